This design comes from an exercise in tuning for small area and a short achievable clock period on the open sky130 flow, not from production work. Where RTL was checked, it was by simulation tests only, not by an equivalence proof against the original. Order is by start time. A run may have started before the one above it ended, and the first run may already hold edits. Not every run is shown, and edits may drop behaviour that the tests do not exercise. For runs 1 and 3 to 8, only the layout was checked, not whether the RTL still works. Power is estimated from default activity; no workload was simulated.

## design/flow/design.v

```verilog
module decoder_2x4(
  input wire [1:0] in,
  output reg out0,
  output reg out1,
  output reg out2,
  output reg out3
  );
  always @(*)
  begin
    case (in)
      2'b00:
        begin
          out0 = 1'b1;
          out1 = 1'b0;
          out2 = 1'b0;
          out3 = 1'b0;
        end
      2'b01:
        begin
          out0 = 1'b0;
          out1 = 1'b1;
          out2 = 1'b0;
          out3 = 1'b0;
        end
      2'b10:
        begin
          out0 = 1'b0;
          out1 = 1'b0;
          out2 = 1'b1;
          out3 = 1'b0;
        end
      2'b11:
        begin
          out0 = 1'b0;
          out1 = 1'b0;
          out2 = 1'b0;
          out3 = 1'b1;
        end
    endcase
  end
endmodule
module ARITHMETIC_UNIT #(
  parameter DATA_WIDTH = 8
  ) (
  input wire [DATA_WIDTH - 1 : 0]        in1,
  input wire [DATA_WIDTH - 1 : 0]        in2,
  input wire                            clk,
  input wire [1:0]                      arith_fun,
  input wire                            arith_en,
  output reg [DATA_WIDTH - 1 : 0]  arith_out,
  output reg                            arith_cout,
  output reg                            arith_flag
  );
  reg [DATA_WIDTH - 1 : 0] arith_out_comb;
  reg arith_cout_comb;
  reg arith_flag_comb;
  always @(posedge clk)
  begin
    arith_out <= arith_out_comb;
    arith_cout <= arith_cout_comb;
    arith_flag <= arith_flag_comb;
  end
  always @(*)
    begin
      arith_out_comb = 'b0;
      arith_cout_comb = 1'b0;
      arith_flag_comb = 1'b0;
      if (arith_en)
        begin
          case (arith_fun)
            2'b00: 
            begin
              {arith_cout_comb, arith_out_comb} = in1 + in2;
              arith_flag_comb = 1'b1;
            end
            2'b01:
            begin
              {arith_cout_comb, arith_out_comb} = in1 - in2;
              arith_flag_comb = 1'b1;
            end
            2'b10:
            begin
              {arith_cout_comb, arith_out_comb} = in1 * in2;
              arith_flag_comb = 1'b1;
            end
            2'b11:
            begin
              if (in2 == 0)
                {arith_cout_comb, arith_out_comb} = {1'b0, {DATA_WIDTH{1'b1}}};
              else
                {arith_cout_comb, arith_out_comb} = in1 / in2;
              arith_flag_comb = 1'b1;
            end
            default:
            begin
              arith_out_comb = 'b0;
              arith_cout_comb = 1'b0;
              arith_flag_comb = 1'b0;
            end
          endcase
        end
      else
        begin
          arith_out_comb = 'b0;
          arith_cout_comb = 1'b0;
          arith_flag_comb = 1'b0;
        end  
    end
endmodule
module LOGIC_UNIT #(
  parameter DATA_WIDTH = 8
  ) (
  input wire [DATA_WIDTH - 1 : 0]        in1,
  input wire [DATA_WIDTH - 1 : 0]        in2,
  input wire                            clk,
  input wire [1:0]                      logic_fun,
  input wire                            logic_en,
  output reg [DATA_WIDTH - 1 : 0]  logic_out,
  output reg                            logic_flag
  );
  reg [DATA_WIDTH - 1 : 0] logic_out_comb;
  reg logic_flag_comb;
  always @(posedge clk)
    begin
      logic_out <= logic_out_comb;
      logic_flag <= logic_flag_comb;      
    end
  always @(*)
    begin
      logic_out_comb = 'b0;
      logic_flag_comb = 1'b0;
      if (logic_en)
        begin
          case (logic_fun)
            2'b00: 
            begin
              logic_out_comb = in1 & in2;
              logic_flag_comb = 1'b1;
            end
            2'b01:
            begin
              logic_out_comb = in1 | in2;
              logic_flag_comb = 1'b1;
            end
            2'b10:
            begin
              logic_out_comb = ~(in1 & in2);
              logic_flag_comb = 1'b1;
            end
            2'b11:
            begin
              logic_out_comb = ~(in1 | in2);
              logic_flag_comb = 1'b1;
            end
            default:
            begin
              logic_out_comb = 'b0;
              logic_flag_comb = 1'b0;
            end
          endcase
        end
      else
        begin
          logic_out_comb = 'b0;
          logic_flag_comb = 1'b0;
        end  
    end
endmodule
module SHIFT_UNIT #(
  parameter DATA_WIDTH = 8
  ) (
  input wire [DATA_WIDTH - 1 : 0]        in1,
  input wire [DATA_WIDTH - 1 : 0]        in2,
  input wire                            clk,
  input wire [1:0]                      shift_fun,
  input wire                            shift_en,
  output reg [DATA_WIDTH - 1 : 0]  shift_out,
  output reg                            shift_flag
  );
  reg [DATA_WIDTH - 1 : 0] shift_out_comb;
  reg shift_flag_comb;
  always @(posedge clk)
    begin
      shift_out <= shift_out_comb;
      shift_flag <= shift_flag_comb;      
    end
  always @(*)
    begin
      shift_out_comb = 'b0;
      shift_flag_comb = 1'b0;
      if (shift_en)
        begin
          case (shift_fun)
            2'b00: 
            begin
              shift_out_comb = in1 >> 1'b1;
              shift_flag_comb = 1'b1;
            end
            2'b01:
            begin
              shift_out_comb = in1 << 1'b1;
              shift_flag_comb = 1'b1;
            end
            2'b10:
            begin
              shift_out_comb = in2 >> 1'b1;
              shift_flag_comb = 1'b1;
            end
            2'b11:
            begin
              shift_out_comb = in2 << 1'b1;
              shift_flag_comb = 1'b1;
            end
            default:
            begin
              shift_out_comb = 'b0;
              shift_flag_comb = 1'b0;
            end
          endcase
        end
      else
        begin
          shift_out_comb = 'b0;
          shift_flag_comb = 1'b0;
        end  
    end
endmodule
module CMP_UNIT #(
  parameter DATA_WIDTH = 8
  ) (
  input wire [DATA_WIDTH - 1 : 0]        in1,
  input wire [DATA_WIDTH - 1 : 0]        in2,
  input wire                            clk,
  input wire [1:0]                      cmp_fun,
  input wire                            cmp_en,
  output reg [DATA_WIDTH - 1 : 0]    cmp_out,
  output reg                            cmp_flag
  );
  reg [DATA_WIDTH - 1 : 0] cmp_out_comb;
  reg cmp_flag_comb;
  always @(posedge clk)
    begin
      cmp_out <= cmp_out_comb;
      cmp_flag <= cmp_flag_comb;      
    end
  always @(*)
    begin
      cmp_out_comb = 'b0;
      cmp_flag_comb = 1'b0;
      if (cmp_en)
        begin
          case (cmp_fun)
            2'b00: 
            begin
              cmp_out_comb = 'b0;
              cmp_flag_comb = 1'b1;
            end
            2'b01:
            begin
              if(in1 == in2)
                begin
                  cmp_out_comb = 'b1;
                end
              else
                begin
                  cmp_out_comb = 'b0;
                end
              cmp_flag_comb = 1'b1;
            end
            2'b10:
            begin
              if(in1 > in2)
                begin
                  cmp_out_comb = 'b10;
                end
              else
                begin
                  cmp_out_comb = 'b0;
                end
              cmp_flag_comb = 1'b1;
            end
            2'b11:
            begin
              if(in1 < in2)
                begin
                  cmp_out_comb = 'b11;
                end
              else
                begin
                  cmp_out_comb = 'b0;
                end
              cmp_flag_comb = 1'b1;
            end
            default:
            begin
              cmp_out_comb = 'b0;
              cmp_flag_comb = 1'b0;
            end
          endcase
        end
      else
        begin
          cmp_out_comb = 'b0;
          cmp_flag_comb = 1'b0;
        end  
    end
endmodule
module ALU_TOP #(
  parameter DATA_WIDTH = 16
  ) (
  input wire [DATA_WIDTH - 1 : 0] A,
  input wire [DATA_WIDTH - 1 : 0] B,
  input wire [3:0] ALU_FUN,
  input wire CLK,
  output wire [DATA_WIDTH - 1 : 0] Arith_OUT,
  output wire Carry_OUT,
  output wire Arith_Flag,  
  output wire [DATA_WIDTH - 1 : 0] Logic_OUT,
  output wire Logic_Flag,
  output wire [DATA_WIDTH - 1 : 0] Shift_OUT,
  output wire Shift_Flag,
  output wire [DATA_WIDTH - 1 : 0] CMP_OUT,
  output wire CMP_Flag
  );
  wire Arith_Enable, Logic_Enable, Shift_Enable, CMP_Enable;
  ARITHMETIC_UNIT # (
  .DATA_WIDTH(DATA_WIDTH)
  ) U_arith(
  .in1(A),
  .in2(B),
  .clk(CLK),
  .arith_fun( ALU_FUN[1:0] ),
  .arith_en(Arith_Enable),
  .arith_out(Arith_OUT),
  .arith_cout(Carry_OUT),
  .arith_flag(Arith_Flag)
  );
  LOGIC_UNIT # (
  .DATA_WIDTH(DATA_WIDTH)
  ) U_logic(
  .in1(A),
  .in2(B),
  .clk(CLK),
  .logic_fun( ALU_FUN[1:0] ),
  .logic_en(Logic_Enable),
  .logic_out(Logic_OUT),
  .logic_flag(Logic_Flag)
  );
  SHIFT_UNIT # (
  .DATA_WIDTH(DATA_WIDTH)
  ) U_shift(
  .in1(A),
  .in2(B),
  .clk(CLK),
  .shift_fun( ALU_FUN[1:0] ),
  .shift_en(Shift_Enable),
  .shift_out(Shift_OUT),
  .shift_flag(Shift_Flag)
  );
  CMP_UNIT # (
  .DATA_WIDTH(DATA_WIDTH)
  ) U_cmp(
  .in1(A),
  .in2(B),
  .clk(CLK),
  .cmp_fun( ALU_FUN[1:0] ),
  .cmp_en(CMP_Enable),
  .cmp_out(CMP_OUT),
  .cmp_flag(CMP_Flag)
  );
  decoder_2x4 U_decoder(
  .in( ALU_FUN[3:2] ),
  .out0(Arith_Enable),
  .out1(Logic_Enable),
  .out2(CMP_Enable),
  .out3(Shift_Enable)
  );
endmodule
```

## design/flow/run.sh

```bash
#!/bin/bash
# synth_recipe.tcl (not shown) runs the flow's synth.tcl, then flattens the netlist and writes it again
# the make line also repeats each setting of config.mk as NAME=value (left out here)
make -C /OpenROAD-flow-scripts/flow DESIGN_CONFIG=/design/flow/config.mk WORK_HOME=/design/flow/orfs CLKGATE_MAP_FILE= SYNTH_SCRIPT=/design/flow/synth_recipe.tcl finish
```

## design/flow/config.mk

```make
export PLATFORM = sky130hd
export DESIGN_NAME = ALU_TOP
export DESIGN_NICKNAME = ALU_TOP
export VERILOG_FILES = /design/flow/design.v
export SDC_FILE = /design/flow/constraint.sdc
export NUM_CORES = 4
export LEC_CHECK = 0
export CAP_MARGIN = 20
export CORE_MARGIN = 2
export CORE_UTILIZATION = 40
export SLEW_MARGIN = 20
```

## design/flow/constraint.sdc

```tcl
create_clock -name core_clock -period 38.0 [get_ports {CLK}]
set_input_delay 7.6000 -clock core_clock [delete_from_list [all_inputs] [get_ports {CLK}]]
set_output_delay 7.6000 -clock core_clock [all_outputs]
set_load 0.01 [all_outputs]
```

==> results.yml, run 1 <==
synthesis:
  synth_async_sr_flop_share_pct: 0
  ys_ff_latch: 55
  synth_top_cell_by_area: "ha_1"
  synth-edff-count: 0
  ys.flop_type: "dfxtp_1"
  ys_warn_count: 5
  syn_avg_cell_area_um2: 7.69
  ys_top_cells_by_area: "ha_1, fa_1, dfxtp_1"
  synth_top_area_share_pct: 19.2
  netlist_area_um2: 16400
  synthCells: 2135
  synth.distinct_cells: 96
  seq_area_frac_synth_pct: 6.70
die:
  start_util_pct: 40.4
  die_w_um: 207
  num_rows: 74
  coreArea_um2: 40600
  die_h_um: 207
  die-area_um2: 42700
  ios: 106
clock_tree:
  numCtsBuffers: 5
  clkSinkCount: 55
  clk_pin_slew_worst_paths_ns: 0.07
  cts_tree: "built"
  cts_buffer_depth: 2
  root_buffer: "clkbuf_16"
  ctsHtreeMaxLevel: 2
global_routing:
  grt_pass1_wl_um: 92300
  grt_max_degree: 76
  grt_pass1_vias: 15900
  antenna_found_initial: 2
  overflow: 0
  grtUsageTotal_pct: 28.3
placed_design:
  dpl-instance-area_um2: 17900
  place.gp.congestion: 0.985
  dp_hpwl_um: 47100
  dp.cells: 2717
  io_buffers: 91
setup_path:
  crit_path_max_incr_delay_ns: 0.55
  critical_path_arrival_ns: 36.39
  endpoint_kind: "register"
  path_class: "primary input to register"
  crit_required_ns: 38.18
  path_max_fanout: 23
  crit_path_top_delay_cell: "or4_1"
  crit_path_frequent_cell: "ha_1"
  cp-start-kind: "primary input"
status:
  status: "finished clean"
sta:
  finalCritPeriodShare_pct: 95.3
  rsz0062_at_grt: "no"
  tightest_slew_ns: 0.950
  period_minus_slack_ns: 36.22
  setup_violations: 0
  drv_slew: 0
  timing_hold_violations_final: 0
  slew_headroom_pct: 35.1
  timing.fmax_ghz: 0.0276
worst_hold_path:
  hold_start: "ALU_FUN[1]"
  hold_class: "primary input to register"
  holdPathEnd: "U_arith.arith_out[2]"
  whs_path_depth: 2
layout:
  layout-drive-gt1-share_pct: 8.22
  fillers: 4085
  fin_cells: 2734
  fin_area_um2: 18300
  n_antenna_cell: 0
  final_cell_mix: "ha_1, nor2_1, inv_1, nand2_1, a21oi_1"
  mostFrequentLayoutCell: "ha_1"
  nets: 2586
  synthToLayoutAreaGrowth_pct: 11.6
job:
  maxCapViolCount: 0
power_and_ir_drop:
  leakage_nw: 8.20
  power_density_nw_per_um2: 40.8
  ir_worst_vdd_mv: 0.0516
route:
  drt-vias-per-instance: 5.99
  ant_nets: 0
  routed_wl_um: 61100
  first_pass_iters: 6
  wl_per_cell_um: 22.4
  drc: 0
  drtIter0Drc: 1626
  num_vias: 16400
layer usage:
| metal | up-vias | wire length, um | global-route usage (%) |
|---|---|---|---|
| li1 | 7655 | - | - |
| met1 | 7809 | 26600 | 38.4 |
| met2 | 767 | 27300 | 46.3 |
| met3 | 152 | 4920 | 3.74 |
| met4 | 2 | 2330 | 9.77 |
| met5 | - | 13 | 0 |
worst max path at each step:
stage	from	endpoint	slack (ns)	cells past startpoint
floorplan	B[0]	U_arith.arith_out[0]	3.06	126
global placement	B[12]	U_arith.arith_out[0]	0.57	122
detailed placement	B[12]	U_arith.arith_out[0]	-0.01	120
CTS	B[12]	U_arith.arith_out[0]	0.20	120
global route	B[12]	U_arith.arith_out[0]	0.07	125
finish	B[0]	U_arith.arith_out[0]	1.78	125
cell families after synthesis:
kind of cell / after synthesis / synth area share, %
AOI/OAI and AO/OA: 533 / 22.1
xor gates and xnor gates: 137 / 7.30
adders and majority gates: 348 / 30.9
buffers and inverters: 300 / 7.37
DFF: 55 / 6.70
muxes: 65 / 5.26
other: 1 / 0.0228
and+or+nand+nor: 696 / 20.3
flip-flops by register name, summed over array words and instances (netlist names):
signal	count
U_cmp.cmp_out	2
U_arith.arith_cout	1
U_shift.shift_out	16
U_arith.arith_flag	1
U_logic.logic_flag	1
U_arith.arith_out	16
U_logic.logic_out	16
U_shift.shift_flag	1
U_cmp.cmp_flag	1
timing repair:
action / in CTS / in global routing
hold buffers: 0 / 0
endpoints found under the setup margin: 0 / 2
resized for setup: 0 / 36
buffers inserted: 0 / 9
report_power, final:
group	total, mW	switching (mW)	leakage [nW]	internal, mW
logic	0.634	0.369	7.68	0.265
registers	0.0642	0.00136	0.452	0.0628
clock network	0.0490	0.0239	0.0719	0.0251
total	0.747	0.394	8.20	0.353
critical path, delay by kind of cell:
kind	cells	cell delay (ns)
adders and majority gates	16	4.93
muxes	3	1.09
buffers and inverters	10	1.94
and+or+nand+nor	33	6.99
AOI/OAI and AO/OA	63	13.74
layout make-up:
class / instances / area, um2 / share of cell area (%)
repair buffers: 148 / 1340 / 7.33
inverters: 197 / 739 / 4.03
well taps: 532 / 666 / 3.63
flip-flops and latches: 55 / 1100 / 6.01
clock buffers: 5 / 125 / 0.683
clock inverters: 3 / 27.5 / 0.150
multi-input cells: 1794 / 14300 / 78.2
cells in the mapped netlist, drive strengths merged (9+ instances only):
master  number
xor2        43
o211ai      23
o21ai       76
dfxtp       55
nor2b       47
nand2      177
xnor2       94
nand2b      22
a21oi      142
a211oi      29
or3         31
o31ai       25
nand3       32
or2         15
nor3        60
a31oi       19
a21o        43
mux2i       21
a21boi      14
buf         29
o21a        40
mux2        30
clkbuf      74
ha         252
nor2       225
nor4        15
mux4        14
and2        15
o21bai      12
fa          96
and3         9
nand4       19
a41oi        9
o22ai       21
inv        194
per-stage QoR:
step / util, % / worst slack [ns] / setup TNS, ns / total power, mW / hold WS (ns)
2_1_floorplan: - / 3.06 / 0 / 0.515 / 7.69
3_3_place_gp: 44.2 / 0.568 / 0 / 0.676 / 8.00
3_5_place_dp: 44.2 / -0.0121 / -0.0121 / 0.679 / 8.00
4_1_cts: 44.5 / 0.201 / 0 / 0.733 / 7.67
5_1_grt: 45.1 / 0.0743 / 0 / 0.816 / 7.68
6_report: 45.1 / 1.78 / 0 / 0.747 / 7.68
==> run 2, diff against run 1 <==
==> design/flow/design.v (replaced) <==
module DIV_STAGES #(
  parameter FIRST = 0,
  parameter LAST = 15
  ) (
  input  wire [15:0] a,
  input  wire [15:0] b,
  input  wire [15:0] r_in,
  output wire [15:0] q,
  output wire [15:0] r_out
  );
  wire [16:0] bhi;
  assign bhi[16] = 1'b0;
  genvar w;
  generate
    for (w = 15; w >= 0; w = w - 1) begin : g_bhi
      assign bhi[w] = bhi[w + 1] | b[w];
    end
  endgenerate
  wire [15:0] r [FIRST:LAST + 1];
  assign r[FIRST] = r_in;
  genvar s;
  generate
    for (s = FIRST; s <= LAST; s = s + 1) begin : g_stage
      wire [s:0] t;
      if (s == 0) begin : g_t0
        assign t = a[15];
      end else begin : g_tn
        assign t = {r[s][s-1:0], a[15-s]};
      end
      wire [s:0] gg = ~t & b[s:0];
      wire [s:0] pp = ~t | b[s:0];
      wire [s:0] G [0:5];
      wire [s:0] P [0:5];
      assign G[0] = gg;
      assign P[0] = pp;
      genvar l, j;
      for (l = 0; l < 5; l = l + 1) begin : g_lvl
        for (j = 0; j <= s; j = j + 1) begin : g_bit
          if (j >= (1 << l)) begin : g_c
            assign G[l+1][j] = G[l][j] | (P[l][j] & G[l][j - (1 << l)]);
            assign P[l+1][j] = P[l][j] & P[l][j - (1 << l)];
          end else begin : g_p
            assign G[l+1][j] = G[l][j];
            assign P[l+1][j] = P[l][j];
          end
        end
      end
      wire [s+1:0] c = {G[5], 1'b0};
      wire ge = ~c[s+1] & ~bhi[s+1];
      wire [s:0] bc = b[s:0] ^ c[s:0];
      wire [s:0] d = t ^ bc;
      assign q[15-s] = ge;
      if (s == 15) begin : g_last
        assign r[s+1] = ge ? d : t;
      end else begin : g_mid
        assign r[s+1] = {{(15-s){1'b0}}, (ge ? d : t)};
      end
    end
  endgenerate
  assign r_out = r[LAST + 1];
  genvar u;
  generate
    for (u = 0; u < 16; u = u + 1) begin : g_q
      if (u > 15 - FIRST || u < 15 - LAST) begin : g_z
        assign q[u] = 1'b0;
      end
    end
  endgenerate
endmodule
module ALU_TOP #(
  parameter DATA_WIDTH = 16
  ) (
  input wire [DATA_WIDTH - 1 : 0] A,
  input wire [DATA_WIDTH - 1 : 0] B,
  input wire [3:0] ALU_FUN,
  input wire CLK,
  output wire [DATA_WIDTH - 1 : 0] Arith_OUT,
  output wire Carry_OUT,
  output wire Arith_Flag,
  output wire [DATA_WIDTH - 1 : 0] Logic_OUT,
  output wire Logic_Flag,
  output wire [DATA_WIDTH - 1 : 0] Shift_OUT,
  output wire Shift_Flag,
  output wire [DATA_WIDTH - 1 : 0] CMP_OUT,
  output wire CMP_Flag
  );
  localparam K = 9;    
  wire [15:0] q_pre;
  wire [15:0] r_pre;
  DIV_STAGES #(.FIRST(0), .LAST(K - 1)) U_div_pre (
    .a(A), .b(B), .r_in(16'd0), .q(q_pre), .r_out(r_pre)
  );
  reg [15:0] a_q, b_q;
  reg [3:0]  fun_q;
  reg [K-1:0] qh_q;
  reg [K-1:0] r_q;
  always @(posedge CLK) begin
    a_q   <= A;
    b_q   <= B;
    fun_q <= ALU_FUN;
    qh_q  <= q_pre[15:16-K];
    r_q   <= r_pre[K-1:0];
  end
  wire [15:0] q_post;
  wire [15:0] r_post;
  DIV_STAGES #(.FIRST(K), .LAST(15)) U_div_post (
    .a(a_q), .b(b_q), .r_in({{(16-K){1'b0}}, r_q}), .q(q_post), .r_out(r_post)
  );
  wire [15:0] quot = {qh_q, q_post[15-K:0]};
  wire [16:0] sum  = {1'b0, a_q} + {1'b0, b_q};
  wire [16:0] dif  = {1'b0, a_q} - {1'b0, b_q};
  wire [16:0] prod = a_q * b_q;
  wire sel_arith = (fun_q[3:2] == 2'b00);
  wire sel_logic = (fun_q[3:2] == 2'b01);
  wire sel_cmp   = (fun_q[3:2] == 2'b10);
  wire sel_shift = (fun_q[3:2] == 2'b11);
  reg [16:0] arith;
  always @(*) begin
    case (fun_q[1:0])
      2'b00: arith = sum;
      2'b01: arith = dif;
      2'b10: arith = prod;
      default: arith = {1'b0, quot};
    endcase
  end
  assign {Carry_OUT, Arith_OUT} = sel_arith ? arith : 17'd0;
  assign Arith_Flag = sel_arith;
  reg [15:0] logic_r;
  always @(*) begin
    case (fun_q[1:0])
      2'b00: logic_r = a_q & b_q;
      2'b01: logic_r = a_q | b_q;
      2'b10: logic_r = ~(a_q & b_q);
      default: logic_r = ~(a_q | b_q);
    endcase
  end
  assign Logic_OUT  = sel_logic ? logic_r : 16'd0;
  assign Logic_Flag = sel_logic;
  reg [1:0] cmp_r;
  always @(*) begin
    case (fun_q[1:0])
      2'b00: cmp_r = 2'd0;
      2'b01: cmp_r = (a_q == b_q) ? 2'd1 : 2'd0;
      2'b10: cmp_r = (a_q > b_q) ? 2'd2 : 2'd0;
      default: cmp_r = (a_q < b_q) ? 2'd3 : 2'd0;
    endcase
  end
  assign CMP_OUT  = sel_cmp ? {14'd0, cmp_r} : 16'd0;
  assign CMP_Flag = sel_cmp;
  reg [15:0] shift_r;
  always @(*) begin
    case (fun_q[1:0])
      2'b00: shift_r = a_q >> 1;
      2'b01: shift_r = a_q << 1;
      2'b10: shift_r = b_q >> 1;
      default: shift_r = b_q << 1;
    endcase
  end
  assign Shift_OUT  = sel_shift ? shift_r : 16'd0;
  assign Shift_Flag = sel_shift;
endmodule
==> results.yml, run 2 <==
route:
  drt-vias-per-instance: 6.02
  routed_wl_um: 64600
  drc: 0
  first_pass_iters: 5
  wl_per_cell_um: 21.6
  ant_nets: 0
  num_vias: 18000
  drtIter0Drc: 1641
setup_path:
  crit_path_max_incr_delay_ns: 0.71
  path_class: "register to output pin"
  crit_path_frequent_cell: "maj3_1"
  path_max_fanout: 22
  cpLargestDelayFamily: "compound AO/OA/AOI/OAI gates"
  endpoint_kind: "output pin"
  critical_path_arrival_ns: 16.69
  crit_path_top_delay_cell: "o21ai_2"
  crit_buf_inv: 3
  cp-start-kind: "register"
  crit_required_ns: 30.40
clock_tree:
  cts_hold_buf: 0
  ctsResizeCount: 0
  ctsHtreeMaxLevel: 2
  numCtsBuffers: 5
  clkSinkCount: 54
  clk_pin_slew_worst_paths_ns: 0.11
  cts_setup_buffers: 0
  cts_tree: "built"
  root_buffer: "clkbuf_16"
  cts_buffer_depth: 2
layout:
  final_core_utilization_pct: 43.7
  final_cell_mix: "nor2_1, inv_1, nand2_1, xnor2_1, a21oi_1"
  multi_input_area_um2: 15100
  synthToLayoutAreaGrowth_pct: 8.40
  layout-drive-gt1-share_pct: 7.54
  mostFrequentLayoutCell: "nor2_1"
  seqCellArea_um2: 1090
  reg_top3: "a_q (16), b_q (16)"
  n_antenna_cell: 0
  nets: 2662
  fin_area_um2: 19200
  fillers: 4617
  fin_cells: 2992
die:
  num_rows: 77
  die_h_um: 214
  die_w_um: 214
  ios: 106
  die-area_um2: 46000
  start_util_pct: 40.3
  coreArea_um2: 43900
sta:
  setup_tns_ns: 0
  rsz0062_at_grt: "no"
  setup_violations: 0
  finalCritPeriodShare_pct: 63.9
  timing.fmax_ghz: 0.0412
  tightest_slew_ns: 1.13
  worst_slack_ns: 13.71
  drv_slew: 0
  whs_ns: 7.69
  period_minus_slack_ns: 24.29
  slew_headroom_pct: 24.1
  timing_hold_violations_final: 0
synthesis:
  synth_top_area_share_pct: 12.0
  ys_warn_count: 3
  ys.flop_type: "dfxtp_1"
  ys_ff_latch: 54
  ys_top_cells_by_count: "nor2_1, inv_1, nand2_1"
  synth_top_cell_by_area: "fa_1"
  synth-edff-count: 0
  synthCells: 2398
  ys_top_cells_by_area: "fa_1, ha_1, xnor2_1"
  yosysMostFrequentCell: "nor2_1"
  syn_avg_cell_area_um2: 7.39
  seq_area_frac_synth_pct: 6.10
  netlist_area_um2: 17700
  synth.distinct_cells: 120
  synth_async_sr_flop_share_pct: 0
power_and_ir_drop:
  leakage_nw: 7.87
  power_density_nw_per_um2: 38.3
  power_mw: 0.735
  ir_worst_vdd_mv: 0.0400
placed_design:
  dpl-instance-area_um2: 19000
  place.gp.congestion: 0.923
  dp_hpwl_um: 48800
  post-place-ws_ns: 14.38
  dp.cells: 2984
  io_buffers: 91
global_routing:
  grt_pass1_wl_um: 101000
  antenna_found_initial: 1
  grt_pass1_vias: 17500
  grtUsageTotal_pct: 27.6
  overflow: 0
  grt_max_degree: 70
job:
  maxCapViolCount: 0
worst_hold_path:
  hold_class: "primary input to register"
status:
  status: "finished clean"
[run 2: cell count changes after synthesis, moves of 18 or more]
| cell | delta |
|---|---|
| ha_1 | -132 |
| xnor2_1 | +62 |
| nor2_1 | +40 |
| maj3_1 | +37 |
| nand2_1 | +35 |
| inv_1 | +29 |
| o21a_1 | -25 |
| and2_1 | +22 |
| o21ai_0 | +21 |
| a31oi_1 | +18 |
| nor2b_1 | -18 |
[run 2: path summary, 6_finish.rpt]
path / start / to / slack (ns) / cells after the start
max: a_q[6] / Arith_OUT[0] / 13.71 / 56
min: A[0] / a_q[0] / 7.69 / 1
[run 2: logic make-up after synthesis]
group                      Yosys count  synth area share (%)
AOI/OAI and AO/OA                  618                  25.2
buffers and inverters              378                  8.67
DFF                                 54                  6.10
adders and majority gates          271                  23.1
muxes                               55                  4.28
xor gates and xnor gates           198                  10.0
other                                1                0.0212
and+or+nand+nor                    823                  22.7
[run 2: layer usage]
layer  GRT usage [%]  vias to the layer above  part of all wire (%)
met5               0                        -                     0
met4            7.41                        0                   2.8
met3            4.26                       98                   7.9
met2            43.7                      745                    44
met1            39.0                     8737                    45
li1                -                     8426                     -
[run 2: report_power, final]
| part | internal [mW] | switching, mW | total (mW) |
|---|---|---|---|
| combinational | 0.252 | 0.354 | 0.606 |
| clock | 0.0334 | 0.0296 | 0.0630 |
| sequential | 0.0592 | 0.00675 | 0.0660 |
[run 2: area by class of cell]
type                       instances  area share, %
sequential                        54           5.66
inverter                         233           4.56
timing repair buffer             126           6.11
clock buffer                       6          0.723
tap                              592           3.86
clock inverter                     2          0.202
multi-input combinational       1979           78.9
==> run 3, diff against run 2 <==
--- a/design/flow/design.v
+++ b/design/flow/design.v
@@ -1,59 +1,85 @@
-module DIV_STAGES #(
+module SUBW #(
+  parameter W = 8
+  ) (
+  input  wire [W-1:0] x,
+  input  wire [W-1:0] y,
+  output wire [W-1:0] d,
+  output wire         bo
+  );
+  wire [W-1:0] G [0:5];
+  wire [W-1:0] P [0:5];
+  assign G[0] = ~x & y;
+  assign P[0] = ~x | y;
+  genvar l, j;
+  generate
+    for (l = 0; l < 5; l = l + 1) begin : g_lvl
+      for (j = 0; j < W; j = j + 1) begin : g_bit
+        if (j >= (1 << l)) begin : g_c
+          assign G[l+1][j] = G[l][j] | (P[l][j] & G[l][j - (1 << l)]);
+          assign P[l+1][j] = P[l][j] & P[l][j - (1 << l)];
+        end else begin : g_p
+          assign G[l+1][j] = G[l][j];
+          assign P[l+1][j] = P[l][j];
+        end
+      end
+    end
+  endgenerate
+  wire [W:0] c = {G[5], 1'b0};
+  wire [W-1:0] yc = y ^ c[W-1:0];
+  assign d  = x ^ yc;
+  assign bo = c[W];
+endmodule
+module DIV_R4 #(
   parameter FIRST = 0,
   parameter LAST = 15
   ) (
   input  wire [15:0] a,
   input  wire [15:0] b,
+  input  wire [17:0] b3,      
   input  wire [15:0] r_in,
   output wire [15:0] q,
   output wire [15:0] r_out
   );
-  wire [16:0] bhi;
-  assign bhi[16] = 1'b0;
+  wire [16:0] b2 = {b, 1'b0};
+  wire [18:0] hi1, hi2, hi3;
+  assign hi1[18] = 1'b0;
+  assign hi2[18] = 1'b0;
+  assign hi3[18] = 1'b0;
   genvar w;
   generate
-    for (w = 15; w >= 0; w = w - 1) begin : g_bhi
-      assign bhi[w] = bhi[w + 1] | b[w];
+    for (w = 17; w >= 0; w = w - 1) begin : g_hi
+      assign hi1[w] = hi1[w + 1] | ((w < 16) ? b[w < 16 ? w : 0] : 1'b0);
+      assign hi2[w] = hi2[w + 1] | ((w < 17) ? b2[w < 17 ? w : 0] : 1'b0);
+      assign hi3[w] = hi3[w + 1] | b3[w];
     end
   endgenerate
-  wire [15:0] r [FIRST:LAST + 1];
+  wire [15:0] r [FIRST:LAST + 2];
   assign r[FIRST] = r_in;
   genvar s;
   generate
-    for (s = FIRST; s <= LAST; s = s + 1) begin : g_stage
-      wire [s:0] t;
-      if (s == 0) begin : g_t0
-        assign t = a[15];
-      end else begin : g_tn
-        assign t = {r[s][s-1:0], a[15-s]};
+    for (s = FIRST; s <= LAST; s = s + 2) begin : g_step
+      localparam W = s + 2;
+      wire [W-1:0] x;
+      if (s == 0) begin : g_x0
+        assign x = a[15:14];
+      end else begin : g_xn
+        assign x = {r[s][s-1:0], a[15-s], a[14-s]};
       end
-      wire [s:0] gg = ~t & b[s:0];
-      wire [s:0] pp = ~t | b[s:0];
-      wire [s:0] G [0:5];
-      wire [s:0] P [0:5];
-      assign G[0] = gg;
-      assign P[0] = pp;
-      genvar l, j;
-      for (l = 0; l < 5; l = l + 1) begin : g_lvl
-        for (j = 0; j <= s; j = j + 1) begin : g_bit
-          if (j >= (1 << l)) begin : g_c
-            assign G[l+1][j] = G[l][j] | (P[l][j] & G[l][j - (1 << l)]);
-            assign P[l+1][j] = P[l][j] & P[l][j - (1 << l)];
-          end else begin : g_p
-            assign G[l+1][j] = G[l][j];
-            assign P[l+1][j] = P[l][j];
-          end
-        end
-      end
-      wire [s+1:0] c = {G[5], 1'b0};
-      wire ge = ~c[s+1] & ~bhi[s+1];
-      wire [s:0] bc = b[s:0] ^ c[s:0];
-      wire [s:0] d = t ^ bc;
-      assign q[15-s] = ge;
-      if (s == 15) begin : g_last
-        assign r[s+1] = ge ? d : t;
+      wire [W-1:0] d1, d2, d3;
+      wire bo1, bo2, bo3;
+      SUBW #(.W(W)) U_s1 (.x(x), .y(b [W-1:0]), .d(d1), .bo(bo1));
+      SUBW #(.W(W)) U_s2 (.x(x), .y(b2[W-1:0]), .d(d2), .bo(bo2));
+      SUBW #(.W(W)) U_s3 (.x(x), .y(b3[W-1:0]), .d(d3), .bo(bo3));
+      wire ge1 = ~bo1 & ~hi1[W];
+      wire ge2 = ~bo2 & ~hi2[W];
+      wire ge3 = ~bo3 & ~hi3[W];
+      assign q[15-s] = ge2;
+      assign q[14-s] = ge3 | (ge1 & ~ge2);
+      wire [W-1:0] rn = ge3 ? d3 : ge2 ? d2 : ge1 ? d1 : x;
+      if (W >= 16) begin : g_last
+        assign r[s+2] = rn[15:0];
       end else begin : g_mid
-        assign r[s+1] = {{(15-s){1'b0}}, (ge ? d : t)};
+        assign r[s+2] = {{(16-W){1'b0}}, rn};
       end
     end
   endgenerate
@@ -84,27 +110,30 @@
   output wire [DATA_WIDTH - 1 : 0] CMP_OUT,
   output wire CMP_Flag
   );
-  localparam K = 9;    
+  localparam K = 8;    
   wire [15:0] q_pre;
   wire [15:0] r_pre;
-  DIV_STAGES #(.FIRST(0), .LAST(K - 1)) U_div_pre (
-    .a(A), .b(B), .r_in(16'd0), .q(q_pre), .r_out(r_pre)
+  wire [17:0] b3_pre = {2'b00, B} + {1'b0, B, 1'b0};
+  DIV_R4 #(.FIRST(0), .LAST(K - 1)) U_div_pre (
+    .a(A), .b(B), .b3(b3_pre), .r_in(16'd0), .q(q_pre), .r_out(r_pre)
   );
   reg [15:0] a_q, b_q;
   reg [3:0]  fun_q;
   reg [K-1:0] qh_q;
   reg [K-1:0] r_q;
+  reg [17:0] b3_q;
   always @(posedge CLK) begin
     a_q   <= A;
     b_q   <= B;
     fun_q <= ALU_FUN;
     qh_q  <= q_pre[15:16-K];
     r_q   <= r_pre[K-1:0];
+    b3_q  <= b3_pre;
   end
   wire [15:0] q_post;
   wire [15:0] r_post;
-  DIV_STAGES #(.FIRST(K), .LAST(15)) U_div_post (
-    .a(a_q), .b(b_q), .r_in({{(16-K){1'b0}}, r_q}), .q(q_post), .r_out(r_post)
+  DIV_R4 #(.FIRST(K), .LAST(15)) U_div_post (
+    .a(a_q), .b(b_q), .b3(b3_q), .r_in({{(16-K){1'b0}}, r_q}), .q(q_post), .r_out(r_post)
   );
   wire [15:0] quot = {qh_q, q_post[15-K:0]};
   wire [16:0] sum  = {1'b0, a_q} + {1'b0, b_q};
==> design/flow/flow/run.sh (new file) <==
#!/bin/bash
# The standard layout, with the resizer's setup repair aimed well below the
# clock period (the SDC is unchanged; only how hard repair_timing works).
set -euo pipefail
MARGIN=${MARGIN:-22}
bash standard.sh SETUP_SLACK_MARGIN=$MARGIN finish > standard_make.log 2>&1
==> design/flow/standard.sh (new file) <==
#!/bin/bash
# synth_recipe.tcl (not shown) runs the flow's synth.tcl, then flattens the netlist and writes it again
# the make line also repeats each setting of config.mk as NAME=value (left out here)
make -C /OpenROAD-flow-scripts/flow DESIGN_CONFIG=/design/flow/config.mk WORK_HOME=/design/flow/orfs CLKGATE_MAP_FILE= SYNTH_SCRIPT=/design/flow/synth_recipe.tcl "${@:-finish}"
removed: design/flow/run.sh
==> results.yml, run 3 <==
power_and_ir_drop:
  power_frac_seq_pct: 10.0
  leakage_nw: 10.3
  clock_power_share_pct: 9.5
  p_switching_mw: 0.510
  internal-power_mw: 0.472
  swShare_pct: 51.9
  power_density_nw_per_um2: 39.1
  p_comb_share_pct: 80.6
  ir_worst_vdd_mv: 0.0386
layout:
  mostFrequentLayoutCell: "nor2_1"
  fin_cells: 3554
  layout-drive-gt1-share_pct: 20.8
  nets: 3176
  final_cell_mix: "nor2_1, inv_1, nand2_1, buf_4, xnor2_1"
  synthToLayoutAreaGrowth_pct: 25.5
  reg_top3: "b3_q (18), a_q (16), b_q (15)"
  n_antenna_cell: 0
  final_core_utilization_pct: 51.1
  fin_area_um2: 25100
  largest-register: "b3_q"
  fillers: 4679
  largest_reg_flops: 18
synthesis:
  netlist_area_um2: 20000
  ys_warn_count: 11
  synth-edff-count: 0
  seq_area_frac_synth_pct: 6.90
  synthCells: 2722
  synth_top_area_share_pct: 11.6
  ys_top_cells_by_count: "nor2_1, inv_1, nand2_1"
  ys.flop_type: "dfxtp_1"
  ys_ff_latch: 69
  synth.distinct_cells: 109
  syn_avg_cell_area_um2: 7.35
  synth_async_sr_flop_share_pct: 0
  ys_top_cells_by_area: "fa_1, ha_1, xnor2_1"
  synth_top_cell_by_area: "fa_1"
  yosysMostFrequentCell: "nor2_1"
sta:
  drv_slew: 0
  timing_hold_violations_final: 0
  setup_tns_ns: 0
  finalCritPeriodShare_pct: 43.3
  timing.fmax_ghz: 0.0608
  setup_violations: 0
  slew_headroom_pct: 30.5
  period_minus_slack_ns: 16.45
  rsz0062_at_grt: "yes"
  tightest_slew_ns: 1.03
die:
  num_rows: 81
  die_w_um: 228
  die_h_um: 228
  start_util_pct: 40.7
  die-area_um2: 51900
  coreArea_um2: 49200
  ios: 106
route:
  drc: 0
  drtIter0Drc: 2325
  routed_wl_um: 83700
  drt-vias-per-instance: 6.25
  wl_per_cell_um: 23.6
  ant_nets: 0
  first_pass_iters: 7
  num_vias: 22200
clock_tree:
  cts_buffer_depth: 2
  clk_pin_slew_worst_paths_ns: 0.07
  ctsHtreeMaxLevel: 3
  root_buffer: "clkbuf_16"
  clkSinkCount: 69
  cts_hold_buf: 0
  numCtsBuffers: 9
  cts_tree: "built"
worst_hold_path:
  hold_class: "primary input to register"
setup_path:
  crit_path_frequent_cell: "buf_4"
  crit_start: "b3_q[0]"
  cp-start-kind: "register"
  endpoint_kind: "output pin"
  path_class: "register to output pin"
  crit_required_ns: 30.40
  path_max_fanout: 9
  critical_path_arrival_ns: 8.85
  crit_path_end: "Arith_OUT[0]"
  crit_path_max_incr_delay_ns: 0.43
  crit_path_top_delay_cell: "a311oi_2"
global_routing:
  grt_pass1_vias: 21300
  grt_max_degree: 70
  grt_pass1_wl_um: 124000
  antenna_found_initial: 1
  overflow: 0
  grtUsageTotal_pct: 30.4
placed_design:
  dpl-instance-area_um2: 21400
  place.gp.congestion: 1.00
  dp.cells: 3359
  io_buffers: 91
  dp_hpwl_um: 59200
status:
  status: "finished clean"
job:
  maxCapViolCount: 0
[run 3: kinds of logic (layout without fill, tap and decap cells)]
kind of cell	Yosys count	in the layout	synth area share (%)
flops	69	69	6.90
simple gates	881	881	20.9
fa+ha+maj	343	343	24.8
xor+xnor	206	206	9.01
mux	55	55	3.73
compound gates	731	732	25.9
other cells	1	14	0.0187
buf+inv	436	590	8.79
[run 3: how the worst min path moves through the flow]
stage,end,start,cells after the start
6_report,b_q[10],B[10],1
5_1_grt,b_q[10],B[10],1
4_1_cts,fun_q[0],ALU_FUN[0],1
3_5_place_dp,fun_q[0],ALU_FUN[0],1
3_3_place_gp,fun_q[0],ALU_FUN[0],1
2_1_floorplan,a_q[0],A[0],0
[run 3: power groups by stage]
stage               registers [mW]  logic, mW  clock network (mW)
global route                0.0985      0.859              0.0973
floorplan                   0.0849      0.510                   0
detailed placement          0.0975      0.686                   0
finish                      0.0980      0.791              0.0930
CTS                         0.0962      0.751              0.0957
global placement            0.0972      0.673                   0
[run 3: final cells by class]
type	count	area, um2	area share (%)
Multi-Input combinational cell	2231	18600	74.1
Timing Repair Buffer	321	2970	11.8
Sequential cell	69	1410	5.63
Inverter	253	983	3.91
Tap cell	664	831	3.31
Clock buffer	11	243	0.966
Clock inverter	5	60.1	0.239
[run 3: repair_timing]
item,CTS,global route
endpoints found under the setup margin,14,11
setup buffers,110,60
resized for setup,259,157
pin swaps,93,87
gates cloned,4,5
[run 3: worst max-delay path, delay by kind of cell, from the launching register on]
kind	cells	cell delay [ns]
muxes	1	0.24
DFF	1	0.35
and+or+nand+nor	4	0.55
buffers and inverters	7	1.22
xor gates and xnor gates	1	0.24
adders and majority gates	3	0.92
AOI/OAI and AO/OA	21	4.92
[run 3: layer usage]
metal	global-route usage (%)	part of all wire [%]	vias to the layer above
li1	-	-	9953
met1	38.8	40	10700
met2	48.7	45	1245
met3	5.56	9.3	262
met4	16.1	5.5	0
met5	0	0	-
[run 3: through the flow]
stage	hold WS [ns]	setup slack, ns	total power [mW]
6_report	7.50	21.55	0.982
2_1_floorplan	7.63	22.00	0.595
3_3_place_gp	8.05	19.75	0.770
5_1_grt	7.52	21.29	1.05
3_5_place_dp	8.05	19.38	0.784
4_1_cts	7.62	21.69	0.942
==> run 4, diff against run 3 <==
==> design/flow/run.sh (new file) <==
#!/bin/bash
# synth_recipe.tcl (not shown) runs the flow's synth.tcl, then flattens the netlist and writes it again
# the make line also repeats each setting of config.mk as NAME=value (left out here)
make -C /OpenROAD-flow-scripts/flow DESIGN_CONFIG=/design/flow/config.mk WORK_HOME=/design/flow/orfs CLKGATE_MAP_FILE= SYNTH_SCRIPT=/design/flow/synth_recipe.tcl finish
removed: design/flow/flow/run.sh
removed: design/flow/standard.sh
==> results.yml, run 4 <==
route:
  ant_nets: 0
  drt-vias-per-instance: 6.19
  routed_wl_um: 77800
  drc: 0
  drtIter0Drc: 2288
  wl_per_cell_um: 23.1
  first_pass_iters: 6
  num_vias: 20900
layout:
  mostFrequentLayoutCell: "nor2_1"
  reg_top3: "b3_q (18), a_q (16), b_q (15)"
  final_cell_mix: "nor2_1, inv_1, nand2_1, xnor2_1, a21oi_1"
  layout-drive-gt1-share_pct: 6.43
  largest-register: "b3_q"
  fin_cells: 3372
  n_antenna_cell: 0
  largest_reg_flops: 18
  nets: 2994
  synthToLayoutAreaGrowth_pct: 8.24
sta:
  timing.fmax_ghz: 0.0516
  tightest_slew_ns: 1.11
  drv_slew: 0
  worst_slack_ns: 18.60
  setup_violations: 0
  finalCritPeriodShare_pct: 51.0
  slew_headroom_pct: 23.8
  timing_hold_violations_final: 0
  whs_ns: 7.65
  setup_tns_ns: 0
  rsz0062_at_grt: "no"
  period_minus_slack_ns: 19.40
global_routing:
  grt_pass1_vias: 19900
  antenna_found_initial: 0
  grt_pass1_wl_um: 118000
  grt_max_degree: 45
  grtUsageTotal_pct: 29.0
  overflow: 0
placed_design:
  place.gp.congestion: 0.997
  io_buffers: 91
  dp.cells: 3356
  post-place-ws_ns: 19.24
  dp_hpwl_um: 59300
status:
  status: "finished clean"
synthesis:
  ys_warn_count: 11
  ys_ff_latch: 69
  synth-edff-count: 0
  ys.flop_type: "dfxtp_1"
  synthCells: 2722
  synth_top_area_share_pct: 11.6
  synth.distinct_cells: 109
  yosysMostFrequentCell: "nor2_1"
  syn_avg_cell_area_um2: 7.35
  synth_top_cell_by_area: "fa_1"
  synth_async_sr_flop_share_pct: 0
  seq_area_frac_synth_pct: 6.90
  ys_top_cells_by_area: "fa_1, ha_1, xnor2_1"
  ys_top_cells_by_count: "nor2_1, inv_1, nand2_1"
  netlist_area_um2: 20000
clock_tree:
  root_buffer: "clkbuf_16"
  clkSinkCount: 69
  cts_hold_buf: 0
  cts_buffer_depth: 2
  numCtsBuffers: 9
  ctsHtreeMaxLevel: 3
  cts_tree: "built"
  cts_setup_buffers: 0
  clk_pin_slew_worst_paths_ns: 0.09
  ctsResizeCount: 0
power_and_ir_drop:
  leakage_nw: 8.88
  ir_worst_vdd_mv: 0.0434
  power_density_nw_per_um2: 39.8
  power_frac_seq_pct: 11.7
  internal-power_mw: 0.410
  clock_power_share_pct: 10.1
  p_switching_mw: 0.452
  p_comb_share_pct: 78.1
  swShare_pct: 52.4
die:
  coreArea_um2: 49200
  num_rows: 81
  die_w_um: 228
  ios: 106
  die-area_um2: 51900
  start_util_pct: 40.7
  die_h_um: 228
setup_path:
  cp-start-kind: "register"
  crit_path_max_incr_delay_ns: 0.58
  endpoint_kind: "output pin"
  path_max_fanout: 17
  crit_path_top_delay_cell: "xor2_1"
  cpLargestDelayFamily: "compound AO/OA/AOI/OAI gates"
  path_class: "register to output pin"
  critical_path_arrival_ns: 11.80
  crit_required_ns: 30.40
  crit_buf_inv: 2
job:
  maxCapViolCount: 0
worst_hold_path:
  hold_class: "primary input to register"
-- run 4: metal layers --
| layer | up-vias | routed length, um | global-route usage, % |
|---|---|---|---|
| li1 | 9573 | - | - |
| met1 | 10100 | 33100 | 38.9 |
| met2 | 1034 | 34600 | 46.5 |
| met3 | 194 | 6930 | 5.06 |
| met4 | 0 | 3170 | 10.8 |
| met5 | - | 0 | 0 |
-- run 4: area by class of cell --
type | instances | area (um2)
Fill cell | 4997 | 27500
Multi-Input combinational cell | 2230 | 16900
Sequential cell | 69 | 1390
Timing Repair Buffer | 140 | 1280
Inverter | 253 | 950
Tap cell | 664 | 831
Clock buffer | 10 | 239
Clock inverter | 6 | 43.8
-- run 4: worst paths after layout --
check                   from            to  depth (start not counted)
worst max-delay path  a_q[6]  Arith_OUT[0]                         32
worst min-delay path    A[3]        a_q[3]                          1
-- run 4: kinds of logic (layout without fill, tap and decap cells) --
family	count (synthesis)	count (layout)	synth area share (%)
other	1	14	0.0187
AO/OA/AOI/OAI	731	731	25.9
buffers and inverters	436	409	8.79
multiplexers	55	55	3.73
adder cells (fa/ha/maj)	343	343	24.8
XOR/XNOR	206	206	9.01
flip-flops	69	69	6.90
AND/OR/NAND/NOR	881	881	20.9
-- run 4: power by group through the flow --
| stage | Combinational, mW | Sequential [mW] | Clock (mW) |
|---|---|---|---|
| finish | 0.674 | 0.101 | 0.0875 |
| global route | 0.743 | 0.102 | 0.0908 |
| CTS | 0.667 | 0.0999 | 0.0885 |
| detailed placement | 0.662 | 0.102 | 0 |
| global placement | 0.655 | 0.101 | 0 |
| floorplan | 0.508 | 0.0849 | 0 |
-- run 4: through the flow --
step	total power [mW]	cell area, um2	utilization [%]
2_1_floorplan	0.593	20100	-
6_report	0.862	21700	44.1
4_1_cts	0.856	21700	44.1
5_1_grt	0.935	21700	44.1
3_5_place_dp	0.763	21400	43.5
3_3_place_gp	0.756	21400	43.5
==> run 5, diff against run 4 <==
==> design/flow/flow/run.sh (new file) <==
#!/bin/bash
# The standard layout, with the resizer's setup repair aimed well below the
# clock period (the SDC is unchanged; only how hard repair_timing works).
set -euo pipefail
bash standard.sh SETUP_SLACK_MARGIN=23 finish > standard_make.log 2>&1
==> design/flow/standard.sh (new file) <==
#!/bin/bash
# synth_recipe.tcl (not shown) runs the flow's synth.tcl, then flattens the netlist and writes it again
# the make line also repeats each setting of config.mk as NAME=value (left out here)
make -C /OpenROAD-flow-scripts/flow DESIGN_CONFIG=/design/flow/config.mk WORK_HOME=/design/flow/orfs CLKGATE_MAP_FILE= SYNTH_SCRIPT=/design/flow/synth_recipe.tcl "${@:-finish}"
--- a/design/flow/config.mk
+++ b/design/flow/config.mk
@@ -7,5 +7,5 @@
 export LEC_CHECK = 0
 export CAP_MARGIN = 20
 export CORE_MARGIN = 2
-export CORE_UTILIZATION = 40
+export CORE_UTILIZATION = 60
 export SLEW_MARGIN = 20
removed: design/flow/run.sh
==> results.yml, run 5 <==
die:
  start_util_pct: 61.2
  coreArea_um2: 32700
  die_h_um: 187
  die-area_um2: 34800
  ios: 106
  die_w_um: 187
  num_rows: 66
setup_path:
  cp-start-kind: "register"
  critical_path_arrival_ns: 8.78
  crit_required_ns: 30.40
  crit_path_top_delay_cell: "or4b_4"
  crit_path_max_incr_delay_ns: 0.61
  path_class: "register to output pin"
  path_max_fanout: 7
  endpoint_kind: "output pin"
layout:
  final_core_utilization_pct: 78.9
  final_cell_mix: "nor2_1, buf_4, inv_1, nand2_1, xnor2_1"
  mostFrequentLayoutCell: "nor2_1"
  reg_top3: "b3_q (18), a_q (16), b_q (15)"
  nets: 3231
  largest_reg_flops: 18
  largest-register: "b3_q"
  fin_cells: 3387
  n_antenna_cell: 0
  fillers: 2267
  synthToLayoutAreaGrowth_pct: 28.8
  layout-drive-gt1-share_pct: 24.5
power_and_ir_drop:
  power_density_nw_per_um2: 39.4
  clock_power_share_pct: 9.7
  swShare_pct: 51.9
  power_frac_seq_pct: 10.3
  leakage_nw: 10.7
  p_comb_share_pct: 79.9
  internal-power_mw: 0.488
  ir_worst_vdd_mv: 0.0521
  p_switching_mw: 0.527
synthesis:
  ys_warn_count: 11
  ys_top_cells_by_area: "fa_1, ha_1, xnor2_1"
  yosysMostFrequentCell: "nor2_1"
  synth_top_cell_by_area: "fa_1"
  synth-edff-count: 0
  synth_async_sr_flop_share_pct: 0
  seq_area_frac_synth_pct: 6.90
  ys_ff_latch: 69
  synth_top_area_share_pct: 11.6
  netlist_area_um2: 20000
  ys.flop_type: "dfxtp_1"
  ys_top_cells_by_count: "nor2_1, inv_1, nand2_1"
  syn_avg_cell_area_um2: 7.35
  synth.distinct_cells: 109
  synthCells: 2722
route:
  routed_wl_um: 83700
  drt-vias-per-instance: 6.94
  ant_nets: 0
  drc: 0
  first_pass_iters: 7
  num_vias: 23500
  drtIter0Drc: 3303
  wl_per_cell_um: 24.7
sta:
  setup_violations: 0
  rsz0062_at_grt: "yes"
  setup_tns_ns: 0
  slew_headroom_pct: 31.5
  tightest_slew_ns: 1.02
  timing.fmax_ghz: 0.0610
  drv_slew: 0
  period_minus_slack_ns: 16.38
  finalCritPeriodShare_pct: 43.1
  timing_hold_violations_final: 0
placed_design:
  dp_hpwl_um: 54900
  place.gp.congestion: 0.987
  dp.cells: 3129
  io_buffers: 91
global_routing:
  grt_max_degree: 51
  overflow: 0
  use_met3_pct: 8.01
  grt-busiest-layer: "met2"
  grtUsageTotal_pct: 44.6
  gr-usage-met2_pct: 70.0
  use_met1_pct: 57.6
  grt_pass1_wl_um: 123000
  grt_pass1_vias: 22000
  antenna_found_initial: 0
worst_hold_path:
  hold_class: "primary input to register"
clock_tree:
  root_buffer: "clkbuf_16"
  clkSinkCount: 69
  cts_buffer_depth: 2
  numCtsBuffers: 9
  clk_pin_slew_worst_paths_ns: 0.09
  ctsHtreeMaxLevel: 3
  cts_tree: "built"
job:
  maxCapViolCount: 0
status:
  status: "finished clean"
[run 5: cell counts after synthesis]
Identical to the previous run, type by type.
[run 5: metal layers]
layer | wire, um | up-vias
met5 | 0 | -
met4 | 6440 | 0
met3 | 10100 | 481
met2 | 36600 | 1902
met1 | 30500 | 11100
li1 | - | 10100
[run 5: worst paths after layout]
| kind | end | startpoint | cells past startpoint |
|---|---|---|---|
| setup / recovery | Arith_OUT[0] | a_q[6] | 35 |
| hold / removal | b_q[11] | B[11] | 1 |
[run 5: what timing repair did]
| action | CTS | global route |
|---|---|---|
| setup buffers | 178 | 54 |
| setup endpoints to repair | 17 | 16 |
| hold buffers | 0 | 0 |
| pin swaps | 157 | 94 |
| resized for setup | 351 | 147 |
| cloned | 8 | 2 |
[run 5: layout make-up]
type | count | area, um2 | area share [%]
clock inverter | 6 | 76.3 | 0.296
timing repair buffer | 376 | 3480 | 13.5
inverter | 253 | 1020 | 3.94
multi-input combinational | 2231 | 19000 | 73.6
sequential | 69 | 1430 | 5.56
tap | 442 | 553 | 2.14
clock buffer | 10 | 250 | 0.970
[run 5: cells by family after synthesis]
kind of cell               share of synthesized area (%)
AOI/OAI and AO/OA                                   25.9
and+or+nand+nor                                     20.9
other                                             0.0187
muxes                                               3.73
xor gates and xnor gates                            9.01
DFF                                                 6.90
buffers and inverters                               8.79
adders and majority gates                           24.8
[run 5: stage by stage]
stage / power (mW) / cell area [um2] / hold WS [ns] / setup slack, ns
2_1_floorplan: 0.602 / 20400 / 7.63 / 22.52
3_3_place_gp: 0.761 / 21400 / 8.04 / 20.27
3_5_place_dp: 0.777 / 21400 / 8.04 / 19.99
4_1_cts: 0.945 / 24700 / 7.62 / 21.88
5_1_grt: 1.08 / 25800 / 7.47 / 21.43
6_report: 1.02 / 25800 / 7.48 / 21.62
[run 5: worst max-delay path, delay by kind of cell (launching register included)]
kind | cells | cell delay, ns
simple gates | 3 | 0.86
fa+ha+maj | 5 | 1.59
mux | 1 | 0.24
xor+xnor | 1 | 0.21
flops | 1 | 0.40
buf+inv | 5 | 0.63
compound gates | 20 | 4.43
[run 5: power by group through the flow]
stage,clock [mW],combinational (mW),sequential (mW)
CTS,0.0990,0.745,0.102
global placement,0,0.659,0.103
finish,0.0990,0.812,0.105
global route,0.101,0.869,0.105
detailed placement,0,0.674,0.103
floorplan,0,0.517,0.0849
==> run 6, diff against run 5 <==
==> design/flow/flow/run.sh (replaced) <==
#!/bin/bash
# The standard layout, with the resizer's setup repair aimed well below the
# clock period (the SDC is unchanged; only how hard repair_timing works).
set -euo pipefail
bash standard.sh SETUP_SLACK_MARGIN=22 finish > standard_make.log 2>&1
--- a/design/flow/config.mk
+++ b/design/flow/config.mk
@@ -9,3 +9,4 @@
 export CORE_MARGIN = 2
 export CORE_UTILIZATION = 60
 export SLEW_MARGIN = 20
+export TNS_END_PERCENT = 0
==> results.yml, run 6 <==
synthesis:
  synthXorXnorAreaFrac_pct: 9.01
  synth_top_cell_by_area: "fa_1"
  synth.distinct_cells: 109
  synthCells: 2722
  synth_top_family_by_area: "compound AO/OA/AOI/OAI gates"
  syn_avg_cell_area_um2: 7.35
  ys.flop_type: "dfxtp_1"
  synthMuxAreaShare_pct: 3.73
  ys_top_cells_by_count: "nor2_1, inv_1, nand2_1"
  ys_warn_count: 11
  yosysMostFrequentCell: "nor2_1"
  synth_adder_area_share_pct: 24.8
  synth_compound_area_share_pct: 25.9
  synth-simple-area-share_pct: 20.9
  seq_area_frac_synth_pct: 6.90
  netlist_area_um2: 20000
  synth_async_sr_flop_share_pct: 0
  synth-edff-count: 0
  ys_top_cells_by_area: "fa_1, ha_1, xnor2_1"
  ys_ff_latch: 69
  synth_top_area_share_pct: 11.6
layout:
  reg_top3: "b3_q (18), a_q (16), b_q (15)"
  nets: 3126
  mostFrequentLayoutCell: "nor2_1"
  fin_area_um2: 23800
  synthToLayoutAreaGrowth_pct: 18.8
  largest_reg_flops: 18
  final_cell_mix: "nor2_1, inv_1, nand2_1, xnor2_1, buf_4"
  largest-register: "b3_q"
  layout-drive-gt1-share_pct: 17.2
placed_design:
  io_buffers: 91
  dp_hpwl_um: 55200
  dpl-instance-area_um2: 21100
  place.gp.congestion: 1.03
  post-place-ws_ns: 19.53
sta:
  rsz0062_at_grt: "yes"
  whs_ns: 7.67
  timing.fmax_ghz: 0.0604
  period_minus_slack_ns: 16.55
  tightest_slew_ns: 0.972
  timing_hold_violations_final: 0
  setup_tns_ns: 0
  slew_headroom_pct: 34.7
  worst_slack_ns: 21.45
  drv_slew: 0
  setup_violations: 0
  finalCritPeriodShare_pct: 43.6
route:
  routed_wl_um: 77700
  ant_nets: 0
  drt-vias-per-instance: 6.80
  maxUsedRoutingLayer: "met5"
  wirelength_met1_um: 29100
  wl_met2_um: 33700
  drc: 0
  num_vias: 22300
  drtIter0Drc: 2871
  first_pass_iters: 6
  wl_met3_um: 9430
  wl_per_cell_um: 23.7
setup_path:
  path_class: "register to output pin"
  path_max_fanout: 6
  cp-start-kind: "register"
  crit_path_top_delay_cell: "o211ai_1"
  crit_path_max_incr_delay_ns: 0.47
  critical_path_arrival_ns: 8.95
  endpoint_kind: "output pin"
  crit_required_ns: 30.40
status:
  status: "finished clean"
power_and_ir_drop:
  power_density_nw_per_um2: 40.1
  power_mw: 0.953
  ir_worst_vdd_mv: 0.0508
  leakage_nw: 9.82
clock_tree:
  root_buffer: "clkbuf_16"
  ctsHtreeMaxLevel: 3
  numCtsBuffers: 9
  clkSinkCount: 69
  clk_pin_slew_worst_paths_ns: 0.06
  cts_tree: "built"
  cts_buffer_depth: 2
die:
  num_rows: 66
  die_w_um: 187
  ios: 106
  die_h_um: 187
  start_util_pct: 61.2
  coreArea_um2: 32700
  die-area_um2: 34800
global_routing:
  grtUsageTotal_pct: 43.3
  grt_pass1_vias: 21500
  overflow: 0
  grt_pass1_wl_um: 120000
  antenna_found_initial: 3
  grt_max_degree: 70
job:
  maxCapViolCount: 0
worst_hold_path:
  hold_class: "primary input to register"
[run 6: area by class of cell]
type	count	area, um2
clock buffer	11	243
multi-input combinational	2231	18200
inverter	253	983
timing repair buffer	271	2380
fill	2651	8910
tap	442	553
sequential	69	1410
antenna	1	2.50
clock inverter	4	25.0
[run 6: cells by family (layout without fill, tap and decap cells)]
logic type	count (synthesis)	after routing
other	1	15
AOI/OAI and AO/OA	731	732
xor gates and xnor gates	206	206
muxes	55	55
adders and majority gates	343	343
DFF	69	69
buffers and inverters	436	539
and+or+nand+nor	881	881
[run 6: metrics by stage]
stage,std cells,util (%)
floorplan,2735,-
global placement,3133,64.6
detailed placement,3133,64.6
CTS,3271,71.8
global route,3281,72.7
finish,3282,72.7
[run 6: power breakdown]
group | total [mW] | internal, mW | switching [mW] | leakage [nW]
sequential | 0.0969 | 0.0788 | 0.0181 | 0.581
clock | 0.0821 | 0.0453 | 0.0367 | 0.127
combinational | 0.774 | 0.333 | 0.441 | 9.12
total | 0.953 | 0.457 | 0.496 | 9.82
[run 6: critical path, delay by kind of cell (launching register included)]
kind | cells | cell delay (ns)
compound gates | 19 | 4.54
xor+xnor | 1 | 0.24
fa+ha+maj | 4 | 1.29
buf+inv | 6 | 0.92
flops | 1 | 0.37
mux | 1 | 0.29
simple gates | 4 | 0.88
[run 6: timing repair]
item	in CTS	in global routing
gates resized for setup	249	42
setup endpoints to repair	14	13
setup buffers	121	10
hold buffers	0	0
pin swaps	100	16
cloned	2	0
[run 6: metal layers]
metal / GRT usage [%] / vias up
met1: 54.0 / 10400
met4: 26.7 / 2
met2: 67.5 / 1661
met3: 10.6 / 372
li1: - / 9842
met5: 0 / -
[run 6: final timing paths]
path,endpoint,start,slack [ns],cells after the start
worst max-delay path,Arith_OUT[0],a_q[6],21.45,35
worst min-delay path,fun_q[1],ALU_FUN[1],7.67,1
==> run 7, diff against run 6 <==
--- a/design/flow/design.v
+++ b/design/flow/design.v
@@ -1,37 +1,51 @@
 module SUBW #(
-  parameter W = 8
+  parameter W = 8,
+  parameter PREFIX = 0       
   ) (
   input  wire [W-1:0] x,
   input  wire [W-1:0] y,
   output wire [W-1:0] d,
   output wire         bo
   );
-  wire [W-1:0] G [0:5];
-  wire [W-1:0] P [0:5];
+  localparam L = (W <= 1) ? 1 : $clog2(W);
+  wire [W-1:0] G [0:2*L];
+  wire [W-1:0] P [0:2*L];
   assign G[0] = ~x & y;
   assign P[0] = ~x | y;
   genvar l, j;
   generate
-    for (l = 0; l < 5; l = l + 1) begin : g_lvl
-      for (j = 0; j < W; j = j + 1) begin : g_bit
-        if (j >= (1 << l)) begin : g_c
-          assign G[l+1][j] = G[l][j] | (P[l][j] & G[l][j - (1 << l)]);
-          assign P[l+1][j] = P[l][j] & P[l][j - (1 << l)];
-        end else begin : g_p
-          assign G[l+1][j] = G[l][j];
-          assign P[l+1][j] = P[l][j];
+    if (PREFIX == 3) begin : g_op
+      assign {bo, d} = {1'b0, x} - {1'b0, y};
+    end else begin : g_pf
+      for (l = 0; l < 2 * L; l = l + 1) begin : g_lvl
+        for (j = 0; j < W; j = j + 1) begin : g_bit
+          localparam integer K =
+            (PREFIX == 0) ? ((l < L && j >= (1 << l)) ? j - (1 << l) : -1) :
+            (PREFIX == 1) ? ((l < L && ((j >> l) & 1)) ? ((j >> l) << l) - 1 : -1) :
+            (l < L) ? (((j + 1) % (2 << l) == 0) ? j - (1 << l) : -1) :
+            (l < 2 * L - 1) ?
+              (((j + 1) % (2 << (2 * L - 2 - l)) == (1 << (2 * L - 2 - l)) &&
+                j >= (2 << (2 * L - 2 - l))) ? j - (1 << (2 * L - 2 - l)) : -1) : -1;
+          if (K >= 0) begin : g_c
+            assign G[l+1][j] = G[l][j] | (P[l][j] & G[l][K]);
+            assign P[l+1][j] = P[l][j] & P[l][K];
+          end else begin : g_p
+            assign G[l+1][j] = G[l][j];
+            assign P[l+1][j] = P[l][j];
+          end
         end
       end
-    end
-  endgenerate
-  wire [W:0] c = {G[5], 1'b0};
-  wire [W-1:0] yc = y ^ c[W-1:0];
-  assign d  = x ^ yc;
-  assign bo = c[W];
+      wire [W:0] c = {G[2*L], 1'b0};
+      wire [W-1:0] yc = y ^ c[W-1:0];
+      assign d  = x ^ yc;
+      assign bo = c[W];
+    end
+  endgenerate
 endmodule
 module DIV_R4 #(
   parameter FIRST = 0,
-  parameter LAST = 15
+  parameter LAST = 15,
+  parameter PREFIX = 2
   ) (
   input  wire [15:0] a,
   input  wire [15:0] b,
@@ -67,9 +81,9 @@
       end
       wire [W-1:0] d1, d2, d3;
       wire bo1, bo2, bo3;
-      SUBW #(.W(W)) U_s1 (.x(x), .y(b [W-1:0]), .d(d1), .bo(bo1));
-      SUBW #(.W(W)) U_s2 (.x(x), .y(b2[W-1:0]), .d(d2), .bo(bo2));
-      SUBW #(.W(W)) U_s3 (.x(x), .y(b3[W-1:0]), .d(d3), .bo(bo3));
+      SUBW #(.W(W), .PREFIX(PREFIX)) U_s1 (.x(x), .y(b [W-1:0]), .d(d1), .bo(bo1));
+      SUBW #(.W(W), .PREFIX(PREFIX)) U_s2 (.x(x), .y(b2[W-1:0]), .d(d2), .bo(bo2));
+      SUBW #(.W(W), .PREFIX(PREFIX)) U_s3 (.x(x), .y(b3[W-1:0]), .d(d3), .bo(bo3));
       wire ge1 = ~bo1 & ~hi1[W];
       wire ge2 = ~bo2 & ~hi2[W];
       wire ge3 = ~bo3 & ~hi3[W];
==> design/flow/flow/run.sh (replaced) <==
#!/bin/bash
# The standard layout with two changes to how it is made (the SDC, clock
# period and constraints are unchanged):
#  - synthesis leaves adders to ABC instead of mapping them to full/half-adder
#    cells first (ADDER_MAP_FILE empty skips extract_fa); registers are the
#    same as in the standard synthesis;
#  - the resizer's setup repair aims at a slack well above zero, so it keeps
#    sizing the critical path after the 38 ns clock is met.
set -euo pipefail
MARGIN=22
bash standard.sh ADDER_MAP_FILE= SETUP_SLACK_MARGIN=$MARGIN finish > standard_make.log 2>&1
==> results.yml, run 7 <==
status:
  status: "finished clean"
synthesis:
  ys_top_cells_by_count: "xnor2_1, nand2_1, nor2_1"
  yosysMostFrequentCell: "xnor2_1"
  ys_warn_count: 11
  synthCells: 2751
  syn_avg_cell_area_um2: 6.74
  synth_top_area_share_pct: 16.7
  synth_top_cell_by_area: "xnor2_1"
  synth_async_sr_flop_share_pct: 0
  seq_area_frac_synth_pct: 7.45
  ys_top_cells_by_area: "xnor2_1, dfxtp_1, maj3_1"
  ys_ff_latch: 69
  ys.flop_type: "dfxtp_1"
  synth-edff-count: 0
  synth.distinct_cells: 115
  netlist_area_um2: 18500
power_and_ir_drop:
  leakage_nw: 8.12
  power_frac_seq_pct: 10.5
  swShare_pct: 50.6
  ir_worst_vdd_mv: 0.0474
  power_density_nw_per_um2: 39.8
  p_switching_mw: 0.458
  power_mw: 0.904
  p_comb_share_pct: 78.6
  clock_power_share_pct: 10.9
  internal-power_mw: 0.446
setup_path:
  crit_required_ns: 30.40
  critical_path_arrival_ns: 9.25
  cp-start-kind: "register"
  path_max_fanout: 8
  crit_start: "b3_q[4]"
  crit_path_max_incr_delay_ns: 0.72
  crit_path_top_delay_cell: "dfxtp_1"
  path_class: "register to output pin"
  crit_path_frequent_cell: "buf_4"
  endpoint_kind: "output pin"
global_routing:
  grt_pass1_vias: 21400
  grtUsageTotal_pct: 44.8
  overflow: 0
  antenna_found_initial: 2
  grt_max_degree: 68
  gr-usage-met2_pct: 71.1
  grt-busiest-layer: "met2"
  use_met1_pct: 52.3
  use_met3_pct: 12.7
  grt_pass1_wl_um: 117000
route:
  routed_wl_um: 78800
  num_vias: 23100
  drtIter0Drc: 3564
  ant_nets: 0
  drc: 0
  first_pass_iters: 9
  drt-vias-per-instance: 7.10
  wl_per_cell_um: 24.2
layout:
  mostFrequentLayoutCell: "nand2_1"
  seqCellArea_um2: 1430
  multi_input_area_um2: 17100
  layout-drive-gt1-share_pct: 18.4
  fin_cells: 3252
  reg_top3: "b3_q (18), a_q (16), b_q (15)"
  fillers: 2389
  final_core_utilization_pct: 74.4
  synthToLayoutAreaGrowth_pct: 22.4
  largest-register: "b3_q"
  nets: 2885
  final_cell_mix: "nand2_1, xnor2_1, nor2_1, o21ai_0, buf_4"
  fin_area_um2: 22700
  largest_reg_flops: 18
sta:
  setup_violations: 0
  period_minus_slack_ns: 16.85
  drv_slew: 0
  rsz0062_at_grt: "yes"
  finalCritPeriodShare_pct: 44.4
  timing.fmax_ghz: 0.0593
  setup_tns_ns: 0
  timing_hold_violations_final: 0
  tightest_slew_ns: 1.00
  slew_headroom_pct: 33.3
clock_tree:
  cts_hold_buf: 0
  root_buffer: "clkbuf_16"
  cts_tree: "built"
  clk_pin_slew_worst_paths_ns: 0.07
  numCtsBuffers: 9
  cts_buffer_depth: 2
  ctsHtreeMaxLevel: 3
  clkSinkCount: 69
die:
  num_rows: 64
  start_util_pct: 60.8
  die-area_um2: 32300
  die_h_um: 180
  coreArea_um2: 30500
  die_w_um: 180
  ios: 106
worst_hold_path:
  hold_class: "primary input to register"
  whs_path_depth: 1
  hold_start: "ALU_FUN[3]"
  holdPathEnd: "fun_q[3]"
placed_design:
  dp_hpwl_um: 50600
  io_buffers: 91
  dp.cells: 3072
  place.gp.congestion: 0.997
  dpl-instance-area_um2: 19400
job:
  maxCapViolCount: 0
-- run 7: cell types whose count changed after synthesis, moves of 65 or more --
cell,delta
nand2_1,+126
inv_1,-132
ha_1,-138
fa_1,-116
xnor2_1,+181
o21ai_0,+65
-- run 7: final cells by class --
type	instances	share of cell area [%]
Timing Repair Buffer	287	12.4
Inverter	119	2.11
Sequential cell	69	6.32
Clock buffer	10	1.05
Multi-Input combinational cell	2362	75.5
Tap cell	396	2.18
Clock inverter	6	0.413
Antenna cell	3	0.0331
-- run 7: cell families (layout without fill, tap and decap cells) --
logic type | Yosys count | after routing | share of synthesized area (%)
xor gates and xnor gates | 451 | 451 | 21.6
buffers and inverters | 338 | 422 | 7.53
and+or+nand+nor | 958 | 962 | 24.0
AOI/OAI and AO/OA | 752 | 753 | 28.4
other | 1 | 17 | 0.0202
adders and majority gates | 146 | 146 | 7.95
muxes | 36 | 36 | 2.99
DFF | 69 | 69 | 7.45
-- run 7: layer usage --
metal | part of all wire, % | wire length [um] | vias to the layer above
li1 | - | - | 9974
met1 | 35 | 27500 | 10600
met2 | 43 | 34000 | 1863
met5 | 0 | 0 | -
met3 | 14 | 10700 | 623
met4 | 8.3 | 6520 | 0
-- run 7: power by group through the flow --
stage / clock, mW / combinational (mW) / sequential [mW]
after CTS: 0.0985 / 0.671 / 0.0935
after global routing: 0.101 / 0.763 / 0.0953
after global placement: 0 / 0.603 / 0.0944
final: 0.0984 / 0.711 / 0.0951
after floorplan: 0 / 0.499 / 0.0823
after detailed placement: 0 / 0.618 / 0.0945
-- run 7: how the worst max path moves through the flow --
stage / slack (ns) / cells after the start / endpoint
3_5_place_dp: 18.78 / 31 / Arith_OUT[0]
4_1_cts: 21.62 / 31 / Arith_OUT[0]
3_3_place_gp: 19.21 / 31 / Arith_OUT[0]
2_1_floorplan: 22.29 / 31 / Arith_OUT[0]
5_1_grt: 21.06 / 37 / Arith_OUT[0]
6_report: 21.15 / 35 / Arith_OUT[0]
-- run 7: per-stage QoR --
step           setup WS [ns]  hold slack [ns]
6_report               21.15             7.66
5_1_grt                21.06             7.67
4_1_cts                21.62             7.66
3_5_place_dp           18.78             8.05
3_3_place_gp           19.21             8.05
2_1_floorplan          22.29             7.63
-- run 7: timing repair --
item / 4_1_cts / 5_1_grt
gates resized for setup: 241 / 90
gates cloned: 13 / 1
buffers inserted: 103 / 44
endpoints found under the setup margin: 14 / 14
hold endpoints to repair: 0 / 0
pin swaps: 78 / 52
-- run 7: critical path: cells and delay by family, from the launching register on --
kind | cells | cell delay (ns)
AOI/OAI and AO/OA | 16 | 4.38
DFF | 1 | 0.72
buffers and inverters | 8 | 1.54
and+or+nand+nor | 10 | 1.86
adders and majority gates | 1 | 0.36
==> run 8, diff against run 7 <==
--- a/design/flow/flow/run.sh
+++ b/design/flow/flow/run.sh
@@ -7,5 +7,5 @@
 #  - the resizer's setup repair aims at a slack well above zero, so it keeps
 #    sizing the critical path after the 38 ns clock is met.
 set -euo pipefail
-MARGIN=22
+MARGIN=23.5
 bash standard.sh ADDER_MAP_FILE= SETUP_SLACK_MARGIN=$MARGIN finish > standard_make.log 2>&1
==> results.yml, run 8 <==
synthesis:
  ys_ff_latch: 69
  synth-simple-area-share_pct: 24.0
  synth_top_cell_by_area: "xnor2_1"
  synth_top_area_share_pct: 16.7
  synth_adder_area_share_pct: 7.95
  ys_warn_count: 11
  yosysMostFrequentCell: "xnor2_1"
  synthCells: 2751
  synth_compound_area_share_pct: 28.4
  seq_area_frac_synth_pct: 7.45
  synthXorXnorAreaFrac_pct: 21.6
  syn_avg_cell_area_um2: 6.74
  ys.flop_type: "dfxtp_1"
  synthMuxAreaShare_pct: 2.99
  ys_top_cells_by_area: "xnor2_1, dfxtp_1, maj3_1"
  synth_top_family_by_area: "compound AO/OA/AOI/OAI gates"
  netlist_area_um2: 18500
  synth_async_sr_flop_share_pct: 0
  synth.distinct_cells: 115
  ys_top_cells_by_count: "xnor2_1, nand2_1, nor2_1"
  synth-edff-count: 0
route:
  drt-vias-per-instance: 6.93
  routed_wl_um: 73700
  wl_per_cell_um: 23.2
  first_pass_iters: 8
  num_vias: 22100
  drtIter0Drc: 2876
  drc: 0
  ant_nets: 0
sta:
  timing.fmax_ghz: 0.0592
  drv_slew: 0
  finalCritPeriodShare_pct: 44.4
  tightest_slew_ns: 0.961
  timing_hold_violations_final: 0
  setup_violations: 0
  whs_ns: 7.66
  setup_tns_ns: 0
  slew_headroom_pct: 36.0
  rsz0062_at_grt: "yes"
  worst_slack_ns: 21.11
  period_minus_slack_ns: 16.89
placed_design:
  io_buffers: 91
  dp_hpwl_um: 51100
  place.gp.congestion: 0.985
  post-place-ws_ns: 19.04
clock_tree:
  clk_pin_slew_worst_paths_ns: 0.07
  numCtsBuffers: 9
  root_buffer: "clkbuf_16"
  cts_hold_buf: 0
  clkSinkCount: 69
  cts_tree: "built"
  cts_buffer_depth: 2
  ctsHtreeMaxLevel: 3
layout:
  reg_top3: "b3_q (18), a_q (16), b_q (15)"
  nets: 2816
  largest-register: "b3_q"
  final_cell_mix: "nand2_1, xnor2_1, nor2_1, o21ai_0, a21oi_1"
  synthToLayoutAreaGrowth_pct: 15.8
  fillers: 2644
  largest_reg_flops: 18
  layout-drive-gt1-share_pct: 14.4
  mostFrequentLayoutCell: "nand2_1"
setup_path:
  cpLargestDelayFamily: "compound AO/OA/AOI/OAI gates"
  endpoint_kind: "output pin"
  crit_path_top_delay_cell: "or4_4"
  path_max_fanout: 18
  crit_path_frequent_cell: "a2111o_1"
  crit_required_ns: 30.40
  path_class: "register to output pin"
  crit_cells: 30
  crit_path_max_incr_delay_ns: 0.59
  cp-start-kind: "register"
  critical_path_arrival_ns: 9.29
  crit_buf_inv: 2
die:
  die-area_um2: 32300
  start_util_pct: 60.8
  die_w_um: 180
  coreArea_um2: 30500
  num_rows: 64
  ios: 106
  die_h_um: 180
power_and_ir_drop:
  ir_worst_vdd_mv: 0.0514
  power_frac_seq_pct: 11.0
  p_switching_mw: 0.445
  p_comb_share_pct: 79.1
  leakage_nw: 7.55
  power_density_nw_per_um2: 40.0
  clock_power_share_pct: 9.9
  power_mw: 0.859
  swShare_pct: 51.8
  internal-power_mw: 0.414
worst_hold_path:
  hold_class: "primary input to register"
  whs_path_depth: 1
  holdPathEnd: "fun_q[0]"
  hold_start: "ALU_FUN[0]"
status:
  status: "finished clean"
global_routing:
  grt_pass1_wl_um: 113000
  grt_max_degree: 67
  overflow: 0
  grtUsageTotal_pct: 43.3
  grt_pass1_vias: 20900
  antenna_found_initial: 2
job:
  maxCapViolCount: 0
[run 8: how the worst max path moves through the flow]
stage | from | end | slack [ns]
global route | b_q[12] | Arith_OUT[0] | 20.95
detailed placement | b_q[7] | Arith_OUT[0] | 19.04
finish | b_q[12] | Arith_OUT[0] | 21.11
CTS | b_q[12] | Arith_OUT[0] | 21.49
floorplan | b_q[13] | Arith_OUT[0] | 22.56
global placement | b_q[7] | Arith_OUT[0] | 19.36
[run 8: final cells by class]
type                            instances  area [um2]  area share (%)
Antenna cell                            1        2.50          0.0117
Tap cell                              396         495            2.31
Multi-Input combinational cell       2359       16800            78.2
Inverter                              119         464            2.16
Sequential cell                        69        1410            6.55
Timing Repair Buffer                  221        2040            9.52
Clock inverter                          6        47.5           0.221
Clock buffer                            9         225            1.05
[run 8: metal layers]
metal  up-vias  part of all wire [%]  wire length (um)  track usage (%)
met2      1521                    44             32300             68.7
met3       450                    12              8780             8.95
li1       9792                     -                 -                -
met5         -                     0                 0                0
met1     10300                    37             27300             53.3
met4         0                   7.1              5240             27.4
[run 8: timing repair]
item                       4_1_cts  5_1_grt
cloned                           2        2
setup buffers                   72       11
setup endpoints to repair       22       21
resized for setup              154       33
pin swaps                       56       13
[run 8: cells by family after synthesis]
kind of cell / Yosys count
adders and majority gates: 146
DFF: 69
xor gates and xnor gates: 451
and+or+nand+nor: 958
buffers and inverters: 338
AOI/OAI and AO/OA: 752
other: 1
muxes: 36
[run 8: per-stage QoR]
step	std cells	utilization, %	area, um2
floorplan	2764	-	18900
global placement	3077	64.4	19700
detailed placement	3077	64.4	19700
CTS	3166	69.4	21200
global route	3179	70.4	21500
finish	3180	70.4	21500
[run 8: power groups by stage]
| stage | clock network [mW] | registers [mW] | logic, mW |
|---|---|---|---|
| 2_1_floorplan | 0 | 0.0823 | 0.507 |
| 5_1_grt | 0.0877 | 0.0948 | 0.733 |
| 6_report | 0.0850 | 0.0947 | 0.679 |
| 3_3_place_gp | 0 | 0.0933 | 0.614 |
| 4_1_cts | 0.0847 | 0.0923 | 0.658 |
| 3_5_place_dp | 0 | 0.0935 | 0.627 |
==> run 9, diff against run 8 <==
--- a/design/flow/design.v
+++ b/design/flow/design.v
@@ -7,7 +7,7 @@
   output wire [W-1:0] d,
   output wire         bo
   );
-  localparam L = (W <= 1) ? 1 : $clog2(W);
+  localparam L = (W <= 2) ? 1 : (W <= 4) ? 2 : (W <= 8) ? 3 : (W <= 16) ? 4 : 5;
   wire [W-1:0] G [0:2*L];
   wire [W-1:0] P [0:2*L];
   assign G[0] = ~x & y;
==> results.yml, run 9 <==
status:
  status: "finished clean"
placed_design:
  place.gp.congestion: 0.985
  dp_hpwl_um: 51100
  io_buffers: 91
  dp.cells: 3077
  dpl-instance-area_um2: 19700
  post-place-ws_ns: 19.04
sta:
  period_minus_slack_ns: 16.89
  timing.fmax_ghz: 0.0592
  drv_slew: 0
  setup_violations: 0
  rsz0062_at_grt: "yes"
  slew_headroom_pct: 36.0
  worst_slack_ns: 21.11
  finalCritPeriodShare_pct: 44.4
  tightest_slew_ns: 0.961
  setup_tns_ns: 0
  timing_hold_violations_final: 0
layout:
  final_cell_mix: "nand2_1, xnor2_1, nor2_1, o21ai_0, a21oi_1"
  fin_area_um2: 21500
  mostFrequentLayoutCell: "nand2_1"
  synthToLayoutAreaGrowth_pct: 15.8
  largest-register: "b3_q"
  nets: 2816
  seqCellArea_um2: 1410
  fillers: 2644
  reg_top3: "b3_q (18), a_q (16), b_q (15)"
  layout-drive-gt1-share_pct: 14.4
  final_core_utilization_pct: 70.4
  multi_input_area_um2: 16800
  largest_reg_flops: 18
  fin_cells: 3180
route:
  drtIter0Drc: 2876
  drc: 0
  ant_nets: 0
  num_vias: 22100
  wl_per_cell_um: 23.2
  first_pass_iters: 8
  drt-vias-per-instance: 6.93
  routed_wl_um: 73700
die:
  die_w_um: 180
  start_util_pct: 60.8
  num_rows: 64
  die_h_um: 180
  die-area_um2: 32300
  ios: 106
  coreArea_um2: 30500
synthesis:
  synthCells: 2751
  synth.distinct_cells: 115
  seq_area_frac_synth_pct: 7.45
  ys_warn_count: 11
  ys_top_cells_by_count: "xnor2_1, nand2_1, nor2_1"
  syn_avg_cell_area_um2: 6.74
  synth_top_cell_by_area: "xnor2_1"
  synth-edff-count: 0
  synth_top_area_share_pct: 16.7
  yosysMostFrequentCell: "xnor2_1"
  ys.flop_type: "dfxtp_1"
  netlist_area_um2: 18500
  ys_top_cells_by_area: "xnor2_1, dfxtp_1, maj3_1"
  ys_ff_latch: 69
  synth_async_sr_flop_share_pct: 0
power_and_ir_drop:
  leakage_nw: 7.55
  power_frac_seq_pct: 11.0
  p_comb_share_pct: 79.1
  ir_worst_vdd_mv: 0.0514
  power_density_nw_per_um2: 40.0
  internal-power_mw: 0.414
  swShare_pct: 51.8
  p_switching_mw: 0.445
  clock_power_share_pct: 9.9
setup_path:
  endpoint_kind: "output pin"
  crit_start: "b_q[12]"
  critical_path_arrival_ns: 9.29
  cp-start-kind: "register"
  path_class: "register to output pin"
  crit_path_max_incr_delay_ns: 0.59
  crit_path_frequent_cell: "a2111o_1"
  crit_required_ns: 30.40
  path_max_fanout: 18
  crit_path_top_delay_cell: "or4_4"
clock_tree:
  cts_buffer_depth: 2
  root_buffer: "clkbuf_16"
  clkSinkCount: 69
  clk_pin_slew_worst_paths_ns: 0.07
  numCtsBuffers: 9
  cts_tree: "built"
  ctsHtreeMaxLevel: 3
global_routing:
  grt_pass1_vias: 20900
  grt_max_degree: 67
  grt_pass1_wl_um: 113000
  antenna_found_initial: 2
  grtUsageTotal_pct: 43.3
  overflow: 0
worst_hold_path:
  hold_class: "primary input to register"
  hold_start: "ALU_FUN[0]"
job:
  maxCapViolCount: 0
## run 9: worst max-delay path: cells and delay by family (launching register included)
kind | cells | cell delay, ns
muxes | 2 | 0.58
DFF | 1 | 0.32
and+or+nand+nor | 9 | 3.19
xor gates and xnor gates | 2 | 0.38
adders and majority gates | 1 | 0.26
AOI/OAI and AO/OA | 14 | 3.82
buffers and inverters | 2 | 0.35
## run 9: per-stage QoR
step,hold slack [ns],power [mW]
after detailed placement,8.05,0.721
after global placement,8.05,0.707
final,7.66,0.859
after CTS,7.66,0.835
after floorplan,7.63,0.589
after global routing,7.67,0.915
## run 9: cells by family after synthesis
| family | Yosys count | share of synthesized area, % |
|---|---|---|
| adders and majority gates | 146 | 7.95 |
| and+or+nand+nor | 958 | 24.0 |
| muxes | 36 | 2.99 |
| xor gates and xnor gates | 451 | 21.6 |
| DFF | 69 | 7.45 |
| other | 1 | 0.0202 |
| AOI/OAI and AO/OA | 752 | 28.4 |
| buffers and inverters | 338 | 7.53 |
## run 9: area by class of cell
| cell class | count | share of cell area [%] |
|---|---|---|
| multi-input combinational | 2359 | 78.2 |
| timing repair buffer | 221 | 9.52 |
| sequential | 69 | 6.55 |
| tap | 396 | 2.31 |
| inverter | 119 | 2.16 |
| clock buffer | 9 | 1.05 |
| clock inverter | 6 | 0.221 |
| antenna | 1 | 0.0117 |
## run 9: timing repair
action / 4_1_cts / 5_1_grt
endpoints found under the setup margin: 22 / 21
cloned: 2 / 2
setup buffers: 72 / 11
hold buffers: 0 / 0
gates resized for setup: 154 / 33
pin swaps: 56 / 13
## run 9: worst paths after layout
check	endpoint	slack, ns	cells past startpoint
worst max-delay path	Arith_OUT[0]	21.11	30
worst min-delay path	fun_q[0]	7.66	1
## run 9: routing by layer
metal  up-vias  GRT usage, %  routed length (um)
met5         -             0                   0
met4         0          27.4                5240
met3       450          8.95                8780
met2      1521          68.7               32300
met1     10300          53.3               27300
li1       9792             -                   -
## run 9: power groups by stage
stage	registers (mW)	clock network [mW]	logic [mW]
2_1_floorplan	0.0823	0	0.507
5_1_grt	0.0948	0.0877	0.733
3_5_place_dp	0.0935	0	0.627
6_report	0.0947	0.0850	0.679
3_3_place_gp	0.0933	0	0.614
4_1_cts	0.0923	0.0847	0.658
==> run 10, diff against run 9 <==
--- a/design/flow/design.v
+++ b/design/flow/design.v
@@ -45,7 +45,8 @@
 module DIV_R4 #(
   parameter FIRST = 0,
   parameter LAST = 15,
-  parameter PREFIX = 2
+  parameter PREFIX = 2,
+  parameter HI3_FROM_B = 0    
   ) (
   input  wire [15:0] a,
   input  wire [15:0] b,
@@ -64,7 +65,11 @@
     for (w = 17; w >= 0; w = w - 1) begin : g_hi
       assign hi1[w] = hi1[w + 1] | ((w < 16) ? b[w < 16 ? w : 0] : 1'b0);
       assign hi2[w] = hi2[w + 1] | ((w < 17) ? b2[w < 17 ? w : 0] : 1'b0);
-      assign hi3[w] = hi3[w + 1] | b3[w];
+      if (HI3_FROM_B) begin : g_cmp
+        assign hi3[w] = ({16'd0, b} >= (((32'd1 << w) + 32'd2) / 32'd3));
+      end else begin : g_or
+        assign hi3[w] = hi3[w + 1] | b3[w];
+      end
     end
   endgenerate
   wire [15:0] r [FIRST:LAST + 2];
@@ -128,7 +133,7 @@
   wire [15:0] q_pre;
   wire [15:0] r_pre;
   wire [17:0] b3_pre = {2'b00, B} + {1'b0, B, 1'b0};
-  DIV_R4 #(.FIRST(0), .LAST(K - 1)) U_div_pre (
+  DIV_R4 #(.FIRST(0), .LAST(K - 1), .HI3_FROM_B(1)) U_div_pre (
     .a(A), .b(B), .b3(b3_pre), .r_in(16'd0), .q(q_pre), .r_out(r_pre)
   );
   reg [15:0] a_q, b_q;
==> results.yml, run 10 <==
status:
  status: "finished clean"
synthesis:
  netlist_area_um2: 18300
  ys_warn_count: 11
  ys_ff_latch: 69
  ys_top_cells_by_area: "xnor2_1, maj3_1, dfxtp_1"
  synth_adder_area_share_pct: 9.18
  yosysMostFrequentCell: "nand2_1"
  synth_top_area_share_pct: 15.6
  synth_top_cell_by_area: "xnor2_1"
  ys.flop_type: "dfxtp_1"
  synth-simple-area-share_pct: 22.7
  synthMuxAreaShare_pct: 3.06
  synth.distinct_cells: 132
  synthCells: 2627
  syn_avg_cell_area_um2: 6.98
  ys_top_cells_by_count: "nand2_1, xnor2_1, nor2_1"
  synth_async_sr_flop_share_pct: 0
  synth-edff-count: 0
  synth_top_family_by_area: "compound AO/OA/AOI/OAI gates"
  synthXorXnorAreaFrac_pct: 22.2
  synth_compound_area_share_pct: 27.9
  seq_area_frac_synth_pct: 7.54
layout:
  largest_reg_flops: 18
  nets: 2769
  reg_top3: "b3_q (18), a_q (16), b_q (15)"
  layout-drive-gt1-share_pct: 18.7
  fin_cells: 3127
  n_antenna_cell: 0
  fillers: 2326
  mostFrequentLayoutCell: "nand2_1"
  final_cell_mix: "nand2_1, xnor2_1, nor2_1, buf_4, maj3_1"
  fin_area_um2: 22100
  final_core_utilization_pct: 74.1
  multi_input_area_um2: 16700
  seqCellArea_um2: 1430
  synthToLayoutAreaGrowth_pct: 20.7
  largest-register: "b3_q"
sta:
  whs_ns: 7.65
  setup_tns_ns: 0
  finalCritPeriodShare_pct: 42.6
  timing.fmax_ghz: 0.0617
  timing_hold_violations_final: 0
  tightest_slew_ns: 0.970
  slew_headroom_pct: 34.9
  rsz0062_at_grt: "yes"
  setup_violations: 0
  drv_slew: 0
  worst_slack_ns: 21.80
  period_minus_slack_ns: 16.20
worst_hold_path:
  hold_class: "primary input to register"
setup_path:
  crit_path_frequent_cell: "buf_4"
  critical_path_arrival_ns: 8.60
  path_max_fanout: 12
  crit_buf_inv: 7
  cpLargestDelayFamily: "compound AO/OA/AOI/OAI gates"
  crit_path_max_incr_delay_ns: 0.51
  path_class: "register to output pin"
  cp-start-kind: "register"
  endpoint_kind: "output pin"
  crit_path_top_delay_cell: "or4bb_4"
  crit_required_ns: 30.40
route:
  drt-vias-per-instance: 6.93
  drc: 0
  routed_wl_um: 74900
  wl_per_cell_um: 24.0
  ant_nets: 0
  first_pass_iters: 8
  num_vias: 21700
  drtIter0Drc: 2761
clock_tree:
  root_buffer: "clkbuf_16"
  cts_buffer_depth: 2
  clkSinkCount: 69
  numCtsBuffers: 9
  cts_tree: "built"
  ctsHtreeMaxLevel: 3
  clk_pin_slew_worst_paths_ns: 0.08
die:
  num_rows: 63
  start_util_pct: 61.4
  coreArea_um2: 29900
  die_w_um: 179
  die-area_um2: 32000
  die_h_um: 179
  ios: 106
power_and_ir_drop:
  swShare_pct: 55.1
  p_switching_mw: 0.527
  clock_power_share_pct: 10.0
  ir_worst_vdd_mv: 0.0974
  power_frac_seq_pct: 9.6
  p_comb_share_pct: 80.4
  power_mw: 0.956
  internal-power_mw: 0.429
  leakage_nw: 7.87
  power_density_nw_per_um2: 43.2
global_routing:
  grt-busiest-layer: "met2"
  overflow: 0
  antenna_found_initial: 2
  grt_pass1_wl_um: 112000
  grt_max_degree: 71
  use_met3_pct: 14.5
  grtUsageTotal_pct: 45.2
  grt_pass1_vias: 20200
  gr-usage-met2_pct: 67.5
  use_met1_pct: 54.4
placed_design:
  dp_hpwl_um: 49200
  post-place-ws_ns: 20.42
  dpl-instance-area_um2: 19200
  place.gp.congestion: 1.02
  io_buffers: 91
  dp.cells: 2951
job:
  maxCapViolCount: 0
-- run 10: changes by cell type in the layout (fill, tap and decap cells not counted), sizes merged, moves of 12 or more --
cell	change
buf	+59
inv	-22
maj3	+21
nand3	-12
nor2	-29
nor3	-13
o21ai	-26
o31ai	-15
xnor2	-28
xor2	+37
-- run 10: path summary, 6_finish.rpt --
kind,start,end,depth (start not counted)
min,ALU_FUN[0],fun_q[0],1
max,b3_q[0],Arith_OUT[0],33
-- run 10: power by group through the flow --
stage,logic [mW],clock network [mW],registers [mW]
after floorplan,0.479,0,0.0820
final,0.768,0.0952,0.0922
after CTS,0.700,0.0945,0.0908
after detailed placement,0.643,0,0.0926
after global placement,0.634,0,0.0924
after global routing,0.813,0.0975,0.0925
-- run 10: kinds of logic (layout without fill, tap and decap cells) --
kind of cell,Yosys count,in the layout
simple gates,884,885
buf+inv,306,396
mux,38,38
fa+ha+maj,167,167
other cells,1,14
flops,69,69
compound gates,702,708
xor+xnor,460,460
-- run 10: area by class of cell --
cell class / count / share of cell area, %
clock inverter: 6 / 0.317
timing repair buffer: 286 / 12.6
multi-input combinational: 2272 / 75.6
clock buffer: 10 / 1.08
tap: 390 / 2.21
sequential: 69 / 6.46
inverter: 94 / 1.73
-- run 10: timing repair --
item	4_1_cts	5_1_grt
setup endpoints to repair	22	23
hold buffers	0	0
cloned	15	3
resized for setup	231	42
setup buffers	126	16
pin swaps	97	25
-- run 10: layer usage --
layer	wire length [um]	part of all wire, %
met1	27200	36
met2	31500	42
met3	10400	14
met4	5820	7.8
met5	28	0.037
==> run 11, diff against run 10 <==
==> design/flow/flow/run.sh (replaced) <==
#!/bin/bash
# The standard layout with three changes to how it is made (the SDC, clock
# period and constraints are unchanged):
#  - synthesis leaves adders to ABC instead of mapping them to full/half-adder
#    cells first (ADDER_MAP_FILE empty skips extract_fa); registers are the
#    same as in the standard synthesis;
#  - every input and output port still gets a buffer, but a plain buf_2
#    rather than the delay buffer buffer_ports picks by default;
#  - the resizer's setup repair aims at a slack well above zero, so it keeps
#    sizing the critical path after the 38 ns clock is met.
# standard.sh's make output goes to standard_make.log; each ORFS step writes
# its own log under orfs/logs.
set -euo pipefail
MARGIN=23.5
bash standard.sh ADDER_MAP_FILE= SETUP_SLACK_MARGIN=$MARGIN \
  "BUFFER_PORTS_ARGS=-buffer_cell sky130_fd_sc_hd__buf_2" finish > standard_make.log 2>&1
==> results.yml, run 11 <==
status:
  status: "finished clean"
sta:
  drv_slew: 0
  slew_headroom_pct: 34.9
  setup_violations: 0
  finalCritPeriodShare_pct: 42.2
  setup_tns_ns: 0
  period_minus_slack_ns: 16.04
  timing_hold_violations_final: 0
  timing.fmax_ghz: 0.0623
  rsz0062_at_grt: "yes"
  tightest_slew_ns: 0.969
synthesis:
  synth_async_sr_flop_share_pct: 0
  syn_avg_cell_area_um2: 6.98
  seq_area_frac_synth_pct: 7.54
  ys_top_cells_by_area: "xnor2_1, maj3_1, dfxtp_1"
  netlist_area_um2: 18300
  synthCells: 2627
  synth_top_cell_by_area: "xnor2_1"
  synth-edff-count: 0
  ys_ff_latch: 69
  ys_top_cells_by_count: "nand2_1, xnor2_1, nor2_1"
  ys_warn_count: 11
  ys.flop_type: "dfxtp_1"
  yosysMostFrequentCell: "nand2_1"
  synth.distinct_cells: 132
  synth_top_area_share_pct: 15.6
clock_tree:
  clk_pin_slew_worst_paths_ns: 0.09
  cts_tree: "built"
  cts_hold_buf: 0
  clkSinkCount: 69
  numCtsBuffers: 9
  cts_buffer_depth: 2
  root_buffer: "clkbuf_16"
  ctsHtreeMaxLevel: 3
worst_hold_path:
  hold_class: "primary input to register"
  hold_start: "ALU_FUN[1]"
  holdPathEnd: "fun_q[1]"
  whs_path_depth: 1
die:
  ios: 106
  num_rows: 63
  die_h_um: 179
  die_w_um: 179
  die-area_um2: 32000
  coreArea_um2: 29900
  start_util_pct: 61.4
route:
  drt-vias-per-instance: 6.86
  drc: 0
  num_vias: 21500
  routed_wl_um: 73900
  first_pass_iters: 9
  drtIter0Drc: 2786
  ant_nets: 0
  wl_per_cell_um: 23.6
layout:
  largest-register: "b3_q"
  mostFrequentLayoutCell: "nand2_1"
  largest_reg_flops: 18
  layout-drive-gt1-share_pct: 22.8
  multi_input_area_um2: 16900
  synthToLayoutAreaGrowth_pct: 20.3
  fillers: 2385
  seqCellArea_um2: 1430
  nets: 2773
  reg_top3: "b3_q (18), a_q (16), b_q (15)"
  final_cell_mix: "nand2_1, xnor2_1, nor2_1, buf_4, maj3_1"
placed_design:
  io_buffers: 91
  place.gp.congestion: 1.02
  dp_hpwl_um: 48600
global_routing:
  antenna_found_initial: 1
  grt_pass1_wl_um: 111000
  overflow: 0
  grt_max_degree: 72
  grt_pass1_vias: 19900
  grtUsageTotal_pct: 44.6
setup_path:
  path_max_fanout: 12
  cp-start-kind: "register"
  path_class: "register to output pin"
  crit_required_ns: 30.40
  endpoint_kind: "output pin"
  critical_path_arrival_ns: 8.44
  crit_path_top_delay_cell: "or4_4"
  crit_path_max_incr_delay_ns: 0.51
power_and_ir_drop:
  ir_worst_vdd_mv: 0.0676
  power_density_nw_per_um2: 42.6
  leakage_nw: 8.08
  power_mw: 0.939
job:
  maxCapViolCount: 0
==> run 11: cell counts after synthesis <==
No cell type changed its count.
==> run 11: how the worst max path moves through the flow <==
| stage | endpoint | slack [ns] | from |
|---|---|---|---|
| after floorplan | Arith_OUT[0] | 23.30 | r_q[2] |
| after global placement | Arith_OUT[1] | 20.96 | b_q[1] |
| after detailed placement | Arith_OUT[1] | 20.80 | b_q[1] |
| after CTS | Arith_OUT[0] | 22.24 | b_q[12] |
| after global routing | Arith_OUT[0] | 21.75 | b3_q[0] |
| final | Arith_OUT[0] | 21.96 | b3_q[0] |
==> run 11: metal layers <==
| layer | GRT usage [%] | vias up | share of wire (%) |
|---|---|---|---|
| met5 | 0 | - | 0 |
| met4 | 28.8 | 0 | 7.0 |
| met3 | 12.0 | 395 | 13 |
| met2 | 68.2 | 1492 | 43 |
| met1 | 55.0 | 10100 | 37 |
| li1 | - | 9512 | - |
==> run 11: area by class of cell <==
type | instances | area share [%]
Multi-Input combinational cell | 2270 | 76.8
Tap cell | 390 | 2.21
Timing Repair Buffer | 292 | 11.3
Inverter | 94 | 1.72
Clock buffer | 9 | 1.02
Antenna cell | 2 | 0.0227
Sequential cell | 69 | 6.48
Clock inverter | 7 | 0.375
==> run 11: through the flow <==
step / util (%) / std cells / area [um2] / setup WS, ns / hold WS, ns
2_1_floorplan: - / 2640 / 18500 / 23.30 / 7.63
3_3_place_gp: 62.5 / 2946 / 18700 / 20.96 / 7.70
3_5_place_dp: 62.5 / 2946 / 18700 / 20.80 / 7.70
4_1_cts: 71.6 / 3094 / 21400 / 22.24 / 7.31
5_1_grt: 73.8 / 3132 / 22000 / 21.75 / 7.32
6_report: 73.8 / 3133 / 22000 / 21.96 / 7.31
==> run 11: cell families after synthesis <==
family / count (synthesis) / synth area share, %
adder cells (fa/ha/maj): 167 / 9.18
AND/OR/NAND/NOR: 884 / 22.7
other: 1 / 0.0205
AO/OA/AOI/OAI: 702 / 27.9
buffers and inverters: 306 / 7.40
flip-flops: 69 / 7.54
multiplexers: 38 / 3.06
XOR/XNOR: 460 / 22.2
==> run 11: worst max-delay path: cells and delay by family (launching register included) <==
kind / cells / cell delay, ns
flops: 1 / 0.38
simple gates: 8 / 2.15
compound gates: 18 / 4.22
xor+xnor: 1 / 0.24
fa+ha+maj: 1 / 0.38
buf+inv: 4 / 0.68
==> run 11: timing repair <==
action                     4_1_cts  5_1_grt
cloned                          15        1
setup endpoints to repair       19       22
pin swaps                      102       64
gates resized for setup        228       81
setup buffers                  117       36
==> run 11: power by group <==
part | leakage (nW) | switching, mW | internal, mW
registers | 0.582 | 0.0150 | 0.0778
logic | 7.35 | 0.455 | 0.297
clock network | 0.145 | 0.0420 | 0.0519
==> run 12, diff against run 11 <==
--- a/design/flow/design.v
+++ b/design/flow/design.v
@@ -112,6 +112,17 @@
     end
   endgenerate
 endmodule
+module MUL_LO17 (input wire [15:0] a, input wire [15:0] b, output wire [16:0] p);
+  wire [16:0] acc [0:16];
+  assign acc[0] = 17'd0;
+  genvar i;
+  generate
+    for (i = 0; i < 16; i = i + 1) begin : g_r
+      assign acc[i+1] = acc[i] + (b[i] ? ({1'b0, a} << i) : 17'd0);
+    end
+  endgenerate
+  assign p = acc[16];
+endmodule
 module ALU_TOP #(
   parameter DATA_WIDTH = 16
   ) (
@@ -157,7 +168,8 @@
   wire [15:0] quot = {qh_q, q_post[15-K:0]};
   wire [16:0] sum  = {1'b0, a_q} + {1'b0, b_q};
   wire [16:0] dif  = {1'b0, a_q} - {1'b0, b_q};
-  wire [16:0] prod = a_q * b_q;
+  wire [16:0] prod;
+  MUL_LO17 U_mul (.a(a_q), .b(b_q), .p(prod));
   wire sel_arith = (fun_q[3:2] == 2'b00);
   wire sel_logic = (fun_q[3:2] == 2'b01);
   wire sel_cmp   = (fun_q[3:2] == 2'b10);
==> results.yml, run 12 <==
status:
  status: "finished clean"
layout:
  nets: 2621
  n_antenna_cell: 0
  fin_area_um2: 20200
  seqCellArea_um2: 1420
  synthToLayoutAreaGrowth_pct: 15.3
  largest_reg_flops: 18
  largest-register: "b3_q"
  layout-drive-gt1-share_pct: 19.2
  mostFrequentLayoutCell: "nand2_1"
  fillers: 2478
  reg_top3: "b3_q (18), a_q (16), b_q (15)"
  final_cell_mix: "nand2_1, xnor2_1, nor2_1, o21ai_0, maj3_1"
  multi_input_area_um2: 16000
global_routing:
  overflow: 0
  grt_pass1_wl_um: 99200
  use_met1_pct: 49.5
  grtUsageTotal_pct: 40.3
  grt_pass1_vias: 18500
  use_met3_pct: 7.11
  gr-usage-met2_pct: 66.8
  antenna_found_initial: 0
  grt_max_degree: 73
  grt-busiest-layer: "met2"
route:
  wl_per_cell_um: 21.9
  first_pass_iters: 8
  num_vias: 19800
  drtIter0Drc: 2117
  routed_wl_um: 65100
  drt-vias-per-instance: 6.64
  ant_nets: 0
  drc: 0
setup_path:
  critical_path_arrival_ns: 8.92
  crit_required_ns: 30.40
  path_max_fanout: 20
  crit_path_frequent_cell: "buf_4"
  crit_path_max_incr_delay_ns: 0.48
  cp-start-kind: "register"
  path_class: "register to output pin"
  crit_path_top_delay_cell: "or3_4"
  endpoint_kind: "output pin"
sta:
  setup_tns_ns: 0
  slew_headroom_pct: 37.6
  timing_hold_violations_final: 0
  finalCritPeriodShare_pct: 43.5
  rsz0062_at_grt: "yes"
  timing.fmax_ghz: 0.0605
  tightest_slew_ns: 0.936
  setup_violations: 0
  period_minus_slack_ns: 16.52
  drv_slew: 0
synthesis:
  synth_async_sr_flop_share_pct: 0
  ys.flop_type: "dfxtp_1"
  ys_ff_latch: 69
  ys_top_cells_by_area: "xnor2_1, maj3_1, dfxtp_1"
  netlist_area_um2: 17500
  synth_top_cell_by_area: "xnor2_1"
  synth-edff-count: 0
  yosysMostFrequentCell: "nand2_1"
  synthCells: 2550
  synth_top_area_share_pct: 15.6
  synth.distinct_cells: 122
  ys_top_cells_by_count: "nand2_1, xnor2_1, nor2_1"
  syn_avg_cell_area_um2: 6.86
  ys_warn_count: 12
  seq_area_frac_synth_pct: 7.90
power_and_ir_drop:
  power_density_nw_per_um2: 39.0
  p_switching_mw: 0.405
  power_frac_seq_pct: 12.0
  p_comb_share_pct: 76.7
  internal-power_mw: 0.381
  clock_power_share_pct: 11.2
  power_mw: 0.786
  leakage_nw: 7.28
  swShare_pct: 51.5
  ir_worst_vdd_mv: 0.0379
clock_tree:
  clk_pin_slew_worst_paths_ns: 0.07
  cts_tree: "built"
  numCtsBuffers: 9
  clkSinkCount: 69
  cts_hold_buf: 0
  root_buffer: "clkbuf_16"
  ctsHtreeMaxLevel: 3
  cts_buffer_depth: 2
die:
  ios: 106
  die_h_um: 175
  num_rows: 62
  die_w_um: 175
  coreArea_um2: 28700
  die-area_um2: 30500
  start_util_pct: 60.9
worst_hold_path:
  hold_class: "primary input to register"
job:
  maxCapViolCount: 0
placed_design:
  dp_hpwl_um: 44900
  dpl-instance-area_um2: 17900
  place.gp.congestion: 1.06
  io_buffers: 91
[run 12: critical path: cells and delay by family, from the launching register on]
family,cells,cell delay (ns)
fa+ha+maj,1,0.26
flops,1,0.43
compound gates,23,5.35
buf+inv,5,0.96
simple gates,6,1.55
[run 12: per-stage QoR]
step / worst slack (ns) / std cells / hold slack [ns] / utilization [%]
6_report: 21.48 / 2973 / 7.34 / 70.2
5_1_grt: 21.23 / 2973 / 7.34 / 70.2
4_1_cts: 21.68 / 2947 / 7.33 / 68.3
3_5_place_dp: 20.29 / 2861 / 7.70 / 62.4
3_3_place_gp: 20.55 / 2861 / 7.70 / 62.4
2_1_floorplan: 22.90 / 2563 / 7.63 / -
[run 12: path summary, 6_finish.rpt]
kind,start,to,slack [ns],cells past startpoint
setup / recovery,b_q[13],Arith_OUT[0],21.48,35
hold / removal,A[7],a_q[7],7.34,1
[run 12: area by class of cell]
type                            instances  share of cell area, %
Clock inverter                          7                  0.404
Clock buffer                            9                   1.12
Timing Repair Buffer                  216                   7.94
Tap cell                              384                   2.38
Multi-Input combinational cell       2191                   79.2
Inverter                               97                   1.89
Sequential cell                        69                   7.06
[run 12: cell families (layout without fill, tap and decap cells)]
logic type      Yosys count  in the layout  synth area share (%)
fa+ha+maj               173            173                  10.0
flops                    69             69                  7.90
mux                      37             37                  3.20
simple gates            845            848                  22.4
buf+inv                 309            329                  7.41
other cells               1             14                0.0215
compound gates          679            682                  27.0
xor+xnor                437            437                  22.1
[run 12: power groups by stage]
stage | Combinational (mW) | Sequential, mW | Clock (mW)
after detailed placement | 0.552 | 0.0941 | 0
after CTS | 0.580 | 0.0929 | 0.0893
final | 0.603 | 0.0945 | 0.0884
after global routing | 0.652 | 0.0951 | 0.0922
after global placement | 0.541 | 0.0940 | 0
after floorplan | 0.445 | 0.0823 | 0
[run 12: timing repair]
action	in CTS	in global routing
gates cloned	6	3
pin swaps	43	25
gates resized for setup	163	59
setup endpoints to repair	19	19
setup buffers	64	23
[run 12: per-layer routing]
layer  vias to the layer above  share of wire [%]  wire (um)
li1                       9014                  -          -
met1                      9271                 38      25100
met2                      1152                 46      29700
met3                       315                 10       6680
met4                         0                5.7       3700
met5                         -                  0          0
==> run 13, diff against run 12 <==
--- a/design/flow/design.v
+++ b/design/flow/design.v
@@ -112,17 +112,6 @@
     end
   endgenerate
 endmodule
-module MUL_LO17 (input wire [15:0] a, input wire [15:0] b, output wire [16:0] p);
-  wire [16:0] acc [0:16];
-  assign acc[0] = 17'd0;
-  genvar i;
-  generate
-    for (i = 0; i < 16; i = i + 1) begin : g_r
-      assign acc[i+1] = acc[i] + (b[i] ? ({1'b0, a} << i) : 17'd0);
-    end
-  endgenerate
-  assign p = acc[16];
-endmodule
 module ALU_TOP #(
   parameter DATA_WIDTH = 16
   ) (
@@ -168,8 +157,7 @@
   wire [15:0] quot = {qh_q, q_post[15-K:0]};
   wire [16:0] sum  = {1'b0, a_q} + {1'b0, b_q};
   wire [16:0] dif  = {1'b0, a_q} - {1'b0, b_q};
-  wire [16:0] prod;
-  MUL_LO17 U_mul (.a(a_q), .b(b_q), .p(prod));
+  wire [16:0] prod = a_q * b_q;
   wire sel_arith = (fun_q[3:2] == 2'b00);
   wire sel_logic = (fun_q[3:2] == 2'b01);
   wire sel_cmp   = (fun_q[3:2] == 2'b10);
==> design/flow/flow/run.sh (replaced) <==
#!/bin/bash
set -euo pipefail
MARGIN=23.5
bash standard.sh ADDER_MAP_FILE= SETUP_SLACK_MARGIN=$MARGIN \
  "BUFFER_PORTS_ARGS=-buffer_cell sky130_fd_sc_hd__buf_2" finish > standard_make.log 2>&1
--- a/design/flow/config.mk
+++ b/design/flow/config.mk
@@ -5,6 +5,7 @@
 export SDC_FILE = /design/flow/constraint.sdc
 export NUM_CORES = 4
 export LEC_CHECK = 0
+export ABC_AREA = 1
 export CAP_MARGIN = 20
 export CORE_MARGIN = 2
 export CORE_UTILIZATION = 60
==> results.yml, run 13 <==
power_and_ir_drop:
  ir_worst_vdd_mv: 0.0348
  p_comb_share_pct: 73.9
  leakage_nw: 10.8
  clock_power_share_pct: 12.8
  power_density_nw_per_um2: 35.3
  internal-power_mw: 0.283
  swShare_pct: 57.6
  p_switching_mw: 0.385
  power_frac_seq_pct: 13.3
setup_path:
  crit_path_top_delay_cell: "dfxtp_1"
  crit_buf_inv: 5
  crit_required_ns: 30.40
  path_class: "register to output pin"
  crit_path_frequent_cell: "nand2_1"
  cp-start-kind: "register"
  crit_path_max_incr_delay_ns: 0.46
  critical_path_arrival_ns: 6.51
  cpLargestDelayFamily: "simple AND/OR/NAND/NOR gates"
  endpoint_kind: "output pin"
  path_max_fanout: 18
worst_hold_path:
  hold_start: "ALU_FUN[3]"
  holdPathEnd: "fun_q[3]"
  whs_path_depth: 1
  hold_class: "primary input to register"
synthesis:
  synth_top_area_share_pct: 25.4
  ys_top_cells_by_count: "nand2_1, inv_1, nor2_1"
  synth_adder_area_share_pct: 0.501
  yosysMostFrequentCell: "nand2_1"
  synth.distinct_cells: 69
  synth_async_sr_flop_share_pct: 0
  synth_compound_area_share_pct: 15.9
  synthCells: 3470
  synthMuxAreaShare_pct: 0
  ys_ff_latch: 69
  ys_top_cells_by_area: "nand2_1, inv_1, nand3_1"
  syn_avg_cell_area_um2: 5.19
  synth-edff-count: 0
  ys_warn_count: 11
  synthXorXnorAreaFrac_pct: 9.83
  synth_top_cell_by_area: "nand2_1"
  synth-simple-area-share_pct: 52.8
  seq_area_frac_synth_pct: 7.68
  ys.flop_type: "dfxtp_1"
  synth_top_family_by_area: "simple AND/OR/NAND/NOR gates"
  netlist_area_um2: 18000
route:
  num_vias: 23000
  routed_wl_um: 70300
  drtIter0Drc: 3054
  ant_nets: 0
  drt-vias-per-instance: 5.90
  drc: 0
  first_pass_iters: 12
  wl_per_cell_um: 18.0
sta:
  tightest_slew_ns: 1.22
  drv_slew: 0
  setup_tns_ns: 0
  timing.fmax_ghz: 0.0709
  slew_headroom_pct: 18.5
  rsz0062_at_grt: "no"
  setup_violations: 0
  period_minus_slack_ns: 14.11
  timing_hold_violations_final: 0
  finalCritPeriodShare_pct: 37.1
job:
  maxCapViolCount: 0
die:
  die_h_um: 177
  die-area_um2: 31400
  ios: 106
  die_w_um: 177
  num_rows: 63
  coreArea_um2: 29600
  start_util_pct: 60.9
clock_tree:
  numCtsBuffers: 9
  clkSinkCount: 69
  root_buffer: "clkbuf_16"
  cts_buffer_depth: 2
  ctsHtreeMaxLevel: 3
  clk_pin_slew_worst_paths_ns: 0.08
  cts_tree: "built"
  cts_hold_buf: 0
placed_design:
  place.gp.congestion: 1.05
  dp_hpwl_um: 54400
  io_buffers: 91
layout:
  n_antenna_cell: 0
  mostFrequentLayoutCell: "nand2_1"
  layout-drive-gt1-share_pct: 11.3
  synthToLayoutAreaGrowth_pct: 5.20
  largest-register: "b3_q"
  fillers: 3007
  final_core_utilization_pct: 64.0
  reg_top3: "b3_q (18), a_q (16), b_q (15)"
  largest_reg_flops: 18
  final_cell_mix: "nand2_1, inv_1, nor2_1, nand3_1, o21ai_0"
  nets: 3548
global_routing:
  grt_pass1_vias: 20900
  overflow: 0
  grt_max_degree: 37
  grtUsageTotal_pct: 43.9
  antenna_found_initial: 0
  grt_pass1_wl_um: 108000
status:
  status: "finished clean"
run 13: cell types whose count changed after synthesis, sizes merged, moves of 31 or more:
cell and change:
xnor2 -247, maj3 -164, nand2 +984, inv +329, nand3 +278, or2 +31
nor2 +115, nand2b -34, nand4 +32, nor2b -37, clkbuf -76
run 13: cell type report:
type	count	area, um2	share of cell area [%]
timing repair buffer	137	836	4.42
inverter	427	1650	8.74
tap	390	488	2.58
clock inverter	7	57.6	0.304
sequential	69	1390	7.32
clock buffer	9	225	1.19
multi-input combinational	2867	14300	75.4
run 13: routing by layer:
| layer | routed length (um) | global-route usage [%] | share of wire (%) | vias to the layer above |
|---|---|---|---|---|
| met5 | 0 | 0 | 0 | - |
| met4 | 3930 | 22.2 | 5.6 | 0 |
| li1 | - | - | - | 11200 |
| met1 | 27600 | 55.5 | 39 | 10200 |
| met3 | 9230 | 12.7 | 13 | 293 |
| met2 | 29600 | 67.6 | 42 | 1409 |
run 13: cell families (layout without fill, tap and decap cells):
logic type,Yosys count,after routing
AOI/OAI and AO/OA,492,492
xor gates and xnor gates,202,202
adders and majority gates,9,9
buffers and inverters,547,580
DFF,69,69
other,1,14
and+or+nand+nor,2150,2150
run 13: power groups by stage:
stage	logic, mW	clock network, mW	registers [mW]
after floorplan	0.366	0	0.0831
after global placement	0.458	0	0.0892
after detailed placement	0.469	0	0.0893
after CTS	0.472	0.0851	0.0876
after global routing	0.545	0.0880	0.0891
final	0.494	0.0854	0.0890
run 13: how the worst max path moves through the flow:
stage	startpoint	cells past startpoint	slack, ns	to
3_5_place_dp	b_q[7]	47	23.89	Arith_OUT[0]
6_report	b_q[15]	44	23.89	Arith_OUT[0]
5_1_grt	b_q[1]	51	23.49	Arith_OUT[0]
2_1_floorplan	b_q[14]	48	26.07	Arith_OUT[0]
4_1_cts	b_q[8]	44	23.61	Arith_OUT[0]
3_3_place_gp	b_q[7]	46	23.99	Arith_OUT[0]
run 13: what timing repair did:
action,CTS,global route
setup buffers,1,17
resized for setup,1,23
setup endpoints to repair,1,2
run 13: through the flow:
stage          instances  hold slack, ns  total power [mW]  setup WS (ns)  cell area, um2
6_report            3906            7.31             0.669          23.89           18900
2_1_floorplan       3483            7.63             0.449          26.07           18000
3_3_place_gp        3872            7.70             0.548          23.99           18400
4_1_cts             3889            7.31             0.645          23.61           18700
3_5_place_dp        3872            7.70             0.558          23.89           18400
5_1_grt             3906            7.31             0.722          23.49           18900
==> run 14, diff against run 13 <==
--- a/design/flow/design.v
+++ b/design/flow/design.v
@@ -57,18 +57,23 @@
   );
   wire [16:0] b2 = {b, 1'b0};
   wire [18:0] hi1, hi2, hi3;
-  assign hi1[18] = 1'b0;
-  assign hi2[18] = 1'b0;
-  assign hi3[18] = 1'b0;
+  wire [17:0] b1x = {2'b00, b};
+  wire [17:0] b2x = {1'b0, b2};
   genvar w;
   generate
-    for (w = 17; w >= 0; w = w - 1) begin : g_hi
-      assign hi1[w] = hi1[w + 1] | ((w < 16) ? b[w < 16 ? w : 0] : 1'b0);
-      assign hi2[w] = hi2[w + 1] | ((w < 17) ? b2[w < 17 ? w : 0] : 1'b0);
-      if (HI3_FROM_B) begin : g_cmp
-        assign hi3[w] = ({16'd0, b} >= (((32'd1 << w) + 32'd2) / 32'd3));
+    for (w = 0; w <= 18; w = w + 1) begin : g_hi
+      if (w == 18) begin : g_top
+        assign hi1[w] = 1'b0;
+        assign hi2[w] = 1'b0;
+        assign hi3[w] = 1'b0;
       end else begin : g_or
-        assign hi3[w] = hi3[w + 1] | b3[w];
+        assign hi1[w] = |b1x[17:w];
+        assign hi2[w] = |b2x[17:w];
+        if (HI3_FROM_B) begin : g_cmp
+          assign hi3[w] = ({16'd0, b} >= (((32'd1 << w) + 32'd2) / 32'd3));
+        end else begin : g_b3
+          assign hi3[w] = |b3[17:w];
+        end
       end
     end
   endgenerate
@@ -129,7 +134,7 @@
   output wire [DATA_WIDTH - 1 : 0] CMP_OUT,
   output wire CMP_Flag
   );
-  localparam K = 8;    
+  localparam K = 10;    
   wire [15:0] q_pre;
   wire [15:0] r_pre;
   wire [17:0] b3_pre = {2'b00, B} + {1'b0, B, 1'b0};
==> design/flow/flow/run.sh (replaced) <==
#!/bin/bash
set -euo pipefail
MARGIN=24.5
bash standard.sh ADDER_MAP_FILE= SETUP_SLACK_MARGIN=$MARGIN \
  "BUFFER_PORTS_ARGS=-buffer_cell sky130_fd_sc_hd__buf_2" finish > standard_make.log 2>&1
==> results.yml, run 14 <==
route:
  first_pass_iters: 10
  num_vias: 23700
  routed_wl_um: 72500
  drt-vias-per-instance: 6.12
  drc: 0
  drtIter0Drc: 3178
  ant_nets: 0
  wl_per_cell_um: 18.8
setup_path:
  crit_path_max_incr_delay_ns: 0.37
  path_class: "register to output pin"
  endpoint_kind: "output pin"
  crit_path_frequent_cell: "nand2_1"
  path_max_fanout: 9
  crit_buf_inv: 4
  crit_required_ns: 30.40
  crit_path_top_delay_cell: "a21oi_4"
  cpLargestDelayFamily: "compound AO/OA/AOI/OAI gates"
  critical_path_arrival_ns: 5.88
  cp-start-kind: "register"
synthesis:
  ys_warn_count: 11
  ys_top_cells_by_area: "nand2_1, nand3_1, dfxtp_1"
  yosysMostFrequentCell: "nand2_1"
  synth-edff-count: 0
  synthCells: 3369
  seq_area_frac_synth_pct: 8.38
  ys.flop_type: "dfxtp_1"
  netlist_area_um2: 17400
  synth_top_area_share_pct: 25.6
  synth_top_cell_by_area: "nand2_1"
  synth.distinct_cells: 69
  syn_avg_cell_area_um2: 5.17
  ys_top_cells_by_count: "nand2_1, inv_1, nor2_1"
  ys_ff_latch: 73
  synth_async_sr_flop_share_pct: 0
clock_tree:
  clk_pin_slew_worst_paths_ns: 0.08
  clkSinkCount: 73
  cts_buffer_depth: 2
  root_buffer: "clkbuf_16"
  numCtsBuffers: 9
  cts_tree: "built"
  ctsHtreeMaxLevel: 3
layout:
  fin_area_um2: 19800
  layout-drive-gt1-share_pct: 15.3
  synthToLayoutAreaGrowth_pct: 13.3
  largest-register: "b3_q"
  nets: 3515
  mostFrequentLayoutCell: "nand2_1"
  final_cell_mix: "nand2_1, inv_1, nor2_1, nand3_1, o21ai_0"
  multi_input_area_um2: 14300
  reg_top3: "b3_q (18), a_q (16), b_q (15)"
  seqCellArea_um2: 1490
  final_core_utilization_pct: 69.0
  fillers: 2666
  largest_reg_flops: 18
global_routing:
  antenna_found_initial: 3
  grtUsageTotal_pct: 43.9
  grt_pass1_vias: 20800
  grt_max_degree: 41
  overflow: 0
  grt_pass1_wl_um: 107000
sta:
  slew_headroom_pct: 16.0
  period_minus_slack_ns: 13.48
  timing_hold_violations_final: 0
  tightest_slew_ns: 1.25
  setup_violations: 0
  finalCritPeriodShare_pct: 35.5
  setup_tns_ns: 0
  rsz0062_at_grt: "yes"
  timing.fmax_ghz: 0.0742
  drv_slew: 0
die:
  num_rows: 62
  coreArea_um2: 28600
  start_util_pct: 60.9
  die_h_um: 174
  die-area_um2: 30400
  ios: 106
  die_w_um: 174
placed_design:
  dp_hpwl_um: 52700
  place.gp.congestion: 1.05
  io_buffers: 91
  dpl-instance-area_um2: 18000
worst_hold_path:
  hold_class: "primary input to register"
job:
  maxCapViolCount: 0
power_and_ir_drop:
  leakage_nw: 10.9
  ir_worst_vdd_mv: 0.0240
  power_density_nw_per_um2: 34.1
  power_mw: 0.674
status:
  status: "finished clean"
## run 14: power breakdown
part | switching, mW | internal, mW
combinational | 0.322 | 0.169
sequential | 0.0112 | 0.0823
clock | 0.0361 | 0.0522
total | 0.370 | 0.304
## run 14: path summary, 6_finish.rpt
kind,start,cells past startpoint,end,slack (ns)
max,a_q[5],34,Arith_OUT[0],24.52
min,A[1],1,a_q[1],7.33
## run 14: what timing repair did
item,in CTS,in global routing
pin swaps,1,29
setup buffers,23,61
setup endpoints to repair,7,20
hold buffers,0,0
cloned,1,4
gates resized for setup,29,158
## run 14: final cells by class
cell class | instances | share of cell area [%]
flip-flops and latches | 73 | 7.52
diodes | 2 | 0.0253
repair buffers | 201 | 7.80
inverters | 426 | 8.50
well taps | 384 | 2.43
multi-input cells | 2767 | 72.2
clock buffers | 10 | 1.21
clock inverters | 5 | 0.285
## run 14: kinds of logic after synthesis
family / share of synthesized area (%)
and+or+nand+nor: 51.4
DFF: 8.38
adders and majority gates: 0.459
xor gates and xnor gates: 10.7
other: 0.0215
AOI/OAI and AO/OA: 16.3
buffers and inverters: 12.7
## run 14: per-layer routing
layer	global-route usage, %	part of all wire (%)	vias to the layer above
li1	-	-	11000
met1	54.6	37	10500
met2	67.1	42	1724
met3	12.1	14	475
met4	27.4	7.4	4
met5	0	0.034	-
## run 14: per-stage QoR
step / cells / hold slack (ns) / setup WS [ns]
final: 3868 / 7.33 / 24.52
after global routing: 3866 / 7.33 / 24.31
after CTS: 3801 / 7.33 / 24.40
after detailed placement: 3762 / 7.70 / 23.05
after global placement: 3762 / 7.70 / 23.39
after floorplan: 3382 / 7.63 / 26.05
==> run 15, diff against run 14 <==
--- a/design/flow/design.v
+++ b/design/flow/design.v
@@ -36,8 +36,8 @@
         end
       end
       wire [W:0] c = {G[2*L], 1'b0};
-      wire [W-1:0] yc = y ^ c[W-1:0];
-      assign d  = x ^ yc;
+      wire [W-1:0] xy = x ^ y;
+      assign d  = xy ^ c[W-1:0];
       assign bo = c[W];
     end
   endgenerate
@@ -45,7 +45,7 @@
 module DIV_R4 #(
   parameter FIRST = 0,
   parameter LAST = 15,
-  parameter PREFIX = 2,
+  parameter PREFIX = 1,
   parameter HI3_FROM_B = 0    
   ) (
   input  wire [15:0] a,
==> results.yml, run 15 <==
status:
  status: "finished clean"
sta:
  timing_hold_violations_final: 0
  setup_violations: 0
  tightest_slew_ns: 0.931
  finalCritPeriodShare_pct: 34.9
  rsz0062_at_grt: "yes"
  drv_slew: 0
  worst_slack_ns: 24.74
  setup_tns_ns: 0
  period_minus_slack_ns: 13.26
  whs_ns: 7.34
  slew_headroom_pct: 37.7
  timing.fmax_ghz: 0.0754
layout:
  fillers: 2802
  synthToLayoutAreaGrowth_pct: 9.40
  n_antenna_cell: 0
  fin_area_um2: 19100
  reg_top3: "b3_q (18), a_q (16), b_q (15)"
  largest_reg_flops: 18
  layout-drive-gt1-share_pct: 12.7
  largest-register: "b3_q"
  final_cell_mix: "nand2_1, nor2_1, inv_1, nand3_1, o21ai_0"
  mostFrequentLayoutCell: "nand2_1"
  nets: 3512
  fin_cells: 3864
  final_core_utilization_pct: 66.6
clock_tree:
  cts_buffer_depth: 2
  clk_pin_slew_worst_paths_ns: 0.06
  cts_tree: "built"
  cts_hold_buf: 0
  ctsHtreeMaxLevel: 3
  numCtsBuffers: 9
  root_buffer: "clkbuf_16"
  clkSinkCount: 73
setup_path:
  crit_required_ns: 30.40
  path_max_fanout: 18
  crit_path_max_incr_delay_ns: 0.32
  endpoint_kind: "output pin"
  crit_start: "a_q[4]"
  critical_path_arrival_ns: 5.66
  path_class: "register to output pin"
  crit_path_top_delay_cell: "dfxtp_1"
  crit_path_frequent_cell: "nand2_1"
  cp-start-kind: "register"
job:
  maxCapViolCount: 0
placed_design:
  io_buffers: 91
  post-place-ws_ns: 23.50
  dp.cells: 3795
  place.gp.congestion: 1.03
  dp_hpwl_um: 51400
  dpl-instance-area_um2: 18000
global_routing:
  grt_max_degree: 36
  grtUsageTotal_pct: 42.8
  antenna_found_initial: 2
  grt_pass1_wl_um: 104000
  grt_pass1_vias: 20300
  overflow: 0
power_and_ir_drop:
  power_density_nw_per_um2: 34.2
  power_mw: 0.651
  leakage_nw: 10.5
  ir_worst_vdd_mv: 0.0268
worst_hold_path:
  hold_class: "primary input to register"
  hold_start: "ALU_FUN[2]"
route:
  ant_nets: 0
  wl_per_cell_um: 17.7
  drc: 0
  num_vias: 23000
  routed_wl_um: 68500
  drtIter0Drc: 2591
  first_pass_iters: 7
  drt-vias-per-instance: 5.96
die:
  coreArea_um2: 28600
  die_h_um: 174
  ios: 106
  die-area_um2: 30400
  start_util_pct: 60.9
  num_rows: 62
  die_w_um: 174
synthesis:
  seq_area_frac_synth_pct: 8.39
  synth.distinct_cells: 64
  yosysMostFrequentCell: "nand2_1"
  synthCells: 3399
  ys_ff_latch: 73
  synth_async_sr_flop_share_pct: 0
  synth_top_area_share_pct: 24.7
  synth-edff-count: 0
  ys_warn_count: 11
  ys_top_cells_by_count: "nand2_1, inv_1, nor2_1"
  ys.flop_type: "dfxtp_1"
  ys_top_cells_by_area: "nand2_1, dfxtp_1, nand3_1"
  synth_top_cell_by_area: "nand2_1"
  syn_avg_cell_area_um2: 5.12
  netlist_area_um2: 17400
-- run 15: cell count changes in the layout (fill, tap and decap cells not counted), moves of 9 or more --
cell and change:
a21oi_1 +16, buf_12 -9, buf_4 -18, inv_2 +15, nand2_1 -24, nand2_2 -24, nand3_1 +9, nand4_1 +25
nor2_1 +56, o21ai_0 +11, or2_2 -9, xnor2_1 +10, xor2_1 -23
-- run 15: repair_timing --
action                                  in CTS  in global routing
pin swaps                                    1                  7
gates cloned                                 1                  3
resized for setup                           16                 88
buffers inserted                            11                 38
endpoints found under the setup margin       6                 21
-- run 15: report_power, final --
part | leakage [nW] | switching, mW | internal (mW)
combinational | 9.70 | 0.310 | 0.161
clock | 0.151 | 0.0368 | 0.0514
sequential | 0.613 | 0.00926 | 0.0822
-- run 15: routing by layer --
metal / GRT usage [%] / wire [um] / share of wire (%) / up-vias
met5: 0 / 13 / 0.019 / -
met4: 29.2 / 5090 / 7.4 / 2
met3: 6.69 / 8230 / 12 / 340
met2: 67.9 / 29400 / 43 / 1437
met1: 53.3 / 25800 / 38 / 10200
li1: - / - / - / 11100
-- run 15: kinds of logic (layout without fill, tap and decap cells) --
kind of cell	count (synthesis)	in the layout	share of synthesized area (%)
and+or+nand+nor	2056	2060	51.2
buffers and inverters	548	612	12.8
adders and majority gates	8	8	0.460
xor gates and xnor gates	199	199	10.0
DFF	73	73	8.39
AOI/OAI and AO/OA	514	514	17.1
other	1	14	0.0215
-- run 15: worst max-delay path: cells and delay by family, from the launching register on --
family	cells	cell delay (ns)
compound gates	14	2.36
buf+inv	8	1.06
flops	1	0.32
simple gates	15	1.56
-- run 15: final timing paths --
path                      endpoint  slack (ns)  cells past startpoint
worst max-delay path  Arith_OUT[0]       24.74                     37
worst min-delay path      fun_q[2]        7.34                      1
-- run 15: final cells by class --
class | instances | area (um2) | share of cell area (%)
timing repair buffer | 164 | 1070 | 5.61
tap | 384 | 480 | 2.52
clock inverter | 7 | 75.1 | 0.394
clock buffer | 9 | 225 | 1.18
multi-input combinational | 2795 | 14000 | 73.6
sequential | 73 | 1480 | 7.74
inverter | 432 | 1700 | 8.92
==> run 16, diff against run 15 <==
--- a/design/flow/design.v
+++ b/design/flow/design.v
@@ -117,6 +117,50 @@
     end
   endgenerate
 endmodule
+module CSA17 (
+  input  wire [16:0] x,
+  input  wire [16:0] y,
+  input  wire [16:0] z,
+  output wire [16:0] s,
+  output wire [16:0] c
+  );
+  assign s = x ^ y ^ z;
+  wire [16:0] m = (x & y) | (x & z) | (y & z);
+  assign c = {m[15:0], 1'b0};
+endmodule
+module MUL_LO17 (
+  input  wire [15:0] a,
+  input  wire [15:0] b,
+  output wire [16:0] p
+  );
+  wire [16:0] v [0:15];
+  genvar i;
+  generate
+    for (i = 0; i < 16; i = i + 1) begin : g_pp
+      assign v[i] = b[i] ? ({1'b0, a} << i) : 17'd0;
+    end
+  endgenerate
+  wire [16:0] a0, a1, a2, a3, a4, a5, a6, a7, a8, a9;
+  CSA17 U_l1a (.x(v[0]),  .y(v[1]),  .z(v[2]),  .s(a0), .c(a1));
+  CSA17 U_l1b (.x(v[3]),  .y(v[4]),  .z(v[5]),  .s(a2), .c(a3));
+  CSA17 U_l1c (.x(v[6]),  .y(v[7]),  .z(v[8]),  .s(a4), .c(a5));
+  CSA17 U_l1d (.x(v[9]),  .y(v[10]), .z(v[11]), .s(a6), .c(a7));
+  CSA17 U_l1e (.x(v[12]), .y(v[13]), .z(v[14]), .s(a8), .c(a9));
+  wire [16:0] b0, b1, b2, b3, b4, b5;
+  CSA17 U_l2a (.x(a0), .y(a1), .z(a2), .s(b0), .c(b1));
+  CSA17 U_l2b (.x(a3), .y(a4), .z(a5), .s(b2), .c(b3));
+  CSA17 U_l2c (.x(a6), .y(a7), .z(a8), .s(b4), .c(b5));
+  wire [16:0] c0, c1, c2, c3;
+  CSA17 U_l3a (.x(b0), .y(b1), .z(b2), .s(c0), .c(c1));
+  CSA17 U_l3b (.x(b3), .y(b4), .z(b5), .s(c2), .c(c3));
+  wire [16:0] d0, d1, d2, d3;
+  CSA17 U_l4a (.x(c0), .y(c1), .z(c2), .s(d0), .c(d1));
+  CSA17 U_l4b (.x(c3), .y(a9), .z(v[15]), .s(d2), .c(d3));
+  wire [16:0] e0, e1, f0, f1;
+  CSA17 U_l5 (.x(d0), .y(d1), .z(d2), .s(e0), .c(e1));
+  CSA17 U_l6 (.x(e0), .y(e1), .z(d3), .s(f0), .c(f1));
+  assign p = f0 + f1;
+endmodule
 module ALU_TOP #(
   parameter DATA_WIDTH = 16
   ) (
@@ -162,7 +206,8 @@
   wire [15:0] quot = {qh_q, q_post[15-K:0]};
   wire [16:0] sum  = {1'b0, a_q} + {1'b0, b_q};
   wire [16:0] dif  = {1'b0, a_q} - {1'b0, b_q};
-  wire [16:0] prod = a_q * b_q;
+  wire [16:0] prod;
+  MUL_LO17 U_mul (.a(a_q), .b(b_q), .p(prod));
   wire sel_arith = (fun_q[3:2] == 2'b00);
   wire sel_logic = (fun_q[3:2] == 2'b01);
   wire sel_cmp   = (fun_q[3:2] == 2'b10);
==> results.yml, run 16 <==
layout:
  seqCellArea_um2: 1510
  nets: 3620
  largest-register: "b3_q"
  synthToLayoutAreaGrowth_pct: 12.6
  final_core_utilization_pct: 69.1
  multi_input_area_um2: 14300
  fin_cells: 3974
  layout-drive-gt1-share_pct: 14.7
  fillers: 2736
  largest_reg_flops: 18
  fin_area_um2: 20000
  mostFrequentLayoutCell: "nand2_1"
  final_cell_mix: "nand2_1, inv_1, nor2_1, nand3_1, a21oi_1"
  reg_top3: "b3_q (18), a_q (16), b_q (15)"
synthesis:
  ys_top_cells_by_area: "nand2_1, inv_1, dfxtp_1"
  yosysMostFrequentCell: "nand2_1"
  ys_warn_count: 12
  ys.flop_type: "dfxtp_1"
  synth_top_cell_by_area: "nand2_1"
  synth-simple-area-share_pct: 49.3
  syn_avg_cell_area_um2: 5.11
  netlist_area_um2: 17800
  ys_top_cells_by_count: "nand2_1, inv_1, nor2_1"
  synth_top_area_share_pct: 24.9
  synth_top_family_by_area: "simple AND/OR/NAND/NOR gates"
  synth-edff-count: 0
  synth_compound_area_share_pct: 16.6
  synth_async_sr_flop_share_pct: 0
  ys_ff_latch: 73
  synthXorXnorAreaFrac_pct: 11.4
  synth_adder_area_share_pct: 0.0564
  synthMuxAreaShare_pct: 0
  synth.distinct_cells: 62
  seq_area_frac_synth_pct: 8.23
  synthCells: 3477
die:
  coreArea_um2: 28900
  die_w_um: 176
  die_h_um: 176
  ios: 106
  start_util_pct: 61.4
  num_rows: 62
  die-area_um2: 31000
route:
  ant_nets: 0
  first_pass_iters: 10
  wl_per_cell_um: 18.7
  drt-vias-per-instance: 6.06
  drc: 0
  routed_wl_um: 74200
  num_vias: 24100
  drtIter0Drc: 3654
setup_path:
  crit_path_max_incr_delay_ns: 0.37
  critical_path_arrival_ns: 5.83
  crit_path_top_delay_cell: "dfxtp_4"
  path_max_fanout: 14
  path_class: "register to output pin"
  endpoint_kind: "output pin"
  crit_path_frequent_cell: "nand2_1"
  cp-start-kind: "register"
  crit_required_ns: 30.40
clock_tree:
  clk_pin_slew_worst_paths_ns: 0.07
  cts_buffer_depth: 2
  cts_tree: "built"
  ctsHtreeMaxLevel: 3
  clkSinkCount: 73
  root_buffer: "clkbuf_16"
  numCtsBuffers: 9
  cts_hold_buf: 0
worst_hold_path:
  hold_start: "A[3]"
  hold_class: "primary input to register"
  holdPathEnd: "a_q[3]"
  whs_path_depth: 1
sta:
  whs_ns: 7.34
  rsz0062_at_grt: "yes"
  period_minus_slack_ns: 13.43
  drv_slew: 0
  timing.fmax_ghz: 0.0745
  worst_slack_ns: 24.57
  finalCritPeriodShare_pct: 35.3
  setup_violations: 0
  tightest_slew_ns: 1.02
  setup_tns_ns: 0
  slew_headroom_pct: 31.5
  timing_hold_violations_final: 0
power_and_ir_drop:
  ir_worst_vdd_mv: 0.0320
  power_density_nw_per_um2: 34.4
  power_mw: 0.687
  leakage_nw: 11.2
global_routing:
  grtUsageTotal_pct: 45.0
  grt_pass1_wl_um: 110000
  grt_pass1_vias: 21300
  antenna_found_initial: 2
  overflow: 0
  grt_max_degree: 38
placed_design:
  dp_hpwl_um: 54400
  post-place-ws_ns: 23.48
  dp.cells: 3866
  place.gp.congestion: 1.03
  io_buffers: 91
  dpl-instance-area_um2: 18300
status:
  status: "finished clean"
job:
  maxCapViolCount: 0
[run 16: changes by cell type after synthesis, sizes merged, moves of 8 or more]
cell,previous run,this run
nand4,62,46
nand3,320,252
xor2,124,164
nor2,397,412
inv,421,505
xnor2,75,67
a21oi,172,192
nand2,1188,1240
[run 16: worst max path at each step]
stage	depth (start not counted)	from	slack [ns]	endpoint
after global placement	35	a_q[5]	23.67	Arith_OUT[0]
after detailed placement	37	b_q[1]	23.48	Arith_OUT[0]
after global routing	43	b_q[1]	24.30	Arith_OUT[0]
after floorplan	43	b_q[1]	26.05	Arith_OUT[1]
after CTS	39	b_q[1]	24.50	Arith_OUT[0]
final	35	b3_q[0]	24.57	Arith_OUT[0]
[run 16: logic make-up after synthesis]
logic type                 Yosys count
AOI/OAI and AO/OA                  512
xor gates and xnor gates           231
adders and majority gates            1
buffers and inverters              628
DFF                                 73
other                                1
and+or+nand+nor                   2031
[run 16: final cells by class]
class,count,share of cell area (%)
multi-input combinational,2794,71.6
clock buffer,9,1.13
tap,384,2.40
inverter,509,9.86
timing repair inverter,1,0.0313
antenna,2,0.0250
timing repair buffer,195,7.05
sequential,73,7.53
clock inverter,7,0.388
[run 16: where the power goes]
part           internal [mW]  total (mW)  switching (mW)
Combinational          0.174       0.504           0.331
Sequential            0.0822      0.0929          0.0107
Clock                 0.0513      0.0901          0.0387
[run 16: worst max-delay path, delay by kind of cell (launching register included)]
kind                   cells  cell delay [ns]
AND/OR/NAND/NOR           16             1.77
AO/OA/AOI/OAI             14             2.62
flip-flops                 1             0.37
buffers and inverters      5             0.66
[run 16: metal layers]
metal,vias up,share of wire (%),track usage (%)
met1,10600,36,53.5
met4,2,8.4,29.2
met2,1751,42,72.4
met3,533,14,10.8
met5,-,0.018,0
li1,11200,-,-
[run 16: what timing repair did]
item | 4_1_cts | 5_1_grt
cloned | 4 | 4
setup endpoints to repair | 8 | 16
gates resized for setup | 48 | 131
hold endpoints to repair | 0 | 0
buffers inserted | 18 | 64
pin swaps | 6 | 38
==> run 17, diff against run 16 <==
--- a/design/flow/design.v
+++ b/design/flow/design.v
@@ -117,49 +117,34 @@
     end
   endgenerate
 endmodule
-module CSA17 (
-  input  wire [16:0] x,
-  input  wire [16:0] y,
-  input  wire [16:0] z,
-  output wire [16:0] s,
-  output wire [16:0] c
-  );
-  assign s = x ^ y ^ z;
-  wire [16:0] m = (x & y) | (x & z) | (y & z);
-  assign c = {m[15:0], 1'b0};
-endmodule
 module MUL_LO17 (
   input  wire [15:0] a,
   input  wire [15:0] b,
   output wire [16:0] p
   );
-  wire [16:0] v [0:15];
-  genvar i;
-  generate
-    for (i = 0; i < 16; i = i + 1) begin : g_pp
-      assign v[i] = b[i] ? ({1'b0, a} << i) : 17'd0;
-    end
-  endgenerate
-  wire [16:0] a0, a1, a2, a3, a4, a5, a6, a7, a8, a9;
-  CSA17 U_l1a (.x(v[0]),  .y(v[1]),  .z(v[2]),  .s(a0), .c(a1));
-  CSA17 U_l1b (.x(v[3]),  .y(v[4]),  .z(v[5]),  .s(a2), .c(a3));
-  CSA17 U_l1c (.x(v[6]),  .y(v[7]),  .z(v[8]),  .s(a4), .c(a5));
-  CSA17 U_l1d (.x(v[9]),  .y(v[10]), .z(v[11]), .s(a6), .c(a7));
-  CSA17 U_l1e (.x(v[12]), .y(v[13]), .z(v[14]), .s(a8), .c(a9));
-  wire [16:0] b0, b1, b2, b3, b4, b5;
-  CSA17 U_l2a (.x(a0), .y(a1), .z(a2), .s(b0), .c(b1));
-  CSA17 U_l2b (.x(a3), .y(a4), .z(a5), .s(b2), .c(b3));
-  CSA17 U_l2c (.x(a6), .y(a7), .z(a8), .s(b4), .c(b5));
-  wire [16:0] c0, c1, c2, c3;
-  CSA17 U_l3a (.x(b0), .y(b1), .z(b2), .s(c0), .c(c1));
-  CSA17 U_l3b (.x(b3), .y(b4), .z(b5), .s(c2), .c(c3));
-  wire [16:0] d0, d1, d2, d3;
-  CSA17 U_l4a (.x(c0), .y(c1), .z(c2), .s(d0), .c(d1));
-  CSA17 U_l4b (.x(c3), .y(a9), .z(v[15]), .s(d2), .c(d3));
-  wire [16:0] e0, e1, f0, f1;
-  CSA17 U_l5 (.x(d0), .y(d1), .z(d2), .s(e0), .c(e1));
-  CSA17 U_l6 (.x(e0), .y(e1), .z(d3), .s(f0), .c(f1));
-  assign p = f0 + f1;
+  wire [18:0] bx = {2'b00, b, 1'b0};    
+  wire [17:0] ax = {1'b0, a, 1'b0};     
+  wire [16:0] pp [0:8];
+  genvar i, j;
+  generate
+    for (i = 0; i < 9; i = i + 1) begin : g_row
+      wire b0 = bx[2*i], b1 = bx[2*i+1], b2 = bx[2*i+2];
+      wire one = b1 ^ b0;
+      wire two = (b2 & ~b1 & ~b0) | (~b2 & b1 & b0);
+      wire neg = b2;
+      wire [16:0] row;
+      for (j = 0; j < 17; j = j + 1) begin : g_bit
+        if (j < 2 * i) begin : g_lo
+          assign row[j] = 1'b0;
+        end else begin : g_hi
+          wire s = (one & ax[j - 2*i + 1]) | (two & ax[j - 2*i]);
+          assign row[j] = s ^ neg;
+        end
+      end
+      assign pp[i] = row + ({16'd0, neg} << (2 * i));
+    end
+  endgenerate
+  assign p = pp[0] + pp[1] + pp[2] + pp[3] + pp[4] + pp[5] + pp[6] + pp[7] + pp[8];
 endmodule
 module ALU_TOP #(
   parameter DATA_WIDTH = 16
==> results.yml, run 17 <==
synthesis:
  synth_top_area_share_pct: 21.2
  yosysMostFrequentCell: "nand2_1"
  ys_warn_count: 12
  synth_async_sr_flop_share_pct: 0
  ys.flop_type: "dfxtp_1"
  synth_top_cell_by_area: "nand2_1"
  seq_area_frac_synth_pct: 9.01
  ys_ff_latch: 73
  netlist_area_um2: 16200
  synth.distinct_cells: 61
  synthCells: 3085
  syn_avg_cell_area_um2: 5.26
  synth-edff-count: 0
  ys_top_cells_by_count: "nand2_1, inv_1, nor2_1"
  ys_top_cells_by_area: "nand2_1, xor2_1, dfxtp_1"
layout:
  final_cell_mix: "nand2_1, inv_1, nor2_1, nand3_1, xor2_1"
  largest-register: "b3_q"
  mostFrequentLayoutCell: "nand2_1"
  layout-drive-gt1-share_pct: 13.9
  reg_top3: "b3_q (18), a_q (16), b_q (15)"
  fin_cells: 3507
  nets: 3197
  largest_reg_flops: 18
  fin_area_um2: 17800
  synthToLayoutAreaGrowth_pct: 9.99
worst_hold_path:
  whs_path_depth: 1
  holdPathEnd: "a_q[1]"
  hold_class: "primary input to register"
  hold_start: "A[1]"
die:
  ios: 106
  start_util_pct: 60.7
  num_rows: 60
  die_w_um: 168
  die_h_um: 168
  coreArea_um2: 26700
  die-area_um2: 28400
route:
  first_pass_iters: 6
  drc: 0
  num_vias: 20700
  drt-vias-per-instance: 5.90
  ant_nets: 0
  drtIter0Drc: 2323
  routed_wl_um: 60000
  wl_per_cell_um: 17.1
sta:
  tightest_slew_ns: 0.907
  slew_headroom_pct: 39.3
  timing.fmax_ghz: 0.0752
  timing_hold_violations_final: 0
  rsz0062_at_grt: "yes"
  setup_tns_ns: 0
  setup_violations: 0
  finalCritPeriodShare_pct: 35.0
  drv_slew: 0
  period_minus_slack_ns: 13.30
job:
  maxCapViolCount: 0
global_routing:
  grtUsageTotal_pct: 39.6
  grt_pass1_vias: 17900
  overflow: 0
  antenna_found_initial: 0
  grt_pass1_wl_um: 90700
  grt_max_degree: 36
power_and_ir_drop:
  leakage_nw: 9.60
  ir_worst_vdd_mv: 0.0278
  power_density_nw_per_um2: 36.4
setup_path:
  crit_path_top_delay_cell: "dfxtp_1"
  cp-start-kind: "register"
  endpoint_kind: "output pin"
  crit_path_frequent_cell: "nand2_1"
  path_class: "register to output pin"
  crit_path_max_incr_delay_ns: 0.35
  path_max_fanout: 18
  crit_required_ns: 30.40
  critical_path_arrival_ns: 5.70
status:
  status: "finished clean"
clock_tree:
  numCtsBuffers: 9
  root_buffer: "clkbuf_16"
  ctsHtreeMaxLevel: 3
  cts_tree: "built"
  clk_pin_slew_worst_paths_ns: 0.06
  clkSinkCount: 73
  cts_buffer_depth: 2
placed_design:
  io_buffers: 91
  dp.cells: 3437
  dp_hpwl_um: 45100
  dpl-instance-area_um2: 16700
  place.gp.congestion: 1.01
run 17: cell types whose count changed after synthesis, moves of 10 or more:
cell,previous run,this run
inv_2,36,22
nand4_1,46,29
nand2_1,1177,917
nand2_2,57,44
inv_1,468,386
clkinv_1,4,18
o22ai_1,26,83
o21ai_0,166,137
nor2_1,389,366
a21oi_1,181,171
nand3_1,231,220
xor2_1,164,176
run 17: per-layer routing:
metal	part of all wire [%]	GRT usage [%]	up-vias
met2	43	63.4	1253
met1	38	49.5	9126
li1	-	-	10000
met5	0	0	-
met3	11	6.51	280
met4	7.1	25.4	0
run 17: cell families after synthesis:
logic type | Yosys count | share of synthesized area (%)
buffers and inverters | 537 | 13.3
DFF | 73 | 9.01
and+or+nand+nor | 1707 | 45.5
AOI/OAI and AO/OA | 521 | 18.8
other | 1 | 0.0231
xor gates and xnor gates | 237 | 12.8
adders and majority gates | 9 | 0.555
run 17: worst max-delay path, delay by kind of cell, from the launching register on:
family | cells | cell delay, ns
buf+inv | 5 | 0.66
simple gates | 24 | 2.74
flops | 1 | 0.35
compound gates | 11 | 1.59
run 17: final cells by class:
class                           instances  area, um2
Antenna cell                            1       2.50
Multi-Input combinational cell       2490      13000
Timing Repair Buffer                  158        997
Clock buffer                           10        239
Inverter                              427       1690
Fill cell                            2657       8890
Clock inverter                          6       42.5
Sequential cell                        73       1480
Timing Repair inverter                  1       5.00
Tap cell                              341        427
run 17: stage by stage:
step                worst slack, ns  power [mW]  util (%)  hold slack, ns
global route                  24.41       0.708      66.7            7.36
detailed placement            22.97       0.539      62.6            7.70
floorplan                     25.96       0.447         -            7.63
CTS                           24.47       0.626      64.8            7.35
global placement              23.27       0.529      62.6            7.70
finish                        24.70       0.650      66.8            7.36
run 17: how the worst max path moves through the flow:
stage | slack [ns] | to | startpoint
after floorplan | 25.96 | Carry_OUT | b_q[7]
after global placement | 23.27 | Arith_OUT[1] | b_q[1]
after detailed placement | 22.97 | Arith_OUT[1] | b_q[1]
after CTS | 24.47 | Arith_OUT[0] | b3_q[0]
after global routing | 24.41 | Arith_OUT[0] | b3_q[0]
final | 24.70 | Arith_OUT[1] | b3_q[0]
run 17: repair_timing:
item | 4_1_cts | 5_1_grt
pin swaps | 4 | 22
resized for setup | 42 | 102
hold buffers | 0 | 0
gates cloned | 2 | 1
setup buffers | 19 | 31
endpoints found under the setup margin | 10 | 18
run 17: report_power, final:
part	internal, mW	leakage [nW]	total [mW]	switching [mW]
Sequential	0.0824	0.613	0.0911	0.00871
Clock	0.0460	0.135	0.0798	0.0338
Combinational	0.170	8.85	0.479	0.309
==> run 18, diff against run 17 <==
--- a/design/flow/design.v
+++ b/design/flow/design.v
@@ -125,6 +125,7 @@
   wire [18:0] bx = {2'b00, b, 1'b0};    
   wire [17:0] ax = {1'b0, a, 1'b0};     
   wire [16:0] pp [0:8];
+  wire [16:0] nv;                       
   genvar i, j;
   generate
     for (i = 0; i < 9; i = i + 1) begin : g_row
@@ -132,19 +133,20 @@
       wire one = b1 ^ b0;
       wire two = (b2 & ~b1 & ~b0) | (~b2 & b1 & b0);
       wire neg = b2;
-      wire [16:0] row;
       for (j = 0; j < 17; j = j + 1) begin : g_bit
         if (j < 2 * i) begin : g_lo
-          assign row[j] = 1'b0;
+          assign pp[i][j] = 1'b0;
         end else begin : g_hi
-          wire s = (one & ax[j - 2*i + 1]) | (two & ax[j - 2*i]);
-          assign row[j] = s ^ neg;
+          assign pp[i][j] = ((one & ax[j - 2*i + 1]) | (two & ax[j - 2*i])) ^ neg;
         end
       end
-      assign pp[i] = row + ({16'd0, neg} << (2 * i));
-    end
-  endgenerate
-  assign p = pp[0] + pp[1] + pp[2] + pp[3] + pp[4] + pp[5] + pp[6] + pp[7] + pp[8];
+      assign nv[2*i] = neg;
+      if (i < 8) begin : g_nz
+        assign nv[2*i+1] = 1'b0;
+      end
+    end
+  endgenerate
+  assign p = pp[0] + pp[1] + pp[2] + pp[3] + pp[4] + pp[5] + pp[6] + pp[7] + pp[8] + nv;
 endmodule
 module ALU_TOP #(
   parameter DATA_WIDTH = 16
==> results.yml, run 18 <==
status:
  status: "finished clean"
route:
  first_pass_iters: 7
  drtIter0Drc: 2946
  num_vias: 21700
  drt-vias-per-instance: 6.16
  wl_per_cell_um: 18.8
  routed_wl_um: 66500
  drc: 0
  ant_nets: 0
placed_design:
  dp_hpwl_um: 49700
  dp.cells: 3423
  post-place-ws_ns: 22.98
  io_buffers: 91
  place.gp.congestion: 1.05
clock_tree:
  numCtsBuffers: 9
  clk_pin_slew_worst_paths_ns: 0.06
  cts_tree: "built"
  ctsHtreeMaxLevel: 3
  clkSinkCount: 73
  cts_hold_buf: 0
  cts_buffer_depth: 2
  root_buffer: "clkbuf_16"
die:
  start_util_pct: 61.2
  num_rows: 60
  die_w_um: 170
  die-area_um2: 28800
  coreArea_um2: 27000
  die_h_um: 170
  ios: 106
synthesis:
  synthXorXnorAreaFrac_pct: 13.0
  synth_adder_area_share_pct: 0.486
  synth_top_area_share_pct: 21.2
  netlist_area_um2: 16500
  yosysMostFrequentCell: "nand2_1"
  synth-simple-area-share_pct: 46.0
  synth.distinct_cells: 65
  ys_warn_count: 12
  synth_async_sr_flop_share_pct: 0
  synth_top_family_by_area: "simple AND/OR/NAND/NOR gates"
  ys.flop_type: "dfxtp_1"
  synth_compound_area_share_pct: 18.7
  seq_area_frac_synth_pct: 8.86
  ys_ff_latch: 73
  synthMuxAreaShare_pct: 0
  synth-edff-count: 0
  synth_top_cell_by_area: "nand2_1"
  syn_avg_cell_area_um2: 5.36
  ys_top_cells_by_count: "nand2_1, inv_1, nor2_1"
  ys_top_cells_by_area: "nand2_1, xor2_1, dfxtp_1"
  synthCells: 3074
global_routing:
  grt_pass1_vias: 19200
  antenna_found_initial: 0
  grtUsageTotal_pct: 43.1
  grt_pass1_wl_um: 99000
  grt_max_degree: 38
  overflow: 0
worst_hold_path:
  hold_class: "primary input to register"
layout:
  reg_top3: "b3_q (18), a_q (16), b_q (15)"
  final_cell_mix: "nand2_1, inv_1, nor2_1, nand3_1, xor2_1"
  mostFrequentLayoutCell: "nand2_1"
  largest-register: "b3_q"
  fin_cells: 3531
  fillers: 2495
  synthToLayoutAreaGrowth_pct: 13.0
  layout-drive-gt1-share_pct: 16.8
  nets: 3221
  largest_reg_flops: 18
  multi_input_area_um2: 13400
  seqCellArea_um2: 1490
sta:
  slew_headroom_pct: 30.3
  timing_hold_violations_final: 0
  tightest_slew_ns: 1.04
  setup_violations: 0
  timing.fmax_ghz: 0.0745
  setup_tns_ns: 0
  finalCritPeriodShare_pct: 35.3
  rsz0062_at_grt: "yes"
  period_minus_slack_ns: 13.42
  worst_slack_ns: 24.58
  drv_slew: 0
power_and_ir_drop:
  leakage_nw: 10.0
  power_density_nw_per_um2: 38.1
  ir_worst_vdd_mv: 0.0326
setup_path:
  crit_path_max_incr_delay_ns: 0.75
  crit_path_frequent_cell: "nand2_1"
  crit_path_top_delay_cell: "nor3_1"
  path_class: "register to output pin"
  path_max_fanout: 8
  critical_path_arrival_ns: 5.82
  cp-start-kind: "register"
  endpoint_kind: "output pin"
  crit_required_ns: 30.40
job:
  maxCapViolCount: 0
## run 18: changes by cell type in the layout (fill, tap and decap cells not counted), sizes merged, moves of 5 or more
cell / delta
o21ai: -19
nor2: -36
o211ai: +7
a21oi: -14
nand2: +14
buf: +32
xor2: +9
nand3: +38
a21boi: +5
inv: -16
## run 18: path summary, 6_finish.rpt
kind | from | endpoint | slack (ns) | depth (start not counted)
worst max-delay path | b_q[14] | Arith_OUT[1] | 24.58 | 32
worst min-delay path | A[5] | a_q[5] | 7.36 | 1
## run 18: where the power goes
group / internal, mW / switching [mW]
Combinational: 0.183 / 0.347
Sequential: 0.0825 / 0.00985
Clock: 0.0534 / 0.0345
## run 18: final cells by class
cell class / count / area share [%]
timing repair inverter: 2 / 0.0672
tap: 341 / 2.29
inverter: 405 / 8.81
sequential: 73 / 8.01
clock buffer: 10 / 1.28
timing repair buffer: 191 / 7.00
clock inverter: 6 / 0.396
antenna: 1 / 0.0134
multi-input combinational: 2502 / 72.1
## run 18: cells by family after synthesis
| logic type | Yosys count |
|---|---|
| AND/OR/NAND/NOR | 1728 |
| buffers and inverters | 516 |
| adder cells (fa/ha/maj) | 8 |
| XOR/XNOR | 244 |
| flip-flops | 73 |
| other | 1 |
| AO/OA/AOI/OAI | 504 |
## run 18: routing by layer
layer  wire (um)  global-route usage, %  up-vias
met2       29000                   70.5     1512
met4        4440                   24.2        0
met1       25000                   52.7     9734
met5           0                      0        -
li1            -                      -    10100
met3        8120                   9.00      377
## run 18: worst max-delay path, delay by kind of cell, from the launching register on
family / cells / cell delay (ns)
compound gates: 5 / 0.63
buf+inv: 8 / 0.97
simple gates: 19 / 3.31
flops: 1 / 0.56
## run 18: stage by stage
step | hold WS (ns) | total power [mW] | cell area [um2] | utilization [%]
after floorplan | 7.63 | 0.463 | 16500 | -
after global routing | 7.36 | 0.762 | 18600 | 69.1
after CTS | 7.36 | 0.666 | 17500 | 65.0
after detailed placement | 7.70 | 0.571 | 16900 | 62.8
after global placement | 7.70 | 0.555 | 16900 | 62.8
final | 7.36 | 0.710 | 18600 | 69.1
## run 18: what timing repair did
item / in CTS / in global routing
pin swaps: 5 / 33
gates cloned: 3 / 4
buffers inserted: 12 / 72
gates resized for setup: 48 / 131
setup endpoints to repair: 10 / 19

[what the ideal ports hide]
The flow's constraints put no driver on any port. The routed layouts listed below were extracted and timed again, unchanged, in two steps.
Step 1, drivers: a clkbuf_16 drives CLK and a buf_2 each remaining input, both assumed.
Step 2 adds t to the input delays and takes it off the output delays; t is the mean of the earliest and latest rising clock arrival at the registers after step 1. Input paths then give back, and output paths get back, about the clock's delay inside the block.
Slacks: ideal / step 1 / step 2; pairs: ideal / step 1.
run	shift t [ns]	setup WS [ns]	worst setup path at the end
run 1	0.351	1.784 / 1.801 / 1.451	input to register
run 2	0.383	13.713 / 13.665 / 14.048	register to output
run 3	0.431	21.552 / 21.502 / 21.809	input to register
run 4	0.436	18.602 / 18.551 / 18.987	register to output
run 5	0.424	21.617 / 21.561 / 21.922	input to register
run 6	0.424	21.450 / 21.396 / 21.393	input to register
run 7	0.426	21.146 / 21.088 / 21.325	input to register
run 8	0.431	21.113 / 21.056 / 21.021	input to register
run 9	0.431	21.113 / 21.056 / 21.021	input to register
run 10	0.432	21.798 / 21.742 / 21.729	input to register
run 11	0.425	21.958 / 21.906 / 21.925	input to register
run 12	0.387	21.483 / 21.440 / 21.392	input to register
run 13	0.422	23.888 / 23.836 / 24.258	register to output
run 14	0.397	24.522 / 24.477 / 24.522	input to register
run 15	0.411	24.743 / 24.690 / 24.516	input to register
run 16	0.408	24.573 / 24.519 / 24.385	input to register
run 17	0.375	24.704 / 24.660 / 24.662	input to register
run 18	0.377	24.581 / 24.536 / 24.637	input to register
After both steps setup and hold are still met in every run listed. For run 1, which loses most, drivers alone change the setup slack by +0.017 ns; drivers and shift together by -0.333 ns.
